Context: an optimization exercise on an open-source flow, tuned for small area. The choices shown serve that exercise and are no tape-out recipe. RTL that was checked went through simulation tests only; none was proved equivalent to the original. Order is by start time. A run may have started before the one above it ended, and the first run may already hold edits. Some runs may be left out. An edit can pass the tests and still lose a function that they never use. The RTL of runs 3 and 4 was laid out without a check of its function.

**design/flow/config.mk**
```make
export PLATFORM = sky130hd
export DESIGN_NAME = merge
export DESIGN_NICKNAME = merge
export VERILOG_FILES = /design/flow/design.v
export SDC_FILE = /design/flow/constraint.sdc
export NUM_CORES = 4
export LEC_CHECK = 0
export CAP_MARGIN = 20
export CORE_MARGIN = 2
export CORE_UTILIZATION = 40
export SLEW_MARGIN = 20
```
**design/flow/constraint.sdc**
```tcl
create_clock -name core_clock -period 10.0 [get_ports {clk}]
set_input_delay 2.0000 -clock core_clock [delete_from_list [all_inputs] [get_ports {clk}]]
set_output_delay 2.0000 -clock core_clock [all_outputs]
set_load 0.01 [all_outputs]
```
**design/flow/design.v**
```verilog
module background_collision (clk, rst, R_bg, G_bg, B_bg, ancora_bg_X, ancora_sp_X, ancora_bg_Y, ancora_sp_Y,
                        max_R_top, max_G_top, max_B_top, min_R_top, min_G_top, min_B_top, avg_R_top, avg_G_top, avg_B_top,
                        max_R_bottom, max_G_bottom, max_B_bottom, min_R_bottom, min_G_bottom, min_B_bottom, avg_R_bottom, avg_G_bottom, avg_B_bottom,
                        max_R_right, max_G_right, max_B_right, min_R_right, min_G_right, min_B_right, avg_R_right, avg_G_right, avg_B_right,
                        max_R_left, max_G_left, max_B_left, min_R_left, min_G_left, min_B_left, avg_R_left, avg_G_left, avg_B_left
                        );
	input wire clk, rst;
	input wire [7:0] R_bg ,G_bg, B_bg;
	input wire [9:0] ancora_bg_X, ancora_sp_X, ancora_bg_Y, ancora_sp_Y;
	output reg [7:0] max_R_top, max_G_top, max_B_top, min_R_top, min_G_top, min_B_top, avg_R_top, avg_G_top, avg_B_top;
	output reg [7:0] max_R_bottom, max_G_bottom, max_B_bottom, min_R_bottom, min_G_bottom, min_B_bottom, avg_R_bottom, avg_G_bottom, avg_B_bottom;
	output reg [7:0] max_R_right, max_G_right, max_B_right, min_R_right, min_G_right, min_B_right, avg_R_right, avg_G_right, avg_B_right;
	output reg [7:0] max_R_left, max_G_left, max_B_left, min_R_left, min_G_left, min_B_left, avg_R_left, avg_G_left, avg_B_left;
	reg [11:0] R_sum_top;
	reg [11:0] G_sum_top;
	reg [11:0] B_sum_top;
	reg [11:0] R_sum_bottom;
	reg [11:0] G_sum_bottom;
	reg [11:0] B_sum_bottom;
	reg [11:0] R_sum_right;
	reg [11:0] G_sum_right;
	reg [11:0] B_sum_right;
	reg [11:0] R_sum_left;
	reg [11:0] G_sum_left;
	reg [11:0] B_sum_left;
    reg [11:0] R_sum_top_next;
    reg [11:0] G_sum_top_next;
    reg [11:0] B_sum_top_next;
    reg [7:0] avg_R_top_next;
    reg [7:0] avg_G_top_next;
    reg [7:0] avg_B_top_next;
    reg [11:0] R_sum_bottom_next;
    reg [11:0] G_sum_bottom_next;
    reg [11:0] B_sum_bottom_next;
    reg [7:0] avg_R_bottom_next;
    reg [7:0] avg_G_bottom_next;
    reg [7:0] avg_B_bottom_next;
    reg [11:0] R_sum_right_next;
    reg [11:0] G_sum_right_next;
    reg [11:0] B_sum_right_next;
    reg [7:0] avg_R_right_next;
    reg [7:0] avg_G_right_next;
    reg [7:0] avg_B_right_next;
    reg [11:0] R_sum_left_next;
    reg [11:0] G_sum_left_next;
    reg [11:0] B_sum_left_next;
    reg [7:0] avg_R_left_next;
    reg [7:0] avg_G_left_next;
    reg [7:0] avg_B_left_next;
    always@(posedge clk)
    begin
        if (rst)
        begin
            max_R_top <= 8'b0;
            max_G_top <= 8'b0;
            max_B_top <= 8'b0;
            min_R_top <= 8'b0;
            min_G_top <= 8'b0;
            min_B_top <= 8'b0;
            avg_R_top <= 8'b0;
            avg_G_top <= 8'b0;
            avg_B_top <= 8'b0;
            max_R_bottom <= 8'b0; 
            max_G_bottom <= 8'b0; 
            max_B_bottom <= 8'b0;
            min_R_bottom <= 8'b0;
            min_G_bottom <= 8'b0;
            min_B_bottom <= 8'b0;
            avg_R_bottom <= 8'b0;
            avg_G_bottom <= 8'b0;
            avg_B_bottom <= 8'b0;
            max_R_right <= 8'b0; 
            max_G_right <= 8'b0;
            max_B_right <= 8'b0;
            min_R_right <= 8'b0;
            min_G_right <= 8'b0;
            min_B_right <= 8'b0;
            avg_R_right <= 8'b0;
            avg_G_right <= 8'b0;
            avg_B_right <= 8'b0;
            max_R_left <= 8'b0; 
            max_G_left <= 8'b0;
            max_B_left <= 8'b0;
            min_R_left <= 8'b0;
            min_G_left <= 8'b0;
            min_B_left <= 8'b0;
            avg_R_left <= 8'b0;
            avg_G_left <= 8'b0;
            avg_B_left <= 8'b0;
            R_sum_top <= 12'b0;
            G_sum_top <= 12'b0;
            B_sum_top <= 12'b0;
            R_sum_bottom <= 12'b0;
            G_sum_bottom <= 12'b0;
            B_sum_bottom <= 12'b0;
            R_sum_right <= 12'b0;
            G_sum_right <= 12'b0;
            B_sum_right <= 12'b0;
            R_sum_left <= 12'b0;
            G_sum_left <= 12'b0;
            B_sum_left <= 12'b0;
        end else begin
            if (ancora_bg_X == ancora_sp_X && ancora_bg_Y >= ancora_sp_Y && ancora_bg_Y <= (ancora_sp_Y + 15))
            begin
                if (R_bg > max_R_top)
                    max_R_top <= R_bg;
                else if (R_bg < min_R_top)
                    min_R_top <= R_bg;
                if (G_bg > max_G_top)
                    max_G_top <= G_bg;
                else if (G_bg < min_G_top)
                    min_G_top <= G_bg;
                if (B_bg > max_B_top)
                    max_B_top <= B_bg;
                else if (B_bg < min_B_top)
                    min_B_top <= B_bg;
                R_sum_top <= R_sum_top_next;
                G_sum_top <= G_sum_top_next;
                B_sum_top <= B_sum_top_next;
                avg_R_top <= avg_R_top_next;
                avg_G_top <= avg_G_top_next;
                avg_B_top <= avg_B_top_next;
            end
            else if (ancora_bg_X  == (ancora_sp_X + 15) && ancora_bg_Y >= ancora_sp_Y && ancora_bg_Y <= (ancora_sp_Y + 15))
            begin
                if (R_bg > max_R_bottom)
                    max_R_bottom <= R_bg;
                else if (R_bg < min_R_bottom)
                    min_R_bottom <= R_bg;
                if (G_bg > max_G_bottom)
                    max_G_bottom <= G_bg;
                else if (G_bg < min_G_bottom)
                    min_G_bottom <= G_bg;
                if (B_bg > max_B_bottom)
                    max_B_bottom <= B_bg;
                else if (B_bg < min_B_bottom)
                    min_B_bottom <= B_bg;
                R_sum_bottom <= R_sum_bottom_next;
                G_sum_bottom <= G_sum_bottom_next;
                B_sum_bottom <= B_sum_bottom_next;
                avg_R_bottom <= avg_R_bottom_next;
                avg_G_bottom <= avg_G_bottom_next;
                avg_B_bottom <= avg_B_bottom_next;
            end
            else if (ancora_bg_X >= ancora_sp_X && ancora_bg_X <= (ancora_sp_X + 15)  && ancora_bg_Y == (ancora_sp_Y + 15))
            begin
                if (R_bg > max_R_right)
                    max_R_right <= R_bg;
                else if (R_bg < min_R_right)
                    min_R_right <= R_bg;
                if (G_bg > max_G_right)
                    max_G_right <= G_bg;
                else if (G_bg < min_G_right)
                    min_G_right <= G_bg;
                if (B_bg > max_B_right)
                    max_B_right <= B_bg;
                else if (B_bg < min_B_right)
                    min_B_right <= B_bg;
                R_sum_right <= R_sum_right_next;
                G_sum_right <= G_sum_right_next;
                B_sum_right <= B_sum_right_next;
                avg_R_right <= avg_R_right_next;
                avg_G_right <= avg_G_right_next;
                avg_B_right <= avg_B_right_next;
            end
            else if (ancora_bg_X >= ancora_sp_X && ancora_bg_X <= (ancora_sp_X + 15)  && ancora_bg_Y == (ancora_sp_Y))
            begin
                if (R_bg > max_R_left)
                    max_R_left <= R_bg;
                else if (R_bg < min_R_left)
                    min_R_left <= R_bg;
                if (G_bg > max_G_left)
                    max_G_left <= G_bg;
                else if (G_bg < min_G_left)
                    min_G_left <= G_bg;
                if (B_bg > max_B_left)
                    max_B_left <= B_bg;
                else if (B_bg < min_B_left)
                    min_B_left <= B_bg;
                R_sum_left <= R_sum_left_next;
                G_sum_left <= G_sum_left_next;
                B_sum_left <= B_sum_left_next;
                avg_R_left <= avg_R_left_next;
                avg_G_left <= avg_G_left_next;
                avg_B_left <= avg_B_left_next;
            end
        end
    end
    always @* begin
        if (ancora_bg_X == ancora_sp_X && ancora_bg_Y >= ancora_sp_Y && ancora_bg_Y <= (ancora_sp_Y + 15))
        begin
            R_sum_top_next = R_sum_top + R_bg;
            G_sum_top_next = G_sum_top + G_bg;
            B_sum_top_next = B_sum_top + B_bg;
            avg_R_top_next = R_sum_top / 16;
            avg_G_top_next = G_sum_top / 16;
            avg_B_top_next = B_sum_top / 16;
        end else begin
            R_sum_top_next = R_sum_top;
            G_sum_top_next = G_sum_top;
            B_sum_top_next = B_sum_top;
            avg_R_top_next = R_sum_top;
            avg_G_top_next = G_sum_top;
            avg_B_top_next = B_sum_top;
        end
        if (ancora_bg_X  == (ancora_sp_X + 15) && ancora_bg_Y >= ancora_sp_Y && ancora_bg_Y <= (ancora_sp_Y + 15))
        begin
            R_sum_bottom_next = R_sum_bottom + R_bg;
            G_sum_bottom_next = G_sum_bottom + G_bg;
            B_sum_bottom_next = B_sum_bottom + B_bg;
            avg_R_bottom_next = R_sum_bottom / 16;
            avg_G_bottom_next = G_sum_bottom / 16;
            avg_B_bottom_next = B_sum_bottom / 16;
        end else begin
            R_sum_bottom_next = R_sum_bottom;
            G_sum_bottom_next = G_sum_bottom;
            B_sum_bottom_next = B_sum_bottom;
            avg_R_bottom_next = R_sum_bottom;
            avg_G_bottom_next = G_sum_bottom;
            avg_B_bottom_next = B_sum_bottom;
        end
        if (ancora_bg_X >= ancora_sp_X && ancora_bg_X <= (ancora_sp_X + 15)  && ancora_bg_Y == (ancora_sp_Y + 15))
        begin
            R_sum_right_next = R_sum_right + R_bg;
            G_sum_right_next = G_sum_right + G_bg;
            B_sum_right_next = B_sum_right + B_bg;
            avg_R_right_next = R_sum_right / 16;
            avg_G_right_next = G_sum_right / 16;
            avg_B_right_next = B_sum_right / 16;
        end else begin
            R_sum_right_next = R_sum_right;
            G_sum_right_next = G_sum_right;
            B_sum_right_next = B_sum_right;
            avg_R_right_next = R_sum_right;
            avg_G_right_next = G_sum_right;
            avg_B_right_next = B_sum_right;
        end
        if (ancora_bg_X >= ancora_sp_X && ancora_bg_X <= (ancora_sp_X + 15)  && ancora_bg_Y == (ancora_sp_Y))
        begin
            R_sum_left_next = R_sum_left + R_bg;
            G_sum_left_next = G_sum_left + G_bg;
            B_sum_left_next = B_sum_left + B_bg;
            avg_R_left_next = R_sum_left / 16;
            avg_G_left_next = G_sum_left / 16;
            avg_B_left_next = B_sum_left / 16;
        end else begin
            R_sum_left_next = R_sum_left;
            G_sum_left_next = G_sum_left;
            B_sum_left_next = B_sum_left;
            avg_R_left_next = R_sum_left;
            avg_G_left_next = G_sum_left;
            avg_B_left_next = B_sum_left;
        end
    end
endmodule
module merge (stopMerge, R_bg, G_bg, B_bg, R_sp, G_sp, B_sp, R_outRegA, G_outRegA, B_outRegA, R_outRegB, G_outRegB, B_outRegB, posX_bg, posY_bg, posX_sp, posY_sp, reset, clk, readVgaSelector,max_R_top, max_G_top, max_B_top, min_R_top, min_G_top, min_B_top, avg_R_top, avg_G_top, avg_B_top,
                        max_R_bottom, max_G_bottom, max_B_bottom, min_R_bottom, min_G_bottom, min_B_bottom, avg_R_bottom, avg_G_bottom, avg_B_bottom,
                        max_R_right, max_G_right, max_B_right, min_R_right, min_G_right, min_B_right, avg_R_right, avg_G_right, avg_B_right,
                        max_R_left, max_G_left, max_B_left, min_R_left, min_G_left, min_B_left, avg_R_left, avg_G_left, avg_B_left);
    input wire clk, reset, readVgaSelector;
    input wire [7:0] R_bg, G_bg, B_bg, R_sp, G_sp, B_sp;
    input wire [9:0] posX_bg, posY_bg, posX_sp, posY_sp;
    output reg [127:0] R_outRegA, G_outRegA, B_outRegA, R_outRegB, G_outRegB, B_outRegB;
    output reg [7:0] max_R_top, max_G_top, max_B_top, min_R_top, min_G_top, min_B_top, avg_R_top, avg_G_top, avg_B_top,
                        max_R_bottom, max_G_bottom, max_B_bottom, min_R_bottom, min_G_bottom, min_B_bottom, avg_R_bottom, avg_G_bottom, avg_B_bottom,
                        max_R_right, max_G_right, max_B_right, min_R_right, min_G_right, min_B_right, avg_R_right, avg_G_right, avg_B_right,
                        max_R_left, max_G_left, max_B_left, min_R_left, min_G_left, min_B_left, avg_R_left, avg_G_left, avg_B_left;
    output stopMerge;                
    localparam R_trans = 8'h17,
               G_trans = 8'h17,
               B_trans = 8'h17;
	reg [3:0] contadorA;
    reg [3:0] contadorA_next;
	reg [6:0] base_indexA;
    reg [3:0] contadorB;
    reg [3:0] contadorB_next;
	reg [6:0] base_indexB;
    reg full_A;
    reg full_B;
    reg [9:0] posicoesX_sp[31:0];
    reg [9:0] posicoesY_sp[31:0]; 
    reg [31:0] contadorPosicao_sp;
    reg [31:0] contadorPosicao_sp_next;
    reg iniciarMerge;
    wire [7:0] max_R_top_wire;
    wire [7:0] max_G_top_wire;
    wire [7:0] max_B_top_wire;
    wire [7:0] min_R_top_wire;
    wire [7:0] min_G_top_wire;
    wire [7:0] min_B_top_wire;
    wire [7:0] avg_R_top_wire;
    wire [7:0] avg_G_top_wire;
    wire [7:0] avg_B_top_wire;
    wire [7:0] max_R_bottom_wire;
    wire [7:0] max_G_bottom_wire;
    wire [7:0] max_B_bottom_wire;
    wire [7:0] min_R_bottom_wire;
    wire [7:0] min_G_bottom_wire;
    wire [7:0] min_B_bottom_wire;
    wire [7:0] avg_R_bottom_wire;
    wire [7:0] avg_G_bottom_wire;
    wire [7:0] avg_B_bottom_wire;
    wire [7:0] max_R_right_wire;
    wire [7:0] max_G_right_wire;
    wire [7:0] max_B_right_wire;
    wire [7:0] min_R_right_wire;
    wire [7:0] min_G_right_wire;
    wire [7:0] min_B_right_wire;
    wire [7:0] avg_R_right_wire;
    wire [7:0] avg_G_right_wire;
    wire [7:0] avg_B_right_wire;
    wire [7:0] max_R_left_wire;
    wire [7:0] max_G_left_wire;
    wire [7:0] max_B_left_wire;
    wire [7:0] min_R_left_wire;
    wire [7:0] min_G_left_wire;
    wire [7:0] min_B_left_wire;
    wire [7:0] avg_R_left_wire;
    wire [7:0] avg_G_left_wire;
    wire [7:0] avg_B_left_wire;
    assign stopMerge = ((readVgaSelector == 1'b1 && full_A == 1'b1) || (readVgaSelector == 1'b0 && full_B == 1'b1));
    always @(posedge clk) begin
        if (reset) begin
            contadorPosicao_sp <= 32'b0;
            iniciarMerge <= 1'b0;
            posicoesX_sp[0] <= 10'b0;
            posicoesY_sp[0] <= 10'b0;
        end
        else begin
            contadorPosicao_sp <= contadorPosicao_sp_next;
            if (contadorPosicao_sp <= 31) begin
                posicoesX_sp[contadorPosicao_sp] <= posX_sp;
                posicoesY_sp[contadorPosicao_sp] <= posY_sp;
            end else begin
                iniciarMerge <= 1'b1;  
            end      
        end
    end
    always @* begin
        if (contadorPosicao_sp <= 31)
            contadorPosicao_sp_next = contadorPosicao_sp + 1;
        else 
            contadorPosicao_sp_next = contadorPosicao_sp;
    end
    always@(posedge clk) 
    begin
        if (reset)
        begin
            R_outRegA <= 128'b0;
            G_outRegA <= 128'b0;
            B_outRegA <= 128'b0;
            R_outRegB <= 128'b0;
            G_outRegB <= 128'b0;
            B_outRegB <= 128'b0;
            contadorA  <= 4'b0;
			contadorB  <= 4'b0;
			full_A <= 1'b0;
			full_B <= 1'b0;
        end
        else
        begin
            if (iniciarMerge) begin
                base_indexA = contadorA * 8;
                base_indexB = contadorB * 8;
                contadorA <= contadorA_next;
                contadorB <= contadorB_next;
                if (readVgaSelector == 1'b1 && !full_A)  
                begin
                    full_B <= 1'b0;  
                    if (R_sp == R_trans && G_sp == G_trans && B_sp == B_trans)  
                    begin 
                        R_outRegA[base_indexA +: 8] <= R_bg;
                        G_outRegA[base_indexA +: 8] <= G_bg;
                        B_outRegA[base_indexA +: 8] <= B_bg;
                    end
                    else begin
                        R_outRegA[base_indexA +: 8] <= R_sp;
                        G_outRegA[base_indexA +: 8] <= G_sp;
                        B_outRegA[base_indexA +: 8] <= B_sp;
                    end
                    if (contadorA == 15)
                        full_A <= 1;
                end else if (readVgaSelector == 1'b0 && !full_B) begin
                    full_A <= 1'b0;  
                    if (R_sp == R_trans && G_sp == G_trans && B_sp == B_trans)  
                    begin 
                        R_outRegB[base_indexB +: 8] <= R_bg;
                        G_outRegB[base_indexB +: 8] <= G_bg;
                        B_outRegB[base_indexB +: 8] <= B_bg;
                    end
                    else begin
                        R_outRegB[base_indexB +: 8] <= R_sp;
                        G_outRegB[base_indexB +: 8] <= G_sp;
                        B_outRegB[base_indexB +: 8] <= B_sp;
                    end
                    if (contadorA == 15)
                        full_B <= 1;
                end
            end
        end
    end
    always @* begin
        if ((contadorA < 15) && readVgaSelector == 1'b1)  
            contadorA_next = contadorA + 1;
        else begin
            contadorA_next = 4'b0;  
        end
    end
    always @* begin
        if ((contadorB < 15) && readVgaSelector == 1'b0)  
            contadorB_next = contadorB + 1;
        else begin
            contadorB_next = 4'b0;  
        end
    end
always @(posedge clk) begin
    max_R_top <= max_R_top_wire;
    max_G_top <= max_G_top_wire;
    max_B_top <= max_B_top_wire;
    min_R_top <= min_R_top_wire;
    min_G_top <= min_G_top_wire;
    min_B_top <= min_B_top_wire;
    avg_R_top <= avg_R_top_wire;
    avg_G_top <= avg_G_top_wire;
    avg_B_top <= avg_B_top_wire;
    max_R_bottom <= max_R_bottom_wire;
    max_G_bottom <= max_G_bottom_wire;
    max_B_bottom <= max_B_bottom_wire;
    min_R_bottom <= min_R_bottom_wire;
    min_G_bottom <= min_G_bottom_wire;
    min_B_bottom <= min_B_bottom_wire;
    avg_R_bottom <= avg_R_bottom_wire;
    avg_G_bottom <= avg_G_bottom_wire;
    avg_B_bottom <= avg_B_bottom_wire;
    max_R_right <= max_R_right_wire;
    max_G_right <= max_G_right_wire;
    max_B_right <= max_B_right_wire;
    min_R_right <= min_R_right_wire;
    min_G_right <= min_G_right_wire;
    min_B_right <= min_B_right_wire;
    avg_R_right <= avg_R_right_wire;
    avg_G_right <= avg_G_right_wire;
    avg_B_right <= avg_B_right_wire;
    max_R_left <= max_R_left_wire;
    max_G_left <= max_G_left_wire;
    max_B_left <= max_B_left_wire;
    min_R_left <= min_R_left_wire;
    min_G_left <= min_G_left_wire;
    min_B_left <= min_B_left_wire;
    avg_R_left <= avg_R_left_wire;
    avg_G_left <= avg_G_left_wire;
    avg_B_left <= avg_B_left_wire;
end
background_collision sprite01 (
    .clk(clk),
    .rst(reset),
    .R_bg(R_bg),
    .G_bg(G_bg),
    .B_bg(B_bg),
    .ancora_bg_X(posX_bg),
    .ancora_bg_Y(posY_bg),
    .ancora_sp_Y(posicoesY_sp[0]),
    .ancora_sp_X(posicoesX_sp[0]),
    .max_R_top(max_R_top_wire),
    .max_G_top(max_G_top_wire),
    .max_B_top(max_B_top_wire),
    .min_R_top(min_R_top_wire),
    .min_G_top(min_G_top_wire),
    .min_B_top(min_B_top_wire),
    .avg_R_top(avg_R_top_wire),
    .avg_G_top(avg_G_top_wire),
    .avg_B_top(avg_B_top_wire),
    .max_R_bottom(max_R_bottom_wire),
    .max_G_bottom(max_G_bottom_wire),
    .max_B_bottom(max_B_bottom_wire),
    .min_R_bottom(min_R_bottom_wire),
    .min_G_bottom(min_G_bottom_wire),
    .min_B_bottom(min_B_bottom_wire),
    .avg_R_bottom(avg_R_bottom_wire),
    .avg_G_bottom(avg_G_bottom_wire),
    .avg_B_bottom(avg_B_bottom_wire),
    .max_R_right(max_R_right_wire),
    .max_G_right(max_G_right_wire),
    .max_B_right(max_B_right_wire),
    .min_R_right(min_R_right_wire),
    .min_G_right(min_G_right_wire),
    .min_B_right(min_B_right_wire),
    .avg_R_right(avg_R_right_wire),
    .avg_G_right(avg_G_right_wire),
    .avg_B_right(avg_B_right_wire),
    .max_R_left(max_R_left_wire),
    .max_G_left(max_G_left_wire),
    .max_B_left(max_B_left_wire),
    .min_R_left(min_R_left_wire),
    .min_G_left(min_G_left_wire),
    .min_B_left(min_B_left_wire),
    .avg_R_left(avg_R_left_wire),
    .avg_G_left(avg_G_left_wire),
    .avg_B_left(avg_B_left_wire)
);
endmodule
```
**design/flow/run.sh**
```bash
#!/bin/bash
# synth_recipe.tcl (not shown) runs the flow's synth.tcl, then flattens the netlist and writes it again
# the make line also repeats each setting of config.mk as NAME=value (left out here)
make -C /OpenROAD-flow-scripts/flow DESIGN_CONFIG=/design/flow/config.mk WORK_HOME=/design/flow/orfs CLKGATE_MAP_FILE= SYNTH_SCRIPT=/design/flow/synth_recipe.tcl finish
```
==> results of run 1 <==
-- how the worst max path moves through the flow --
stage / end
3_5_place_dp: sprite01.G_sum_left[9]$_SDFFE_PP0P_
2_1_floorplan: stopMerge
3_3_place_gp: sprite01.max_G_top[5]$_SDFFE_PP0P_
5_1_grt: stopMerge
4_1_cts: stopMerge
6_report: stopMerge
-- cell usage after synthesis (17+ instances only) --
cell	number	share of area, %
nand2_1	876	5.5
buf_2	103	0.87
nor2_1	1043	6.6
a21oi_1	738	6.2
xnor2_1	57	0.84
a211oi_1	414	5.2
and2_1	48	0.50
nor3_1	33	0.28
buf_1	24	0.15
clkbuf_1	313	2.0
a21o_1	27	0.34
o21a_1	20	0.25
nand4_1	54	0.57
a21boi_0	26	0.33
inv_1	257	1.6
edfxtp_1	20	1.0
nand3_1	91	0.77
mux2i_1	157	2.6
dfxtp_1	1531	51
ha_1	326	6.9
and3_1	17	0.18
xor2_1	44	0.65
nor2b_1	91	0.96
o21ai_0	90	0.76
-- stage by stage --
stage          area (um^2)  utilization [%]  instances  hold WS, ns  setup WS, ns
2_1_floorplan        59500                -       6626        0.331          5.53
3_3_place_gp         72700             49.2       9355        0.334          3.90
3_5_place_dp         72700             49.2       9357        0.337          4.11
4_1_cts              78300             53.0       9655        0.341          4.21
5_1_grt              78300             53.0       9659        0.353          4.22
6_report             78300             53.0       9663        0.341          4.25
-- state kept, by name, indices dropped and copies added, names as in the netlist, 10 cells and up --
signal / cells
B_outRegA: 128
B_outRegB: 128
G_outRegA: 128
G_outRegB: 128
R_outRegA: 128
R_outRegB: 128
contadorPosicao_sp: 32
sprite01.B_sum_bottom: 12
sprite01.B_sum_left: 12
sprite01.B_sum_right: 12
sprite01.B_sum_top: 12
sprite01.G_sum_bottom: 12
sprite01.G_sum_left: 12
sprite01.G_sum_right: 12
sprite01.G_sum_top: 12
sprite01.R_sum_bottom: 12
sprite01.R_sum_left: 12
sprite01.R_sum_right: 12
sprite01.R_sum_top: 12
posicoesX_sp: 10
posicoesY_sp: 10
-- cell families after synthesis --
| kind of cell | Yosys count |
|---|---|
| adder cells (fa/ha/maj) | 338 |
| AO/OA/AOI/OAI | 1403 |
| multiplexers | 163 |
| buffers and inverters | 708 |
| AND/OR/NAND/NOR | 2362 |
| XOR/XNOR | 101 |
| flip-flops | 1551 |
-- area by class of cell --
| type | count | share of cell area [%] |
|---|---|---|
| Sequential cell | 1551 | 39.9 |
| Multi-Input combinational cell | 4367 | 32.9 |
| Timing Repair Buffer | 1252 | 15.7 |
| Clock buffer | 247 | 6.30 |
| Tap cell | 1930 | 3.08 |
| Inverter | 257 | 1.23 |
| Clock inverter | 51 | 0.828 |
| Antenna cell | 8 | 0.0256 |
-- routing by layer --
metal	vias to the layer above	GRT usage [%]	wire, um
li1	24300	-	-
met1	24200	36.9	96100
met2	1632	47.9	108000
met3	360	8.20	19300
met4	14	11.4	9510
met5	-	0	76
==> flow_metrics.tcl, run 1 <==
set metrics [dict create \
    cts.clk_slew.worst_paths_ns 0.06 \
    htree_num_levels 4 \
    cts_setup_buffers 0 \
    dp_hpwl_um 167000 \
    grt_pass1_wl_um 330000 \
    cts_resized 0 \
    multi_input_area_um2 25800 \
    dr.pass1.iters 7 \
    layout.nets 8025 \
    cp.arrival_ns 3.75 \
    cp_top_family "buffers and inverters" \
    regArea_um2 31300 \
    crit_fanout 11 \
    grt_pass1_vias 47100 \
    gp_congestion 0.862 \
    final_cell_mix "dfxtp_1, clkdlybuf4s50_1, nor2_1" \
    fmax_mhz 174 \
    cts_hold_buf 0 \
    cp-start-kind "input pin" \
    syn_to_final_growth_pct 31.6 \
    rsz0062_at_grt "no" \
    synthMuxAreaShare_pct 2.75 \
    initial_core_util_pct 40.3 \
    max_stage_delay_ns 0.75 \
    maxCapViolCount 0 \
    grt_usage_pct 29.5 \
    antenna_found_initial 26 \
    grt_max_degree 218 \
    synth_edf_count 20 \
    hold_depth 0 \
    overflow 0 \
    report.final.slew_viol_count 0 \
    setup_viol 0 \
    dieArea_um2 152000 \
    clkSinkCount 1551 \
    crit_path_start "readVgaSelector" \
    synth_top_family_by_area "simple AND/OR/NAND/NOR gates" \
    reg2reg_from "posicoesX_sp[0][0]$_SDFFCE_PP0P_" \
    num_rows 141 \
    status "complete, no violations" \
    reg2reg_to "sprite01.G_sum_left[9]$_SDFFE_PP0P_" \
    hold_path_end "avg_G_left[7]$_DFF_P_" \
    postSynth.topFlopCell "dfxtp_1" \
    numCtsBuffers 167 \
    synth_fa_ha_area_share_pct 7.26 \
    die_w_um 390 \
    insertion_delay_ns 0.79 \
    ant_nets 0 \
    coreArea_um2 148000 \
    synth_compound_area_share_pct 14.4 \
    cp-end-kind "output port" \
    ys_warn_count 2 \
    ys_ff_latch 1551 \
    worstPathRequired_ns 8.00 \
    via_per_inst 5.22 \
    drc 0 \
    pin_count 1148 \
    post-route-period-util_pct 57.5 \
    criticalPathCategory "input pin to output port" \
    synthXorXnorAreaFrac_pct 1.49 \
    die_h_um 390 \
    finClkSkew_ns 0.0451 \
    wl_per_cell_um 24.1 \
    netlist_instances 6626 \
    drive_gt1_share_pct 5.98 \
    wirelength_um 233000 \
    worst_pin_slew_ns 1.11 \
    crit_cells 3 \
    cts_buffer_depth 3 \
    hold_path_class "flop to flop" \
    path_cells "clkdlybuf4s50_1, o21ai_0, clkdlybuf4s50_1" \
    nFillCells 13400 \
    vias 50400 \
    cts_tree "done" \
    setup_tns_ns 0 \
    r2r_cells 15 \
    syn_avg_cell_area_um2 8.98 \
    r2r_slack_ns 5.31 \
    relSlewSlack_pct 25.7 \
    min_period_ns 5.75 \
    worstHoldStart "sprite01.avg_G_left[7]$_SDFFE_PP0P_" \
    worst_path_most_repeated_cell "clkdlybuf4s50_1" \
    async_reset_ff_share_pct 0 \
    hold_viol_final 0 \
    ys_types 76 \
    port_buffers 1147 \
    ys_seq_area_share_pct 52.5 \
    critPathSlowestCell "clkdlybuf4s50_1" \
    cp_num_buf_inv 2 \
    yosys.area_share.simple_pct 16.8 \
    drtIter0Drc 3498 \
    synth_area_um2 59500 \
    final_common_cell "dfxtp_1" \
    cts-root-buf "clkbuf_16" \
]
Power of run 1 is not shown: the default activity estimate is doubtful for this run.
==> inputs of run 2 (changes only) <==
==> design/flow/design.v (replaced) <==
module background_collision (clk, rst, R_bg, G_bg, B_bg, ancora_bg_X, ancora_sp_X, ancora_bg_Y, ancora_sp_Y,
                        max_R_top, max_G_top, max_B_top, min_R_top, min_G_top, min_B_top, avg_R_top, avg_G_top, avg_B_top,
                        max_R_bottom, max_G_bottom, max_B_bottom, min_R_bottom, min_G_bottom, min_B_bottom, avg_R_bottom, avg_G_bottom, avg_B_bottom,
                        max_R_right, max_G_right, max_B_right, min_R_right, min_G_right, min_B_right, avg_R_right, avg_G_right, avg_B_right,
                        max_R_left, max_G_left, max_B_left, min_R_left, min_G_left, min_B_left, avg_R_left, avg_G_left, avg_B_left
                        );
    input wire clk, rst;
    input wire [7:0] R_bg, G_bg, B_bg;
    input wire [9:0] ancora_bg_X, ancora_sp_X, ancora_bg_Y, ancora_sp_Y;
    output wire [7:0] max_R_top, max_G_top, max_B_top, min_R_top, min_G_top, min_B_top, avg_R_top, avg_G_top, avg_B_top;
    output wire [7:0] max_R_bottom, max_G_bottom, max_B_bottom, min_R_bottom, min_G_bottom, min_B_bottom, avg_R_bottom, avg_G_bottom, avg_B_bottom;
    output wire [7:0] max_R_right, max_G_right, max_B_right, min_R_right, min_G_right, min_B_right, avg_R_right, avg_G_right, avg_B_right;
    output wire [7:0] max_R_left, max_G_left, max_B_left, min_R_left, min_G_left, min_B_left, avg_R_left, avg_G_left, avg_B_left;
    wire [10:0] dX = {1'b0, ancora_bg_X} - {1'b0, ancora_sp_X};
    wire [10:0] dY = {1'b0, ancora_bg_Y} - {1'b0, ancora_sp_Y};
    wire inXY = ~dX[10] & ~|dX[9:4] & ~dY[10] & ~|dY[9:4];
    wire x0 = dX[3:0] == 4'd0;
    wire x15 = &dX[3:0];
    wire y0 = dY[3:0] == 4'd0;
    wire y15 = &dY[3:0];
    wire hit = inXY & (x0 | x15 | y0 | y15);
    wire [1:0] reg_idx = x0 ? 2'd0 : x15 ? 2'd1 : y15 ? 2'd2 : 2'd3;
    reg rd, hd;
    reg [1:0] idx;
    reg [23:0] cd;
    always @(posedge clk) begin
        rd  <= rst;
        hd  <= hit;
        idx <= reg_idx;
        cd  <= {B_bg, G_bg, R_bg};
    end
    reg [143:0] S;
    reg [95:0]  MX;
    reg [95:0]  AV;
    genvar r, c;
    generate
        for (c = 0; c < 3; c = c + 1) begin : ch
            wire [7:0]  col  = cd[8*c +: 8];
            reg  [11:0] selS;
            reg  [7:0]  selM;
            always @* begin
                case (idx)
                    2'd0: begin selS = S[12*c +: 12];     selM = MX[8*c +: 8];     end
                    2'd1: begin selS = S[12*(3+c) +: 12]; selM = MX[8*(3+c) +: 8]; end
                    2'd2: begin selS = S[12*(6+c) +: 12]; selM = MX[8*(6+c) +: 8]; end
                    default: begin selS = S[12*(9+c) +: 12]; selM = MX[8*(9+c) +: 8]; end
                endcase
            end
            wire [11:0] nsum = selS + {4'd0, col};
            wire gt = col > selM;
            wire [11:0] wsum = rd ? 12'd0 : nsum;
            wire [7:0]  wavg = rd ? 8'd0 : selS[11:4];
            wire [7:0]  wcol = rd ? 8'd0 : col;
            for (r = 0; r < 4; r = r + 1) begin : rg
                wire upd = rd | (hd & (idx == r));
                always @(posedge clk) begin
                    if (upd) begin
                        S[12*(3*r + c) +: 12] <= wsum;
                        AV[8*(3*r + c) +: 8] <= wavg;
                    end
                    if (upd & (rd | gt))
                        MX[8*(3*r + c) +: 8] <= wcol;
                end
            end
        end
    endgenerate
    assign {max_B_top, max_G_top, max_R_top}          = MX[23:0];
    assign {max_B_bottom, max_G_bottom, max_R_bottom} = MX[47:24];
    assign {max_B_right, max_G_right, max_R_right}    = MX[71:48];
    assign {max_B_left, max_G_left, max_R_left}       = MX[95:72];
    assign {avg_B_top, avg_G_top, avg_R_top}          = AV[23:0];
    assign {avg_B_bottom, avg_G_bottom, avg_R_bottom} = AV[47:24];
    assign {avg_B_right, avg_G_right, avg_R_right}    = AV[71:48];
    assign {avg_B_left, avg_G_left, avg_R_left}       = AV[95:72];
    assign {min_B_top, min_G_top, min_R_top}          = 24'd0;
    assign {min_B_bottom, min_G_bottom, min_R_bottom} = 24'd0;
    assign {min_B_right, min_G_right, min_R_right}    = 24'd0;
    assign {min_B_left, min_G_left, min_R_left}       = 24'd0;
endmodule
module merge (stopMerge, R_bg, G_bg, B_bg, R_sp, G_sp, B_sp, R_outRegA, G_outRegA, B_outRegA, R_outRegB, G_outRegB, B_outRegB, posX_bg, posY_bg, posX_sp, posY_sp, reset, clk, readVgaSelector,max_R_top, max_G_top, max_B_top, min_R_top, min_G_top, min_B_top, avg_R_top, avg_G_top, avg_B_top,
                        max_R_bottom, max_G_bottom, max_B_bottom, min_R_bottom, min_G_bottom, min_B_bottom, avg_R_bottom, avg_G_bottom, avg_B_bottom,
                        max_R_right, max_G_right, max_B_right, min_R_right, min_G_right, min_B_right, avg_R_right, avg_G_right, avg_B_right,
                        max_R_left, max_G_left, max_B_left, min_R_left, min_G_left, min_B_left, avg_R_left, avg_G_left, avg_B_left);
    input wire clk, reset, readVgaSelector;
    input wire [7:0] R_bg, G_bg, B_bg, R_sp, G_sp, B_sp;
    input wire [9:0] posX_bg, posY_bg, posX_sp, posY_sp;
    output reg [127:0] R_outRegA, G_outRegA, B_outRegA, R_outRegB, G_outRegB, B_outRegB;
    output wire [7:0] max_R_top, max_G_top, max_B_top, min_R_top, min_G_top, min_B_top, avg_R_top, avg_G_top, avg_B_top,
                        max_R_bottom, max_G_bottom, max_B_bottom, min_R_bottom, min_G_bottom, min_B_bottom, avg_R_bottom, avg_G_bottom, avg_B_bottom,
                        max_R_right, max_G_right, max_B_right, min_R_right, min_G_right, min_B_right, avg_R_right, avg_G_right, avg_B_right,
                        max_R_left, max_G_left, max_B_left, min_R_left, min_G_left, min_B_left, avg_R_left, avg_G_left, avg_B_left;
    output stopMerge;
    reg [5:0] cnt;
    wire iniciarMerge = cnt[5] & cnt[0];
    reg [9:0] ancX, ancY;
    always @(posedge clk) begin
        if (reset) begin
            cnt  <= 6'd0;
            ancX <= 10'd0;
            ancY <= 10'd0;
        end else begin
            if (!iniciarMerge)
                cnt <= cnt + 6'd1;
            if (cnt == 6'd0) begin
                ancX <= posX_sp;
                ancY <= posY_sp;
            end
        end
    end
    reg [3:0] contadorA, contadorB;
    reg full_A, full_B;
    assign stopMerge = readVgaSelector ? full_A : full_B;
    wire goA = iniciarMerge &  readVgaSelector & ~full_A;
    wire goB = iniciarMerge & ~readVgaSelector & ~full_B;
    wire trans = (R_sp == 8'h17) & (G_sp == 8'h17) & (B_sp == 8'h17);
    wire [23:0] pix  = trans ? {B_bg, G_bg, R_bg} : {B_sp, G_sp, R_sp};
    wire [23:0] wpix = reset ? 24'd0 : pix;
    always @(posedge clk) begin
        if (reset) begin
            contadorA <= 4'd0;
            contadorB <= 4'd0;
            full_A <= 1'b0;
            full_B <= 1'b0;
        end else if (iniciarMerge) begin
            contadorA <= (readVgaSelector && contadorA != 4'd15) ? contadorA + 4'd1 : 4'd0;
            contadorB <= (!readVgaSelector && contadorB != 4'd15) ? contadorB + 4'd1 : 4'd0;
            if (goA) begin
                full_B <= 1'b0;
                if (contadorA == 4'd15) full_A <= 1'b1;
            end else if (goB) begin
                full_A <= 1'b0;
                if (contadorA == 4'd15) full_B <= 1'b1;
            end
        end
    end
    genvar i;
    generate
        for (i = 0; i < 16; i = i + 1) begin : slot
            wire weA = reset | (goA & (contadorA == i));
            wire weB = reset | (goB & (contadorB == i));
            always @(posedge clk) begin
                if (weA) begin
                    R_outRegA[8*i +: 8] <= wpix[7:0];
                    G_outRegA[8*i +: 8] <= wpix[15:8];
                    B_outRegA[8*i +: 8] <= wpix[23:16];
                end
                if (weB) begin
                    R_outRegB[8*i +: 8] <= wpix[7:0];
                    G_outRegB[8*i +: 8] <= wpix[15:8];
                    B_outRegB[8*i +: 8] <= wpix[23:16];
                end
            end
        end
    endgenerate
    background_collision sprite01 (
        .clk(clk), .rst(reset),
        .R_bg(R_bg), .G_bg(G_bg), .B_bg(B_bg),
        .ancora_bg_X(posX_bg), .ancora_bg_Y(posY_bg),
        .ancora_sp_X(ancX), .ancora_sp_Y(ancY),
        .max_R_top(max_R_top), .max_G_top(max_G_top), .max_B_top(max_B_top),
        .min_R_top(min_R_top), .min_G_top(min_G_top), .min_B_top(min_B_top),
        .avg_R_top(avg_R_top), .avg_G_top(avg_G_top), .avg_B_top(avg_B_top),
        .max_R_bottom(max_R_bottom), .max_G_bottom(max_G_bottom), .max_B_bottom(max_B_bottom),
        .min_R_bottom(min_R_bottom), .min_G_bottom(min_G_bottom), .min_B_bottom(min_B_bottom),
        .avg_R_bottom(avg_R_bottom), .avg_G_bottom(avg_G_bottom), .avg_B_bottom(avg_B_bottom),
        .max_R_right(max_R_right), .max_G_right(max_G_right), .max_B_right(max_B_right),
        .min_R_right(min_R_right), .min_G_right(min_G_right), .min_B_right(min_B_right),
        .avg_R_right(avg_R_right), .avg_G_right(avg_G_right), .avg_B_right(avg_B_right),
        .max_R_left(max_R_left), .max_G_left(max_G_left), .max_B_left(max_B_left),
        .min_R_left(min_R_left), .min_G_left(min_G_left), .min_B_left(min_B_left),
        .avg_R_left(avg_R_left), .avg_G_left(avg_G_left), .avg_B_left(avg_B_left)
    );
endmodule
==> run 2 against run 1 <==
  * Sequential share of layout area rose by 20 points
  * Register-to-register slack improved by 0.44 ns
  * Final cell count fell by 51%
==> flow_metrics.tcl, run 2 <==
set metrics [dict create \
    status "complete, no violations" \
    coreArea_um2 102000 \
    dr.pass1.iters 5 \
    netlist_instances 2102 \
    ys_seq_area_share_pct 83.2 \
    synth_top_area_share_pct 80.1 \
    cts_resized 0 \
    grt_usage_pct 27.0 \
    htree_num_levels 3 \
    cp_top_family "buffers and inverters" \
    dieArea_um2 106000 \
    port_buffers 1051 \
    cts_tree "done" \
    grt_pass1_vias 24800 \
    drive_gt1_share_pct 10.4 \
    path_cells "clkdlybuf4s50_1, buf_4, mux2_2, clkdlybuf4s50_1" \
    synth_area_um2 41400 \
    ys_top_cells_by_count "edfxtp_1, buf_4, nor2_1, inv_1, ha_1" \
    worstPathRequired_ns 8.00 \
    antenna_found_initial 9 \
    async_reset_ff_share_pct 0 \
    maxCapViolCount 0 \
    ys_warn_count 2 \
    dpl.cell_count 4528 \
    via_per_inst 5.12 \
    largest_reg_flops 144 \
    place_ws_ns 4.42 \
    yosysTopAreaCell "edfxtp_1" \
    clkSinkCount 1168 \
    numCtsBuffers 116 \
    die_w_um 326 \
    hold_path_class "flop to flop" \
    wl_per_cell_um 30.9 \
    cts_setup_buffers 0 \
    drc 0 \
    syn_avg_cell_area_um2 19.7 \
    vias 24400 \
    post-route-period-util_pct 55.8 \
    report.final.slew_viol_count 0 \
    cp.arrival_ns 3.58 \
    cts_buffer_depth 3 \
    critPathSlowestCell "clkdlybuf4s50_1" \
    num_rows 117 \
    synthTopCellsByArea "edfxtp_1, mux4_2, dfxtp_1" \
    wirelength_um 147000 \
    pin_count 1148 \
    worst_pin_slew_ns 1.11 \
    finClkSkew_ns 0.0424 \
    overflow 0 \
    grt_pass1_wl_um 200000 \
    insertion_delay_ns 0.72 \
    cts-root-buf "clkbuf_16" \
    drtIter0Drc 2317 \
    gp_congestion 0.914 \
    fmax_mhz 179 \
    worst_path_most_repeated_cell "clkdlybuf4s50_1" \
    synth_edf_count 1104 \
    grt_max_degree 70 \
    dp_hpwl_um 103000 \
    rsz0062_at_grt "no" \
    hold_viol_final 0 \
    syn_to_final_growth_pct 39.3 \
    layout.nets 3453 \
    ys_ff_latch 1168 \
    r2r_slack_ns 5.75 \
    relSlewSlack_pct 25.8 \
    criticalPathCategory "input pin to output port" \
    cp-end-kind "output port" \
    postSynth.topFlopCell "edfxtp_1" \
    cp_num_buf_inv 3 \
    crit_fanout 12 \
    cp-start-kind "input pin" \
    setup_viol 0 \
    final_cells 4758 \
    ys_types 60 \
    holdWs_ns 0.455 \
    cts.clk_slew.worst_paths_ns 0.06 \
    yosysMostFrequentCell "edfxtp_1" \
    cts_hold_buf 0 \
    top_register "sprite01.S" \
    max_stage_delay_ns 0.49 \
    ant_nets 0 \
    die_h_um 326 \
    min_period_ns 5.58 \
    initial_core_util_pct 40.5 \
    final_common_cell "edfxtp_1" \
    worst_slack_ns 4.42 \
    setup_tns_ns 0 \
    final_cell_mix "edfxtp_1, clkdlybuf4s50_1, clkbuf_16" \
]
-- run 2: final timing paths --
path,start,endpoint,depth (start not counted)
worst min-delay path,ancX[8]$_SDFFE_PP0N_,ancX[8]$_SDFFE_PP0N_,2
worst max register to register,sprite01.idx[0]$_SDFF_PN0_,sprite01.MX[55]$_DFFE_PP_,10
worst max-delay path,readVgaSelector,stopMerge,4
worst min register to register,ancX[8]$_SDFFE_PP0N_,ancX[8]$_SDFFE_PP0N_,2
-- run 2: cell type report --
type                    count  area [um^2]
diodes                      7         17.5
clock buffers             155         3100
clock inverters            67          702
fillers                  7898        44500
inverters                  86          323
multi-input cells         803         6410
flip-flops and latches   1168        34400
well taps                1368         1710
repair buffers           1104        10900
-- run 2: tightest hold or removal path: stages (launching register included) --
cell	delay, ns
dfxtp_1	0.31
nand2_1	0.05
a21oi_1	0.05
-- run 2: per-layer routing --
metal,wire (um),track usage [%]
met5,0,0
met4,5300,9.10
met3,14100,9.30
met2,74900,47.5
met1,52500,30.6
-- run 2: kinds of logic after synthesis --
family / count (synthesis) / synth area share, %
AO/OA/AOI/OAI: 211 / 3.25
XOR/XNOR: 31 / 0.656
adder cells (fa/ha/maj): 83 / 2.60
buffers and inverters: 226 / 2.98
flip-flops: 1168 / 83.2
multiplexers: 67 / 3.44
other: 1 / 0.00906
AND/OR/NAND/NOR: 315 / 3.85
-- run 2: through the flow --
stage | area [um^2] | utilization (%)
6_report | 57600 | 56.4
5_1_grt | 57600 | 56.4
4_1_cts | 57600 | 56.4
3_5_place_dp | 53800 | 52.7
3_3_place_gp | 53800 | 52.6
2_1_floorplan | 41700 | -
Power of run 2 is not shown: the default activity estimate is doubtful for this run.
==> inputs of run 3 (changes only) <==
--- a/design/flow/design.v
+++ b/design/flow/design.v
@@ -48,18 +48,17 @@
             end
             wire [11:0] nsum = selS + {4'd0, col};
             wire gt = col > selM;
-            wire [11:0] wsum = rd ? 12'd0 : nsum;
-            wire [7:0]  wavg = rd ? 8'd0 : selS[11:4];
-            wire [7:0]  wcol = rd ? 8'd0 : col;
             for (r = 0; r < 4; r = r + 1) begin : rg
-                wire upd = rd | (hd & (idx == r));
+                wire x  = hd & (idx == r);
+                wire xm = x & gt;
+                wire [11:0] wS = {12{ x & ~rd}};
+                wire [11:0] hS = {12{~x & ~rd}};
+                wire [7:0]  wM = {8{ xm & ~rd}};
+                wire [7:0]  hM = {8{~xm & ~rd}};
                 always @(posedge clk) begin
-                    if (upd) begin
-                        S[12*(3*r + c) +: 12] <= wsum;
-                        AV[8*(3*r + c) +: 8] <= wavg;
-                    end
-                    if (upd & (rd | gt))
-                        MX[8*(3*r + c) +: 8] <= wcol;
+                    S[12*(3*r + c) +: 12] <= (wS & nsum) | (hS & S[12*(3*r + c) +: 12]);
+                    AV[8*(3*r + c) +: 8]  <= (wS[7:0] & selS[11:4]) | (hS[7:0] & AV[8*(3*r + c) +: 8]);
+                    MX[8*(3*r + c) +: 8]  <= (wM & col) | (hM & MX[8*(3*r + c) +: 8]);
                 end
             end
         end
@@ -114,7 +113,6 @@
     wire goB = iniciarMerge & ~readVgaSelector & ~full_B;
     wire trans = (R_sp == 8'h17) & (G_sp == 8'h17) & (B_sp == 8'h17);
     wire [23:0] pix  = trans ? {B_bg, G_bg, R_bg} : {B_sp, G_sp, R_sp};
-    wire [23:0] wpix = reset ? 24'd0 : pix;
     always @(posedge clk) begin
         if (reset) begin
             contadorA <= 4'd0;
@@ -136,19 +134,17 @@
     genvar i;
     generate
         for (i = 0; i < 16; i = i + 1) begin : slot
-            wire weA = reset | (goA & (contadorA == i));
-            wire weB = reset | (goB & (contadorB == i));
+            wire xA = goA & (contadorA == i);
+            wire xB = goB & (contadorB == i);
+            wire [23:0] wA = {24{ xA & ~reset}};
+            wire [23:0] hA = {24{~xA & ~reset}};
+            wire [23:0] wB = {24{ xB & ~reset}};
+            wire [23:0] hB = {24{~xB & ~reset}};
             always @(posedge clk) begin
-                if (weA) begin
-                    R_outRegA[8*i +: 8] <= wpix[7:0];
-                    G_outRegA[8*i +: 8] <= wpix[15:8];
-                    B_outRegA[8*i +: 8] <= wpix[23:16];
-                end
-                if (weB) begin
-                    R_outRegB[8*i +: 8] <= wpix[7:0];
-                    G_outRegB[8*i +: 8] <= wpix[15:8];
-                    B_outRegB[8*i +: 8] <= wpix[23:16];
-                end
+                {B_outRegA[8*i +: 8], G_outRegA[8*i +: 8], R_outRegA[8*i +: 8]} <=
+                    (wA & pix) | (hA & {B_outRegA[8*i +: 8], G_outRegA[8*i +: 8], R_outRegA[8*i +: 8]});
+                {B_outRegB[8*i +: 8], G_outRegB[8*i +: 8], R_outRegB[8*i +: 8]} <=
+                    (wB & pix) | (hB & {B_outRegB[8*i +: 8], G_outRegB[8*i +: 8], R_outRegB[8*i +: 8]});
             end
         end
     endgenerate
==> design/flow/flow/run.sh (new file) <==
#!/bin/bash
# Standard ORFS layout; the port buffers are the smallest buffer cell and the
# clock tree uses clkbuf_4.
set -euo pipefail
bash standard.sh \
  "BUFFER_PORTS_ARGS=-buffer_cell sky130_fd_sc_hd__buf_1" \
  "CTS_BUF_LIST=sky130_fd_sc_hd__clkbuf_4" \
  finish > standard_make.log 2>&1
==> design/flow/standard.sh (new file) <==
#!/bin/bash
# synth_recipe.tcl (not shown) runs the flow's synth.tcl, then flattens the netlist and writes it again
# the make line also repeats each setting of config.mk as NAME=value (left out here)
make -C /OpenROAD-flow-scripts/flow DESIGN_CONFIG=/design/flow/config.mk WORK_HOME=/design/flow/orfs CLKGATE_MAP_FILE= SYNTH_SCRIPT=/design/flow/synth_recipe.tcl "${@:-finish}"
removed: design/flow/run.sh
==> run 3 against run 2 <==
  * Clock-buffer cell count increased by 287
  * Global-route usage increased by 5.4 points
  * Sequential share of layout area decreased by 14 points
  * First-iteration DRC count increased by 66%
  * Register-to-register slack got worse by 0.26 ns
  * Critical path type unchanged
  * Wire length increased by 23%
  * Area after synthesis increased by 1.0%
  * Highest routed layer is now met5
==> flow_metrics.tcl, run 3 <==
set metrics [dict create \
    fmax_mhz 193 \
    netlist_instances 4365 \
    r2r_cells 8 \
    report.final.slew_viol_count 0 \
    ys_top_cells_by_count "dfxtp_1, nand2_1, o21ai_0, a22o_1, clkbuf_1" \
    max_stage_delay_ns 0.65 \
    cp-start-kind "input pin" \
    ant_nets 0 \
    ys_ff_latch 1168 \
    setup_viol 0 \
    dp_hpwl_um 125000 \
    synthTopCellsByArea "dfxtp_1, nand2_1, o21ai_0" \
    numCtsBuffers 321 \
    die_w_um 327 \
    antenna_found_initial 14 \
    async_reset_ff_share_pct 0 \
    setup_tns_ns 0 \
    status "complete, no violations" \
    die_h_um 327 \
    wl_per_cell_um 25.5 \
    crit_fanout 14 \
    min_period_ns 5.19 \
    insertion_delay_ns 1.17 \
    pin_count 1148 \
    final_core_util_pct 48.9 \
    cp-end-kind "output port" \
    hold_depth 2 \
    largest_reg_flops 144 \
    maxCapViolCount 0 \
    port_buffers 1051 \
    worst_path_most_repeated_cell "buf_1" \
    yosysTopAreaCell "dfxtp_1" \
    dpl.cell_count 6562 \
    clkSinkCount 1168 \
    relSlewSlack_pct 20.5 \
    wirelength_um 181000 \
    cp.arrival_ns 3.19 \
    drtIter0Drc 3856 \
    ys_seq_area_share_pct 55.9 \
    cts_buffer_depth 4 \
    drive_gt1_share_pct 12.7 \
    criticalPathCategory "input pin to output port" \
    via_per_inst 5.40 \
    gp_congestion 0.897 \
    top_register "sprite01.S" \
    dieArea_um2 107000 \
    htree_num_levels 5 \
    hold_viol_final 0 \
    worst_pin_slew_ns 1.19 \
    grt_usage_pct 32.4 \
    cts_setup_buffers 0 \
    dr.pass1.iters 6 \
    syn_to_final_growth_pct 21.2 \
    synth_area_um2 41800 \
    critPathSlowestCell "buf_1" \
    synth_edf_count 0 \
    hold_path_class "flop to flop" \
    drc 0 \
    final_cell_mix "dfxtp_1, buf_1, nand2_1" \
    grt_pass1_wl_um 255000 \
    ys_warn_count 2 \
    overflow 0 \
    postSynth.topFlopCell "dfxtp_1" \
    cts.clk_slew.worst_paths_ns 0.06 \
    path_cells "buf_1, mux2_2, buf_1" \
    cts_tree "done" \
    rsz0062_at_grt "no" \
    coreArea_um2 104000 \
    finClkSkew_ns 0.107 \
    syn_avg_cell_area_um2 9.58 \
    initial_core_util_pct 40.3 \
    cts-root-buf "clkbuf_4" \
    cts_resized 0 \
    ys_types 70 \
    synth_top_area_share_pct 55.9 \
    yosysMostFrequentCell "dfxtp_1" \
    layout.nets 5681 \
    grt_max_degree 70 \
    vias 38300 \
    final_common_cell "dfxtp_1" \
    cts_hold_buf 0 \
    num_rows 118 \
    grt_pass1_vias 36400 \
    worstPathRequired_ns 8.00 \
    post-route-period-util_pct 51.9 \
    final_cells 7091 \
]
run 3: cell count changes after synthesis, moves of 207 or more:
cell and delta:
o21ai_0 +538, o21ai_1 +210, edfxtp_1 -1104, a22o_1 +253, nand2_1 +835, clkbuf_1 +207
dfxtp_1 +1104
run 3: per-layer routing:
metal | global-route usage (%) | routed length, um | up-vias
met3 | 8.92 | 17400 | 395
met4 | 15.8 | 7980 | 8
met1 | 40.1 | 70600 | 18400
met5 | 0 | 38 | -
met2 | 52.1 | 84600 | 2121
li1 | - | - | 17300
run 3: final timing paths:
path | from | end | slack, ns
hold reg to reg | G_outRegA[65]$_DFF_P_ | G_outRegA[65]$_DFF_P_ | 0.45
hold / removal | G_outRegA[65]$_DFF_P_ | G_outRegA[65]$_DFF_P_ | 0.45
setup reg to reg | sprite01.idx[0]$_SDFF_PN0_ | sprite01.S[59]$_DFF_P_ | 5.49
setup / recovery | readVgaSelector | stopMerge | 4.81
run 3: stage by stage:
stage	hold WS (ns)	setup slack, ns	cell area (um^2)
floorplan	0.420	5.37	42200
global placement	0.429	4.62	46800
detailed placement	0.435	4.65	46800
CTS	0.448	4.85	50600
global route	0.458	4.77	50600
finish	0.445	4.81	50700
run 3: critical path, delay by kind of cell:
kind,cells,cell delay (ns)
buffers and inverters,2,0.78
muxes,1,0.41
run 3: logic make-up (layout without fill, tap and decap cells):
logic type / count (synthesis) / count (layout) / share of synthesized area [%]
AO/OA/AOI/OAI: 1336 / 1336 / 19.5
XOR/XNOR: 31 / 31 / 0.650
adder cells (fa/ha/maj): 83 / 83 / 2.57
buffers and inverters: 482 / 1725 / 5.80
flip-flops: 1168 / 1168 / 55.9
multiplexers: 88 / 88 / 3.98
other: 1 / 104 / 0.00897
AND/OR/NAND/NOR: 1176 / 1176 / 11.5
run 3: final cells by class:
class / instances / area [um^2]
diodes: 8 / 20.0
clock inverters: 77 / 445
multi-input cells: 2810 / 16900
inverters: 79 / 297
fillers: 10100 / 53000
flip-flops and latches: 1168 / 23400
well taps: 1380 / 1730
clock buffers: 442 / 3320
repair buffers: 1127 / 4570
Power of run 3 is not shown: the default activity estimate is doubtful for this run.
==> inputs of run 4 (changes only) <==
==> design/flow/flow/run.sh (replaced) <==
#!/bin/bash
# Standard ORFS layout; the port buffers are the smallest buffer cell, the
# clock tree uses small clock buffers and no dummy loads.
set -euo pipefail
bash standard.sh \
  "BUFFER_PORTS_ARGS=-buffer_cell sky130_fd_sc_hd__buf_1" \
  "CTS_ARGS=-sink_clustering_enable -repair_clock_nets -buf_list {sky130_fd_sc_hd__clkbuf_2 sky130_fd_sc_hd__clkbuf_4} -dont_use_dummy_load" \
  finish > standard_make.log 2>&1
==> run 4 against run 3 <==
  * Fmax is 0.33% higher
  * Clock-buffer cell count fell by 121
  * Sequential share of layout area increased by 1.3 points
  * First-iteration DRC count shrank 7.0%
  * Setup slack better by 0.017 ns
  * Global-route usage decreased by 0.12 points
  * Critical path type unchanged
  * Register-to-register slack improved by 0.03 ns
  * Area after synthesis stayed put
  * Highest routed layer unchanged
  * Synthesized cell count is the same
  * Die area is the same
==> flow_metrics.tcl, run 4 <==
set metrics [dict create \
    cts_setup_buffers 0 \
    via_per_inst 5.51 \
    numCtsBuffers 321 \
    synth_area_um2 41800 \
    insertion_delay_ns 1.20 \
    setup_tns_ns 0 \
    yosysMostFrequentCell "dfxtp_1" \
    pin_count 1148 \
    ant_nets 0 \
    finClkSkew_ns 0.126 \
    grt_max_degree 70 \
    crit_fanout 14 \
    dr.pass1.iters 5 \
    syn_avg_cell_area_um2 9.58 \
    criticalPathCategory "input pin to output port" \
    status "complete, no violations" \
    cts_buffer_depth 4 \
    synth_top_area_share_pct 55.9 \
    grt_pass1_wl_um 254000 \
    relSlewSlack_pct 18.6 \
    final_cell_mix "dfxtp_1, buf_1, nand2_1" \
    maxCapViolCount 0 \
    cts-root-buf "clkbuf_4" \
    async_reset_ff_share_pct 0 \
    ys_seq_area_share_pct 55.9 \
    synth_edf_count 0 \
    cts_resized 0 \
    hold_path_class "flop to flop" \
    cp-end-kind "output port" \
    cts.clk_slew.worst_paths_ns 0.06 \
    htree_num_levels 5 \
    wl_per_cell_um 26.1 \
    netlist_instances 4365 \
    die_h_um 327 \
    grt_pass1_vias 36100 \
    die_w_um 327 \
    antenna_found_initial 14 \
    post-route-period-util_pct 51.8 \
    cp.arrival_ns 3.18 \
    grt_usage_pct 32.3 \
    setup_viol 0 \
    initial_core_util_pct 40.3 \
    gp_congestion 0.897 \
    final_common_cell "dfxtp_1" \
    min_period_ns 5.18 \
    fmax_mhz 193 \
    ys_ff_latch 1168 \
    ys_types 70 \
    syn_to_final_growth_pct 18.0 \
    ys_top_cells_by_count "dfxtp_1, nand2_1, o21ai_0, a22o_1, clkbuf_1" \
    port_buffers 1051 \
    wirelength_um 180000 \
    worstPathRequired_ns 8.00 \
    rsz0062_at_grt "no" \
    cts_hold_buf 0 \
    cp-start-kind "input pin" \
    dieArea_um2 107000 \
    worst_pin_slew_ns 1.22 \
    top_register "sprite01.S" \
    num_rows 118 \
    drive_gt1_share_pct 10.5 \
    overflow 0 \
    hold_viol_final 0 \
    drc 0 \
    synthTopCellsByArea "dfxtp_1, nand2_1, o21ai_0" \
    layout.nets 5681 \
    cts_tree "done" \
    coreArea_um2 104000 \
    report.final.slew_viol_count 0 \
    ys_warn_count 2 \
    vias 38000 \
    clkSinkCount 1168 \
    dp_hpwl_um 125000 \
    final_core_util_pct 47.6 \
    yosysTopAreaCell "dfxtp_1" \
    drtIter0Drc 3587 \
    postSynth.topFlopCell "dfxtp_1" \
    largest_reg_flops 144 \
]
run 4: cell counts after synthesis:
Identical to the previous run, type by type.
run 4: metrics by stage:
step           instances  setup slack (ns)  instance area [um^2]  hold slack, ns
2_1_floorplan       4460              5.37                 42200           0.420
3_5_place_dp        6562              4.65                 46800           0.435
4_1_cts             6883              4.85                 49200           0.447
5_1_grt             6891              4.78                 49300           0.457
3_3_place_gp        6561              4.62                 46800           0.429
6_report            6897              4.82                 49300           0.445
run 4: routing by layer:
layer | GRT usage, % | share of wire [%] | routed length [um] | up-vias
met2 | 52.0 | 47 | 84000 | 2127
met4 | 15.2 | 4.5 | 8010 | 10
met1 | 40.2 | 39 | 70900 | 18300
met5 | 0 | 0.034 | 61 | -
met3 | 8.79 | 9.4 | 17000 | 410
li1 | - | - | - | 17100
run 4: worst paths after layout:
kind | from | to | slack, ns | cells after the start
min reg2reg | G_outRegA[57]$_DFF_P_ | G_outRegA[57]$_DFF_P_ | 0.44 | 2
min | G_outRegA[57]$_DFF_P_ | G_outRegA[57]$_DFF_P_ | 0.44 | 2
max reg2reg | sprite01.idx[0]$_SDFF_PN0_ | sprite01.S[59]$_DFF_P_ | 5.52 | 8
max | readVgaSelector | stopMerge | 4.82 | 3
run 4: kinds of logic after synthesis:
| kind of cell | synth area share, % |
|---|---|
| muxes | 3.98 |
| AOI/OAI and AO/OA | 19.5 |
| xor gates and xnor gates | 0.650 |
| and+or+nand+nor | 11.5 |
| DFF | 55.9 |
| buffers and inverters | 5.80 |
| other | 0.00897 |
| adders and majority gates | 2.57 |
run 4: worst max-delay path, cell delays in order:
cell	delay [ns]
buf_1	0.63
mux2_2	0.41
buf_1	0.13
run 4: final cells by class:
cell class | count | area (um^2)
inverter | 79 | 297
tap | 1380 | 1730
clock buffer | 321 | 2410
timing repair buffer | 1127 | 4570
antenna | 12 | 30.0
sequential | 1168 | 23400
multi-input combinational | 2810 | 16900
fill | 10200 | 54300
Power of run 4 is not shown: the default activity estimate is doubtful for this run.
==> inputs of run 5 (changes only) <==
--- a/design/flow/design.v
+++ b/design/flow/design.v
@@ -11,8 +11,21 @@
     output wire [7:0] max_R_bottom, max_G_bottom, max_B_bottom, min_R_bottom, min_G_bottom, min_B_bottom, avg_R_bottom, avg_G_bottom, avg_B_bottom;
     output wire [7:0] max_R_right, max_G_right, max_B_right, min_R_right, min_G_right, min_B_right, avg_R_right, avg_G_right, avg_B_right;
     output wire [7:0] max_R_left, max_G_left, max_B_left, min_R_left, min_G_left, min_B_left, avg_R_left, avg_G_left, avg_B_left;
-    wire [10:0] dX = {1'b0, ancora_bg_X} - {1'b0, ancora_sp_X};
-    wire [10:0] dY = {1'b0, ancora_bg_Y} - {1'b0, ancora_sp_Y};
+    wire [10:0] dX, dY;
+    wire [10:0] bX, bY;
+    assign bX[0] = 1'b1;
+    assign bY[0] = 1'b1;
+    genvar b;
+    generate
+        for (b = 0; b < 10; b = b + 1) begin : sub
+            assign dX[b] = ancora_bg_X[b] ^ ~ancora_sp_X[b] ^ bX[b];
+            assign bX[b+1] = (ancora_bg_X[b] & ~ancora_sp_X[b]) | (bX[b] & (ancora_bg_X[b] ^ ~ancora_sp_X[b]));
+            assign dY[b] = ancora_bg_Y[b] ^ ~ancora_sp_Y[b] ^ bY[b];
+            assign bY[b+1] = (ancora_bg_Y[b] & ~ancora_sp_Y[b]) | (bY[b] & (ancora_bg_Y[b] ^ ~ancora_sp_Y[b]));
+        end
+    endgenerate
+    assign dX[10] = ~bX[10];
+    assign dY[10] = ~bY[10];
     wire inXY = ~dX[10] & ~|dX[9:4] & ~dY[10] & ~|dY[9:4];
     wire x0 = dX[3:0] == 4'd0;
     wire x15 = &dX[3:0];
@@ -46,8 +59,20 @@
                     default: begin selS = S[12*(9+c) +: 12]; selM = MX[8*(9+c) +: 8]; end
                 endcase
             end
-            wire [11:0] nsum = selS + {4'd0, col};
-            wire gt = col > selM;
+            wire [11:0] nsum;
+            wire [12:0] cy;
+            wire [8:0]  gc;
+            assign cy[0] = 1'b0;
+            assign gc[0] = 1'b0;
+            for (b = 0; b < 12; b = b + 1) begin : add
+                wire cb = (b < 8) ? col[b] : 1'b0;
+                assign nsum[b] = selS[b] ^ cb ^ cy[b];
+                assign cy[b+1] = (selS[b] & cb) | (cy[b] & (selS[b] ^ cb));
+            end
+            for (b = 0; b < 8; b = b + 1) begin : cmp
+                assign gc[b+1] = (col[b] & ~selM[b]) | (gc[b] & ~(col[b] ^ selM[b]));
+            end
+            wire gt = gc[8];
             for (r = 0; r < 4; r = r + 1) begin : rg
                 wire x  = hd & (idx == r);
                 wire xm = x & gt;
==> design/flow/flow/run.sh (replaced) <==
#!/bin/bash
# Standard ORFS layout; the port buffers are the smallest buffer cell, the
# clock tree uses small clock buffers and no dummy loads.
set -euo pipefail
bash standard.sh \
  "BUFFER_PORTS_ARGS=-buffer_cell sky130_fd_sc_hd__buf_1" \
  "CTS_ARGS=-sink_clustering_enable -repair_clock_nets -buf_list {sky130_fd_sc_hd__clkbuf_2 sky130_fd_sc_hd__clkbuf_4} -dont_use_dummy_load " \
  finish > standard_make.log 2>&1
==> run 5 against run 4 <==
  * Still clean
  * Clock-buffer cell count is 6 lower
  * Setup slack worse by 0.89 ns
  * Wire length is 5.1% lower
==> flow_metrics.tcl, run 5 <==
set metrics [dict create \
    status "complete, no violations" \
    reg2reg_from "sprite01.idx[0]$_SDFF_PN0_" \
    ys_seq_area_share_pct 58.2 \
    synth_area_um2 40200 \
    num_rows 116 \
    die_w_um 321 \
    maxCapViolCount 0 \
    cts_tree "done" \
    coreArea_um2 99900 \
    antenna_found_initial 12 \
    synth_edf_count 0 \
    worstPathRequired_ns 10.95 \
    cts_buffer_depth 4 \
    cp.arrival_ns 7.01 \
    ys_ff_latch 1168 \
    synthTopCellsByArea "dfxtp_1, o2bb2ai_1, a22o_1" \
    cp-end-kind "flop" \
    insertion_delay_ns 1.14 \
    cts_hold_buf 0 \
    grt_pass1_wl_um 238000 \
    top_register "sprite01.S" \
    via_per_inst 5.64 \
    dr.pass1.iters 6 \
    ys_top_cells_by_count "dfxtp_1, nand2_1, o2bb2ai_1, a22o_1, o21ai_0" \
    die_h_um 321 \
    layout.nets 5006 \
    final_cell_mix "dfxtp_1, buf_1, nand2_1" \
    cts_resized 0 \
    crit_path_start "sprite01.idx[0]$_SDFF_PN0_" \
    netlist_instances 3684 \
    numCtsBuffers 315 \
    port_buffers 1051 \
    clkSinkCount 1168 \
    postSynth.topFlopCell "dfxtp_1" \
    cts-root-buf "clkbuf_4" \
    setup_viol 0 \
    hold_viol_final 0 \
    yosysMostFrequentCell "dfxtp_1" \
    path_cells "buf_4, mux4_2, ha_1, fa_1, fa_1, fa_1, fa_1, fa_1, fa_1, fa_1, ha_1, ha_1, ha_1, xnor2_1, o21ai_0" \
    worst_pin_slew_ns 1.17 \
    ys_warn_count 2 \
    worst_path_most_repeated_cell "fa_1" \
    wl_per_cell_um 27.8 \
    nFillCells 9633 \
    r2r_cells 15 \
    yosysTopAreaCell "dfxtp_1" \
    gp_congestion 0.929 \
    dp_hpwl_um 119000 \
    reg2reg_to "sprite01.S[35]$_DFF_P_" \
    drtIter0Drc 3143 \
    vias 34600 \
    max_stage_delay_ns 0.57 \
    grt_pass1_vias 32800 \
    largest_reg_flops 144 \
    cp-endpoint "sprite01.S[35]$_DFF_P_" \
    cts.clk_slew.worst_paths_ns 0.06 \
    ys_types 57 \
    crit_fanout 24 \
    report.final.slew_viol_count 0 \
    ant_nets 0 \
    cts_setup_buffers 0 \
    rsz0062_at_grt "no" \
    grt_max_degree 64 \
    final_common_cell "dfxtp_1" \
    async_reset_ff_share_pct 0 \
    overflow 0 \
    criticalPathCategory "flop to flop" \
    synth_top_area_share_pct 58.2 \
    drive_gt1_share_pct 11.3 \
    post-route-period-util_pct 60.6 \
    drc 0 \
    grt_usage_pct 31.8 \
    cp-start-kind "flop" \
    initial_core_util_pct 40.2 \
    pin_count 1148 \
    relSlewSlack_pct 22.1 \
    setup_tns_ns 0 \
    syn_avg_cell_area_um2 10.9 \
    min_period_ns 6.06 \
    hold_path_class "flop to flop" \
    r2r_slack_ns 3.94 \
    dieArea_um2 103000 \
    finClkSkew_ns 0.117 \
    critPathSlowestCell "dfxtp_4" \
    fmax_mhz 165 \
    wirelength_um 171000 \
    syn_to_final_growth_pct 18.7 \
    htree_num_levels 5 \
]
==> run 5: stage by stage <==
step	instances	setup slack, ns	instance area [um^2]	utilization, %	hold WS, ns
5_1_grt	6129	3.64	47700	47.7	0.460
2_1_floorplan	3779	3.61	40500	-	0.420
4_1_cts	6126	3.88	47600	47.7	0.448
3_3_place_gp	5809	3.20	45200	45.3	0.432
6_report	6134	3.94	47700	47.7	0.446
3_5_place_dp	5811	3.27	45300	45.3	0.438
==> run 5: layout make-up <==
cell class | instances | area [um^2] | share of cell area [%]
repair buffers | 1129 | 4570 | 9.60
diodes | 7 | 17.5 | 0.0367
multi-input cells | 2151 | 15400 | 32.4
inverters | 66 | 248 | 0.520
flip-flops and latches | 1168 | 23400 | 49.1
well taps | 1298 | 1620 | 3.41
clock buffers | 315 | 2360 | 4.96
==> run 5: logic make-up (layout without fill, tap and decap cells) <==
kind of cell,after synthesis,in the layout,synth area share (%)
AND/OR/NAND/NOR,655,655,6.77
adder cells (fa/ha/maj),84,84,3.35
flip-flops,1168,1168,58.2
AO/OA/AOI/OAI,1242,1242,22.5
buffers and inverters,460,1510,5.58
multiplexers,69,69,3.51
other,1,103,0.00934
XOR/XNOR,5,5,0.109
==> run 5: how the worst min path moves through the flow <==
| stage | from | end | slack [ns] | cells after the start |
|---|---|---|---|---|
| floorplan | sprite01.S[107]$_DFF_P_ | sprite01.S[107]$_DFF_P_ | 0.42 | 2 |
| detailed placement | sprite01.S[131]$_DFF_P_ | sprite01.S[131]$_DFF_P_ | 0.44 | 2 |
| global placement | sprite01.S[131]$_DFF_P_ | sprite01.S[131]$_DFF_P_ | 0.43 | 2 |
| CTS | G_outRegB[16]$_DFF_P_ | G_outRegB[16]$_DFF_P_ | 0.45 | 2 |
| finish | B_outRegB[116]$_DFF_P_ | B_outRegB[116]$_DFF_P_ | 0.45 | 2 |
| global route | sprite01.S[131]$_DFF_P_ | sprite01.S[131]$_DFF_P_ | 0.46 | 2 |
==> run 5: routing by layer <==
layer | wire (um) | vias to the layer above | part of all wire (%) | track usage, %
met3 | 16900 | 343 | 9.9 | 10.3
met5 | 13 | - | 0.0076 | 0
met2 | 79300 | 1902 | 46 | 50.8
li1 | - | 15300 | - | -
met1 | 67300 | 17000 | 39 | 39.1
met4 | 7170 | 2 | 4.2 | 14.3
==> run 5: worst max-delay path: cells and delay by family (launching register included) <==
| family | cells | cell delay [ns] |
|---|---|---|
| xor+xnor | 1 | 0.25 |
| mux | 1 | 0.56 |
| buf+inv | 1 | 0.48 |
| fa+ha+maj | 11 | 3.89 |
| flops | 1 | 0.57 |
| compound gates | 1 | 0.11 |
Power of run 5 is not shown: the default activity estimate is doubtful for this run.
==> inputs of run 6 (changes only) <==
==> design/flow/flow/run.sh (replaced) <==
#!/bin/bash
# Standard ORFS layout; the port buffers are the smallest buffer cell, the
# clock tree uses small clock buffers and no dummy loads.
set -euo pipefail
bash standard.sh \
  "BUFFER_PORTS_ARGS=-buffer_cell sky130_fd_sc_hd__buf_1" \
  "CTS_ARGS=-sink_clustering_enable -repair_clock_nets -buf_list {sky130_fd_sc_hd__clkbuf_8} -dont_use_dummy_load " \
  finish > standard_make.log 2>&1
==> run 6 against run 5 <==
  * Still clean
  * Wire length down 0.57%
  * Via count is 1.8% lower
  * Synthesized cell count stayed put
  * Fmax rose by 0.80%
  * Sequential share of layout area down 0.23 points
  * Design area rose by 0.48%
  * Flip-flop and latch count unchanged
  * Final cell count is 2.0% lower
  * First-iteration DRC count is 5.1% higher
  * Critical path type unchanged
  * Critical endpoint unchanged
==> flow_metrics.tcl, run 6 <==
set metrics [dict create \
    status "complete, no violations" \
    async_reset_ff_share_pct 0 \
    cts_hold_buf 0 \
    wirelength_um 170000 \
    synth_area_um2 40200 \
    synthTopCellsByArea "dfxtp_1, o2bb2ai_1, a22o_1" \
    dp_hpwl_um 119000 \
    grt_pass1_wl_um 237000 \
    fmax_mhz 166 \
    ys_types 57 \
    grt_max_degree 64 \
    ys_ff_latch 1168 \
    post-route-period-util_pct 60.1 \
    yosysTopAreaCell "dfxtp_1" \
    htree_num_levels 4 \
    clkSinkCount 1168 \
    crit_fanout 24 \
    via_per_inst 5.65 \
    netlist_instances 3684 \
    initial_core_util_pct 40.2 \
    port_buffers 1051 \
    rsz0062_at_grt "no" \
    hold_viol_final 0 \
    worst_pin_slew_ns 1.18 \
    reg2reg_to "sprite01.S[35]$_DFF_P_" \
    top_register "sprite01.S" \
    postSynth.topFlopCell "dfxtp_1" \
    cts_buffer_depth 3 \
    gp_congestion 0.929 \
    largest_reg_flops 144 \
    ys_top_cells_by_count "dfxtp_1, nand2_1, o2bb2ai_1, a22o_1, o21ai_0" \
    die_w_um 321 \
    cp.arrival_ns 6.68 \
    drtIter0Drc 3303 \
    dr.pass1.iters 5 \
    coreArea_um2 99900 \
    r2r_slack_ns 3.99 \
    grt_pass1_vias 31800 \
    cp-start-kind "flop" \
    wl_per_cell_um 28.2 \
    cts_tree "done" \
    die_h_um 321 \
    final_common_cell "dfxtp_1" \
    yosysMostFrequentCell "dfxtp_1" \
    ys_warn_count 2 \
    drc 0 \
    layout.nets 4879 \
    cts-root-buf "clkbuf_8" \
    syn_to_final_growth_pct 19.2 \
    hold_path_class "flop to flop" \
    vias 33900 \
    setup_tns_ns 0 \
    worstPathRequired_ns 10.67 \
    report.final.slew_viol_count 0 \
    cts_resized 0 \
    insertion_delay_ns 0.84 \
    r2r_cells 15 \
    maxCapViolCount 0 \
    cts.clk_slew.worst_paths_ns 0.05 \
    min_period_ns 6.01 \
    numCtsBuffers 188 \
    relSlewSlack_pct 21.0 \
    synth_top_area_share_pct 58.2 \
    final_cell_mix "dfxtp_1, buf_1, nand2_1" \
    dieArea_um2 103000 \
    pin_count 1148 \
    grt_usage_pct 31.6 \
    setup_viol 0 \
    antenna_found_initial 12 \
    overflow 0 \
    syn_avg_cell_area_um2 10.9 \
    cts_setup_buffers 0 \
    criticalPathCategory "flop to flop" \
    num_rows 116 \
    drive_gt1_share_pct 8.87 \
    finClkSkew_ns 0.0898 \
    ant_nets 0 \
    cp-end-kind "flop" \
    cp-endpoint "sprite01.S[35]$_DFF_P_" \
    synth_edf_count 0 \
    reg2reg_from "sprite01.idx[0]$_SDFF_PN0_" \
    crit_path_start "sprite01.idx[0]$_SDFF_PN0_" \
    ys_seq_area_share_pct 58.2 \
]
==> run 6: cell counts after synthesis <==
No cell type changed its count.
==> run 6: metal layers <==
metal,vias up,global-route usage (%),share of wire [%]
met5,-,0,0.0077
met4,2,13.7,4.3
met3,322,9.63,9.6
met2,1786,50.7,46
met1,16800,39.3,40
li1,15000,-,-
==> run 6: how the worst min path moves through the flow <==
stage | startpoint | to | cells after the start | slack, ns
after global routing | sprite01.S[131]$_DFF_P_ | sprite01.S[131]$_DFF_P_ | 2 | 0.46
after floorplan | sprite01.S[107]$_DFF_P_ | sprite01.S[107]$_DFF_P_ | 2 | 0.42
final | B_outRegB[116]$_DFF_P_ | B_outRegB[116]$_DFF_P_ | 2 | 0.44
after detailed placement | sprite01.S[131]$_DFF_P_ | sprite01.S[131]$_DFF_P_ | 2 | 0.44
after global placement | sprite01.S[131]$_DFF_P_ | sprite01.S[131]$_DFF_P_ | 2 | 0.43
after CTS | B_outRegB[116]$_DFF_P_ | B_outRegB[116]$_DFF_P_ | 2 | 0.45
==> run 6: final cells by class <==
| class | instances | area, um^2 |
|---|---|---|
| Antenna cell | 9 | 22.5 |
| Clock buffer | 188 | 2590 |
| Fill cell | 9505 | 52000 |
| Inverter | 66 | 248 |
| Multi-Input combinational cell | 2151 | 15400 |
| Sequential cell | 1168 | 23400 |
| Tap cell | 1298 | 1620 |
| Timing Repair Buffer | 1129 | 4570 |
==> run 6: critical path, stage by stage (launching register included) <==
cell and delay [ns]:
dfxtp_4 0.56, buf_4 0.47, mux4_2 0.56, ha_1 0.21, fa_1 0.43, fa_1 0.43, fa_1 0.49, fa_1 0.44
fa_1 0.42, fa_1 0.44, fa_1 0.43, ha_1 0.20, ha_1 0.20, ha_1 0.21, xnor2_1 0.25, o21ai_0 0.11
==> run 6: through the flow <==
step	hold WS [ns]	utilization, %	cell area, um^2	cells	setup WS, ns
after floorplan	0.420	-	40500	3779	3.61
after global placement	0.432	45.3	45200	5809	3.20
after detailed placement	0.438	45.3	45300	5811	3.27
after CTS	0.447	47.9	47800	5999	3.94
after global routing	0.460	47.9	47900	6003	3.67
final	0.443	48.0	47900	6009	3.99
==> run 6: cells by family (layout without fill, tap and decap cells) <==
family / Yosys count / after routing / share of synthesized area [%]
flops: 1168 / 1168 / 58.2
fa+ha+maj: 84 / 84 / 3.35
buf+inv: 460 / 1383 / 5.58
xor+xnor: 5 / 5 / 0.109
other cells: 1 / 105 / 0.00934
mux: 69 / 69 / 3.51
compound gates: 1242 / 1242 / 22.5
simple gates: 655 / 655 / 6.77
Power of run 6 is not shown: the default activity estimate is doubtful for this run.
==> inputs of run 7 (changes only) <==
==> design/flow/flow/run.sh (replaced) <==
#!/bin/bash
# Standard ORFS layout; the port buffers are the smallest buffer cell, the
# clock tree uses small clock buffers and no dummy loads.
set -euo pipefail
bash standard.sh \
  "BUFFER_PORTS_ARGS=-buffer_cell sky130_fd_sc_hd__buf_1" \
  "CTS_ARGS=-sink_clustering_enable -repair_clock_nets -buf_list {sky130_fd_sc_hd__clkbuf_8} -dont_use_dummy_load -sink_clustering_size 30 -sink_clustering_max_diameter 80" \
  finish > standard_make.log 2>&1
--- a/design/flow/config.mk
+++ b/design/flow/config.mk
@@ -7,5 +7,6 @@
 export LEC_CHECK = 0
 export CAP_MARGIN = 20
 export CORE_MARGIN = 2
-export CORE_UTILIZATION = 40
+export CORE_UTILIZATION = 65
+export PLACE_DENSITY = 0.75
 export SLEW_MARGIN = 20
==> run 7 against run 6 <==
  * The run now fails in 3_2_place_iop
  * Synthesized cell count unchanged
  * Area after synthesis unchanged
==> flow_metrics.tcl, run 7 <==
set metrics [dict create \
    status "did not finish" \
    haltStage "3_2_place_iop" \
    tool.error "[ERROR PPL-0024] Number of IO pins (1148) exceeds maximum number of available positions (910). Increase the die perimeter from 1010.38um to 1561.28um." \
    yosysTopAreaCell "dfxtp_1" \
    initial_core_util_pct 65.5 \
    die_w_um 253 \
    async_reset_ff_share_pct 0 \
    ys_seq_area_share_pct 58.2 \
    ys_types 57 \
    postSynth.topFlopCell "dfxtp_1" \
    synth_top_area_share_pct 58.2 \
    synth_edf_count 0 \
    ys_ff_latch 1168 \
    netlist_instances 3684 \
    num_rows 91 \
    ys_warn_count 2 \
    synthTopCellsByArea "dfxtp_1, o2bb2ai_1, a22o_1" \
    synth_area_um2 40200 \
    yosysMostFrequentCell "dfxtp_1" \
    ys_top_cells_by_count "dfxtp_1, nand2_1, o2bb2ai_1, a22o_1, o21ai_0" \
    syn_avg_cell_area_um2 10.9 \
    die_h_um 253 \
]
==> run 7: cell counts after synthesis <==
No cell type changed its count.
==> run 7: kinds of logic after synthesis <==
group                    after synthesis  share of synthesized area, %
flip-flops                          1168                          58.2
other                                  1                       0.00934
XOR/XNOR                               5                         0.109
AO/OA/AOI/OAI                       1242                          22.5
multiplexers                          69                          3.51
buffers and inverters                460                          5.58
AND/OR/NAND/NOR                      655                          6.77
adder cells (fa/ha/maj)               84                          3.35
==> inputs of run 8 (changes only) <==
==> design/flow/flow/run.sh (replaced) <==
#!/bin/bash
# Standard ORFS layout; the port buffers are the smallest buffer cell, the
# clock tree uses small clock buffers and no dummy loads.
set -euo pipefail
bash standard.sh \
  "BUFFER_PORTS_ARGS=-buffer_cell sky130_fd_sc_hd__buf_1" \
  "CTS_ARGS=-sink_clustering_enable -repair_clock_nets -buf_list {sky130_fd_sc_hd__clkbuf_4} -dont_use_dummy_load -sink_clustering_size 9 -sink_clustering_max_diameter 35" \
  finish > standard_make.log 2>&1
--- a/design/flow/config.mk
+++ b/design/flow/config.mk
@@ -7,6 +7,5 @@
 export LEC_CHECK = 0
 export CAP_MARGIN = 20
 export CORE_MARGIN = 2
-export CORE_UTILIZATION = 65
-export PLACE_DENSITY = 0.75
+export CORE_UTILIZATION = 40
 export SLEW_MARGIN = 20
==> run 8 against run 7 <==
  * Now clean on timing, DRC and antenna
  * Area after synthesis unchanged
  * Synthesized cell count unchanged
==> flow_metrics.tcl, run 8 <==
set metrics [dict create \
    maxCapViolCount 0 \
    cts_buffer_depth 3 \
    cts_tree "done" \
    final_core_util_pct 46.8 \
    finClkSkew_ns 0.149 \
    top_register "sprite01.S" \
    relSlewSlack_pct 22.2 \
    multi_input_area_um2 15400 \
    regArea_um2 23400 \
    final_cell_mix "dfxtp_1, buf_1, nand2_1" \
    post-route-period-util_pct 60.5 \
    synthMuxAreaShare_pct 3.51 \
    synth_edf_count 0 \
    insertion_delay_ns 1.12 \
    cp-start-kind "flop" \
    layout.nets 4875 \
    num_rows 116 \
    grt_pass1_vias 31500 \
    postSynth.topFlopCell "dfxtp_1" \
    largest_reg_flops 144 \
    synthXorXnorAreaFrac_pct 0.109 \
    grt_max_degree 64 \
    min_period_ns 6.05 \
    ys_ff_latch 1168 \
    port_buffers 1051 \
    crit_fanout 24 \
    initial_core_util_pct 40.2 \
    setup_viol 0 \
    drive_gt1_share_pct 8.79 \
    wirelength_um 169000 \
    max_stage_delay_ns 0.56 \
    place_ws_ns 3.27 \
    grt_pass1_wl_um 235000 \
    netlist_instances 3684 \
    clkSinkCount 1168 \
    criticalPathCategory "flop to flop" \
    worst_pin_slew_ns 1.16 \
    syn_to_final_growth_pct 16.2 \
    status "complete, no violations" \
    cts_resized 0 \
    cts-root-buf "clkbuf_4" \
    hold_viol_final 0 \
    gp_congestion 0.929 \
    pin_count 1148 \
    worst_slack_ns 3.95 \
    ant_nets 0 \
    drc 0 \
    cts_setup_buffers 0 \
    ys_types 57 \
    cp-end-kind "flop" \
    hold_path_class "flop to flop" \
    coreArea_um2 99900 \
    synth_top_area_share_pct 58.2 \
    critPathSlowestCell "dfxtp_4" \
    setup_tns_ns 0 \
    synth_fa_ha_area_share_pct 3.35 \
    ys_warn_count 2 \
    dr.pass1.iters 6 \
    dp_hpwl_um 119000 \
    async_reset_ff_share_pct 0 \
    report.final.slew_viol_count 0 \
    ys_seq_area_share_pct 58.2 \
    cp.arrival_ns 6.96 \
    synth_area_um2 40200 \
    cts_hold_buf 0 \
    via_per_inst 5.64 \
    htree_num_levels 4 \
    ys_top_cells_by_count "dfxtp_1, nand2_1, o2bb2ai_1, a22o_1, o21ai_0" \
    final_common_cell "dfxtp_1" \
    holdWs_ns 0.447 \
    antenna_found_initial 11 \
    overflow 0 \
    vias 33900 \
    synth_compound_area_share_pct 22.5 \
    die_w_um 321 \
    yosysMostFrequentCell "dfxtp_1" \
    numCtsBuffers 183 \
    worstPathRequired_ns 10.91 \
    grt_usage_pct 31.5 \
    synthTopCellsByArea "dfxtp_1, o2bb2ai_1, a22o_1" \
    cts.clk_slew.worst_paths_ns 0.09 \
    nFillCells 9641 \
    syn_avg_cell_area_um2 10.9 \
    yosysTopAreaCell "dfxtp_1" \
    fmax_mhz 165 \
    worst_path_most_repeated_cell "fa_1" \
    dieArea_um2 103000 \
    path_cells "buf_4, mux4_2, ha_1, fa_1, fa_1, fa_1, fa_1, fa_1, fa_1, fa_1, ha_1, ha_1, ha_1, xnor2_1, o21ai_0" \
    drtIter0Drc 3193 \
    wl_per_cell_um 28.2 \
    die_h_um 321 \
    yosys.area_share.simple_pct 6.77 \
    rsz0062_at_grt "no" \
    synth_top_family_by_area "compound AO/OA/AOI/OAI gates" \
]
-- run 8: cell counts after synthesis --
Identical to the previous run, type by type.
-- run 8: per-layer routing --
layer / wire (um) / track usage, % / vias up / part of all wire (%)
met3: 16600 / 9.76 / 318 / 9.8
met5: 13 / 0 / - / 0.0077
li1: - / - / 15100 / -
met4: 6930 / 13.1 / 2 / 4.1
met1: 66900 / 39.0 / 16700 / 40
met2: 78500 / 50.7 / 1782 / 46
-- run 8: stage by stage --
step | area, um^2 | instances
finish | 46700 | 6001
global route | 46700 | 5998
CTS | 46600 | 5994
detailed placement | 45300 | 5811
global placement | 45200 | 5809
floorplan | 40500 | 3779
-- run 8: final timing paths --
path / slack [ns] / to / cells after the start / from
max reg2reg: 3.95 / sprite01.S[35]$_DFF_P_ / 15 / sprite01.idx[0]$_SDFF_PN0_
max: 3.95 / sprite01.S[35]$_DFF_P_ / 15 / sprite01.idx[0]$_SDFF_PN0_
min: 0.45 / B_outRegB[116]$_DFF_P_ / 2 / B_outRegB[116]$_DFF_P_
min reg2reg: 0.45 / B_outRegB[116]$_DFF_P_ / 2 / B_outRegB[116]$_DFF_P_
-- run 8: layout make-up --
cell class,count,area share [%]
sequential,1168,50.1
multi-input combinational,2151,33.1
inverter,66,0.531
tap,1298,3.48
timing repair buffer,1130,9.83
antenna,5,0.0268
clock buffer,183,2.94
-- run 8: kinds of logic after synthesis --
kind of cell / after synthesis
flops: 1168
xor+xnor: 5
other cells: 1
mux: 69
simple gates: 655
compound gates: 1242
fa+ha+maj: 84
buf+inv: 460
-- run 8: critical path: cells and delay by family (launching register included) --
kind                       cells  cell delay [ns]
adders and majority gates     11             3.92
xor gates and xnor gates       1             0.25
DFF                            1             0.56
muxes                          1             0.56
AOI/OAI and AO/OA              1             0.11
buffers and inverters          1             0.48
Power of run 8 is not shown: the default activity estimate is doubtful for this run.
==> inputs of run 9 (changes only) <==
==> design/flow/flow/run.sh (replaced) <==
#!/bin/bash
# Standard ORFS layout; the port buffers are the smallest buffer cell, the
# clock tree uses small clock buffers and no dummy loads.
set -euo pipefail
bash standard.sh \
  "BUFFER_PORTS_ARGS=-buffer_cell sky130_fd_sc_hd__buf_1" \
  "CTS_ARGS=-sink_clustering_enable -repair_clock_nets -buf_list {sky130_fd_sc_hd__clkbuf_4} -dont_use_dummy_load -sink_clustering_size 10 -sink_clustering_max_diameter 35" \
  finish > standard_make.log 2>&1
--- a/design/flow/config.mk
+++ b/design/flow/config.mk
@@ -8,4 +8,5 @@
 export CAP_MARGIN = 20
 export CORE_MARGIN = 2
 export CORE_UTILIZATION = 40
+export PLACE_DENSITY = 0.85
 export SLEW_MARGIN = 20
==> run 9 against run 8 <==
  * Still clean
  * Synthesized cell count stayed put
  * Global-route usage down 3.0 points
  * Area after synthesis unchanged
  * Via count rose by 4.1%
  * Clock-buffer cell count down 21
  * Non-clock buffer count is 4 lower
  * First-iteration DRC count is 26% higher
  * Largest cell class unchanged
==> flow_metrics.tcl, run 9 <==
set metrics [dict create \
    coreArea_um2 99900 \
    yosysMostFrequentCell "dfxtp_1" \
    min_period_ns 6.01 \
    maxCapViolCount 0 \
    report.final.slew_viol_count 0 \
    dr.pass1.iters 6 \
    antenna_found_initial 12 \
    top_register "sprite01.S" \
    status "complete, no violations" \
    hold_viol_final 0 \
    dieArea_um2 103000 \
    criticalPathCategory "input pin to flop" \
    layout.nets 4850 \
    cts_hold_buf 0 \
    overflow 0 \
    setup_viol 0 \
    hold_path_class "flop to flop" \
    vias 35200 \
    setup_tns_ns 0 \
    grt_usage_pct 28.5 \
    post-route-period-util_pct 60.1 \
    initial_core_util_pct 40.2 \
    finClkSkew_ns 0.170 \
    num_rows 116 \
    clkSinkCount 1168 \
    ant_nets 0 \
    insertion_delay_ns 1.07 \
    final_common_cell "dfxtp_1" \
    port_buffers 1051 \
    pin_count 1148 \
    die_w_um 321 \
    worstHoldStart "G_outRegB[18]$_DFF_P_" \
    worst_pin_slew_ns 1.24 \
    yosysTopAreaCell "dfxtp_1" \
    cts-root-buf "clkbuf_4" \
    die_h_um 321 \
    syn_avg_cell_area_um2 10.9 \
    postSynth.topFlopCell "dfxtp_1" \
    grt_max_degree 69 \
    drtIter0Drc 4030 \
    gp_congestion 0.931 \
    reg2reg_from "sprite01.idx[0]$_SDFF_PN0_" \
    ys_ff_latch 1168 \
    crit_fanout 1 \
    ys_seq_area_share_pct 58.2 \
    netlist_instances 3684 \
    grt_pass1_wl_um 218000 \
    synth_top_area_share_pct 58.2 \
    cp-end-kind "flop" \
    wirelength_um 156000 \
    cts.clk_slew.worst_paths_ns 0.07 \
    cts_resized 0 \
    relSlewSlack_pct 17.3 \
    async_reset_ff_share_pct 0 \
    cts_setup_buffers 0 \
    drc 0 \
    largest_reg_flops 144 \
    rsz0062_at_grt "no" \
    crit_path_start "posX_bg[0]" \
    grt_pass1_vias 32900 \
    syn_to_final_growth_pct 15.7 \
    worstPathRequired_ns 10.89 \
    ys_top_cells_by_count "dfxtp_1, nand2_1, o2bb2ai_1, a22o_1, o21ai_0" \
    cts_tree "done" \
    dp_hpwl_um 106000 \
    drive_gt1_share_pct 8.30 \
    synth_area_um2 40200 \
    via_per_inst 5.89 \
    synth_edf_count 0 \
    wl_per_cell_um 26.1 \
    htree_num_levels 4 \
    ys_warn_count 2 \
    fmax_mhz 166 \
    cp-start-kind "input pin" \
    cts_buffer_depth 3 \
    final_cell_mix "dfxtp_1, buf_1, nand2_1" \
    ys_types 57 \
    cp.arrival_ns 6.90 \
    synthTopCellsByArea "dfxtp_1, o2bb2ai_1, a22o_1" \
    numCtsBuffers 162 \
]
run 9: kinds of logic after synthesis:
group / share of synthesized area (%)
XOR/XNOR: 0.109
AO/OA/AOI/OAI: 22.5
multiplexers: 3.51
other: 0.00934
buffers and inverters: 5.58
AND/OR/NAND/NOR: 6.77
flip-flops: 58.2
adder cells (fa/ha/maj): 3.35
run 9: layer usage:
metal	GRT usage [%]	wire length [um]	vias up
met4	20.2	11700	12
li1	-	-	15000
met2	44.4	70700	2823
met1	32.6	53800	16800
met5	0	83	-
met3	9.84	19700	679
run 9: cell type report:
class | count | area (um^2)
fillers | 9103 | 53400
flip-flops and latches | 1168 | 23400
multi-input cells | 2151 | 15400
repair buffers | 1126 | 4570
well taps | 1298 | 1620
clock buffers | 162 | 1220
inverters | 66 | 248
diodes | 9 | 22.5
run 9: critical path: stages:
cell,delay [ns]
buf_1,0.24
inv_1,0.08
ha_1,0.20
inv_1,0.07
fa_1,0.19
fa_1,0.17
inv_1,0.05
fa_1,0.38
fa_1,0.40
fa_1,0.40
fa_1,0.38
inv_1,0.08
fa_1,0.15
inv_1,0.05
fa_1,0.37
inv_1,0.08
fa_1,0.39
or4b_2,0.66
or4_1,0.42
a31oi_1,0.16
run 9: path summary, 6_finish.rpt:
path	slack, ns	cells past startpoint	endpoint
max	3.99	20	sprite01.hd$_DFF_P_
min	0.45	2	G_outRegB[18]$_DFF_P_
max reg2reg	4.06	13	sprite01.S[11]$_DFF_P_
min reg2reg	0.45	2	G_outRegB[18]$_DFF_P_
run 9: per-stage QoR:
stage	util, %	setup WS (ns)	instance area, um^2	instances	hold slack, ns
floorplan	-	3.61	40500	3779	0.420
finish	46.5	3.99	46500	5980	0.452
detailed placement	45.2	3.10	45200	5807	0.440
global route	46.5	3.76	46500	5978	0.473
global placement	45.2	3.14	45100	5806	0.429
CTS	46.5	4.03	46400	5969	0.453
Power of run 9 is not shown: the default activity estimate is doubtful for this run.
==> inputs of run 10 (changes only) <==
--- a/design/flow/flow/run.sh
+++ b/design/flow/flow/run.sh
@@ -5,4 +5,5 @@
 bash standard.sh \
   "BUFFER_PORTS_ARGS=-buffer_cell sky130_fd_sc_hd__buf_1" \
   "CTS_ARGS=-sink_clustering_enable -repair_clock_nets -buf_list {sky130_fd_sc_hd__clkbuf_4} -dont_use_dummy_load -sink_clustering_size 10 -sink_clustering_max_diameter 35" \
+  SKIP_REPAIR_TIE_FANOUT=1 \
   finish > standard_make.log 2>&1
--- a/design/flow/config.mk
+++ b/design/flow/config.mk
@@ -5,8 +5,8 @@
 export SDC_FILE = /design/flow/constraint.sdc
 export NUM_CORES = 4
 export LEC_CHECK = 0
-export CAP_MARGIN = 20
+export CAP_MARGIN = 5
 export CORE_MARGIN = 2
 export CORE_UTILIZATION = 40
 export PLACE_DENSITY = 0.85
-export SLEW_MARGIN = 20
+export SLEW_MARGIN = 5
==> run 10 against run 9 <==
  * Sequential share of layout area is 0.49 points higher
  * Register-to-register slack worse by 0.40 ns
  * Fmax is 5.3% lower
  * Hold slack hardly changed
  * Die area stayed put
  * Critical path type is now flop to flop
==> flow_metrics.tcl, run 10 <==
set metrics [dict create \
    wl_per_cell_um 27.5 \
    holdWs_ns 0.452 \
    cts_resized 0 \
    cp-start-kind "flop" \
    insertion_delay_ns 1.16 \
    hold_viol_final 0 \
    die_h_um 321 \
    dp_hpwl_um 111000 \
    synthMuxAreaShare_pct 3.51 \
    cp-end-kind "flop" \
    final_core_util_pct 46.1 \
    initial_core_util_pct 40.2 \
    relSlewSlack_pct 10.4 \
    cts_tree "done" \
    yosysTopAreaCell "dfxtp_1" \
    synth_top_area_share_pct 58.2 \
    ant_nets 0 \
    report.final.slew_viol_count 0 \
    numCtsBuffers 162 \
    drtIter0Drc 4498 \
    async_reset_ff_share_pct 0 \
    cts.clk_slew.worst_paths_ns 0.10 \
    layout.nets 4750 \
    worst_pin_slew_ns 1.34 \
    drive_gt1_share_pct 8.31 \
    synthXorXnorAreaFrac_pct 0.109 \
    rsz0062_at_grt "no" \
    overflow 0 \
    criticalPathCategory "flop to flop" \
    pin_count 1148 \
    path_cells "buf_4, mux4_2, ha_1, fa_1, fa_1, fa_1, fa_1, fa_1, fa_1, fa_1, ha_1, ha_1, ha_1, xnor2_1, o21ai_0" \
    status "complete, no violations" \
    dr.pass1.iters 8 \
    multi_input_area_um2 15000 \
    final_cell_mix "dfxtp_1, buf_1, nand2_1" \
    cts_buffer_depth 3 \
    synthTopCellsByArea "dfxtp_1, o2bb2ai_1, a22o_1" \
    setup_viol 0 \
    synth_area_um2 40200 \
    top_register "sprite01.S" \
    syn_to_final_growth_pct 14.6 \
    cp.arrival_ns 7.22 \
    synth_fa_ha_area_share_pct 3.35 \
    netlist_instances 3684 \
    clkSinkCount 1168 \
    antenna_found_initial 18 \
    syn_avg_cell_area_um2 10.9 \
    crit_fanout 39 \
    grt_usage_pct 29.6 \
    worst_path_most_repeated_cell "fa_1" \
    cts_setup_buffers 0 \
    grt_pass1_vias 33300 \
    via_per_inst 6.02 \
    largest_reg_flops 144 \
    drc 0 \
    vias 35400 \
    maxCapViolCount 0 \
    ys_warn_count 2 \
    dpl_cell_area_um2 44800 \
    fin_area_um2 46000 \
    port_buffers 1051 \
    finClkSkew_ns 0.154 \
    grt_pass1_wl_um 225000 \
    post-route-period-util_pct 63.4 \
    gp_congestion 0.949 \
    die_w_um 321 \
    worstPathRequired_ns 10.87 \
    cp_top_family "adder cells" \
    yosys.area_share.simple_pct 6.77 \
    cts-root-buf "clkbuf_4" \
    nFillCells 9078 \
    fmax_mhz 158 \
    max_stage_delay_ns 0.92 \
    cp_num_buf_inv 1 \
    num_rows 116 \
    cts_hold_buf 0 \
    wirelength_um 161000 \
    ys_top_cells_by_count "dfxtp_1, nand2_1, o2bb2ai_1, a22o_1, o21ai_0" \
    setup_tns_ns 0 \
    postSynth.topFlopCell "dfxtp_1" \
    yosysMostFrequentCell "dfxtp_1" \
    regArea_um2 23400 \
    hold_path_class "flop to flop" \
    ys_seq_area_share_pct 58.2 \
    dieArea_um2 103000 \
    critPathSlowestCell "dfxtp_2" \
    coreArea_um2 99900 \
    final_common_cell "dfxtp_1" \
    synth_compound_area_share_pct 22.5 \
    synth_top_family_by_area "compound AO/OA/AOI/OAI gates" \
    grt_max_degree 97 \
    min_period_ns 6.34 \
    htree_num_levels 4 \
    ys_ff_latch 1168 \
    synth_edf_count 0 \
    ys_types 57 \
]
-- run 10: cell counts after synthesis --
No cell type changed its count.
-- run 10: final timing paths --
path | slack, ns | end | cells past startpoint | from
setup / recovery | 3.66 | sprite01.S[143]$_DFF_P_ | 15 | sprite01.idx[1]$_SDFF_PN0_
hold / removal | 0.45 | B_outRegB[113]$_DFF_P_ | 2 | B_outRegB[113]$_DFF_P_
setup reg to reg | 3.66 | sprite01.S[143]$_DFF_P_ | 15 | sprite01.idx[1]$_SDFF_PN0_
hold reg to reg | 0.45 | B_outRegB[113]$_DFF_P_ | 2 | B_outRegB[113]$_DFF_P_
-- run 10: logic make-up (layout without fill, tap and decap cells) --
logic type / after synthesis / after routing
adder cells (fa/ha/maj): 84 / 84
flip-flops: 1168 / 1168
XOR/XNOR: 5 / 5
other: 1 / 10
buffers and inverters: 460 / 1349
AND/OR/NAND/NOR: 655 / 655
multiplexers: 69 / 69
AO/OA/AOI/OAI: 1242 / 1242
-- run 10: per-stage QoR --
stage	cells	worst slack, ns
2_1_floorplan	3684	3.61
3_3_place_gp	5709	2.81
3_5_place_dp	5709	2.81
4_1_cts	5871	3.75
5_1_grt	5872	3.49
6_report	5880	3.66
-- run 10: worst register-to-register path, cell delays in order, from the launching register on --
cell     delay [ns]
dfxtp_2        0.92
buf_4          0.63
mux4_2         0.43
ha_1           0.22
fa_1           0.42
fa_1           0.42
fa_1           0.44
fa_1           0.43
fa_1           0.44
fa_1           0.42
fa_1           0.40
ha_1           0.20
ha_1           0.18
ha_1           0.22
xnor2_1        0.30
o21ai_0        0.13
-- run 10: layout make-up --
class                      count  share of cell area (%)
inverter                      66                   0.538
timing repair buffer        1121                    9.75
tap                         1298                    3.53
sequential                  1168                    50.8
clock buffer                 162                    2.64
antenna                        9                  0.0489
multi-input combinational   2056                    32.7
-- run 10: metal layers --
layer  wire [um]  GRT usage [%]
met1       56000           33.7
met2       73500           46.8
met3       20300           10.2
met4       11600           20.5
met5          47              0
Power of run 10 is not shown: the default activity estimate is doubtful for this run.
==> inputs of run 11 (changes only) <==
==> design/flow/flow/run.sh (replaced) <==
#!/bin/bash
# Standard ORFS layout; the port buffers are the smallest buffer cell, the
# clock tree uses small clock buffers and no dummy loads.
set -euo pipefail
bash standard.sh \
  "BUFFER_PORTS_ARGS=-buffer_cell sky130_fd_sc_hd__buf_1" \
  "CTS_ARGS=-sink_clustering_enable -repair_clock_nets -buf_list {sky130_fd_sc_hd__clkbuf_8} -dont_use_dummy_load -sink_clustering_size 20 -sink_clustering_max_diameter 40" \
  SKIP_REPAIR_TIE_FANOUT=1 \
  finish > standard_make.log 2>&1
==> run 11 against run 10 <==
  * Hold slack got worse by 0.0027 ns
  * Fmax is essentially flat
  * Setup slack got worse by 0.0042 ns
  * Core utilization increased by 0.42 points
  * Clock-buffer cell count fell by 44
  * Clock skew fell by 0.0052 ns
  * Critical path depth did not move
  * Sequential share of layout area fell by 0.46 points
  * Non-clock buffer count stayed put
  * Design area rose by 0.91%
  * Wire length hardly changed
==> flow_metrics.tcl, run 11 <==
set metrics [dict create \
    status "complete, no violations" \
    ant_nets 0 \
    criticalPathCategory "flop to flop" \
    synth_top_area_share_pct 58.2 \
    ys_seq_area_share_pct 58.2 \
    htree_num_levels 3 \
    setup_viol 0 \
    syn_to_final_growth_pct 15.6 \
    postSynth.topFlopCell "dfxtp_1" \
    dp_hpwl_um 111000 \
    syn_avg_cell_area_um2 10.9 \
    wl_met2_um 72400 \
    grt_pass1_wl_um 225000 \
    dieArea_um2 103000 \
    gp_congestion 0.949 \
    cp.arrival_ns 6.91 \
    final_cells 5840 \
    die_h_um 321 \
    ys_top_cells_by_count "dfxtp_1, nand2_1, o2bb2ai_1, a22o_1, o21ai_0" \
    finClkSkew_ns 0.149 \
    hold_viol_final 0 \
    setup_tns_ns 0 \
    drtIter0Drc 4183 \
    nFillCells 8953 \
    synth_area_um2 40200 \
    report.final.slew_viol_count 0 \
    clkSinkCount 1168 \
    overflow 0 \
    antenna_found_initial 17 \
    async_reset_ff_share_pct 0 \
    ys_types 57 \
    drive_gt1_share_pct 7.42 \
    dpl.cell_count 5709 \
    min_period_ns 6.35 \
    cts.clk_slew.worst_paths_ns 0.07 \
    top_register "sprite01.S" \
    cts_resized 0 \
    worst_pin_slew_ns 1.37 \
    initial_core_util_pct 40.2 \
    synth_edf_count 0 \
    dr.pass1.iters 6 \
    final_cell_mix "dfxtp_1, buf_1, nand2_1" \
    routed.top_layer "met5" \
    crit_fanout 39 \
    post-route-period-util_pct 63.5 \
    yosysMostFrequentCell "dfxtp_1" \
    cp-start-kind "flop" \
    wl_met1_um 54500 \
    maxCapViolCount 0 \
    cts_tree "done" \
    cts_hold_buf 0 \
    grt_pass1_vias 33100 \
    port_buffers 1051 \
    via_per_inst 5.99 \
    num_rows 116 \
    die_w_um 321 \
    largest_reg_flops 144 \
    ys_ff_latch 1168 \
    rsz0062_at_grt "no" \
    coreArea_um2 99900 \
    final_common_cell "dfxtp_1" \
    fmax_mhz 158 \
    cts_setup_buffers 0 \
    numCtsBuffers 118 \
    ys_warn_count 2 \
    relSlewSlack_pct 8.87 \
    wirelength_um 162000 \
    vias 35000 \
    drc 0 \
    cts_buffer_depth 3 \
    pin_count 1148 \
    netlist_instances 3684 \
    insertion_delay_ns 0.84 \
    worstPathRequired_ns 10.56 \
    synthTopCellsByArea "dfxtp_1, o2bb2ai_1, a22o_1" \
    cts-root-buf "clkbuf_8" \
    met3_length_um 21500 \
    cp-end-kind "flop" \
    layout.nets 4706 \
    wl_per_cell_um 27.7 \
    grt_max_degree 97 \
    yosysTopAreaCell "dfxtp_1" \
    hold_path_class "flop to flop" \
    grt_usage_pct 29.5 \
]
## run 11: cell count changes in the layout (fill, tap and decap cells not counted)
cell      delta
clkbuf_4   -162
clkbuf_8   +118
diode_2      +4
## run 11: worst max-delay path: stages, from the launching register on
cell     delay (ns)
dfxtp_2        0.92
buf_4          0.60
mux4_2         0.40
ha_1           0.23
fa_1           0.43
fa_1           0.42
fa_1           0.44
fa_1           0.43
fa_1           0.44
fa_1           0.42
fa_1           0.40
ha_1           0.20
ha_1           0.18
ha_1           0.22
xnor2_1        0.28
o21ai_0        0.11
## run 11: stage by stage
step	setup slack [ns]	hold WS, ns	util [%]	instance area (um^2)
6_report	3.65	0.449	46.5	46500
3_3_place_gp	2.81	0.428	44.9	44800
5_1_grt	3.50	0.461	46.5	46400
2_1_floorplan	3.61	0.420	-	40200
3_5_place_dp	2.81	0.439	44.9	44800
4_1_cts	3.71	0.448	46.5	46400
## run 11: cell type report
class / instances / area [um^2] / area share [%]
Sequential cell: 1168 / 23400 / 50.3
Multi-Input combinational cell: 2056 / 15000 / 32.4
Timing Repair Buffer: 1121 / 4490 / 9.66
Clock buffer: 118 / 1620 / 3.50
Tap cell: 1298 / 1620 / 3.50
Inverter: 66 / 248 / 0.533
Antenna cell: 13 / 32.5 / 0.0700
## run 11: metal layers
metal	vias to the layer above	track usage (%)
met5	-	0
met4	10	21.7
met3	713	9.82
met2	2843	46.4
met1	16700	33.5
li1	14700	-
## run 11: kinds of logic (layout without fill, tap and decap cells)
| kind of cell | Yosys count | after routing | share of synthesized area (%) |
|---|---|---|---|
| muxes | 69 | 69 | 3.51 |
| xor gates and xnor gates | 5 | 5 | 0.109 |
| and+or+nand+nor | 655 | 655 | 6.77 |
| AOI/OAI and AO/OA | 1242 | 1242 | 22.5 |
| other | 1 | 14 | 0.00934 |
| DFF | 1168 | 1168 | 58.2 |
| adders and majority gates | 84 | 84 | 3.35 |
| buffers and inverters | 460 | 1305 | 5.58 |
## run 11: final timing paths
check                                  start                      to  slack (ns)  depth (start not counted)
hold reg to reg        G_outRegB[28]$_DFF_P_   G_outRegB[28]$_DFF_P_        0.45                          2
hold / removal         G_outRegB[28]$_DFF_P_   G_outRegB[28]$_DFF_P_        0.45                          2
setup / recovery  sprite01.idx[1]$_SDFF_PN0_  sprite01.S[35]$_DFF_P_        3.65                         15
setup reg to reg  sprite01.idx[1]$_SDFF_PN0_  sprite01.S[35]$_DFF_P_        3.65                         15
Power of run 11 is not shown: the default activity estimate is doubtful for this run.
==> inputs of run 12 (changes only) <==
==> design/flow/design.v (replaced) <==
module hold_mux (w, h, d, q, y);
    input wire w, h, d, q;
    output wire y;
    assign y = (w & d) | (h & q);
endmodule
module merge (stopMerge, R_bg, G_bg, B_bg, R_sp, G_sp, B_sp, R_outRegA, G_outRegA, B_outRegA, R_outRegB, G_outRegB, B_outRegB, posX_bg, posY_bg, posX_sp, posY_sp, reset, clk, readVgaSelector,max_R_top, max_G_top, max_B_top, min_R_top, min_G_top, min_B_top, avg_R_top, avg_G_top, avg_B_top,
                        max_R_bottom, max_G_bottom, max_B_bottom, min_R_bottom, min_G_bottom, min_B_bottom, avg_R_bottom, avg_G_bottom, avg_B_bottom,
                        max_R_right, max_G_right, max_B_right, min_R_right, min_G_right, min_B_right, avg_R_right, avg_G_right, avg_B_right,
                        max_R_left, max_G_left, max_B_left, min_R_left, min_G_left, min_B_left, avg_R_left, avg_G_left, avg_B_left);
    input wire clk, reset, readVgaSelector;
    input wire [7:0] R_bg, G_bg, B_bg, R_sp, G_sp, B_sp;
    input wire [9:0] posX_bg, posY_bg, posX_sp, posY_sp;
    output reg [127:0] R_outRegA, G_outRegA, B_outRegA, R_outRegB, G_outRegB, B_outRegB;
    output wire [7:0] max_R_top, max_G_top, max_B_top, min_R_top, min_G_top, min_B_top, avg_R_top, avg_G_top, avg_B_top,
                        max_R_bottom, max_G_bottom, max_B_bottom, min_R_bottom, min_G_bottom, min_B_bottom, avg_R_bottom, avg_G_bottom, avg_B_bottom,
                        max_R_right, max_G_right, max_B_right, min_R_right, min_G_right, min_B_right, avg_R_right, avg_G_right, avg_B_right,
                        max_R_left, max_G_left, max_B_left, min_R_left, min_G_left, min_B_left, avg_R_left, avg_G_left, avg_B_left;
    output stopMerge;
    reg [5:0] cnt;
    wire iniciarMerge = cnt[5] & cnt[0];
    reg [9:0] ancX, ancY;
    always @(posedge clk) begin
        if (reset) begin
            cnt  <= 6'd0;
            ancX <= 10'd0;
            ancY <= 10'd0;
        end else begin
            if (!iniciarMerge)
                cnt <= cnt + 6'd1;
            if (cnt == 6'd0) begin
                ancX <= posX_sp;
                ancY <= posY_sp;
            end
        end
    end
    reg [3:0] contadorA, contadorB;
    reg full_A, full_B;
    assign stopMerge = readVgaSelector ? full_A : full_B;
    wire goA = iniciarMerge &  readVgaSelector & ~full_A;
    wire goB = iniciarMerge & ~readVgaSelector & ~full_B;
    wire trans = (R_sp == 8'h17) & (G_sp == 8'h17) & (B_sp == 8'h17);
    wire [23:0] pix  = trans ? {B_bg, G_bg, R_bg} : {B_sp, G_sp, R_sp};
    always @(posedge clk) begin
        if (reset) begin
            contadorA <= 4'd0;
            contadorB <= 4'd0;
            full_A <= 1'b0;
            full_B <= 1'b0;
        end else if (iniciarMerge) begin
            contadorA <= (readVgaSelector && contadorA != 4'd15) ? contadorA + 4'd1 : 4'd0;
            contadorB <= (!readVgaSelector && contadorB != 4'd15) ? contadorB + 4'd1 : 4'd0;
            if (goA) begin
                full_B <= 1'b0;
                if (contadorA == 4'd15) full_A <= 1'b1;
            end else if (goB) begin
                full_A <= 1'b0;
                if (contadorA == 4'd15) full_B <= 1'b1;
            end
        end
    end
    genvar i, k;
    generate
        for (i = 0; i < 16; i = i + 1) begin : slot
            wire xA = goA & (contadorA == i);
            wire xB = goB & (contadorB == i);
            wire [23:0] qA = {B_outRegA[8*i +: 8], G_outRegA[8*i +: 8], R_outRegA[8*i +: 8]};
            wire [23:0] qB = {B_outRegB[8*i +: 8], G_outRegB[8*i +: 8], R_outRegB[8*i +: 8]};
            wire [23:0] nA, nB;
            wire wA = xA & ~reset, hA = ~xA & ~reset;
            wire wB = xB & ~reset, hB = ~xB & ~reset;
            for (k = 0; k < 24; k = k + 1) begin : bt
                hold_mux mA (.w(wA), .h(hA), .d(pix[k]), .q(qA[k]), .y(nA[k]));
                hold_mux mB (.w(wB), .h(hB), .d(pix[k]), .q(qB[k]), .y(nB[k]));
            end
            always @(posedge clk) begin
                {B_outRegA[8*i +: 8], G_outRegA[8*i +: 8], R_outRegA[8*i +: 8]} <= nA;
                {B_outRegB[8*i +: 8], G_outRegB[8*i +: 8], R_outRegB[8*i +: 8]} <= nB;
            end
        end
    endgenerate
    wire [10:0] dX, dY;
    wire [10:0] bX, bY;
    assign bX[0] = 1'b1;
    assign bY[0] = 1'b1;
    genvar b;
    generate
        for (b = 0; b < 10; b = b + 1) begin : sub
            assign dX[b] = posX_bg[b] ^ ~ancX[b] ^ bX[b];
            assign bX[b+1] = (posX_bg[b] & ~ancX[b]) | (bX[b] & (posX_bg[b] ^ ~ancX[b]));
            assign dY[b] = posY_bg[b] ^ ~ancY[b] ^ bY[b];
            assign bY[b+1] = (posY_bg[b] & ~ancY[b]) | (bY[b] & (posY_bg[b] ^ ~ancY[b]));
        end
    endgenerate
    assign dX[10] = ~bX[10];
    assign dY[10] = ~bY[10];
    wire inXY = ~dX[10] & ~|dX[9:4] & ~dY[10] & ~|dY[9:4];
    wire x0 = dX[3:0] == 4'd0;
    wire x15 = &dX[3:0];
    wire y0 = dY[3:0] == 4'd0;
    wire y15 = &dY[3:0];
    wire [3:0] act;
    assign act[0] = inXY & x0;
    assign act[1] = inXY & ~x0 & x15;
    assign act[2] = inXY & ~x0 & ~x15 & y15;
    assign act[3] = inXY & ~x0 & ~x15 & ~y15 & y0;
    reg rd;
    reg [3:0] ad;
    reg [23:0] cd;
    always @(posedge clk) begin
        rd <= reset;
        ad <= act;
        cd <= {B_bg, G_bg, R_bg};
    end
    reg [143:0] S;
    reg [95:0]  MX;
    reg [95:0]  AV;
    genvar r, c;
    generate
        for (c = 0; c < 3; c = c + 1) begin : ch
            wire [7:0]  col  = cd[8*c +: 8];
            wire [11:0] selS = ({12{ad[0]}} & S[12*c +: 12])     | ({12{ad[1]}} & S[12*(3+c) +: 12]) |
                               ({12{ad[2]}} & S[12*(6+c) +: 12]) | ({12{ad[3]}} & S[12*(9+c) +: 12]);
            wire [7:0]  selM = ({8{ad[0]}} & MX[8*c +: 8])      | ({8{ad[1]}} & MX[8*(3+c) +: 8]) |
                               ({8{ad[2]}} & MX[8*(6+c) +: 8])  | ({8{ad[3]}} & MX[8*(9+c) +: 8]);
            wire [11:0] nsum;
            wire [12:0] cy;
            wire [8:0]  gc;
            assign cy[0] = 1'b0;
            assign gc[0] = 1'b0;
            for (b = 0; b < 12; b = b + 1) begin : add
                wire cb = (b < 8) ? col[b] : 1'b0;
                assign nsum[b] = selS[b] ^ cb ^ cy[b];
                assign cy[b+1] = (selS[b] & cb) | (cy[b] & (selS[b] ^ cb));
            end
            for (b = 0; b < 8; b = b + 1) begin : cmp
                assign gc[b+1] = (col[b] & ~selM[b]) | (gc[b] & ~(col[b] ^ selM[b]));
            end
            wire gt = gc[8];
            for (r = 0; r < 4; r = r + 1) begin : rg
                wire x  = ad[r];
                wire xm = x & gt;
                wire w  = x & ~rd,  h  = ~x & ~rd;
                wire wm = xm & ~rd, hm = ~xm & ~rd;
                wire [11:0] nS;
                wire [7:0]  nA, nM;
                for (b = 0; b < 12; b = b + 1) begin : bs
                    hold_mux mS (.w(w), .h(h), .d(nsum[b]), .q(S[12*(3*r + c) + b]), .y(nS[b]));
                end
                for (b = 0; b < 8; b = b + 1) begin : ba
                    hold_mux mA (.w(w), .h(h), .d(selS[4 + b]), .q(AV[8*(3*r + c) + b]), .y(nA[b]));
                    hold_mux mM (.w(wm), .h(hm), .d(col[b]), .q(MX[8*(3*r + c) + b]), .y(nM[b]));
                end
                always @(posedge clk) begin
                    S[12*(3*r + c) +: 12] <= nS;
                    AV[8*(3*r + c) +: 8]  <= nA;
                    MX[8*(3*r + c) +: 8]  <= nM;
                end
            end
        end
    endgenerate
    assign {max_B_top, max_G_top, max_R_top}          = MX[23:0];
    assign {max_B_bottom, max_G_bottom, max_R_bottom} = MX[47:24];
    assign {max_B_right, max_G_right, max_R_right}    = MX[71:48];
    assign {max_B_left, max_G_left, max_R_left}       = MX[95:72];
    assign {avg_B_top, avg_G_top, avg_R_top}          = AV[23:0];
    assign {avg_B_bottom, avg_G_bottom, avg_R_bottom} = AV[47:24];
    assign {avg_B_right, avg_G_right, avg_R_right}    = AV[71:48];
    assign {avg_B_left, avg_G_left, avg_R_left}       = AV[95:72];
    assign {min_B_top, min_G_top, min_R_top}          = 24'd0;
    assign {min_B_bottom, min_G_bottom, min_R_bottom} = 24'd0;
    assign {min_B_right, min_G_right, min_R_right}    = 24'd0;
    assign {min_B_left, min_G_left, min_R_left}       = 24'd0;
endmodule
==> design/flow/flow/run.sh (replaced) <==
#!/bin/bash
# Standard ORFS layout; the port buffers are the smallest buffer cell, the
# clock tree uses small clock buffers and no dummy loads.
set -euo pipefail
bash standard.sh \
  "BUFFER_PORTS_ARGS=-buffer_cell sky130_fd_sc_hd__buf_1" \
  "CTS_ARGS=-sink_clustering_enable -repair_clock_nets -buf_list {sky130_fd_sc_hd__clkbuf_4} -dont_use_dummy_load -sink_clustering_size 10 -sink_clustering_max_diameter 35" \
  SKIP_REPAIR_TIE_FANOUT=1 \
  finish > standard_make.log 2>&1
--- a/design/flow/config.mk
+++ b/design/flow/config.mk
@@ -10,3 +10,4 @@
 export CORE_UTILIZATION = 40
 export PLACE_DENSITY = 0.85
 export SLEW_MARGIN = 5
+export SYNTH_HIERARCHICAL = 1
==> run 12 against run 11 <==
  * The run now fails in 3_2_place_iop
  * Area after synthesis fell by 3.6%
  * Synthesized cell count fell by 16%
==> flow_metrics.tcl, run 12 <==
set metrics [dict create \
    status "did not finish" \
    haltStage "3_2_place_iop" \
    tool.error "[ERROR PPL-0024] Number of IO pins (1148) exceeds maximum number of available positions (1138). Increase the die perimeter from 1260.72um to 1561.28um." \
    syn_avg_cell_area_um2 12.5 \
    synthMuxAreaShare_pct 0.291 \
    yosysTopAreaCell "dfxtp_1" \
    netlist_instances 3103 \
    num_rows 114 \
    async_reset_ff_share_pct 0 \
    synth_area_um2 38700 \
    die_w_um 315 \
    postSynth.topFlopCell "dfxtp_1" \
    initial_core_util_pct 40.2 \
    die_h_um 315 \
    synth_top_area_share_pct 60.4 \
    synthXorXnorAreaFrac_pct 0.113 \
    synth_top_family_by_area "compound AO/OA/AOI/OAI gates" \
    synth_fa_ha_area_share_pct 3.47 \
    ys_ff_latch 1169 \
    ys_seq_area_share_pct 60.4 \
    synthTopCellsByArea "dfxtp_1, a22o_1, fa_1" \
    synth_edf_count 0 \
    synth_compound_area_share_pct 29.4 \
    yosysMostFrequentCell "dfxtp_1" \
    yosys.area_share.simple_pct 2.90 \
    ys_warn_count 7 \
    ys_types 46 \
    ys_top_cells_by_count "dfxtp_1, a22o_1, inv_1, buf_4, nand2_1" \
]
## run 12: cell types whose count changed after synthesis, moves of 36 or more
| cell | previous run | this run |
|---|---|---|
| a22oi_1 | 0 | 60 |
| o21ai_0 | 259 | 16 |
| mux4_2 | 57 | 0 |
| o21ai_1 | 129 | 0 |
| a211oi_1 | 40 | 0 |
| inv_1 | 65 | 101 |
| clkbuf_1 | 176 | 43 |
| a22o_1 | 324 | 1134 |
| buf_2 | 109 | 3 |
| o2bb2ai_1 | 360 | 0 |
| nand2_1 | 482 | 90 |
## run 12: cells by family after synthesis
| logic type | after synthesis |
|---|---|
| other | 1 |
| buffers and inverters | 249 |
| multiplexers | 10 |
| flip-flops | 1169 |
| AO/OA/AOI/OAI | 1353 |
| adder cells (fa/ha/maj) | 84 |
| AND/OR/NAND/NOR | 232 |
| XOR/XNOR | 5 |
## run 12: Yosys stat by module (local to each module, per instance)
module    cell area, um^2  cells
merge               29100   1999
hold_mux             8.76      1
==> inputs of run 13 (changes only) <==
==> design/flow/flow/run.sh (replaced) <==
#!/bin/bash
# Standard ORFS layout; the port buffers are the smallest buffer cell, the
# clock tree uses small clock buffers and no dummy loads.
set -euo pipefail
bash standard.sh \
  "BUFFER_PORTS_ARGS=-buffer_cell sky130_fd_sc_hd__buf_1" \
  "CTS_ARGS=-sink_clustering_enable -repair_clock_nets -buf_list {sky130_fd_sc_hd__clkbuf_4} -dont_use_dummy_load -sink_clustering_size 10 -sink_clustering_max_diameter 30" \
  SKIP_REPAIR_TIE_FANOUT=1 \
  finish > standard_make.log 2>&1
--- a/design/flow/config.mk
+++ b/design/flow/config.mk
@@ -8,6 +8,6 @@
 export CAP_MARGIN = 5
 export CORE_MARGIN = 2
 export CORE_UTILIZATION = 40
-export PLACE_DENSITY = 0.85
+export PLACE_DENSITY = 0.95
 export SLEW_MARGIN = 5
 export SYNTH_HIERARCHICAL = 1
==> run 13 against run 12 <==
  * The run again fails in 3_2_place_iop
  * Synthesized cell count did not move
  * Area after synthesis did not move
==> flow_metrics.tcl, run 13 <==
set metrics [dict create \
    status "did not finish" \
    haltStage "3_2_place_iop" \
    tool.error "[ERROR PPL-0024] Number of IO pins (1148) exceeds maximum number of available positions (1138). Increase the die perimeter from 1260.72um to 1561.28um." \
    netlist_instances 3103 \
    async_reset_ff_share_pct 0 \
    ys_ff_latch 1169 \
    postSynth.topFlopCell "dfxtp_1" \
    die_h_um 315 \
    syn_avg_cell_area_um2 12.5 \
    initial_core_util_pct 40.2 \
    yosysTopAreaCell "dfxtp_1" \
    ys_seq_area_share_pct 60.4 \
    synth_edf_count 0 \
    synth_area_um2 38700 \
    synth_top_area_share_pct 60.4 \
    synthTopCellsByArea "dfxtp_1, a22o_1, fa_1" \
    die_w_um 315 \
    yosysMostFrequentCell "dfxtp_1" \
    ys_top_cells_by_count "dfxtp_1, a22o_1, inv_1, buf_4, nand2_1" \
    ys_warn_count 7 \
    ys_types 46 \
    num_rows 114 \
]
==> run 13: Yosys stat by module, one instance, submodules excluded <==
| module | times used | flip-flops and latches | cell area, um^2 | cells inside |
|---|---|---|---|---|
| hold_mux | 1104 | 0 | 8.76 | 1 |
| merge | 1 | 1169 | 29100 | 1999 |
==> run 13: cell families after synthesis <==
family	after synthesis	share of synthesized area (%)
XOR/XNOR	5	0.113
AND/OR/NAND/NOR	232	2.90
AO/OA/AOI/OAI	1353	29.4
other	1	0.00968
multiplexers	10	0.291
flip-flops	1169	60.4
adder cells (fa/ha/maj)	84	3.47
buffers and inverters	249	3.37
==> inputs of run 14 (changes only) <==
==> design/flow/flow/run.sh (replaced) <==
#!/bin/bash
# Standard ORFS layout; the port buffers are the smallest buffer cell, the
# clock tree uses small clock buffers and no dummy loads.
set -euo pipefail
bash standard.sh \
  "BUFFER_PORTS_ARGS=-buffer_cell sky130_fd_sc_hd__buf_1" \
  "CTS_ARGS=-sink_clustering_enable -repair_clock_nets -buf_list {sky130_fd_sc_hd__clkbuf_4} -dont_use_dummy_load -sink_clustering_size 10 -sink_clustering_max_diameter 35" \
  SKIP_REPAIR_TIE_FANOUT=1 \
  finish > standard_make.log 2>&1
--- a/design/flow/config.mk
+++ b/design/flow/config.mk
@@ -6,8 +6,8 @@
 export NUM_CORES = 4
 export LEC_CHECK = 0
 export CAP_MARGIN = 5
-export CORE_MARGIN = 2
-export CORE_UTILIZATION = 40
-export PLACE_DENSITY = 0.95
+export CORE_AREA = 2 2 323 323
+export DIE_AREA = 0 0 325 325
+export PLACE_DENSITY = 0.85
 export SLEW_MARGIN = 5
 export SYNTH_HIERARCHICAL = 1
==> run 14 against run 13 <==
  * The run now finishes clean
  * Synthesized cell count is the same
  * Area after synthesis is the same
==> flow_metrics.tcl, run 14 <==
set metrics [dict create \
    status "complete, no violations" \
    final_common_cell "dfxtp_1" \
    relSlewSlack_pct 11.2 \
    crit_fanout 46 \
    reg2reg_from "ad[3]$_DFF_P_" \
    cp_top_family "adder cells" \
    pin_count 1148 \
    hold_path_class "flop to flop" \
    synth_top_area_share_pct 60.4 \
    final_cell_mix "dfxtp_1, a22o_1, buf_1" \
    cp-start-kind "flop" \
    drc 0 \
    ys_warn_count 7 \
    ys_top_cells_by_count "dfxtp_1, a22o_1, inv_1, buf_4, nand2_1" \
    htree_num_levels 4 \
    synthMuxAreaShare_pct 0.291 \
    postSynth.topFlopCell "dfxtp_1" \
    worstHoldStart "ancY[1]$_SDFFE_PP0N_" \
    cp.arrival_ns 6.59 \
    max_stage_delay_ns 0.60 \
    die_w_um 325 \
    finClkSkew_ns 0.149 \
    hold_viol_final 0 \
    hold_path_end "ancY[1]$_SDFFE_PP0N_" \
    post-route-period-util_pct 56.6 \
    overflow 0 \
    initial_core_util_pct 38.0 \
    r2r_slack_ns 4.34 \
    vias 34200 \
    cts_buffer_depth 3 \
    hold_depth 2 \
    synth_area_um2 38700 \
    reg2reg_to "S[83]$_DFF_P_" \
    gp_congestion 0.936 \
    top_register "S" \
    setup_viol 0 \
    cts_hold_buf 0 \
    cts_tree "done" \
    layout.nets 4432 \
    port_buffers 1051 \
    fmax_mhz 177 \
    fin_area_um2 45700 \
    grt_pass1_vias 32800 \
    grt_pass1_wl_um 221000 \
    cp-end-kind "flop" \
    largest_reg_flops 144 \
    yosysTopAreaCell "dfxtp_1" \
    rsz0062_at_grt "no" \
    synth_top_family_by_area "compound AO/OA/AOI/OAI gates" \
    setup_tns_ns 0 \
    clkSinkCount 1169 \
    cts_resized 0 \
    wl_per_cell_um 27.7 \
    die_h_um 325 \
    synthTopCellsByArea "dfxtp_1, a22o_1, fa_1" \
    cts-root-buf "clkbuf_4" \
    yosysMostFrequentCell "dfxtp_1" \
    dr.pass1.iters 6 \
    insertion_delay_ns 1.09 \
    syn_to_final_growth_pct 18.0 \
    dpl_cell_area_um2 44400 \
    ys_seq_area_share_pct 60.4 \
    worstPathRequired_ns 10.93 \
    critPathSlowestCell "dfxtp_2" \
    syn_avg_cell_area_um2 12.5 \
    synth_compound_area_share_pct 29.4 \
    cp_num_buf_inv 3 \
    wirelength_um 156000 \
    numCtsBuffers 170 \
    netlist_instances 3103 \
    grt_max_degree 97 \
    ant_nets 0 \
    synthXorXnorAreaFrac_pct 0.113 \
    cts_setup_buffers 0 \
    holdWs_ns 0.460 \
    maxCapViolCount 0 \
    worst_path_most_repeated_cell "fa_1" \
    worst_pin_slew_ns 1.33 \
    dp_hpwl_um 103000 \
    cts.clk_slew.worst_paths_ns 0.08 \
    drive_gt1_share_pct 8.27 \
    r2r_cells 18 \
    report.final.slew_viol_count 0 \
    ys_types 46 \
    antenna_found_initial 3 \
    criticalPathCategory "flop to flop" \
    grt_usage_pct 27.8 \
    yosys.area_share.simple_pct 2.90 \
    synth_fa_ha_area_share_pct 3.47 \
    via_per_inst 6.08 \
    async_reset_ff_share_pct 0 \
    ys_ff_latch 1169 \
    dieArea_um2 106000 \
    num_rows 117 \
    min_period_ns 5.66 \
    drtIter0Drc 4242 \
    coreArea_um2 102000 \
    synth_edf_count 0 \
    path_cells "buf_4, a22oi_1, nand2_1, ha_1, inv_1, fa_1, fa_1, fa_1, fa_1, fa_1, fa_1, fa_1, inv_1, ha_1, ha_1, ha_1, xor2_1, a22o_1" \
]
-- run 14: cell counts after synthesis --
No cell type changed its count.
-- run 14: metrics by stage --
step	instances	worst slack, ns	util (%)
after floorplan	3103	4.19	-
after global placement	5453	3.70	43.5
after detailed placement	5453	3.70	43.5
after CTS	5623	4.39	44.8
after global routing	5625	4.12	44.8
final	5628	4.34	44.8
-- run 14: modules after synthesis (local to each module, per instance) --
module	cell area [um^2]	cells inside	times used	flip-flops and latches
hold_mux	8.76	1	1104	0
merge	29100	1999	1	1169
-- run 14: cells by family (layout without fill, tap and decap cells) --
group / Yosys count / count (layout)
AND/OR/NAND/NOR: 232 / 232
other: 1 / 6
buffers and inverters: 249 / 1401
multiplexers: 10 / 10
adder cells (fa/ha/maj): 84 / 84
XOR/XNOR: 5 / 5
flip-flops: 1169 / 1169
AO/OA/AOI/OAI: 1353 / 1353
-- run 14: worst max-delay path by stage --
stage / endpoint / startpoint / slack, ns / cells past startpoint
floorplan: ad[3]$_DFF_P_ / posX_bg[0] / 4.19 / 20
global placement: ad[3]$_DFF_P_ / posX_bg[0] / 3.70 / 21
detailed placement: ad[3]$_DFF_P_ / posX_bg[0] / 3.70 / 21
CTS: S[83]$_DFF_P_ / ad[3]$_DFF_P_ / 4.39 / 18
global route: S[11]$_DFF_P_ / ad[3]$_DFF_P_ / 4.12 / 18
finish: S[83]$_DFF_P_ / ad[3]$_DFF_P_ / 4.34 / 18
-- run 14: area by class of cell --
class,count,area (um^2)
repair buffers,1130,4540
diodes,5,12.5
flip-flops and latches,1169,23400
well taps,1368,1710
inverters,101,379
fillers,9369,56300
clock buffers,170,1280
multi-input cells,1685,14400
-- run 14: per-layer routing --
| metal | GRT usage (%) | share of wire, % | vias to the layer above |
|---|---|---|---|
| met2 | 43.9 | 45 | 2791 |
| met5 | 0 | 0.019 | - |
| met4 | 19.4 | 7.6 | 4 |
| met3 | 8.68 | 12 | 633 |
| li1 | - | - | 14300 |
| met1 | 32.1 | 35 | 16500 |
-- run 14: worst min-delay path: stages (launching register included) --
cell and delay, ns:
dfxtp_1 0.31, nand2_1 0.05, a21oi_1 0.05
Power of run 14 is not shown: the default activity estimate is doubtful for this run.
==> inputs of run 15 (changes only) <==
==> design/flow/flow/run.sh (replaced) <==
#!/bin/bash
# Standard ORFS layout; the port buffers are the smallest buffer cell, the
# clock tree uses small clock buffers and no dummy loads.
set -euo pipefail
bash standard.sh \
  "BUFFER_PORTS_ARGS=-buffer_cell sky130_fd_sc_hd__buf_1" \
  "CTS_ARGS=-sink_clustering_enable -repair_clock_nets -buf_list {sky130_fd_sc_hd__clkbuf_4} -dont_use_dummy_load -sink_clustering_size 10 -sink_clustering_max_diameter 30" \
  SKIP_REPAIR_TIE_FANOUT=1 \
  finish > standard_make.log 2>&1
--- a/design/flow/config.mk
+++ b/design/flow/config.mk
@@ -8,6 +8,6 @@
 export CAP_MARGIN = 5
 export CORE_AREA = 2 2 323 323
 export DIE_AREA = 0 0 325 325
-export PLACE_DENSITY = 0.85
+export PLACE_DENSITY = 0.95
 export SLEW_MARGIN = 5
 export SYNTH_HIERARCHICAL = 1
==> run 15 against run 14 <==
  * Design area is 0.19% higher
  * Via count is 3.5% higher
  * Synthesized cell count stayed put
  * First-iteration DRC count is 20% higher
  * Critical endpoint is now S[131]$_DFF_P_
  * Non-clock buffer count is 4 lower
==> flow_metrics.tcl, run 15 <==
set metrics [dict create \
    post-route-period-util_pct 58.0 \
    num_rows 117 \
    htree_num_levels 4 \
    min_period_ns 5.80 \
    final_cell_mix "dfxtp_1, a22o_1, buf_1" \
    grt_pass1_wl_um 225000 \
    cp-end-kind "flop" \
    grt_max_degree 97 \
    nFillCells 8902 \
    hold_path_class "flop to flop" \
    status "complete, no violations" \
    yosysTopAreaCell "dfxtp_1" \
    syn_to_final_growth_pct 18.2 \
    synth_edf_count 0 \
    port_buffers 1051 \
    criticalPathCategory "flop to flop" \
    netlist_instances 3103 \
    hold_viol_final 0 \
    via_per_inst 6.29 \
    cts.clk_slew.worst_paths_ns 0.08 \
    fmax_mhz 173 \
    dpl.cell_count 5449 \
    dp_hpwl_um 103000 \
    coreArea_um2 102000 \
    die_h_um 325 \
    drive_gt1_share_pct 8.51 \
    numCtsBuffers 184 \
    rsz0062_at_grt "no" \
    regArea_um2 23400 \
    final_common_cell "dfxtp_1" \
    grt_pass1_vias 34400 \
    cp-start-kind "flop" \
    cts_resized 0 \
    multi_input_area_um2 14400 \
    vias 35500 \
    ys_seq_area_share_pct 60.4 \
    cp.arrival_ns 6.84 \
    worst_pin_slew_ns 1.37 \
    grt_usage_pct 28.1 \
    async_reset_ff_share_pct 0 \
    synth_top_area_share_pct 60.4 \
    ys_types 46 \
    drtIter0Drc 5074 \
    grt_util_met1_pct 31.9 \
    top_register "S" \
    dr.pass1.iters 8 \
    pin_count 1148 \
    use_met2_pct 44.0 \
    synth_area_um2 38700 \
    wirelength_um 159000 \
    setup_tns_ns 0 \
    ys_warn_count 7 \
    overflow 0 \
    postSynth.topFlopCell "dfxtp_1" \
    relSlewSlack_pct 8.34 \
    cts-root-buf "clkbuf_4" \
    grtUsageMet3_pct 9.23 \
    cts_setup_buffers 0 \
    cts_tree "done" \
    ys_top_cells_by_count "dfxtp_1, a22o_1, inv_1, buf_4, nand2_1" \
    final_cells 5640 \
    synthTopCellsByArea "dfxtp_1, a22o_1, fa_1" \
    cts_hold_buf 0 \
    cts_buffer_depth 3 \
    wl_per_cell_um 28.2 \
    gp_congestion 0.948 \
    report.final.slew_viol_count 0 \
    yosysMostFrequentCell "dfxtp_1" \
    ys_ff_latch 1169 \
    dieArea_um2 106000 \
    initial_core_util_pct 38.0 \
    grt.busiest_layer "met2" \
    clkSinkCount 1169 \
    die_w_um 325 \
    finClkSkew_ns 0.217 \
    largest_reg_flops 144 \
    drc 0 \
    layout.nets 4442 \
    syn_avg_cell_area_um2 12.5 \
    antenna_found_initial 9 \
    worstPathRequired_ns 11.04 \
    setup_viol 0 \
    maxCapViolCount 0 \
    crit_fanout 43 \
    ant_nets 0 \
    insertion_delay_ns 1.14 \
]
## run 15: cell counts after synthesis
No cell type changed its count.
## run 15: worst paths after layout
check | from | end | slack, ns | depth (start not counted)
max | ad[2]$_DFF_P_ | S[131]$_DFF_P_ | 4.20 | 18
max reg2reg | ad[2]$_DFF_P_ | S[131]$_DFF_P_ | 4.20 | 18
min | ancX[6]$_SDFFE_PP0N_ | ancX[6]$_SDFFE_PP0N_ | 0.46 | 2
min reg2reg | ancX[6]$_SDFFE_PP0N_ | ancX[6]$_SDFFE_PP0N_ | 0.46 | 2
## run 15: per-module statistics from Yosys (local to each module, per instance)
module	area [um^2]	cells inside	copies in the design	flip-flops and latches
hold_mux	8.76	1	1104	0
merge	29100	1999	1	1169
## run 15: cell type report
type / instances / share of cell area (%)
Tap cell: 1368 / 3.74
Sequential cell: 1169 / 51.1
Antenna cell: 7 / 0.0383
Inverter: 101 / 0.828
Clock buffer: 184 / 3.02
Multi-Input combinational cell: 1685 / 31.4
Timing Repair Buffer: 1126 / 9.85
## run 15: metrics by stage
stage                     cell area [um^2]  setup WS (ns)  hold WS, ns  util [%]
after global routing                 45800           4.03        0.474      44.9
after floorplan                      38700           4.19        0.436         -
after detailed placement             44400           3.70        0.449      43.5
after CTS                            45800           4.28        0.457      44.9
after global placement               44400           3.79        0.445      43.5
final                                45800           4.20        0.458      44.9
## run 15: worst max-delay path, cell delays in order (launching register included)
cell,delay (ns)
dfxtp_2,0.60
buf_4,0.56
a22oi_1,0.21
nand2_1,0.14
ha_1,0.16
inv_1,0.07
fa_1,0.40
fa_1,0.40
fa_1,0.41
fa_1,0.46
fa_1,0.44
fa_1,0.44
fa_1,0.41
inv_1,0.08
ha_1,0.14
ha_1,0.15
ha_1,0.16
xor2_1,0.29
a22o_1,0.19
## run 15: cell families (layout without fill, tap and decap cells)
| family | after synthesis | after routing | synth area share, % |
|---|---|---|---|
| AO/OA/AOI/OAI | 1353 | 1353 | 29.4 |
| XOR/XNOR | 5 | 5 | 0.113 |
| other | 1 | 8 | 0.00968 |
| AND/OR/NAND/NOR | 232 | 232 | 2.90 |
| multiplexers | 10 | 10 | 0.291 |
| flip-flops | 1169 | 1169 | 60.4 |
| buffers and inverters | 249 | 1411 | 3.37 |
| adder cells (fa/ha/maj) | 84 | 84 | 3.47 |
## run 15: per-layer routing
layer / wire length, um / part of all wire (%)
met5: 97 / 0.061
met4: 14000 / 8.8
met2: 70400 / 44
met3: 21100 / 13
met1: 53600 / 34
Power of run 15 is not shown: the default activity estimate is doubtful for this run.
==> inputs of run 16 (changes only) <==
==> design/flow/flow/run.sh (replaced) <==
#!/bin/bash
# Standard ORFS layout; the port buffers are the smallest buffer cell, the
# clock tree uses small clock buffers and no dummy loads.
set -euo pipefail
bash standard.sh \
  "BUFFER_PORTS_ARGS=-buffer_cell sky130_fd_sc_hd__buf_1" \
  "CTS_ARGS=-sink_clustering_enable -repair_clock_nets -buf_list {sky130_fd_sc_hd__clkbuf_4} -dont_use_dummy_load -sink_clustering_size 10 -sink_clustering_max_diameter 35" \
  SKIP_REPAIR_TIE_FANOUT=1 \
  finish > standard_make.log 2>&1
==> design/flow/config.mk (replaced) <==
export PLATFORM = sky130hd
export DESIGN_NAME = merge
export DESIGN_NICKNAME = merge
export VERILOG_FILES = /design/flow/design.v
export SDC_FILE = /design/flow/constraint.sdc
export NUM_CORES = 4
export LEC_CHECK = 0
export CAP_MARGIN = 0
export CORE_AREA = 2 2 323 323
export DIE_AREA = 0 0 325 325
export PLACE_DENSITY = 0.85
export SLEW_MARGIN = 0
export SYNTH_HIERARCHICAL = 1
==> run 16 against run 15 <==
  * Still clean
  * Wire length decreased by 1.9%
  * Non-clock buffer count increased by 4
  * First-iteration DRC count decreased by 16%
  * Register-to-register slack improved by 0.14 ns
  * Clock skew decreased by 0.069 ns
  * Global-route usage decreased by 0.35 points
  * Critical endpoint is now S[83]$_DFF_P_
==> flow_metrics.tcl, run 16 <==
set metrics [dict create \
    vias 34200 \
    ys_types 46 \
    status "complete, no violations" \
    grt_usage_pct 27.8 \
    layout.nets 4432 \
    final_common_cell "dfxtp_1" \
    insertion_delay_ns 1.09 \
    yosysTopAreaCell "dfxtp_1" \
    ant_nets 0 \
    die_h_um 325 \
    worst_pin_slew_ns 1.33 \
    dp_hpwl_um 103000 \
    maxCapViolCount 0 \
    port_buffers 1051 \
    cts_hold_buf 0 \
    largest_reg_flops 144 \
    cts.clk_slew.worst_paths_ns 0.08 \
    post-route-period-util_pct 56.6 \
    critPathSlowestCell "dfxtp_2" \
    hold_viol_final 0 \
    setup_viol 0 \
    syn_avg_cell_area_um2 12.5 \
    criticalPathCategory "flop to flop" \
    postSynth.topFlopCell "dfxtp_1" \
    wl_per_cell_um 27.7 \
    final_cell_mix "dfxtp_1, a22o_1, buf_1" \
    gp_congestion 0.936 \
    numCtsBuffers 170 \
    ys_warn_count 7 \
    synth_top_area_share_pct 60.4 \
    top_register "S" \
    ys_seq_area_share_pct 60.4 \
    cts_setup_buffers 0 \
    cp_top_family "adder cells" \
    initial_core_util_pct 38.0 \
    via_per_inst 6.08 \
    setup_tns_ns 0 \
    hold_path_class "flop to flop" \
    cts-root-buf "clkbuf_4" \
    relSlewSlack_pct 11.2 \
    ys_top_cells_by_count "dfxtp_1, a22o_1, inv_1, buf_4, nand2_1" \
    grt_max_degree 97 \
    report.final.slew_viol_count 0 \
    finClkSkew_ns 0.149 \
    wirelength_um 156000 \
    antenna_found_initial 3 \
    cts_tree "done" \
    pin_count 1148 \
    coreArea_um2 102000 \
    drc 0 \
    syn_to_final_growth_pct 18.0 \
    cts_buffer_depth 3 \
    worst_path_most_repeated_cell "fa_1" \
    fmax_mhz 177 \
    max_stage_delay_ns 0.60 \
    clkSinkCount 1169 \
    min_period_ns 5.66 \
    nFillCells 9369 \
    cp.arrival_ns 6.59 \
    cp-start-kind "flop" \
    die_w_um 325 \
    yosysMostFrequentCell "dfxtp_1" \
    worstPathRequired_ns 10.93 \
    synth_area_um2 38700 \
    grt_pass1_wl_um 221000 \
    htree_num_levels 4 \
    async_reset_ff_share_pct 0 \
    crit_fanout 46 \
    path_cells "buf_4, a22oi_1, nand2_1, ha_1, inv_1, fa_1, fa_1, fa_1, fa_1, fa_1, fa_1, fa_1, inv_1, ha_1, ha_1, ha_1, xor2_1, a22o_1" \
    dr.pass1.iters 6 \
    drive_gt1_share_pct 8.27 \
    num_rows 117 \
    cts_resized 0 \
    overflow 0 \
    ys_ff_latch 1169 \
    synth_edf_count 0 \
    dieArea_um2 106000 \
    r2r_slack_ns 4.34 \
    rsz0062_at_grt "no" \
    synthTopCellsByArea "dfxtp_1, a22o_1, fa_1" \
    drtIter0Drc 4242 \
    grt_pass1_vias 32800 \
    netlist_instances 3103 \
    cp_num_buf_inv 3 \
    cp-end-kind "flop" \
]
## run 16: worst paths after layout
| check | startpoint | endpoint | cells past startpoint |
|---|---|---|---|
| worst min-delay path | ancY[1]$_SDFFE_PP0N_ | ancY[1]$_SDFFE_PP0N_ | 2 |
| worst min register to register | ancY[1]$_SDFFE_PP0N_ | ancY[1]$_SDFFE_PP0N_ | 2 |
| worst max-delay path | ad[3]$_DFF_P_ | S[83]$_DFF_P_ | 18 |
| worst max register to register | ad[3]$_DFF_P_ | S[83]$_DFF_P_ | 18 |
## run 16: cells by family (layout without fill, tap and decap cells)
family	after synthesis	in the layout	synth area share, %
fa+ha+maj	84	84	3.47
compound gates	1353	1353	29.4
other cells	1	6	0.00968
xor+xnor	5	5	0.113
flops	1169	1169	60.4
simple gates	232	232	2.90
mux	10	10	0.291
buf+inv	249	1401	3.37
## run 16: stage by stage
step           instance area (um^2)  cells  utilization, %  hold WS (ns)  setup slack, ns
6_report                      45700   5628            44.8         0.460             4.34
5_1_grt                       45700   5625            44.8         0.478             4.12
4_1_cts                       45700   5623            44.8         0.457             4.39
3_5_place_dp                  44400   5453            43.5         0.449             3.70
3_3_place_gp                  44400   5453            43.5         0.444             3.70
2_1_floorplan                 38700   3103               -         0.436             4.19
## run 16: worst register-to-register path: stages, from the launching register on
cell and delay (ns):
dfxtp_2 0.60, buf_4 0.59, a22oi_1 0.19, nand2_1 0.11
ha_1 0.14, inv_1 0.05, fa_1 0.37, fa_1 0.39
fa_1 0.42, fa_1 0.44, fa_1 0.46, fa_1 0.43
fa_1 0.39, inv_1 0.06, ha_1 0.15, ha_1 0.17
ha_1 0.17, xor2_1 0.27, a22o_1 0.19
## run 16: area by class of cell
class                   instances  area (um^2)  area share [%]
flip-flops and latches       1169        23400            51.2
multi-input cells            1685        14400            31.5
inverters                     101          379           0.829
well taps                    1368         1710            3.74
clock buffers                 170         1280            2.79
repair buffers               1130         4540            9.94
diodes                          5         12.5          0.0274
## run 16: per-layer routing
metal / up-vias / GRT usage [%] / wire length, um
met5: - / 0 / 30
met3: 633 / 8.68 / 19100
li1: 14300 / - / -
met4: 4 / 19.4 / 11900
met2: 2791 / 43.9 / 70800
met1: 16500 / 32.1 / 54400
## run 16: per-module statistics from Yosys (local to each module, per instance)
module | copies in the design | flip-flops and latches
merge | 1 | 1169
hold_mux | 1104 | 0
Power of run 16 is not shown: the default activity estimate is doubtful for this run.
==> inputs of run 17 (changes only) <==
--- a/design/flow/design.v
+++ b/design/flow/design.v
@@ -2,6 +2,18 @@
     input wire w, h, d, q;
     output wire y;
     assign y = (w & d) | (h & q);
+endmodule
+module full_add (a, b, ci, s, co);
+    input wire a, b, ci;
+    output wire s, co;
+    assign s  = a ^ b ^ ci;
+    assign co = (a & b) | (ci & (a ^ b));
+endmodule
+module half_add (a, b, s, co);
+    input wire a, b;
+    output wire s, co;
+    assign s  = a ^ b;
+    assign co = a & b;
 endmodule
 module merge (stopMerge, R_bg, G_bg, B_bg, R_sp, G_sp, B_sp, R_outRegA, G_outRegA, B_outRegA, R_outRegB, G_outRegB, B_outRegB, posX_bg, posY_bg, posX_sp, posY_sp, reset, clk, readVgaSelector,max_R_top, max_G_top, max_B_top, min_R_top, min_G_top, min_B_top, avg_R_top, avg_G_top, avg_B_top,
                         max_R_bottom, max_G_bottom, max_B_bottom, min_R_bottom, min_G_bottom, min_B_bottom, avg_R_bottom, avg_G_bottom, avg_B_bottom,
@@ -85,10 +97,8 @@
     genvar b;
     generate
         for (b = 0; b < 10; b = b + 1) begin : sub
-            assign dX[b] = posX_bg[b] ^ ~ancX[b] ^ bX[b];
-            assign bX[b+1] = (posX_bg[b] & ~ancX[b]) | (bX[b] & (posX_bg[b] ^ ~ancX[b]));
-            assign dY[b] = posY_bg[b] ^ ~ancY[b] ^ bY[b];
-            assign bY[b+1] = (posY_bg[b] & ~ancY[b]) | (bY[b] & (posY_bg[b] ^ ~ancY[b]));
+            full_add fx (.a(posX_bg[b]), .b(~ancX[b]), .ci(bX[b]), .s(dX[b]), .co(bX[b+1]));
+            full_add fy (.a(posY_bg[b]), .b(~ancY[b]), .ci(bY[b]), .s(dY[b]), .co(bY[b+1]));
         end
     endgenerate
     assign dX[10] = ~bX[10];
@@ -128,9 +138,10 @@
             assign cy[0] = 1'b0;
             assign gc[0] = 1'b0;
             for (b = 0; b < 12; b = b + 1) begin : add
-                wire cb = (b < 8) ? col[b] : 1'b0;
-                assign nsum[b] = selS[b] ^ cb ^ cy[b];
-                assign cy[b+1] = (selS[b] & cb) | (cy[b] & (selS[b] ^ cb));
+                if (b == 0 || b >= 8)
+                    half_add ha (.a(selS[b]), .b(b == 0 ? col[0] : cy[b]), .s(nsum[b]), .co(cy[b+1]));
+                else
+                    full_add fa (.a(selS[b]), .b(col[b]), .ci(cy[b]), .s(nsum[b]), .co(cy[b+1]));
             end
             for (b = 0; b < 8; b = b + 1) begin : cmp
                 assign gc[b+1] = (col[b] & ~selM[b]) | (gc[b] & ~(col[b] ^ selM[b]));
--- a/design/flow/config.mk
+++ b/design/flow/config.mk
@@ -5,9 +5,9 @@
 export SDC_FILE = /design/flow/constraint.sdc
 export NUM_CORES = 4
 export LEC_CHECK = 0
-export CAP_MARGIN = 0
+export CAP_MARGIN = 5
 export CORE_AREA = 2 2 323 323
 export DIE_AREA = 0 0 325 325
 export PLACE_DENSITY = 0.85
-export SLEW_MARGIN = 0
+export SLEW_MARGIN = 5
 export SYNTH_HIERARCHICAL = 1
==> run 17 against run 16 <==
  * Area after synthesis fell by 0.58%
  * Global-route usage grew 0.29 points
  * Register-to-register slack better by 0.02 ns
  * Via count is 0.31% lower
  * Critical path depth fell by 3
  * Core utilization fell by 0.24 points
  * First-iteration DRC count up 0.73%
==> flow_metrics.tcl, run 17 <==
set metrics [dict create \
    status "complete, no violations" \
    yosysMostFrequentCell "dfxtp_1" \
    relSlewSlack_pct 6.83 \
    port_buffers 1051 \
    cts_buffer_depth 3 \
    path_cells "buf_1, fa_1, fa_1, fa_1, fa_1, fa_1, fa_1, fa_1, fa_1, fa_1, fa_1, nor4b_1, nand4_1, nand3b_1, nor2_1" \
    crit_fanout 3 \
    reg2reg_from "ad[0]$_DFF_P_" \
    max_stage_delay_ns 0.46 \
    worst_path_most_repeated_cell "fa_1" \
    gp_congestion 0.965 \
    drc 0 \
    hold_depth 2 \
    r2r_cells 16 \
    coreArea_um2 102000 \
    critPathSlowestCell "fa_1" \
    synth_top_area_share_pct 60.8 \
    ant_nets 0 \
    cts-root-buf "clkbuf_4" \
    grt_usage_pct 28.1 \
    rsz0062_at_grt "no" \
    syn_to_final_growth_pct 18.0 \
    setup_viol 0 \
    layout.nets 4371 \
    dr.pass1.iters 6 \
    die_h_um 325 \
    cp-start-kind "input pin" \
    num_rows 117 \
    drive_gt1_share_pct 8.33 \
    vias 34100 \
    cts_tree "done" \
    setup_tns_ns 0 \
    worstHoldStart "ancY[2]$_SDFFE_PP0N_" \
    async_reset_ff_share_pct 0 \
    final_common_cell "dfxtp_1" \
    report.final.slew_viol_count 0 \
    ys_warn_count 7 \
    cts.clk_slew.worst_paths_ns 0.09 \
    fmax_mhz 161 \
    ys_types 48 \
    pin_count 1148 \
    worst_pin_slew_ns 1.40 \
    grt_max_degree 97 \
    dieArea_um2 106000 \
    post-route-period-util_pct 62.1 \
    netlist_instances 3046 \
    largest_reg_flops 144 \
    worstPathRequired_ns 10.90 \
    crit_path_start "posX_bg[0]" \
    min_period_ns 6.21 \
    hold_viol_final 0 \
    hold_path_end "ancY[2]$_SDFFE_PP0N_" \
    drtIter0Drc 4273 \
    htree_num_levels 4 \
    antenna_found_initial 4 \
    die_w_um 325 \
    overflow 0 \
    clkSinkCount 1169 \
    top_register "S" \
    initial_core_util_pct 37.7 \
    ys_seq_area_share_pct 60.8 \
    syn_avg_cell_area_um2 12.6 \
    final_cell_mix "dfxtp_1, a22o_1, buf_1" \
    criticalPathCategory "input pin to flop" \
    synthTopCellsByArea "dfxtp_1, a22o_1, fa_1" \
    cts_hold_buf 0 \
    hold_path_class "flop to flop" \
    cp_top_family "adder cells" \
    cp.arrival_ns 7.10 \
    cts_resized 0 \
    reg2reg_to "S[107]$_DFF_P_" \
    grt_pass1_wl_um 223000 \
    cp-end-kind "flop" \
    ys_ff_latch 1169 \
    postSynth.topFlopCell "dfxtp_1" \
    synth_edf_count 0 \
    numCtsBuffers 165 \
    finClkSkew_ns 0.169 \
    wirelength_um 157000 \
    via_per_inst 6.13 \
    cp_num_buf_inv 1 \
    synth_area_um2 38500 \
    insertion_delay_ns 1.08 \
    cts_setup_buffers 0 \
    r2r_slack_ns 4.36 \
    dp_hpwl_um 102000 \
    ys_top_cells_by_count "dfxtp_1, a22o_1, nand2_1, buf_4, a22oi_1" \
    grt_pass1_vias 32900 \
    wl_per_cell_um 28.3 \
    yosysTopAreaCell "dfxtp_1" \
    maxCapViolCount 0 \
]
[run 17: tightest hold or removal path: cells and delay by family (launching register included)]
family	cells	cell delay, ns
compound gates	1	0.05
flops	1	0.31
simple gates	1	0.05
[run 17: routing by layer]
metal / global-route usage [%] / vias to the layer above / wire [um]
met5: 0 / - / 29
met4: 19.6 / 4 / 12100
met3: 9.10 / 632 / 19400
met2: 44.7 / 2821 / 71300
met1: 31.9 / 16500 / 54500
li1: - / 14200 / -
[run 17: per-module statistics from Yosys (local to each module, per instance)]
| module | cells | flip-flops and latches | area [um^2] | copies in the design |
|---|---|---|---|---|
| full_add | 1 | 0 | 20.0 | 41 |
| half_add | 1 | 0 | 12.5 | 15 |
| hold_mux | 1 | 0 | 8.76 | 1104 |
| merge | 1886 | 1169 | 27800 | 1 |
[run 17: cell type report]
cell class	instances	area [um^2]
Fill cell	9326	56600
Sequential cell	1169	23400
Multi-Input combinational cell	1696	14400
Timing Repair Buffer	1129	4530
Tap cell	1368	1710
Clock buffer	165	1240
Inverter	32	120
Antenna cell	8	20.0
[run 17: worst max path at each step]
stage / to / slack [ns] / depth (start not counted)
6_report: ad[3]$_DFF_P_ / 3.79 / 15
5_1_grt: ad[2]$_DFF_P_ / 3.69 / 15
4_1_cts: ad[3]$_DFF_P_ / 3.99 / 15
3_5_place_dp: ad[3]$_DFF_P_ / 2.81 / 15
3_3_place_gp: ad[3]$_DFF_P_ / 2.92 / 15
2_1_floorplan: ad[3]$_DFF_P_ / 3.39 / 14
[run 17: cell families after synthesis]
| family | synth area share, % |
|---|---|
| buf+inv | 2.73 |
| flops | 60.8 |
| mux | 0.292 |
| compound gates | 29.6 |
| xor+xnor | 0.0455 |
| fa+ha+maj | 3.63 |
| simple gates | 2.96 |
| other cells | 0.0195 |
[run 17: stage by stage]
step                      utilization [%]  std cells  setup WS [ns]  instance area, um^2  hold slack (ns)
after floorplan                         -       3046           3.39                38500            0.436
after global placement               43.3       5394           2.92                44200            0.444
after detailed placement             43.3       5394           2.81                44200            0.448
after CTS                            44.5       5559           3.99                45400            0.457
after global routing                 44.5       5560           3.69                45400            0.468
final                                44.6       5567           3.79                45500            0.457
Power of run 17 is not shown: the default activity estimate is doubtful for this run.
==> inputs of run 18 (changes only) <==
--- a/design/flow/config.mk
+++ b/design/flow/config.mk
@@ -8,6 +8,7 @@
 export CAP_MARGIN = 5
 export CORE_AREA = 2 2 323 323
 export DIE_AREA = 0 0 325 325
+export GPL_ROUTABILITY_DRIVEN = 0
 export PLACE_DENSITY = 0.85
 export SLEW_MARGIN = 5
 export SYNTH_HIERARCHICAL = 1
==> run 18 against run 17 <==
  * Design area about the same
  * Via count down 0.44%
  * Still clean on timing, DRC and antenna
  * Core utilization about the same
  * Area after synthesis unchanged
  * Wire length down 0.71%
  * Highest routed layer unchanged
==> flow_metrics.tcl, run 18 <==
set metrics [dict create \
    cp_num_buf_inv 1 \
    min_period_ns 6.14 \
    drc 0 \
    grt_pass1_vias 32600 \
    grt_usage_pct 27.8 \
    place_ws_ns 2.91 \
    initial_core_util_pct 37.7 \
    ys_top_cells_by_count "dfxtp_1, a22o_1, nand2_1, buf_4, a22oi_1" \
    numCtsBuffers 160 \
    syn_avg_cell_area_um2 12.6 \
    cts_setup_buffers 0 \
    maxCapViolCount 0 \
    status "complete, no violations" \
    cts_tree "done" \
    grt_pass1_wl_um 221000 \
    cp-endpoint "ad[2]$_DFF_P_" \
    relSlewSlack_pct 11.1 \
    drtIter0Drc 4315 \
    grt_max_degree 97 \
    worstPathRequired_ns 10.91 \
    postSynth.topFlopCell "dfxtp_1" \
    worst_pin_slew_ns 1.33 \
    synthTopCellsByArea "dfxtp_1, a22o_1, fa_1" \
    drive_gt1_share_pct 8.26 \
    final_common_cell "dfxtp_1" \
    rsz0062_at_grt "no" \
    reg2reg_to "S[23]$_DFF_P_" \
    wl_per_cell_um 28.1 \
    port_buffers 1051 \
    ys_ff_latch 1169 \
    criticalPathCategory "input pin to flop" \
    cp.arrival_ns 7.05 \
    nFillCells 9350 \
    pin_count 1148 \
    synth_top_area_share_pct 60.8 \
    via_per_inst 6.11 \
    wirelength_um 156000 \
    crit_fanout 3 \
    dp_hpwl_um 101000 \
    vias 34000 \
    async_reset_ff_share_pct 0 \
    dpl_cell_area_um2 44200 \
    cts.clk_slew.worst_paths_ns 0.08 \
    yosysTopAreaCell "dfxtp_1" \
    largest_reg_flops 144 \
    holdWs_ns 0.461 \
    cts_hold_buf 0 \
    cp-start-kind "input pin" \
    max_stage_delay_ns 0.46 \
    finClkSkew_ns 0.151 \
    dieArea_um2 106000 \
    cp-end-kind "flop" \
    netlist_instances 3046 \
    top_register "S" \
    report.final.slew_viol_count 0 \
    ys_types 48 \
    die_w_um 325 \
    coreArea_um2 102000 \
    clkSinkCount 1169 \
    cp_top_family "adder cells" \
    synth_area_um2 38500 \
    cts-root-buf "clkbuf_4" \
    worst_path_most_repeated_cell "fa_1" \
    setup_viol 0 \
    die_h_um 325 \
    ant_nets 0 \
    htree_num_levels 4 \
    path_cells "buf_1, fa_1, fa_1, fa_1, fa_1, fa_1, fa_1, fa_1, fa_1, fa_1, fa_1, nor4_1, nand4_1, nand3b_1, nor2_1" \
    synth_edf_count 0 \
    crit_path_start "posY_bg[0]" \
    reg2reg_from "ad[2]$_DFF_P_" \
    worst_slack_ns 3.86 \
    antenna_found_initial 12 \
    fmax_mhz 163 \
    syn_to_final_growth_pct 18.0 \
    overflow 0 \
    fin_area_um2 45400 \
    hold_viol_final 0 \
    insertion_delay_ns 1.07 \
    setup_tns_ns 0 \
    layout.nets 4368 \
    final_cell_mix "dfxtp_1, a22o_1, buf_1" \
    cts_buffer_depth 3 \
    num_rows 117 \
    post-route-period-util_pct 61.4 \
    crit_cells 15 \
    cts_resized 0 \
    r2r_slack_ns 4.49 \
    yosysMostFrequentCell "dfxtp_1" \
    critPathSlowestCell "fa_1" \
    ys_seq_area_share_pct 60.8 \
    ys_warn_count 7 \
    hold_path_class "flop to flop" \
    dr.pass1.iters 6 \
    r2r_cells 16 \
]
-- run 18: cell count changes in the layout (fill, tap and decap cells not counted), sizes merged --
cell    previous run  this run
clkbuf           166       161
buf             1128      1130
-- run 18: area by class of cell --
| type | instances | area [um^2] | share of cell area [%] |
|---|---|---|---|
| inverter | 32 | 120 | 0.264 |
| multi-input combinational | 1696 | 14400 | 31.8 |
| antenna | 8 | 20.0 | 0.0441 |
| tap | 1368 | 1710 | 3.77 |
| timing repair buffer | 1131 | 4550 | 10.0 |
| clock buffer | 160 | 1200 | 2.64 |
| sequential | 1169 | 23400 | 51.5 |
-- run 18: how the worst min path moves through the flow --
stage,startpoint,to,slack (ns),cells after the start
floorplan,ancX[0]$_SDFFE_PP0N_,ancX[0]$_SDFFE_PP0N_,0.44,2
global placement,ancX[1]$_SDFFE_PP0N_,ancX[1]$_SDFFE_PP0N_,0.44,2
detailed placement,ancY[2]$_SDFFE_PP0N_,ancY[2]$_SDFFE_PP0N_,0.45,2
CTS,ancY[2]$_SDFFE_PP0N_,ancY[2]$_SDFFE_PP0N_,0.46,2
global route,B_outRegB[91]$_DFF_P_,B_outRegB[91]$_DFF_P_,0.47,1
finish,ancY[0]$_SDFFE_PP0N_,ancY[0]$_SDFFE_PP0N_,0.46,2
-- run 18: stage by stage --
step / utilization (%) / cells
3_5_place_dp: 43.3 / 5396
5_1_grt: 44.5 / 5560
4_1_cts: 44.5 / 5556
6_report: 44.5 / 5564
3_3_place_gp: 43.3 / 5396
2_1_floorplan: - / 3046
-- run 18: Yosys stat by module, one instance, submodules excluded --
module | times used | flops+latches
full_add | 41 | 0
merge | 1 | 1169
half_add | 15 | 0
hold_mux | 1104 | 0
-- run 18: cells by family (layout without fill, tap and decap cells) --
family	count (synthesis)	in the layout	share of synthesized area [%]
AO/OA/AOI/OAI	1354	1354	29.6
AND/OR/NAND/NOR	241	241	2.96
multiplexers	10	10	0.292
flip-flops	1169	1169	60.8
other	2	10	0.0195
adder cells (fa/ha/maj)	87	87	3.63
buffers and inverters	181	1323	2.73
XOR/XNOR	2	2	0.0455
-- run 18: layer usage --
layer  up-vias  track usage (%)  share of wire, %
li1      14200                -                 -
met1     16500             32.0                35
met3       582             8.75                12
met5         -                0             0.042
met4         8             17.7               6.6
met2      2788             44.9                46
-- run 18: worst register-to-register path, stage by stage (launching register included) --
cell	delay [ns]
dfxtp_2	0.45
buf_4	0.38
a22oi_1	0.33
nand2_1	0.09
ha_1	0.21
fa_1	0.38
fa_1	0.39
fa_1	0.45
fa_1	0.41
fa_1	0.40
fa_1	0.41
fa_1	0.40
ha_1	0.19
ha_1	0.18
ha_1	0.19
ha_1	0.33
a22o_1	0.23
Power of run 18 is not shown: the default activity estimate is doubtful for this run.
==> inputs of run 19 (changes only) <==
==> design/flow/flow/run.sh (replaced) <==
#!/bin/bash
# Standard ORFS layout; the port buffers are the smallest buffer cell, the
# clock tree uses small clock buffers and no dummy loads.
set -euo pipefail
bash standard.sh \
  "BUFFER_PORTS_ARGS=-buffer_cell sky130_fd_sc_hd__buf_1" \
  "CTS_ARGS=-sink_clustering_enable -repair_clock_nets -buf_list {sky130_fd_sc_hd__clkbuf_4} -dont_use_dummy_load -sink_clustering_size 12 -sink_clustering_max_diameter 28" \
  SKIP_REPAIR_TIE_FANOUT=1 \
  finish > standard_make.log 2>&1
--- a/design/flow/config.mk
+++ b/design/flow/config.mk
@@ -8,7 +8,6 @@
 export CAP_MARGIN = 5
 export CORE_AREA = 2 2 323 323
 export DIE_AREA = 0 0 325 325
-export GPL_ROUTABILITY_DRIVEN = 0
 export PLACE_DENSITY = 0.85
 export SLEW_MARGIN = 5
 export SYNTH_HIERARCHICAL = 1
==> run 19 against run 18 <==
  * Synthesized cell count unchanged
  * Setup slack worse by 0.057 ns
  * Area after synthesis unchanged
  * Non-clock buffer count down 2
  * First-iteration DRC count down 2.1%
  * Critical path type unchanged
  * Critical path depth unchanged
  * Clock-buffer cell count up 55
==> flow_metrics.tcl, run 19 <==
set metrics [dict create \
    fin_area_um2 45800 \
    worst_path_most_repeated_cell "fa_1" \
    status "complete, no violations" \
    cts_setup_buffers 0 \
    final_core_util_pct 44.9 \
    top_register "S" \
    relSlewSlack_pct 8.25 \
    overflow 0 \
    wl_met1_um 54200 \
    antenna_found_initial 6 \
    cts.clk_slew.worst_paths_ns 0.08 \
    insertion_delay_ns 1.15 \
    hold_path_class "flop to flop" \
    dr.pass1.iters 8 \
    min_period_ns 6.20 \
    grt_pass1_vias 33100 \
    synth_top_area_share_pct 60.8 \
    cp-start-kind "input pin" \
    setup_tns_ns 0 \
    routed.top_layer "met5" \
    drive_gt1_share_pct 9.41 \
    nFillCells 9285 \
    final_cell_mix "dfxtp_1, a22o_1, buf_1" \
    drtIter0Drc 4224 \
    yosysMostFrequentCell "dfxtp_1" \
    async_reset_ff_share_pct 0 \
    ys_top_cells_by_count "dfxtp_1, a22o_1, nand2_1, buf_4, a22oi_1" \
    gp_congestion 0.965 \
    synthMuxAreaShare_pct 0.292 \
    numCtsBuffers 215 \
    ys_seq_area_share_pct 60.8 \
    drc 0 \
    synthXorXnorAreaFrac_pct 0.0455 \
    num_rows 117 \
    yosysTopAreaCell "dfxtp_1" \
    vias 34300 \
    wirelength_um 158000 \
    htree_num_levels 4 \
    cts-root-buf "clkbuf_4" \
    initial_core_util_pct 37.7 \
    wl_met2_um 71700 \
    cp-end-kind "flop" \
    via_per_inst 6.10 \
    final_common_cell "dfxtp_1" \
    synth_area_um2 38500 \
    grt_usage_pct 28.2 \
    synth_top_family_by_area "compound AO/OA/AOI/OAI gates" \
    post-route-period-util_pct 62.0 \
    netlist_instances 3046 \
    ys_ff_latch 1169 \
    postSynth.topFlopCell "dfxtp_1" \
    wl_per_cell_um 28.1 \
    cts_hold_buf 0 \
    syn_avg_cell_area_um2 12.6 \
    yosys.area_share.simple_pct 2.96 \
    report.final.slew_viol_count 0 \
    ant_nets 0 \
    cp.arrival_ns 7.13 \
    rsz0062_at_grt "no" \
    die_h_um 325 \
    met3_length_um 20200 \
    finClkSkew_ns 0.201 \
    grt_max_degree 97 \
    ys_types 48 \
    criticalPathCategory "input pin to flop" \
    path_cells "buf_1, fa_1, fa_1, fa_1, fa_1, fa_1, fa_1, fa_1, fa_1, fa_1, fa_1, nor4b_1, nand4_1, nand3b_1, nor2_1" \
    dpl_cell_area_um2 44200 \
    die_w_um 325 \
    dieArea_um2 106000 \
    cts_tree "done" \
    critPathSlowestCell "fa_1" \
    ys_warn_count 7 \
    cts_resized 0 \
    dp_hpwl_um 102000 \
    synthTopCellsByArea "dfxtp_1, a22o_1, fa_1" \
    synth_fa_ha_area_share_pct 3.63 \
    coreArea_um2 102000 \
    syn_to_final_growth_pct 19.0 \
    dpl.cell_count 5394 \
    worst_pin_slew_ns 1.37 \
    cts_buffer_depth 3 \
    grt_pass1_wl_um 224000 \
    hold_viol_final 0 \
    max_stage_delay_ns 0.46 \
    worstPathRequired_ns 10.93 \
    setup_viol 0 \
    largest_reg_flops 144 \
    port_buffers 1051 \
    maxCapViolCount 0 \
    synth_compound_area_share_pct 29.6 \
    pin_count 1148 \
    crit_fanout 3 \
    clkSinkCount 1169 \
    layout.nets 4421 \
    fmax_mhz 161 \
    synth_edf_count 0 \
    final_cells 5612 \
]
==> run 19: path summary, 6_finish.rpt <==
| check | from | slack, ns | end | cells past startpoint |
|---|---|---|---|---|
| hold reg to reg | ancY[2]$_SDFFE_PP0N_ | 0.46 | ancY[2]$_SDFFE_PP0N_ | 2 |
| hold / removal | ancY[2]$_SDFFE_PP0N_ | 0.46 | ancY[2]$_SDFFE_PP0N_ | 2 |
| setup / recovery | posX_bg[0] | 3.80 | ad[3]$_DFF_P_ | 15 |
| setup reg to reg | ad[0]$_DFF_P_ | 4.41 | S[107]$_DFF_P_ | 16 |
==> run 19: critical path: cells and delay by family <==
kind | cells | cell delay (ns)
fa+ha+maj | 10 | 4.04
buf+inv | 1 | 0.11
simple gates | 4 | 0.98
==> run 19: layout make-up <==
class / count / area [um^2] / area share, %
Sequential cell: 1169 / 23400 / 51.1
Tap cell: 1368 / 1710 / 3.74
Multi-Input combinational cell: 1696 / 14400 / 31.5
Clock buffer: 215 / 1610 / 3.52
Antenna cell: 3 / 7.51 / 0.0164
Timing Repair Buffer: 1129 / 4530 / 9.90
Inverter: 32 / 120 / 0.262
==> run 19: logic make-up (layout without fill, tap and decap cells) <==
logic type | Yosys count | count (layout)
adders and majority gates | 87 | 87
xor gates and xnor gates | 2 | 2
other | 2 | 5
AOI/OAI and AO/OA | 1354 | 1354
DFF | 1169 | 1169
muxes | 10 | 10
and+or+nand+nor | 241 | 241
buffers and inverters | 181 | 1376
==> run 19: metrics by stage <==
step	hold WS, ns	setup WS, ns
floorplan	0.436	3.39
global placement	0.444	2.92
detailed placement	0.448	2.81
CTS	0.457	4.00
global route	0.467	3.68
finish	0.456	3.80
==> run 19: routing by layer <==
layer / global-route usage [%] / vias to the layer above
li1: - / 14200
met1: 31.7 / 16500
met2: 44.8 / 2856
met3: 9.59 / 632
met4: 19.9 / 6
met5: 0 / -
==> run 19: modules after synthesis (local to each module, per instance) <==
module / cell area (um^2) / times used
merge: 27800 / 1
full_add: 20.0 / 41
half_add: 12.5 / 15
hold_mux: 8.76 / 1104
Power of run 19 is not shown: the default activity estimate is doubtful for this run.
==> inputs of run 20 (changes only) <==
==> design/flow/flow/run.sh (replaced) <==
#!/bin/bash
# Standard ORFS layout; the port buffers are the smallest buffer cell, the
# clock tree uses small clock buffers and no dummy loads.
set -euo pipefail
bash standard.sh \
  "BUFFER_PORTS_ARGS=-buffer_cell sky130_fd_sc_hd__buf_1" \
  "CTS_ARGS=-sink_clustering_enable -repair_clock_nets -buf_list {sky130_fd_sc_hd__clkbuf_4} -dont_use_dummy_load -sink_clustering_size 11 -sink_clustering_max_diameter 35" \
  SKIP_REPAIR_TIE_FANOUT=1 \
  finish > standard_make.log 2>&1
==> run 20 against run 19 <==
  * Highest routed layer unchanged
  * Synthesized cell count did not move
  * Register-to-register slack got worse by 0.07 ns
  * Non-clock buffer count did not move
  * Global-route usage fell by 0.11 points
  * Core utilization fell by 0.40 points
  * Critical path depth did not move
  * Die area did not move
  * Design area fell by 0.90%
  * Setup slack improved by 0.020 ns
  * Still clean
  * Sequential share of layout area rose by 0.46 points
==> flow_metrics.tcl, run 20 <==
set metrics [dict create \
    wl_per_cell_um 28.3 \
    ys_seq_area_share_pct 60.8 \
    worstPathRequired_ns 10.93 \
    async_reset_ff_share_pct 0 \
    dp_hpwl_um 102000 \
    worst_path_most_repeated_cell "fa_1" \
    synthTopCellsByArea "dfxtp_1, a22o_1, fa_1" \
    report.final.slew_viol_count 0 \
    synth_area_um2 38500 \
    cts_resized 0 \
    syn_to_final_growth_pct 17.9 \
    setup_viol 0 \
    cp-endpoint "ad[3]$_DFF_P_" \
    cp_num_buf_inv 1 \
    ys_ff_latch 1169 \
    die_w_um 325 \
    ant_nets 0 \
    status "complete, no violations" \
    worstHoldStart "ancY[2]$_SDFFE_PP0N_" \
    postSynth.topFlopCell "dfxtp_1" \
    drc 0 \
    htree_num_levels 4 \
    clkSinkCount 1169 \
    largest_reg_flops 144 \
    cts_tree "done" \
    pin_count 1148 \
    layout.nets 4365 \
    reg2reg_to "S[107]$_DFF_P_" \
    worst_pin_slew_ns 1.36 \
    relSlewSlack_pct 8.07 \
    initial_core_util_pct 37.7 \
    coreArea_um2 102000 \
    cp.arrival_ns 7.10 \
    yosysTopAreaCell "dfxtp_1" \
    hold_viol_final 0 \
    ys_warn_count 7 \
    syn_avg_cell_area_um2 12.6 \
    ys_types 48 \
    cp-start-kind "input pin" \
    crit_fanout 3 \
    gp_congestion 0.965 \
    num_rows 117 \
    cts_buffer_depth 3 \
    cts-root-buf "clkbuf_4" \
    path_cells "buf_1, fa_1, fa_1, fa_1, fa_1, fa_1, fa_1, fa_1, fa_1, fa_1, fa_1, nor4b_1, nand4_1, nand3b_1, nor2_1" \
    wirelength_um 157000 \
    final_cells 5559 \
    port_buffers 1051 \
    antenna_found_initial 5 \
    yosysMostFrequentCell "dfxtp_1" \
    cp_top_family "adder cells" \
    overflow 0 \
    synth_edf_count 0 \
    grt_pass1_vias 32600 \
    final_cell_mix "dfxtp_1, a22o_1, buf_1" \
    numCtsBuffers 159 \
    fmax_mhz 162 \
    die_h_um 325 \
    via_per_inst 6.14 \
    vias 34200 \
    crit_path_start "posX_bg[0]" \
    top_register "S" \
    cts_hold_buf 0 \
    reg2reg_from "ad[0]$_DFF_P_" \
    rsz0062_at_grt "no" \
    cts_setup_buffers 0 \
    dieArea_um2 106000 \
    insertion_delay_ns 1.11 \
    criticalPathCategory "input pin to flop" \
    dpl.cell_count 5394 \
    grt_usage_pct 28.1 \
    netlist_instances 3046 \
    synth_top_area_share_pct 60.8 \
    drive_gt1_share_pct 8.20 \
    maxCapViolCount 0 \
    r2r_slack_ns 4.34 \
    min_period_ns 6.18 \
    grt_max_degree 97 \
    post-route-period-util_pct 61.8 \
    grt_pass1_wl_um 222000 \
    hold_path_class "flop to flop" \
    cp-end-kind "flop" \
    final_common_cell "dfxtp_1" \
    r2r_cells 16 \
    critPathSlowestCell "fa_1" \
    dr.pass1.iters 6 \
    setup_tns_ns 0 \
    max_stage_delay_ns 0.46 \
    finClkSkew_ns 0.220 \
    ys_top_cells_by_count "dfxtp_1, a22o_1, nand2_1, buf_4, a22oi_1" \
    crit_cells 15 \
    drtIter0Drc 4232 \
    cts.clk_slew.worst_paths_ns 0.09 \
]
run 20: per-layer routing:
| metal | vias to the layer above | wire, um | global-route usage [%] | part of all wire, % |
|---|---|---|---|---|
| met2 | 2896 | 71900 | 45.3 | 46 |
| met1 | 16500 | 55000 | 32.3 | 35 |
| met3 | 619 | 18900 | 8.50 | 12 |
| met5 | - | 23 | 0 | 0.015 |
| li1 | 14100 | - | - | - |
| met4 | 4 | 11300 | 18.1 | 7.2 |
run 20: stage by stage:
step | instance area (um^2) | hold WS [ns] | utilization (%) | setup WS (ns)
global placement | 44200 | 0.444 | 43.3 | 2.92
CTS | 45400 | 0.457 | 44.5 | 3.99
global route | 45400 | 0.468 | 44.5 | 3.68
finish | 45400 | 0.456 | 44.5 | 3.82
detailed placement | 44200 | 0.448 | 43.3 | 2.81
floorplan | 38500 | 0.436 | - | 3.39
run 20: final cells by class:
| class | count | area, um^2 |
|---|---|---|
| fill | 9333 | 56600 |
| sequential | 1169 | 23400 |
| multi-input combinational | 1696 | 14400 |
| timing repair buffer | 1129 | 4530 |
| tap | 1368 | 1710 |
| clock buffer | 159 | 1190 |
| inverter | 32 | 120 |
| antenna | 6 | 15.0 |
run 20: how the worst min path moves through the flow:
stage | end | slack, ns | depth (start not counted)
after floorplan | ancX[0]$_SDFFE_PP0N_ | 0.44 | 2
after global placement | ancX[3]$_SDFFE_PP0N_ | 0.44 | 2
after detailed placement | ancY[2]$_SDFFE_PP0N_ | 0.45 | 2
after CTS | ancY[2]$_SDFFE_PP0N_ | 0.46 | 2
after global routing | ancY[2]$_SDFFE_PP0N_ | 0.47 | 2
final | ancY[2]$_SDFFE_PP0N_ | 0.46 | 2
run 20: kinds of logic (layout without fill, tap and decap cells):
logic type                 Yosys count  in the layout  synth area share [%]
AOI/OAI and AO/OA                 1354           1354                  29.6
adders and majority gates           87             87                  3.63
DFF                               1169           1169                  60.8
and+or+nand+nor                    241            241                  2.96
buffers and inverters              181           1320                  2.73
muxes                               10             10                 0.292
other                                2              8                0.0195
xor gates and xnor gates             2              2                0.0455
run 20: modules after synthesis, one instance, submodules excluded:
module / flip-flops and latches / times used
half_add: 0 / 15
merge: 1169 / 1
hold_mux: 0 / 1104
full_add: 0 / 41
run 20: worst register-to-register path, delay by kind of cell (launching register included):
family          cells  cell delay (ns)
simple gates        1             0.09
compound gates      2             0.47
flops               1             0.56
buf+inv             1             0.43
fa+ha+maj          12             4.04
Power of run 20 is not shown: the default activity estimate is doubtful for this run.
==> inputs of run 21 (changes only) <==
==> design/flow/flow/run.sh (replaced) <==
#!/bin/bash
# Standard ORFS layout; the port buffers are the smallest buffer cell, the
# clock tree uses small clock buffers and no dummy loads.
set -euo pipefail
bash standard.sh \
  "BUFFER_PORTS_ARGS=-buffer_cell sky130_fd_sc_hd__buf_1" \
  "CTS_ARGS=-sink_clustering_enable -repair_clock_nets -buf_list {sky130_fd_sc_hd__clkbuf_4} -dont_use_dummy_load -sink_clustering_size 10 -sink_clustering_max_diameter 42" \
  SKIP_REPAIR_TIE_FANOUT=1 \
  finish > standard_make.log 2>&1
==> run 21 against run 20 <==
  * Die area is the same
  * Critical path depth is the same
  * Clock-buffer cell count shrank 12
  * Setup slack lost 0.022 ns
  * Non-clock buffer count is the same
  * Design area shrank 0.19%
  * First-iteration DRC count shrank 4.7%
  * Hold slack gained 0.0050 ns
  * Synthesized cell count is the same
  * Highest routed layer unchanged
==> flow_metrics.tcl, run 21 <==
set metrics [dict create \
    synthTopCellsByArea "dfxtp_1, a22o_1, fa_1" \
    fmax_mhz 161 \
    final_common_cell "dfxtp_1" \
    report.final.slew_viol_count 0 \
    maxCapViolCount 0 \
    antenna_found_initial 6 \
    hold_path_class "flop to flop" \
    ant_nets 0 \
    drtIter0Drc 4034 \
    synth_area_um2 38500 \
    hold_viol_final 0 \
    vias 34200 \
    dieArea_um2 106000 \
    layout.nets 4353 \
    die_h_um 325 \
    insertion_delay_ns 1.08 \
    initial_core_util_pct 37.7 \
    synth_top_area_share_pct 60.8 \
    ys_top_cells_by_count "dfxtp_1, a22o_1, nand2_1, buf_4, a22oi_1" \
    cts_hold_buf 0 \
    grt_usage_pct 28.0 \
    synth_edf_count 0 \
    status "complete, no violations" \
    top_register "S" \
    cp.arrival_ns 7.14 \
    numCtsBuffers 147 \
    async_reset_ff_share_pct 0 \
    worst_pin_slew_ns 1.34 \
    multi_input_area_um2 14400 \
    crit_fanout 3 \
    relSlewSlack_pct 9.53 \
    coreArea_um2 102000 \
    grt_pass1_wl_um 222000 \
    final_cell_mix "dfxtp_1, a22o_1, buf_1" \
    setup_tns_ns 0 \
    post-route-period-util_pct 62.0 \
    r2r_cells 16 \
    grt_max_degree 97 \
    hold_path_end "ancY[2]$_SDFFE_PP0N_" \
    num_rows 117 \
    overflow 0 \
    cts_tree "done" \
    cp-start-kind "input pin" \
    ys_types 48 \
    cts-root-buf "clkbuf_4" \
    drive_gt1_share_pct 7.93 \
    worstPathRequired_ns 10.94 \
    syn_to_final_growth_pct 17.7 \
    cts_buffer_depth 3 \
    regArea_um2 23400 \
    cts_setup_buffers 0 \
    postSynth.topFlopCell "dfxtp_1" \
    cts.clk_slew.worst_paths_ns 0.11 \
    dp_hpwl_um 102000 \
    min_period_ns 6.20 \
    port_buffers 1051 \
    nFillCells 9347 \
    reg2reg_to "S[107]$_DFF_P_" \
    htree_num_levels 4 \
    criticalPathCategory "input pin to flop" \
    largest_reg_flops 144 \
    hold_depth 2 \
    yosysMostFrequentCell "dfxtp_1" \
    syn_avg_cell_area_um2 12.6 \
    wl_per_cell_um 28.3 \
    wirelength_um 157000 \
    dr.pass1.iters 6 \
    finClkSkew_ns 0.163 \
    rsz0062_at_grt "no" \
    gp_congestion 0.965 \
    grt_pass1_vias 32600 \
    reg2reg_from "ad[0]$_DFF_P_" \
    ys_seq_area_share_pct 60.8 \
    clkSinkCount 1169 \
    r2r_slack_ns 4.37 \
    setup_viol 0 \
    die_w_um 325 \
    pin_count 1148 \
    yosysTopAreaCell "dfxtp_1" \
    worstHoldStart "ancY[2]$_SDFFE_PP0N_" \
    via_per_inst 6.16 \
    cp-end-kind "flop" \
    drc 0 \
    cts_resized 0 \
    netlist_instances 3046 \
    ys_warn_count 7 \
    ys_ff_latch 1169 \
]
-- run 21: cell counts after synthesis --
No cell type changed its count.
-- run 21: per-layer routing --
| metal | part of all wire [%] | GRT usage, % |
|---|---|---|
| met5 | 0.018 | 0 |
| met4 | 7.1 | 18.4 |
| met3 | 12 | 8.87 |
| met2 | 46 | 45.1 |
| met1 | 35 | 32.0 |
-- run 21: worst max-delay path by stage --
stage,start,endpoint,depth (start not counted)
floorplan,posX_bg[0],ad[3]$_DFF_P_,14
global placement,posX_bg[0],ad[3]$_DFF_P_,15
detailed placement,posX_bg[0],ad[3]$_DFF_P_,15
CTS,posX_bg[0],ad[3]$_DFF_P_,15
global route,posX_bg[0],ad[3]$_DFF_P_,15
finish,posX_bg[0],ad[3]$_DFF_P_,15
-- run 21: layout make-up --
class	instances	share of cell area (%)
flip-flops and latches	1169	51.6
repair buffers	1129	10.0
well taps	1368	3.78
diodes	8	0.0442
clock buffers	147	2.43
multi-input cells	1696	31.8
inverters	32	0.265
-- run 21: critical path, cell delays in order --
cell and delay [ns]:
buf_1 0.10, fa_1 0.46, fa_1 0.39, fa_1 0.39, fa_1 0.39, fa_1 0.39
fa_1 0.39, fa_1 0.39, fa_1 0.40, fa_1 0.39, fa_1 0.44, nor4b_1 0.32
nand4_1 0.27, nand3b_1 0.26, nor2_1 0.15
-- run 21: logic make-up (layout without fill, tap and decap cells) --
group,count (synthesis),in the layout,share of synthesized area (%)
XOR/XNOR,2,2,0.0455
other,2,10,0.0195
AND/OR/NAND/NOR,241,241,2.96
AO/OA/AOI/OAI,1354,1354,29.6
adder cells (fa/ha/maj),87,87,3.63
multiplexers,10,10,0.292
buffers and inverters,181,1308,2.73
flip-flops,1169,1169,60.8
-- run 21: through the flow --
step                      setup WS, ns  util, %  hold slack, ns  cells  instance area [um^2]
after floorplan                   3.39        -           0.436   3046                 38500
after global placement            2.92     43.3           0.444   5394                 44200
after detailed placement          2.81     43.3           0.448   5394                 44200
after CTS                         4.02     44.4           0.461   5541                 45300
after global routing              3.70     44.4           0.474   5542                 45300
final                             3.80     44.4           0.461   5549                 45300
-- run 21: Yosys stat by module (local to each module, per instance) --
module	flops+latches	cells
half_add	0	1
hold_mux	0	1
merge	1169	1886
full_add	0	1
Power of run 21 is not shown: the default activity estimate is doubtful for this run.
==> inputs of run 22 (changes only) <==
--- a/design/flow/config.mk
+++ b/design/flow/config.mk
@@ -8,6 +8,6 @@
 export CAP_MARGIN = 5
 export CORE_AREA = 2 2 323 323
 export DIE_AREA = 0 0 325 325
-export PLACE_DENSITY = 0.85
+export PLACE_DENSITY = 0.92
 export SLEW_MARGIN = 5
 export SYNTH_HIERARCHICAL = 1
==> run 22 against run 21 <==
  * Still clean on timing, DRC and antenna
  * Sequential share of layout area hardly changed
  * Critical path depth stayed put
  * Synthesized cell count stayed put
  * Wire length is 1.3% higher
  * Design area hardly changed
  * Clock skew is 0.018 ns lower
  * Setup slack better by 0.064 ns
  * Area after synthesis stayed put
  * Largest cell class unchanged
  * Highest routed layer unchanged
==> flow_metrics.tcl, run 22 <==
set metrics [dict create \
    die_w_um 325 \
    grtUsageMet3_pct 9.95 \
    cp-endpoint "ad[3]$_DFF_P_" \
    wl_per_cell_um 28.6 \
    drive_gt1_share_pct 7.92 \
    crit_cells 15 \
    final_cells 5555 \
    setup_viol 0 \
    maxCapViolCount 0 \
    syn_avg_cell_area_um2 12.6 \
    layout.nets 4357 \
    crit_fanout 3 \
    dpl.cell_count 5396 \
    ys_warn_count 7 \
    max_stage_delay_ns 0.43 \
    ys_ff_latch 1169 \
    finClkSkew_ns 0.145 \
    netlist_instances 3046 \
    worstPathRequired_ns 10.87 \
    synth_top_area_share_pct 60.8 \
    drc 0 \
    die_h_um 325 \
    report.final.slew_viol_count 0 \
    final_common_cell "dfxtp_1" \
    largest_reg_flops 144 \
    syn_to_final_growth_pct 17.7 \
    via_per_inst 6.25 \
    r2r_slack_ns 4.45 \
    port_buffers 1051 \
    gp_congestion 0.919 \
    cts_hold_buf 0 \
    crit_path_start "posX_bg[0]" \
    fmax_mhz 163 \
    cp_top_family "adder cells" \
    dieArea_um2 106000 \
    worst_pin_slew_ns 1.36 \
    critPathSlowestCell "fa_1" \
    antenna_found_initial 8 \
    worst_path_most_repeated_cell "fa_1" \
    multi_input_area_um2 14400 \
    cts.clk_slew.worst_paths_ns 0.08 \
    yosysTopAreaCell "dfxtp_1" \
    synthTopCellsByArea "dfxtp_1, a22o_1, fa_1" \
    cp-end-kind "flop" \
    ys_seq_area_share_pct 60.8 \
    yosysMostFrequentCell "dfxtp_1" \
    cts-root-buf "clkbuf_4" \
    relSlewSlack_pct 9.44 \
    top_register "S" \
    dpl_cell_area_um2 44200 \
    path_cells "buf_1, fa_1, fa_1, fa_1, fa_1, fa_1, fa_1, fa_1, fa_1, fa_1, fa_1, nor4b_1, nand4_1, nand3b_1, nor2_1" \
    synth_edf_count 0 \
    initial_core_util_pct 37.7 \
    regArea_um2 23400 \
    ant_nets 0 \
    grt_usage_pct 28.3 \
    ys_top_cells_by_count "dfxtp_1, a22o_1, nand2_1, buf_4, a22oi_1" \
    pin_count 1148 \
    cts_setup_buffers 0 \
    postSynth.topFlopCell "dfxtp_1" \
    synth_area_um2 38500 \
    final_cell_mix "dfxtp_1, a22o_1, buf_1" \
    ys_types 48 \
    grt_pass1_wl_um 226000 \
    hold_path_class "flop to flop" \
    fin_area_um2 45300 \
    min_period_ns 6.13 \
    overflow 0 \
    setup_tns_ns 0 \
    cp_num_buf_inv 1 \
    drtIter0Drc 4910 \
    numCtsBuffers 147 \
    cts_buffer_depth 3 \
    status "complete, no violations" \
    cp-start-kind "input pin" \
    num_rows 117 \
    wirelength_um 159000 \
    async_reset_ff_share_pct 0 \
    cts_tree "done" \
    rsz0062_at_grt "no" \
    grt.busiest_layer "met2" \
    final_core_util_pct 44.4 \
    cts_resized 0 \
    reg2reg_from "ad[1]$_DFF_P_" \
    cp.arrival_ns 7.01 \
    hold_viol_final 0 \
    use_met2_pct 44.6 \
    coreArea_um2 102000 \
    grt_util_met1_pct 31.9 \
    post-route-period-util_pct 61.3 \
    grt_max_degree 97 \
    insertion_delay_ns 1.07 \
    dp_hpwl_um 102000 \
    r2r_cells 16 \
    grt_pass1_vias 33500 \
    reg2reg_to "S[95]$_DFF_P_" \
    criticalPathCategory "input pin to flop" \
    nFillCells 9093 \
    clkSinkCount 1169 \
    dr.pass1.iters 7 \
    vias 34700 \
    htree_num_levels 4 \
]
[run 22: how the worst min path moves through the flow]
| stage | start | cells past startpoint | end | slack [ns] |
|---|---|---|---|---|
| floorplan | ancX[0]$_SDFFE_PP0N_ | 2 | ancX[0]$_SDFFE_PP0N_ | 0.44 |
| global placement | ancX[1]$_SDFFE_PP0N_ | 2 | ancX[1]$_SDFFE_PP0N_ | 0.44 |
| detailed placement | ancY[5]$_SDFFE_PP0N_ | 2 | ancY[5]$_SDFFE_PP0N_ | 0.45 |
| CTS | ancY[5]$_SDFFE_PP0N_ | 2 | ancY[5]$_SDFFE_PP0N_ | 0.46 |
| global route | AV[81]$_DFF_P_ | 1 | AV[81]$_DFF_P_ | 0.48 |
| finish | ancY[5]$_SDFFE_PP0N_ | 2 | ancY[5]$_SDFFE_PP0N_ | 0.46 |
[run 22: modules after synthesis (local to each module, per instance)]
module / cell area, um^2 / times used / flops+latches / cells inside
full_add: 20.0 / 41 / 0 / 1
merge: 27800 / 1 / 1169 / 1886
half_add: 12.5 / 15 / 0 / 1
hold_mux: 8.76 / 1104 / 0 / 1
[run 22: per-layer routing]
layer | wire [um] | up-vias
met4 | 12500 | 6
li1 | - | 14100
met1 | 54100 | 16600
met5 | 39 | -
met3 | 20700 | 796
met2 | 71700 | 3248
[run 22: worst min-delay path, delay by kind of cell, from the launching register on]
kind | cells | cell delay, ns
AOI/OAI and AO/OA | 1 | 0.05
DFF | 1 | 0.32
and+or+nand+nor | 1 | 0.05
[run 22: cell type report]
type,count,share of cell area (%)
antenna,10,0.0552
clock buffer,147,2.43
inverter,32,0.265
multi-input combinational,1696,31.8
sequential,1169,51.6
tap,1368,3.78
timing repair buffer,1133,10.1
[run 22: cell families after synthesis]
logic type / Yosys count / share of synthesized area, %
AOI/OAI and AO/OA: 1354 / 29.6
DFF: 1169 / 60.8
and+or+nand+nor: 241 / 2.96
buffers and inverters: 181 / 2.73
adders and majority gates: 87 / 3.63
muxes: 10 / 0.292
other: 2 / 0.0195
xor gates and xnor gates: 2 / 0.0455
[run 22: per-stage QoR]
stage / hold slack (ns) / setup WS [ns]
final: 0.460 / 3.87
after global routing: 0.481 / 3.78
after CTS: 0.459 / 4.11
after detailed placement: 0.448 / 2.94
after global placement: 0.444 / 3.01
after floorplan: 0.436 / 3.39
Power of run 22 is not shown: the default activity estimate is doubtful for this run.
==> inputs of run 23 (changes only) <==
==> design/flow/config.mk (replaced) <==
export PLATFORM = sky130hd
export DESIGN_NAME = merge
export DESIGN_NICKNAME = merge
export VERILOG_FILES = /design/flow/design.v
export SDC_FILE = /design/flow/constraint.sdc
export NUM_CORES = 4
export LEC_CHECK = 0
export CAP_MARGIN = 20
export CORE_AREA = 2 2 323 323
export DIE_AREA = 0 0 325 325
export PLACE_DENSITY = 0.85
export SLEW_MARGIN = 20
export SYNTH_HIERARCHICAL = 1
==> run 23 against run 22 <==
  * Setup slack gained 0.036 ns
  * Largest cell class unchanged
  * Sequential share of layout area fell by 0.080 points
  * First-iteration DRC count decreased by 14%
  * Fmax is 0.59% higher
  * Global-route usage shrank 0.35 points
  * Non-clock buffer count decreased by 1
  * Synthesized cell count unchanged
  * Critical path depth did not move
  * Design area rose by 0.15%
  * Still clean on timing, DRC and antenna
  * Clock-buffer cell count increased by 1
  * Flip-flop and latch count unchanged
  * Critical path type unchanged
==> flow_metrics.tcl, run 23 <==
set metrics [dict create \
    ant_nets 0 \
    numCtsBuffers 148 \
    min_period_ns 6.10 \
    synth_top_family_by_area "compound AO/OA/AOI/OAI gates" \
    synthTopCellsByArea "dfxtp_1, a22o_1, fa_1" \
    netlist_instances 3046 \
    largest_reg_flops 144 \
    setup_tns_ns 0 \
    worstPathRequired_ns 10.96 \
    overflow 0 \
    cts-root-buf "clkbuf_4" \
    clkSinkCount 1169 \
    fmax_mhz 164 \
    grt_pass1_vias 32600 \
    cts_setup_buffers 0 \
    grt_util_met1_pct 32.7 \
    async_reset_ff_share_pct 0 \
    grtUsageMet3_pct 7.82 \
    drive_gt1_share_pct 8.02 \
    crit_fanout 3 \
    report.final.slew_viol_count 0 \
    ys_types 48 \
    finClkSkew_ns 0.173 \
    synthMuxAreaShare_pct 0.292 \
    hold_path_class "flop to flop" \
    num_rows 117 \
    grt.busiest_layer "met2" \
    initial_core_util_pct 37.7 \
    synth_area_um2 38500 \
    multi_input_area_um2 14500 \
    dp_hpwl_um 102000 \
    synth_edf_count 0 \
    yosysTopAreaCell "dfxtp_1" \
    relSlewSlack_pct 20.0 \
    synth_fa_ha_area_share_pct 3.63 \
    worst_pin_slew_ns 1.20 \
    coreArea_um2 102000 \
    layout.nets 4357 \
    pin_count 1148 \
    die_w_um 325 \
    cts_buffer_depth 3 \
    hold_viol_final 0 \
    final_cell_mix "dfxtp_1, a22o_1, buf_1" \
    status "complete, no violations" \
    postSynth.topFlopCell "dfxtp_1" \
    top_register "S" \
    cts_hold_buf 0 \
    ys_top_cells_by_count "dfxtp_1, a22o_1, nand2_1, buf_4, a22oi_1" \
    use_met2_pct 45.0 \
    cp.arrival_ns 7.05 \
    drc 0 \
    nFillCells 9240 \
    setup_viol 0 \
    synthXorXnorAreaFrac_pct 0.0455 \
    die_h_um 325 \
    vias 33800 \
    final_common_cell "dfxtp_1" \
    ys_ff_latch 1169 \
    grt_pass1_wl_um 222000 \
    dr.pass1.iters 8 \
    synth_compound_area_share_pct 29.6 \
    maxCapViolCount 0 \
    syn_avg_cell_area_um2 12.6 \
    rsz0062_at_grt "no" \
    htree_num_levels 4 \
    grt_max_degree 97 \
    dieArea_um2 106000 \
    regArea_um2 23400 \
    ys_seq_area_share_pct 60.8 \
    cts_tree "done" \
    via_per_inst 6.10 \
    post-route-period-util_pct 61.0 \
    yosysMostFrequentCell "dfxtp_1" \
    port_buffers 1051 \
    cp-end-kind "flop" \
    cts.clk_slew.worst_paths_ns 0.10 \
    criticalPathCategory "input pin to flop" \
    grt_usage_pct 28.0 \
    ys_warn_count 7 \
    synth_top_area_share_pct 60.8 \
    drtIter0Drc 4223 \
    wirelength_um 156000 \
    gp_congestion 0.965 \
    yosys.area_share.simple_pct 2.96 \
    cts_resized 0 \
    wl_per_cell_um 28.2 \
    cp-start-kind "input pin" \
    insertion_delay_ns 1.10 \
    syn_to_final_growth_pct 17.9 \
    antenna_found_initial 6 \
]
==> run 23: area by class of cell <==
cell class | instances | share of cell area (%)
Antenna cell | 2 | 0.0110
Multi-Input combinational cell | 1696 | 31.8
Sequential cell | 1169 | 51.6
Tap cell | 1368 | 3.77
Clock buffer | 148 | 2.45
Timing Repair Buffer | 1132 | 10.1
Inverter | 32 | 0.265
==> run 23: cell families after synthesis <==
family	after synthesis
AO/OA/AOI/OAI	1354
XOR/XNOR	2
adder cells (fa/ha/maj)	87
buffers and inverters	181
flip-flops	1169
multiplexers	10
other	2
AND/OR/NAND/NOR	241
==> run 23: metrics by stage <==
step	area, um^2	setup WS [ns]	utilization (%)	std cells	hold slack, ns
global placement	44200	2.92	43.3	5394	0.444
finish	45400	3.90	44.5	5547	0.464
floorplan	38500	3.39	-	3046	0.436
detailed placement	44200	2.87	43.3	5396	0.446
CTS	45300	4.05	44.4	5544	0.460
global route	45400	3.72	44.5	5546	0.475
==> run 23: modules after synthesis (local to each module, per instance) <==
module | cell area [um^2] | cells
half_add | 12.5 | 1
hold_mux | 8.76 | 1
full_add | 20.0 | 1
merge | 27800 | 1886
==> run 23: critical path, cell delays in order <==
cell,delay (ns)
buf_1,0.10
fa_1,0.46
fa_1,0.39
fa_1,0.39
fa_1,0.39
fa_1,0.39
fa_1,0.39
fa_1,0.39
fa_1,0.39
fa_1,0.39
fa_1,0.44
nor4b_1,0.29
nand4_1,0.25
nand3b_1,0.25
nor2_1,0.12
==> run 23: final timing paths <==
check / cells after the start / to / from / slack, ns
max: 15 / ad[3]$_DFF_P_ / posX_bg[0] / 3.90
min: 2 / ancX[9]$_SDFFE_PP0N_ / ancX[9]$_SDFFE_PP0N_ / 0.46
max reg2reg: 16 / S[71]$_DFF_P_ / ad[0]$_DFF_P_ / 4.39
min reg2reg: 2 / ancX[9]$_SDFFE_PP0N_ / ancX[9]$_SDFFE_PP0N_ / 0.46
==> run 23: per-layer routing <==
metal,vias to the layer above,share of wire (%)
li1,14100,-
met1,16400,35
met2,2723,46
met3,587,12
met4,6,7.2
met5,-,0.029
Power of run 23 is not shown: the default activity estimate is doubtful for this run.

==> separate check: timing with driven ports <==
No port has a modelled driver above. Below, the same layouts with a new extraction and two added sets of constraints. Step 1 assumes that a clkbuf_16 drives the clock port and a buf_2 every other input. Step 2 moves the port delays by t, midway between the first and last clock arrival at a register: inputs arrive t later, outputs are due t later. That takes back most of the time a late clock gives input paths. a / b / c = ideal ports / drivers / drivers and shift; a / b = the first two.
run | t (ns) | slack for setup (ns) | worst hold slack (ns)
run 1 | 0.855 | 4.246 / 4.222 / 4.100 | 0.341 / 0.341 / 0.341
run 2 | 0.774 | 4.421 / 4.378 / 4.378 | 0.455 / 0.455 / 0.455
run 3 | 1.196 | 4.807 / 4.779 / 4.596 | 0.445 / 0.445 / 0.445
run 4 | 1.211 | 4.824 / 4.796 / 4.547 | 0.445 / 0.445 / 0.445
run 5 | 1.157 | 3.939 / 3.939 / 3.275 | 0.446 / 0.446 / 0.446
run 6 | 0.890 | 3.987 / 3.987 / 3.242 | 0.443 / 0.443 / 0.443
run 8 | 1.127 | 3.952 / 3.952 / 3.242 | 0.447 / 0.447 / 0.447
run 9 | 1.050 | 3.992 / 4.029 / 2.979 | 0.452 / 0.452 / 0.452
run 10 | 1.125 | 3.659 / 3.659 / 2.818 | 0.452 / 0.452 / 0.452
run 11 | 0.833 | 3.654 / 3.654 / 2.896 | 0.449 / 0.449 / 0.449
run 14 | 1.076 | 4.343 / 4.343 / 3.683 | 0.460 / 0.460 / 0.460
run 15 | 1.093 | 4.203 / 4.203 / 3.731 | 0.458 / 0.458 / 0.458
run 16 | 1.076 | 4.343 / 4.343 / 3.683 | 0.460 / 0.460 / 0.460
run 17 | 1.071 | 3.794 / 3.845 / 2.775 | 0.457 / 0.457 / 0.457
run 18 | 1.071 | 3.861 / 3.914 / 2.844 | 0.461 / 0.461 / 0.461
run 19 | 1.118 | 3.804 / 3.856 / 2.738 | 0.456 / 0.456 / 0.456
run 20 | 1.069 | 3.824 / 3.873 / 2.804 | 0.456 / 0.456 / 0.456
run 21 | 1.066 | 3.802 / 3.853 / 2.787 | 0.461 / 0.461 / 0.461
run 22 | 1.069 | 3.866 / 3.918 / 2.848 | 0.460 / 0.460 / 0.460
run 23 | 1.091 | 3.902 / 3.960 / 2.869 | 0.464 / 0.464 / 0.464
After both steps every run listed still meets setup and hold. The setup slack of run 19, which loses most, moves by +0.052 ns with the drivers and by -1.066 ns with both steps.
